Context: an optimization exercise on an open-source flow, tuned for small area and a short achievable clock period. The choices shown serve that exercise and are no tape-out recipe. At most, simulation tests tie the RTL to the original design; equivalence was not proved. Order is by start time. A run may have started before the one above it ended, and the first run may already hold edits. The series may have gaps, and a smaller design here may also do less where the tests do not look. The RTL of runs 2 and 4 was laid out without a check of its function. Power and IR drop assume default switching activity.

**flow/config.mk**
```make
export PLATFORM = sky130hd
export DESIGN_NAME = Multiplier
export DESIGN_NICKNAME = Multiplier
export VERILOG_FILES = /design/flow/design.v
export SDC_FILE = /design/flow/constraint.sdc
export NUM_CORES = 4
export LEC_CHECK = 0
export CAP_MARGIN = 20
export CORE_MARGIN = 2
export CORE_UTILIZATION = 40
export SLEW_MARGIN = 20
```
**flow/constraint.sdc**
```tcl
create_clock -name core_clock -period 6.0 [get_ports {clk}]
set_input_delay 1.2000 -clock core_clock [delete_from_list [all_inputs] [get_ports {clk}]]
set_output_delay 1.2000 -clock core_clock [all_outputs]
set_load 0.01 [all_outputs]
```
**flow/design.v**
```verilog
`timescale 1ns / 1ps
module Multiplier #(parameter	Waiting=3'h0,
					Multiplying=3'h1,
					Accumulating=3'h2,
					Activating=3'h3,
					MultWithoutAcc=3'h4)
	(
	input clk,
	input resetn,
	input [2:0] step,
	input [7:0] shift,
	input signed [7:0] A,
	input signed [7:0] B0,
	input signed [7:0] B1,
	input signed [7:0] B2,
	input signed [7:0] B3,
	input signed [7:0] B4,
	input signed [7:0] B5,
	input signed [7:0] B6,
	input signed [7:0] B7,
	output [7:0] Y0,
	output [7:0] Y1,
	output [7:0] Y2,
	output [7:0] Y3,
	output [7:0] Y4,
	output [7:0] Y5,
	output [7:0] Y6,
	output [7:0] Y7,
	output reg overflow
	);
	reg [2:0] state;
	wire signed [17:0] extA;
	wire signed [17:0] extB[7:0];
	wire signed [35:0] AB[7:0];
	reg signed [27:0] AB_Dly[7:0];
	reg signed [27:0] AB_acc[7:0];
	reg signed [27:0] extY[7:0];
	assign extA={ A[7:0], 10'b0 };
	assign extB[0]={ B0, 10'b0 };
	assign extB[1]={ B1, 10'b0 };
	assign extB[2]={ B2, 10'b0 };
	assign extB[3]={ B3, 10'b0 };
	assign extB[4]={ B4, 10'b0 };
	assign extB[5]={ B5, 10'b0 };
	assign extB[6]={ B6, 10'b0 };
	assign extB[7]={ B7, 10'b0 };
	assign AB[0] = extA  * extB[0];
	assign AB[1] = extA  * extB[1];
	assign AB[2] = extA  * extB[2];
	assign AB[3] = extA  * extB[3];
	assign AB[4] = extA  * extB[4];
	assign AB[5] = extA  * extB[5];
	assign AB[6] = extA  * extB[6];
	assign AB[7] = extA  * extB[7];
	reg now_ov[7:0];
	always @(posedge clk) begin
		if(~resetn) begin	overflow <= 0; end
		else begin overflow <= overflow
			| (now_ov[0] | now_ov[1] | now_ov[2] | now_ov[3] | now_ov[4] | now_ov[5] | now_ov[6] | now_ov[7]); end
	end
	always @(posedge clk) begin
		state <= step;
	end
	integer i;
	always @(posedge clk) begin
	for(i=0; i<8; i=i+1) begin  
		if(~resetn) begin
			AB_Dly[i] <= 0;
			AB_acc[i] <= 0;
			extY[i] <= 0;
			now_ov[i] <= 0;
		end
		else begin
			if(state==Waiting) begin
				AB_Dly[i] <= AB_Dly[i];
				AB_acc[i] <= AB_acc[i];
			end
			else if(state==Multiplying) begin  
				AB_Dly[i] <= { {12{AB[i][35]}}, AB[i][35:20]};
			end
			else if(state==MultWithoutAcc) begin  
				AB_acc[i] <= 0;
				AB_Dly[i] <= { {12{AB[i][35]}}, AB[i][35:20]};
			end
			else if(state==Accumulating) begin  
				AB_acc[i] <= AB_acc[i] + AB_Dly[i];
				now_ov[i] <= (AB_acc[i][26] ^ AB_acc[i][27]);
			end
			else if(state==Activating) begin  
				extY[i] <= (AB_acc[i][27]) ? (0): ( AB_acc[i]>>shift );
			end
			else begin
				AB_Dly[i] <= 0;
				AB_acc[i] <= 0;
			end
		end
	end
	end
	assign Y0 = (extY[0] > 28'sd127)?(8'sd127):(extY[0][7:0]);  
	assign Y1 = (extY[1] > 28'sd127)?(8'sd127):(extY[1][7:0]);
	assign Y2 = (extY[2] > 28'sd127)?(8'sd127):(extY[2][7:0]);
	assign Y3 = (extY[3] > 28'sd127)?(8'sd127):(extY[3][7:0]);
	assign Y4 = (extY[4] > 28'sd127)?(8'sd127):(extY[4][7:0]);
	assign Y5 = (extY[5] > 28'sd127)?(8'sd127):(extY[5][7:0]);
	assign Y6 = (extY[6] > 28'sd127)?(8'sd127):(extY[6][7:0]);
	assign Y7 = (extY[7] > 28'sd127)?(8'sd127):(extY[7][7:0]);
endmodule
```
**flow/run.sh**
```bash
#!/bin/bash
# synth_recipe.tcl (not shown) runs the flow's synth.tcl, then flattens the netlist and writes it again
# the make line also repeats each setting of config.mk as NAME=value (left out here)
make -C /OpenROAD-flow-scripts/flow DESIGN_CONFIG=/design/flow/config.mk WORK_HOME=/design/flow/orfs CLKGATE_MAP_FILE= SYNTH_SCRIPT=/design/flow/synth_recipe.tcl finish
```
==> out/results.tsv, run 1 <==
metric	value	unit
dpl.cell_count	9578	
cts_resized	0	
fillers	15000	
avgSynthCellArea	7.78	um2
ant_nets	0	
final_nets	8617	
fp.dieArea	153000	um2
slew_headroom	16.2	%
drc_errors	0	
cp.arrival	5960	ps
die_x	391	um
cap_viol_max_count	0	
cts.htree.levels	3	
syn_area	60000	um2
p_per_area	290	nW/um2
clock_sinks	588	
port-buffer-count	149	
clk_latency	670	ps
post_cts_buffers	0	
io_pins	150	
period_share	90.8	%
tightest_slew	1260	ps
final_cell_mix	nand2_1, inv_1, nor2_1, dfxtp_1, a21oi_1	
fin_hold_ws	446	ps
clock.fmax	0.184	GHz
status	finished clean	
ys_async_sr_fraction	0	%
finalSetupViolations	0	
viasPerCell	5.47	
endpoint_kind	flop	
synth_edf_count	0	
final_common_cell	nand2_1	
p_leak	0.0291	uW
dr_total_vias	53100	
rows	142	
critPathRequiredTime	6510	ps
final_cells	9706	
ctsHoldBuffers	0	
drt_first_iter_violations	4787	
wl	182	mm
synth_seq_area_share	19.6	%
cts_max_path_buffers	3	
worstSetupStartpointType	primary input	
cts_tree	done	
grt-ovfl-total	0	
grtUsageTotal	23.5	%
grt_pass1_vias	50300	
core-area	149000	um2
dr.pass1.iters	6	
synthFlopType	dfxtp_1	
layout-drive-gt1-share	5.62	%
ys_ff_latch	588	
hpwlAfterDp	138	mm
crit_type	in2reg	
grt_max_degree	226	
vdd_ir_drop_max	0.000195	V
areaGrowthSynthToFinish	10.3	%
place.gp.congestion	0.939	
cts_root_buf	clkbuf_16	
slew_viol_final	0	
hold_viol	0	
antenna_found_initial	6	
ys_warn_count	5	
die_y	391	um
cts.clk_slew.worst_paths	60	ps
cp_max_fo	5	
grt_setup_unrepaired	false	
cts_made_buffers	72	
grt_pass1_wl	289	mm
initial_core_util	40.2	%
wl_per_cell	18.7	um
min_period	5450	ps
worst_clock_skew	36.9	ps
synth_cell_types	80	
netlist_instances	7708	
hold_class	reg2reg	
-- area by class of cell --
class / instances / area [um2] / share of cell area [%]
multi-input combinational: 5913 / 43700 / 66.1
sequential: 588 / 11800 / 17.8
timing repair buffer: 304 / 2910 / 4.40
inverter: 757 / 2860 / 4.32
tap: 2016 / 2520 / 3.81
clock buffer: 100 / 2090 / 3.16
clock inverter: 27 / 305 / 0.461
antenna: 1 / 2.50 / 0.00378
-- synthesized netlist by cell type, types with 25 or more instances --
library cell	count	area (um2)
or3_1	34	213
nor2_1	609	2290
nand3_1	161	806
nor2b_1	73	457
dfxtp_1	588	11800
o21a_1	38	285
a22oi_1	172	1290
o21bai_1	52	390
inv_1	755	2830
and2_1	360	2250
nand2b_1	110	688
a211oi_1	75	563
nor3_1	98	490
o21ai_0	458	2290
or2_2	25	156
mux2_2	80	901
xnor2_1	197	1730
mux2i_1	174	1740
a21o_1	127	953
a21oi_1	549	2750
o211ai_1	104	781
ha_1	448	5610
a221oi_1	26	228
buf_1	83	312
clkbuf_1	344	1290
and3_1	35	219
a31oi_1	57	357
nand2_1	939	3520
xor2_1	108	946
fa_1	448	8970
nor4_1	96	601
-- registers in the layout (all words and copies together), names as in the netlist --
register  count
state         3
now_ov        8
AB_acc      224
AB_Dly      128
extY        224
overflow      1
-- metrics by stage --
stage	setup slack, ps	TNS [ps]	utilization (%)	instance area [um2]	power, uW
after floorplan	465	0	-	60000	12000
after global placement	21.8	0	42.7	63800	14500
after detailed placement	-63.4	-103	42.7	63800	14700
after CTS	629	0	44.3	66200	19300
after global routing	229	0	44.3	66200	20800
final	553	0	44.3	66200	19200
-- cell families after synthesis --
logic type	Yosys count	synth area share (%)
adders and majority gates	896	24.3
DFF	588	19.6
muxes	254	4.40
AOI/OAI and AO/OA	1864	19.5
buffers and inverters	1207	7.60
xor gates and xnor gates	305	4.45
and+or+nand+nor	2594	20.2
-- final timing paths --
check / start / to / slack, ps / cells after the start
setup / recovery: B5[0] / AB_Dly[5][14] / 550 / 20
hold / removal: extY[6][0] / extY[6][0] / 450 / 2
hold reg to reg: extY[6][0] / extY[6][0] / 450 / 2
setup reg to reg: state[2] / extY[1][7] / 2420 / 7
-- worst max-delay path: stages --
cell             delay (ps)
clkdlybuf4s50_1         570
and2_1                  280
fa_1                    490
inv_1                    60
fa_1                    510
inv_1                    60
fa_1                    520
inv_1                    50
fa_1                    490
inv_1                    50
ha_1                    320
a21oi_1                 260
o21bai_1                100
a21oi_1                 230
o21bai_1                 90
a21oi_1                 220
o21bai_1                 80
a21oi_1                 170
xor2_1                  150
o21ai_0                  80
-- routing by layer --
| layer | GRT usage [%] | wire, um | vias to the layer above |
|---|---|---|---|
| met3 | 4.23 | 12900 | 168 |
| li1 | - | - | 26000 |
| met4 | 4.85 | 3020 | 10 |
| met1 | 35.8 | 92000 | 25300 |
| met2 | 34.0 | 74000 | 1617 |
| met5 | 0 | 57 | - |
-- power breakdown --
part	internal [uW]	switching, uW
clock	2650	1860
sequential	4210	491
combinational	4220	5760
total	11100	8120
==> run 2, diff against run 1 <==
==> flow/design.v (replaced) <==
module Multiplier (
	input clk,
	input resetn,
	input [2:0] step,
	input [7:0] shift,
	input signed [7:0] A,
	input signed [7:0] B0,
	input signed [7:0] B1,
	input signed [7:0] B2,
	input signed [7:0] B3,
	input signed [7:0] B4,
	input signed [7:0] B5,
	input signed [7:0] B6,
	input signed [7:0] B7,
	output [7:0] Y0,
	output [7:0] Y1,
	output [7:0] Y2,
	output [7:0] Y3,
	output [7:0] Y4,
	output [7:0] Y5,
	output [7:0] Y6,
	output [7:0] Y7,
	output reg overflow
	);
	reg s_mul;    
	reg s_zp;     
	reg s_acc;    
	reg s_act;    
	reg s_clr;    
	always @(posedge clk) begin
		s_mul <= (step == 3'd1) | (step == 3'd4);
		s_zp  <= step[2] & (step[1] | step[0]);
		s_acc <= (step == 3'd2);
		s_act <= (step == 3'd3);
		s_clr <= step[2];
	end
	wire rst = ~resetn;
	reg [7:0] a_r;
	wire [7:0] a_nx = (rst | s_zp) ? 8'd0 : s_mul ? A : a_r;
	always @(posedge clk) a_r <= a_nx;
	reg [3:0] d_one, d_two, d_neg;
	wire [8:0] ae = {a_nx, 1'b0};
	wire nx_acc = (step == 3'd2);
	integer j;
	always @(posedge clk) begin
		for (j = 0; j < 4; j = j + 1) begin
			d_one[j] <= nx_acc & (ae[2*j+1] ^ ae[2*j]);
			d_two[j] <= nx_acc & ((ae[2*j+2] & ~ae[2*j+1] & ~ae[2*j]) | (~ae[2*j+2] & ae[2*j+1] & ae[2*j]));
			d_neg[j] <= nx_acc & ae[2*j+2] & ~(ae[2*j+1] & ae[2*j]);
		end
	end
	wire [7:0] b_in [0:7];
	assign b_in[0] = B0; assign b_in[1] = B1; assign b_in[2] = B2; assign b_in[3] = B3;
	assign b_in[4] = B4; assign b_in[5] = B5; assign b_in[6] = B6; assign b_in[7] = B7;
	wire sh_big = |shift[7:5];
	wire [4:0] sh = shift[4:0];
	wire [26:7] m;
	genvar g, k;
	generate for (k = 7; k < 27; k = k + 1) begin : mk
		assign m[k] = ({1'b0, sh} <= k - 7);
	end endgenerate
	reg [6:0] y_r [0:7];
	reg f_r;
	wire [7:0] fl;
	generate for (g = 0; g < 8; g = g + 1) begin : lane
		reg [7:0] b_r;
		reg [27:0] acc;
		always @(posedge clk) if (s_mul) b_r <= b_in[g];
		wire [17:0] u;
		mac_lo mac (.acc(acc[15:0]), .b(b_r), .one(d_one), .two(d_two), .neg(d_neg), .u(u));
		wire [11:0] hi_p = acc[27:16] + 12'd1;
		wire [11:0] hi_m = acc[27:16] - 12'd1;
		wire [11:0] hi = u[17] ? hi_p : u[16] ? acc[27:16] : hi_m;
		always @(posedge clk) begin
			if (rst | s_clr) acc <= 28'd0;
			else acc <= {hi, u[15:0]};
		end
		wire [26:0] x0 = acc[26:0];
		wire [22:0] x1 = sh[4] ? {4'd0, x0[26:16]} : x0[22:0];
		wire [14:0] x2 = sh[3] ? x1[22:8] : x1[14:0];
		wire [10:0] x3 = sh[2] ? x2[14:4] : x2[10:0];
		wire [8:0] x4 = sh[1] ? x3[10:2] : x3[8:0];
		wire [6:0] x5 = sh[0] ? x4[7:1] : x4[6:0];
		wire sat = |(acc[26:7] & m);
		wire [6:0] ynew = (acc[27] | sh_big) ? 7'd0 : sat ? 7'h7f : x5;
		always @(posedge clk) begin
			if (rst) y_r[g] <= 7'd0;
			else if (s_act) y_r[g] <= ynew;
		end
		assign fl[g] = acc[26] ^ acc[27];
	end endgenerate
	always @(posedge clk) begin
		if (rst) begin
			f_r <= 1'b0;
			overflow <= 1'b0;
		end else begin
			if (s_acc) f_r <= |fl;
			overflow <= overflow | f_r;
		end
	end
	assign Y0 = {1'b0, y_r[0]};
	assign Y1 = {1'b0, y_r[1]};
	assign Y2 = {1'b0, y_r[2]};
	assign Y3 = {1'b0, y_r[3]};
	assign Y4 = {1'b0, y_r[4]};
	assign Y5 = {1'b0, y_r[5]};
	assign Y6 = {1'b0, y_r[6]};
	assign Y7 = {1'b0, y_r[7]};
endmodule
module mac_lo (
	input [15:0] acc,
	input [7:0] b,
	input [3:0] one,
	input [3:0] two,
	input [3:0] neg,
	output [17:0] u
);
	wire [8:0] bx = {b[7], b};
	wire [9:0] bs = {bx, 1'b0};
	wire [8:0] pp0 = (({9{one[0]}} & bx) | ({9{two[0]}} & bs[8:0])) ^ {9{neg[0]}};
	wire [8:0] pp1 = (({9{one[1]}} & bx) | ({9{two[1]}} & bs[8:0])) ^ {9{neg[1]}};
	wire [8:0] pp2 = (({9{one[2]}} & bx) | ({9{two[2]}} & bs[8:0])) ^ {9{neg[2]}};
	wire [8:0] pp3 = (({9{one[3]}} & bx) | ({9{two[3]}} & bs[8:0])) ^ {9{neg[3]}};
	wire t_1;
	wire t_2;
	wire t_3;
	wire t_4;
	wire t_5;
	wire t_6;
	wire t_7;
	wire t_8;
	wire t_9;
	wire t_10;
	wire t_11;
	wire t_12;
	wire t_13;
	wire t_14;
	wire t_15;
	wire t_16;
	wire t_17;
	wire t_18;
	wire t_19;
	wire t_20;
	wire t_21;
	wire t_22;
	wire t_23;
	wire t_24;
	wire t_25;
	wire t_26;
	wire t_27;
	wire t_28;
	wire t_29;
	wire t_30;
	wire t_31;
	wire t_32;
	wire t_33;
	wire t_34;
	wire t_35;
	wire t_36;
	wire t_37;
	wire t_38;
	wire t_39;
	wire t_40;
	wire t_41;
	wire t_42;
	wire t_43;
	wire t_44;
	wire t_45;
	wire t_46;
	wire t_47;
	wire t_48;
	wire t_49;
	wire t_50;
	wire t_51;
	wire t_52;
	wire t_53;
	wire t_54;
	wire t_55;
	wire t_56;
	wire t_57;
	wire t_58;
	wire t_59;
	wire t_60;
	wire t_61;
	wire t_62;
	wire t_63;
	wire t_64;
	wire t_65;
	wire t_66;
	wire t_67;
	wire t_68;
	wire t_69;
	wire t_70;
	wire t_71;
	wire t_72;
	wire t_73;
	wire t_74;
	wire t_75;
	wire t_76;
	wire t_77;
	wire t_78;
	wire t_79;
	wire t_80;
	assign t_1 = acc[4] ^ pp0[4];
	assign t_2 = acc[4] & pp0[4];
	assign t_3 = acc[5] ^ pp0[5];
	assign t_4 = acc[5] & pp0[5];
	assign t_5 = acc[6] ^ pp0[6] ^ pp1[4];
	assign t_6 = (acc[6] & pp0[6]) | (acc[6] & pp1[4]) | (pp0[6] & pp1[4]);
	assign t_7 = pp2[2] ^ pp3[0];
	assign t_8 = pp2[2] & pp3[0];
	assign t_9 = acc[7] ^ pp0[7] ^ pp1[5];
	assign t_10 = (acc[7] & pp0[7]) | (acc[7] & pp1[5]) | (pp0[7] & pp1[5]);
	assign t_11 = pp2[3] ^ pp3[1];
	assign t_12 = pp2[3] & pp3[1];
	assign t_13 = acc[8] ^ ~pp0[8] ^ pp1[6];
	assign t_14 = (acc[8] & ~pp0[8]) | (acc[8] & pp1[6]) | (~pp0[8] & pp1[6]);
	assign t_15 = ~(pp2[4] ^ pp3[2]);
	assign t_16 = pp2[4] | pp3[2];
	assign t_17 = acc[9] ^ pp1[7] ^ pp2[5];
	assign t_18 = (acc[9] & pp1[7]) | (acc[9] & pp2[5]) | (pp1[7] & pp2[5]);
	assign t_19 = ~pp3[3];
	assign t_20 = pp3[3];
	assign t_21 = acc[10] ^ ~pp1[8] ^ pp2[6];
	assign t_22 = (acc[10] & ~pp1[8]) | (acc[10] & pp2[6]) | (~pp1[8] & pp2[6]);
	assign t_23 = acc[11] ^ pp2[7];
	assign t_24 = acc[11] & pp2[7];
	assign t_25 = acc[2] ^ pp0[2];
	assign t_26 = acc[2] & pp0[2];
	assign t_27 = acc[3] ^ pp0[3];
	assign t_28 = acc[3] & pp0[3];
	assign t_29 = pp1[2] ^ pp2[0] ^ neg[2];
	assign t_30 = (pp1[2] & pp2[0]) | (pp1[2] & neg[2]) | (pp2[0] & neg[2]);
	assign t_31 = pp1[3] ^ pp2[1] ^ t_3;
	assign t_32 = (pp1[3] & pp2[1]) | (pp1[3] & t_3) | (pp2[1] & t_3);
	assign t_33 = neg[3] ^ t_5 ^ t_7;
	assign t_34 = (neg[3] & t_5) | (neg[3] & t_7) | (t_5 & t_7);
	assign t_35 = t_9 ^ t_11 ^ t_6;
	assign t_36 = (t_9 & t_11) | (t_9 & t_6) | (t_11 & t_6);
	assign t_37 = t_13 ^ t_15 ^ t_10;
	assign t_38 = (t_13 & t_15) | (t_13 & t_10) | (t_15 & t_10);
	assign t_39 = t_17 ^ t_19 ^ t_14;
	assign t_40 = (t_17 & t_19) | (t_17 & t_14) | (t_19 & t_14);
	assign t_41 = pp3[4] ^ t_21 ^ t_18;
	assign t_42 = (pp3[4] & t_21) | (pp3[4] & t_18) | (t_21 & t_18);
	assign t_43 = ~(pp3[5] ^ t_23);
	assign t_44 = pp3[5] | t_23;
	assign t_45 = acc[12] ^ ~pp2[8] ^ pp3[6];
	assign t_46 = (acc[12] & ~pp2[8]) | (acc[12] & pp3[6]) | (~pp2[8] & pp3[6]);
	assign t_47 = acc[13] ^ pp3[7];
	assign t_48 = acc[13] & pp3[7];
	assign t_49 = acc[0] ^ pp0[0];
	assign t_50 = acc[0] & pp0[0];
	assign t_51 = acc[1] ^ pp0[1];
	assign t_52 = acc[1] & pp0[1];
	assign t_53 = pp1[0] ^ neg[1] ^ t_25;
	assign t_54 = (pp1[0] & neg[1]) | (pp1[0] & t_25) | (neg[1] & t_25);
	assign t_55 = pp1[1] ^ t_27 ^ t_26;
	assign t_56 = (pp1[1] & t_27) | (pp1[1] & t_26) | (t_27 & t_26);
	assign t_57 = t_1 ^ t_29 ^ t_28;
	assign t_58 = (t_1 & t_29) | (t_1 & t_28) | (t_29 & t_28);
	assign t_59 = t_2 ^ t_31 ^ t_30;
	assign t_60 = (t_2 & t_31) | (t_2 & t_30) | (t_31 & t_30);
	assign t_61 = t_4 ^ t_33 ^ t_32;
	assign t_62 = (t_4 & t_33) | (t_4 & t_32) | (t_33 & t_32);
	assign t_63 = t_8 ^ t_35 ^ t_34;
	assign t_64 = (t_8 & t_35) | (t_8 & t_34) | (t_35 & t_34);
	assign t_65 = t_12 ^ t_37 ^ t_36;
	assign t_66 = (t_12 & t_37) | (t_12 & t_36) | (t_37 & t_36);
	assign t_67 = t_16 ^ t_39 ^ t_38;
	assign t_68 = (t_16 & t_39) | (t_16 & t_38) | (t_39 & t_38);
	assign t_69 = t_20 ^ t_41 ^ t_40;
	assign t_70 = (t_20 & t_41) | (t_20 & t_40) | (t_41 & t_40);
	assign t_71 = t_22 ^ t_43 ^ t_42;
	assign t_72 = (t_22 & t_43) | (t_22 & t_42) | (t_43 & t_42);
	assign t_73 = t_24 ^ t_45 ^ t_44;
	assign t_74 = (t_24 & t_45) | (t_24 & t_44) | (t_45 & t_44);
	assign t_75 = ~(t_47 ^ t_46);
	assign t_76 = t_47 | t_46;
	assign t_77 = acc[14] ^ ~pp3[8] ^ t_48;
	assign t_78 = (acc[14] & ~pp3[8]) | (acc[14] & t_48) | (~pp3[8] & t_48);
	assign t_79 = ~acc[15];
	assign t_80 = acc[15];
	wire [17:0] ra = {1'b0, t_80, t_79, t_77, t_75, t_73, t_71, t_69, t_67, t_65, t_63, t_61, t_59, t_57, t_55, t_53, t_51, neg[0]};
	wire [17:0] rb = {1'b0, 1'b0, t_78, t_76, t_74, t_72, t_70, t_68, t_66, t_64, t_62, t_60, t_58, t_56, t_54, t_52, t_50, t_49};
	assign u = ra + rb;
endmodule
==> out/results.tsv, run 2 <==
metric	value	unit	change
endpoint_kind	flop		
antenna_found_initial	6		unchanged
cap_viol_max_count	0		unchanged
port-buffer-count	141		-5.4%
synth_edf_count	64		+64
clock.fmax	0.170	GHz	-7.3%
hold_viol	0		unchanged
layout-drive-gt1-share	11.6	%	+5.9 points
clock_sinks	371		-37%
hpwlAfterDp	95.6	mm	-31%
worst_clock_skew	26.7	ps	-10.1 ps
cp_slowest_cell	or4_1		
slowest_delay	560	ps	about the same
min_delay_path_depth	1		-1
top_regs	lane.acc x224, lane.b_r x64, y_r x56		
ys_ff_latch	371		-37%
fp.dieArea	96800	um2	-37%
ys_async_sr_fraction	0	%	unchanged
viasPerCell	5.57		+1.9%
ant_nets	0		unchanged
p_leak	0.0189	uW	-35%
initial_core_util	40.4	%	+0.26 points
hold_class	reg2reg		
min_period	5880	ps	+429 ps
p_per_area	386	nW/um2	+33%
io_pins	150		unchanged
synth_cell_types	97		+21%
r2r_end	lane[5].acc[27]		
die_x	311	um	-21%
core-area	93300	um2	-38%
synth_top_area_share	16.3	%	-3.3 points
areaGrowthSynthToFinish	16.5	%	
yosys-top-cells-count	inv_1, ha_1, xnor2_1		
synth.most_common_cell	inv_1		
place.gp.congestion	0.988		+5.2%
rows	112		-21%
ctsHoldBuffers	0		unchanged
tightest_slew	1230	ps	-30.7 ps
drc_errors	0		unchanged
syn_area	37700	um2	-37%
cts_made_buffers	47		-35%
grt_max_degree	93		-59%
dr_total_vias	32500		-39%
fillers	9080		-40%
grt_pass1_vias	30700		-39%
fin_ws	124	ps	-429 ps
cts_root_buf	clkbuf_16		
grt-ovfl-total	0		unchanged
wl	122	mm	-33%
worstSetupStartpointType	flop		
avgSynthCellArea	8.61	um2	+11%
cts_max_path_buffers	3		unchanged
r2r_start	lane[5].b_r[3]		
status	finished clean		
holdPathEnd	y_r[7][5]		
synthFlopType	dfxtp_1		
path_delay_family	compound AO/OA/AOI/OAI gates		
ys_warn_count	2		-3
hp-start	y_r[7][5]		
grt_setup_unrepaired	true		
crit_buf_inv	3		-2
cts.htree.levels	2		-1
largest_reg_flops	224		
crit_top_cell	fa_1		
crit_chain	a22oi_1 > xor2_1 > fa_1 > fa_1 > fa_1 > inv_1 > ha_1 > or4_1 > o221ai_2 > a31oi_2 > a31o_2 > inv_2 > buf_4 > ha_1 > o21a_1 > a2111oi_4 > nor3_1 > o22a_1 > nor4b_1 > a31oi_1 > nand3_1		
ys_top_cells_by_area	dfxtp_1, ha_1, fa_1, xnor2_1, mux2i_1		
r2r_cells	21		+14
cts.clk_slew.worst_paths	60	ps	about the same
period_share	97.9	%	+7.1 points
final_common_cell	inv_1		
finalSetupViolations	0		unchanged
top_register	lane.acc		
netlist_instances	4382		-43%
drt_first_iter_violations	2858		-40%
grtUsageTotal	24.6	%	+1.1 points
place_ws	-36.4	ps	+27.0 ps
grt_pass1_wl	187	mm	-35%
setup_tns	0	ps	unchanged
final_cell_mix	inv_1, xnor2_1, nor2_1, ha_1, dfxtp_1		
wl_per_cell	21.0	um	+12%
critPathRequiredTime	6510	ps	about the same
dr.pass1.iters	6		unchanged
yosys.area.top_type	dfxtp_1		
cts_tree	done		
die_y	311	um	-21%
slew_viol_final	0		unchanged
clk_latency	630	ps	-40 ps
cp.arrival	6390	ps	+430 ps
synth_seq_area_share	21.4	%	+1.8 points
vdd_ir_drop_max	0.000275	V	+41%
final_nets	5144		-40%
crit_type	reg2reg		
r2r_setup_slack	120	ps	-2300 ps
cp_max_fo	4		-1
slew_headroom	17.7	%	+1.5 points
run 2: kinds of logic after synthesis:
| logic type | share of synthesized area, % |
|---|---|
| multiplexers | 6.73 |
| other | 0.00994 |
| XOR/XNOR | 10.8 |
| buffers and inverters | 7.36 |
| AND/OR/NAND/NOR | 10.5 |
| AO/OA/AOI/OAI | 21.9 |
| flip-flops | 21.4 |
| adder cells (fa/ha/maj) | 21.3 |
run 2: repair_timing:
| action | CTS | global route |
|---|---|---|
| setup buffers | 1 | 27 |
| pin swaps | 0 | 67 |
| hold endpoints to repair | 0 | 0 |
| gates resized for setup | 4 | 89 |
| endpoints found under the setup margin | 3 | 33 |
run 2: routing by layer:
layer  global-route usage [%]  up-vias  share of wire (%)
met5                        0        -                  0
met1                     37.5    15400                 49
met4                     5.63        0                2.3
met3                     4.99      169                8.5
li1                         -    15700                  -
met2                     35.0     1247                 40
run 2: report_power, final:
group,total [uW],switching (uW),internal (uW)
combinational,10200,5420,4750
sequential,3710,767,2940
clock,3090,1270,1810
run 2: worst max path at each step:
stage | slack (ps) | from | to | cells after the start
final | 120 | lane[5].b_r[3] | lane[5].acc[27] | 21
after floorplan | -220 | d_neg[1] | lane[1].acc[27] | 25
after global placement | -20 | d_two[1] | lane[0].acc[27] | 26
after detailed placement | -40 | d_two[1] | lane[1].acc[27] | 26
after CTS | -7 | d_one[0] | lane[1].acc[27] | 25
after global routing | -140 | lane[5].b_r[4] | lane[5].acc[27] | 21
run 2: final cells by class:
class / count / area (um2) / share of cell area (%)
Multi-Input combinational cell: 3326 / 27500 / 62.6
Clock inverter: 34 / 412 / 0.937
Antenna cell: 1 / 2.50 / 0.00569
Timing Repair Buffer: 391 / 3610 / 8.21
Inverter: 399 / 1500 / 3.41
Sequential cell: 371 / 8100 / 18.4
Tap cell: 1254 / 1570 / 3.57
Clock buffer: 54 / 1240 / 2.83
run 2: through the flow:
step	hold slack [ps]	cell area [um2]	utilization, %	cells	power (uW)
2_1_floorplan	441	38000	-	4389	11000
3_3_place_gp	435	41600	44.5	5713	13200
3_5_place_dp	443	41600	44.5	5713	13300
4_1_cts	456	43300	46.3	5802	16500
5_1_grt	473	43900	47.1	5829	18300
6_report	451	43900	47.1	5830	17000
==> run 3, diff against run 2 <==
--- a/flow/design.v
+++ b/flow/design.v
@@ -64,17 +64,35 @@
 	wire [7:0] fl;
 	generate for (g = 0; g < 8; g = g + 1) begin : lane
 		reg [7:0] b_r;
-		reg [27:0] acc;
+		reg [27:0] v;        
+		reg [1:0] q;         
 		always @(posedge clk) if (s_mul) b_r <= b_in[g];
-		wire [17:0] u;
-		mac_lo mac (.acc(acc[15:0]), .b(b_r), .one(d_one), .two(d_two), .neg(d_neg), .u(u));
-		wire [11:0] hi_p = acc[27:16] + 12'd1;
-		wire [11:0] hi_m = acc[27:16] - 12'd1;
-		wire [11:0] hi = u[17] ? hi_p : u[16] ? acc[27:16] : hi_m;
+		wire [15:0] vn;
+		wire [1:0] qn;
+		mac_lo mac (.v(v[15:0]), .b(b_r), .one(d_one), .two(d_two), .neg(d_neg),
+			.vn(vn), .qn(qn));
+		wire [11:0] ah = v[27:16];
+		wire [11:0] hi_p, hi_m;
+		for (k = 0; k < 12; k = k + 1) begin : incdec
+			if (k == 0) begin : b0
+				assign hi_p[k] = ~ah[k];
+				assign hi_m[k] = ~ah[k];
+			end else begin : bk
+				assign hi_p[k] = ah[k] ^ (&ah[k-1:0]);
+				assign hi_m[k] = ah[k] ^ ~(|ah[k-1:0]);
+			end
+		end
+		wire [11:0] hin = ({12{q[1]}} & hi_m) | ({12{~q[1] & q[0]}} & hi_p) | ({12{~q[0]}} & ah);
 		always @(posedge clk) begin
-			if (rst | s_clr) acc <= 28'd0;
-			else acc <= {hi, u[15:0]};
-		end
+			if (rst | s_clr) begin
+				v <= 28'd0;
+				q <= 2'd0;
+			end else begin
+				v <= {hin, vn};
+				q <= qn;
+			end
+		end
+		wire [27:0] acc = {hin, v[15:0]};
 		wire [26:0] x0 = acc[26:0];
 		wire [22:0] x1 = sh[4] ? {4'd0, x0[26:16]} : x0[22:0];
 		wire [14:0] x2 = sh[3] ? x1[22:8] : x1[14:0];
@@ -108,12 +126,13 @@
 	assign Y7 = {1'b0, y_r[7]};
 endmodule
 module mac_lo (
-	input [15:0] acc,
+	input [15:0] v,
 	input [7:0] b,
 	input [3:0] one,
 	input [3:0] two,
 	input [3:0] neg,
-	output [17:0] u
+	output [15:0] vn,
+	output [1:0] qn
 );
 	wire [8:0] bx = {b[7], b};
 	wire [9:0] bs = {bx, 1'b0};
@@ -201,34 +220,34 @@
 	wire t_78;
 	wire t_79;
 	wire t_80;
-	assign t_1 = acc[4] ^ pp0[4];
-	assign t_2 = acc[4] & pp0[4];
-	assign t_3 = acc[5] ^ pp0[5];
-	assign t_4 = acc[5] & pp0[5];
-	assign t_5 = acc[6] ^ pp0[6] ^ pp1[4];
-	assign t_6 = (acc[6] & pp0[6]) | (acc[6] & pp1[4]) | (pp0[6] & pp1[4]);
+	assign t_1 = v[4] ^ pp0[4];
+	assign t_2 = v[4] & pp0[4];
+	assign t_3 = v[5] ^ pp0[5];
+	assign t_4 = v[5] & pp0[5];
+	assign t_5 = v[6] ^ pp0[6] ^ pp1[4];
+	assign t_6 = (v[6] & pp0[6]) | (v[6] & pp1[4]) | (pp0[6] & pp1[4]);
 	assign t_7 = pp2[2] ^ pp3[0];
 	assign t_8 = pp2[2] & pp3[0];
-	assign t_9 = acc[7] ^ pp0[7] ^ pp1[5];
-	assign t_10 = (acc[7] & pp0[7]) | (acc[7] & pp1[5]) | (pp0[7] & pp1[5]);
+	assign t_9 = v[7] ^ pp0[7] ^ pp1[5];
+	assign t_10 = (v[7] & pp0[7]) | (v[7] & pp1[5]) | (pp0[7] & pp1[5]);
 	assign t_11 = pp2[3] ^ pp3[1];
 	assign t_12 = pp2[3] & pp3[1];
-	assign t_13 = acc[8] ^ ~pp0[8] ^ pp1[6];
-	assign t_14 = (acc[8] & ~pp0[8]) | (acc[8] & pp1[6]) | (~pp0[8] & pp1[6]);
+	assign t_13 = v[8] ^ ~pp0[8] ^ pp1[6];
+	assign t_14 = (v[8] & ~pp0[8]) | (v[8] & pp1[6]) | (~pp0[8] & pp1[6]);
 	assign t_15 = ~(pp2[4] ^ pp3[2]);
 	assign t_16 = pp2[4] | pp3[2];
-	assign t_17 = acc[9] ^ pp1[7] ^ pp2[5];
-	assign t_18 = (acc[9] & pp1[7]) | (acc[9] & pp2[5]) | (pp1[7] & pp2[5]);
+	assign t_17 = v[9] ^ pp1[7] ^ pp2[5];
+	assign t_18 = (v[9] & pp1[7]) | (v[9] & pp2[5]) | (pp1[7] & pp2[5]);
 	assign t_19 = ~pp3[3];
 	assign t_20 = pp3[3];
-	assign t_21 = acc[10] ^ ~pp1[8] ^ pp2[6];
-	assign t_22 = (acc[10] & ~pp1[8]) | (acc[10] & pp2[6]) | (~pp1[8] & pp2[6]);
-	assign t_23 = acc[11] ^ pp2[7];
-	assign t_24 = acc[11] & pp2[7];
-	assign t_25 = acc[2] ^ pp0[2];
-	assign t_26 = acc[2] & pp0[2];
-	assign t_27 = acc[3] ^ pp0[3];
-	assign t_28 = acc[3] & pp0[3];
+	assign t_21 = v[10] ^ ~pp1[8] ^ pp2[6];
+	assign t_22 = (v[10] & ~pp1[8]) | (v[10] & pp2[6]) | (~pp1[8] & pp2[6]);
+	assign t_23 = v[11] ^ pp2[7];
+	assign t_24 = v[11] & pp2[7];
+	assign t_25 = v[2] ^ pp0[2];
+	assign t_26 = v[2] & pp0[2];
+	assign t_27 = v[3] ^ pp0[3];
+	assign t_28 = v[3] & pp0[3];
 	assign t_29 = pp1[2] ^ pp2[0] ^ neg[2];
 	assign t_30 = (pp1[2] & pp2[0]) | (pp1[2] & neg[2]) | (pp2[0] & neg[2]);
 	assign t_31 = pp1[3] ^ pp2[1] ^ t_3;
@@ -245,14 +264,14 @@
 	assign t_42 = (pp3[4] & t_21) | (pp3[4] & t_18) | (t_21 & t_18);
 	assign t_43 = ~(pp3[5] ^ t_23);
 	assign t_44 = pp3[5] | t_23;
-	assign t_45 = acc[12] ^ ~pp2[8] ^ pp3[6];
-	assign t_46 = (acc[12] & ~pp2[8]) | (acc[12] & pp3[6]) | (~pp2[8] & pp3[6]);
-	assign t_47 = acc[13] ^ pp3[7];
-	assign t_48 = acc[13] & pp3[7];
-	assign t_49 = acc[0] ^ pp0[0];
-	assign t_50 = acc[0] & pp0[0];
-	assign t_51 = acc[1] ^ pp0[1];
-	assign t_52 = acc[1] & pp0[1];
+	assign t_45 = v[12] ^ ~pp2[8] ^ pp3[6];
+	assign t_46 = (v[12] & ~pp2[8]) | (v[12] & pp3[6]) | (~pp2[8] & pp3[6]);
+	assign t_47 = v[13] ^ pp3[7];
+	assign t_48 = v[13] & pp3[7];
+	assign t_49 = v[0] ^ pp0[0];
+	assign t_50 = v[0] & pp0[0];
+	assign t_51 = v[1] ^ pp0[1];
+	assign t_52 = v[1] & pp0[1];
 	assign t_53 = pp1[0] ^ neg[1] ^ t_25;
 	assign t_54 = (pp1[0] & neg[1]) | (pp1[0] & t_25) | (neg[1] & t_25);
 	assign t_55 = pp1[1] ^ t_27 ^ t_26;
@@ -277,11 +296,13 @@
 	assign t_74 = (t_24 & t_45) | (t_24 & t_44) | (t_45 & t_44);
 	assign t_75 = ~(t_47 ^ t_46);
 	assign t_76 = t_47 | t_46;
-	assign t_77 = acc[14] ^ ~pp3[8] ^ t_48;
-	assign t_78 = (acc[14] & ~pp3[8]) | (acc[14] & t_48) | (~pp3[8] & t_48);
-	assign t_79 = ~acc[15];
-	assign t_80 = acc[15];
-	wire [17:0] ra = {1'b0, t_80, t_79, t_77, t_75, t_73, t_71, t_69, t_67, t_65, t_63, t_61, t_59, t_57, t_55, t_53, t_51, neg[0]};
-	wire [17:0] rb = {1'b0, 1'b0, t_78, t_76, t_74, t_72, t_70, t_68, t_66, t_64, t_62, t_60, t_58, t_56, t_54, t_52, t_50, t_49};
-	assign u = ra + rb;
+	assign t_77 = v[14] ^ ~pp3[8] ^ t_48;
+	assign t_78 = (v[14] & ~pp3[8]) | (v[14] & t_48) | (~pp3[8] & t_48);
+	assign t_79 = ~v[15];
+	assign t_80 = v[15];
+	wire [17:0] ra = {1'b1, 1'b1, t_79, t_77, t_75, t_73, t_71, t_69, t_67, t_65, t_63, t_61, t_59, t_57, t_55, t_53, t_51, neg[0]};
+	wire [17:0] rb = {1'b0, t_80, t_78, t_76, t_74, t_72, t_70, t_68, t_66, t_64, t_62, t_60, t_58, t_56, t_54, t_52, t_50, t_49};
+	wire [17:0] u = ra + rb;
+	assign vn = u[15:0];
+	assign qn = u[17:16];
 endmodule
--- a/flow/config.mk
+++ b/flow/config.mk
@@ -5,6 +5,7 @@
 export SDC_FILE = /design/flow/constraint.sdc
 export NUM_CORES = 4
 export LEC_CHECK = 0
+export ABC_AREA = 1
 export CAP_MARGIN = 20
 export CORE_MARGIN = 2
 export CORE_UTILIZATION = 40
==> out/results.tsv, run 3 <==
metric	value	unit	change
placed_area	40400	um2	-2.9%
wl_per_cell	19.8	um	-5.6%
worst_clock_skew	33.6	ps	+6.88 ps
cp_max_fo	26		+22
tightest_slew	1080	ps	-144 ps
yosys-top-cells-count	nand2_1, inv_1, nor2_1		
synth_edf_count	64		unchanged
grtUsageTotal	26.9	%	+2.3 points
synth_top_area_share	17.2	%	+0.87 points
cts_made_buffers	52		+11%
drc_errors	0		unchanged
dr_total_vias	36600		+13%
hpwlAfterDp	102	mm	+7.0%
worstSetupStartpointType	flop		
period_share	79.5	%	-18 points
status	finished clean		
final_cell_mix	nand2_1, inv_1, nor2_1, a21oi_1, nand3_1		
areaGrowthSynthToFinish	12.2	%	
cts.clk_slew.worst_paths	60	ps	about the same
crit_type	reg2reg		
post_cts_buffers	0		-1
place.gp.congestion	0.969		-1.9%
hp-start	y_r[1][2]		
min_delay_path_depth	2		+1
cts_resized	0		-4
crit_chain	clkinv_1 > buf_4 > o22ai_1 > xor2_1 > ha_1 > inv_1 > fa_1 > fa_1 > inv_1 > ha_1 > inv_1 > nor3_1 > nand2_1 > nand2_1 > a31oi_1 > o21ai_0 > a31oi_1 > o21ai_0 > a21oi_1		
cp.arrival	5310	ps	-1080 ps
p_per_area	336	nW/um2	-13%
core-area	93300	um2	unchanged
p_leak	0.0199	uW	+5.4%
r2r_setup_slack	1230	ps	+1110 ps
yosys.area.top_type	dfxtp_1		
clock_sinks	387		+4.3%
grt_max_degree	105		+13%
rows	112		unchanged
slew_headroom	27.8	%	+10 points
cp_slowest_cell	o21ai_0		
r2r_end	lane[2].v[14]		
port-buffer-count	141		unchanged
die_x	311	um	about the same
cts.htree.levels	2		unchanged
vdd_ir_drop_max	0.000214	V	-22%
clk_latency	650	ps	+20 ps
ys_top_cells_by_area	dfxtp_1, nand2_1, ha_1, fa_1, inv_1		
synth_cell_types	59		-39%
min_period	4770	ps	-1110 ps
final_common_cell	nand2_1		
fin_util	45.3	%	-1.8 points
ys_warn_count	2		unchanged
syn_area	37700	um2	-0.13%
cts_tree	done		
grt_pass1_vias	33700		+9.8%
layout-drive-gt1-share	4.66	%	-6.9 points
netlist_instances	5372		+23%
endpoint_kind	flop		
finalSetupViolations	0		unchanged
avgSynthCellArea	7.01	um2	-19%
grt-ovfl-total	0		unchanged
largest_reg_flops	224		unchanged
synthFlopType	dfxtp_1		
io_pins	150		unchanged
cts_max_path_buffers	3		unchanged
ys_async_sr_fraction	0	%	unchanged
final_cell_area	42300	um2	-3.9%
hold_class	reg2reg		
antenna_found_initial	3		-3
cts_root_buf	clkbuf_16		
top_register	lane.v		
r2r_cells	19		-9.5%
slowest_delay	610	ps	+50 ps
hold_viol	0		unchanged
final_nets	6013		+17%
crit_buf_inv	5		+2
die_y	311	um	about the same
r2r_start	d_two[0]		
initial_core_util	40.4	%	-0.051 points
synth.most_common_cell	nand2_1		
ctsHoldBuffers	0		unchanged
holdPathEnd	y_r[1][2]		
grt_pass1_wl	204	mm	+8.7%
setup_tns	0	ps	unchanged
clock.fmax	0.210	GHz	+23%
fin_hold_ws	463	ps	+11.3 ps
synth_seq_area_share	22.3	%	+0.88 points
critPathRequiredTime	6540	ps	+30 ps
grt_setup_unrepaired	false		
ant_nets	0		unchanged
drt_first_iter_violations	3787		+33%
viasPerCell	5.44		-2.3%
fp.dieArea	96700	um2	-0.12%
crit_top_cell	inv_1		
path_delay_family	adder cells		
top_regs	lane.v x224, lane.b_r x64, y_r x56		
wl	133	mm	+8.9%
ys_ff_latch	387		+4.3%
slew_viol_final	0		unchanged
dr.pass1.iters	6		unchanged
cap_viol_max_count	0		unchanged
[run 3: cells by family (layout without fill, tap and decap cells)]
family	count (synthesis)	in the layout	share of synthesized area, %
adder cells (fa/ha/maj)	501	501	20.5
buffers and inverters	1042	1132	10.6
XOR/XNOR	296	296	6.88
flip-flops	387	387	22.3
AO/OA/AOI/OAI	1094	1094	16.7
AND/OR/NAND/NOR	2049	2049	23.0
other	1	9	0.00995
multiplexers	2	2	0.0531
[run 3: worst register-to-register path, stage by stage, from the launching register on]
cell and delay (ps):
dfxtp_1 330, clkinv_1 300, buf_4 350, o22ai_1 230, xor2_1 100, ha_1 300
inv_1 50, fa_1 490, fa_1 510, inv_1 40, ha_1 370, inv_1 60
nor3_1 180, nand2_1 70, nand2_1 100, a31oi_1 130, o21ai_0 610, a31oi_1 190
o21ai_0 190, a21oi_1 60
[run 3: where the power goes]
part	internal, uW	switching, uW
sequential	2970	506
combinational	2440	4820
clock	2100	1380
total	7510	6700
[run 3: cell type report]
cell class                      count  area [um2]
Antenna cell                        1        2.50
Clock buffer                       65        1400
Clock inverter                     31         467
Fill cell                        9759       51100
Inverter                          825        3100
Multi-Input combinational cell   3950       25300
Sequential cell                   387        8400
Tap cell                         1254        1570
Timing Repair Buffer              211        2000
[run 3: stage by stage]
| step | instances | power [uW] | setup slack (ps) |
|---|---|---|---|
| finish | 6724 | 14200 | 1230 |
| global route | 6723 | 15400 | 845 |
| CTS | 6723 | 14200 | 1290 |
| detailed placement | 6627 | 10600 | 1310 |
| global placement | 6627 | 10600 | 1360 |
| floorplan | 5379 | 8560 | 1340 |
[run 3: layer usage]
layer	routed length (um)	up-vias	global-route usage (%)	share of wire, %
li1	-	17800	-	-
met1	64100	17000	40.5	48
met2	53900	1547	39.0	40
met3	10800	230	4.29	8.1
met4	4440	4	8.37	3.3
met5	26	-	0	0.020
[run 3: worst max-delay path by stage]
stage	start	endpoint	cells past startpoint
final	d_two[0]	lane[2].v[14]	19
after global routing	d_two[0]	lane[2].v[14]	19
after CTS	d_two[0]	lane[2].v[14]	19
after detailed placement	d_two[0]	lane[2].v[14]	19
after global placement	d_two[0]	lane[2].v[14]	19
after floorplan	d_neg[0]	lane[1].v[14]	19
==> run 4, diff against run 3 <==
==> flow/design.v (replaced) <==
module Multiplier (
	input clk,
	input resetn,
	input [2:0] step,
	input [7:0] shift,
	input signed [7:0] A,
	input signed [7:0] B0,
	input signed [7:0] B1,
	input signed [7:0] B2,
	input signed [7:0] B3,
	input signed [7:0] B4,
	input signed [7:0] B5,
	input signed [7:0] B6,
	input signed [7:0] B7,
	output [7:0] Y0,
	output [7:0] Y1,
	output [7:0] Y2,
	output [7:0] Y3,
	output [7:0] Y4,
	output [7:0] Y5,
	output [7:0] Y6,
	output [7:0] Y7,
	output reg overflow
	);
	reg s_mul;    
	reg s_zp;     
	reg s_acc;    
	reg s_act;    
	reg s_clr;    
	always @(posedge clk) begin
		s_mul <= (step == 3'd1) | (step == 3'd4);
		s_zp  <= step[2] & (step[1] | step[0]);
		s_acc <= (step == 3'd2);
		s_act <= (step == 3'd3);
		s_clr <= step[2];
	end
	wire rst = ~resetn;
	wire clr = rst | s_clr;
	wire [8:0] ae = {A, 1'b0};
	wire [3:0] one, two, neg;
	genvar j;
	generate for (j = 0; j < 4; j = j + 1) begin : enc
		assign one[j] = ae[2*j+1] ^ ae[2*j];
		assign two[j] = (ae[2*j+2] & ~ae[2*j+1] & ~ae[2*j]) | (~ae[2*j+2] & ae[2*j+1] & ae[2*j]);
		assign neg[j] = ae[2*j+2] & ~(ae[2*j+1] & ae[2*j]);
	end endgenerate
	reg [3:0] p_neg;
	reg p_zero;
	always @(posedge clk) begin
		if (s_mul) p_neg <= neg;
		if (rst | s_zp) p_zero <= 1'b1;
		else if (s_mul) p_zero <= 1'b0;
	end
	wire add_en = s_acc & ~p_zero;
	wire [7:0] b_in [0:7];
	assign b_in[0] = B0; assign b_in[1] = B1; assign b_in[2] = B2; assign b_in[3] = B3;
	assign b_in[4] = B4; assign b_in[5] = B5; assign b_in[6] = B6; assign b_in[7] = B7;
	wire sh_big = |shift[7:5];
	wire [4:0] sh = shift[4:0];
	wire [26:7] m;
	genvar g, k;
	generate for (k = 7; k < 27; k = k + 1) begin : mk
		assign m[k] = ({1'b0, sh} <= k - 7);
	end endgenerate
	reg [6:0] y_r [0:7];
	reg f_r;
	wire [7:0] fl;
	generate for (g = 0; g < 8; g = g + 1) begin : lane
		wire [26:0] hn;
		reg [26:0] h;
		mul_rows mr (.b(b_in[g]), .one(one), .two(two), .neg(neg), .h(hn));
		always @(posedge clk) if (s_mul) h <= hn;
		reg [27:0] v;        
		reg [1:0] q;         
		wire [15:0] vn;
		wire [1:0] qn;
		acc_lo al (.v(v[15:0]), .h(h), .neg(p_neg), .vn(vn), .qn(qn));
		wire [11:0] ah = v[27:16];
		wire [11:0] hi_p, hi_m;
		for (k = 0; k < 12; k = k + 1) begin : incdec
			if (k == 0) begin : b0
				assign hi_p[k] = ~ah[k];
				assign hi_m[k] = ~ah[k];
			end else begin : bk
				assign hi_p[k] = ah[k] ^ (&ah[k-1:0]);
				assign hi_m[k] = ah[k] ^ ~(|ah[k-1:0]);
			end
		end
		wire [11:0] hin = ({12{q[1]}} & hi_m) | ({12{~q[1] & q[0]}} & hi_p) | ({12{~q[0]}} & ah);
		always @(posedge clk) begin
			if (clr) begin
				v <= 28'd0;
				q <= 2'd0;
			end else if (add_en) begin
				v <= {hin, vn};
				q <= qn;
			end
		end
		wire [27:0] acc = {hin, v[15:0]};
		wire [26:0] x0 = acc[26:0];
		wire [22:0] x1 = sh[4] ? {4'd0, x0[26:16]} : x0[22:0];
		wire [14:0] x2 = sh[3] ? x1[22:8] : x1[14:0];
		wire [10:0] x3 = sh[2] ? x2[14:4] : x2[10:0];
		wire [8:0] x4 = sh[1] ? x3[10:2] : x3[8:0];
		wire [6:0] x5 = sh[0] ? x4[7:1] : x4[6:0];
		wire sat = |(acc[26:7] & m);
		wire [6:0] ynew = (acc[27] | sh_big) ? 7'd0 : sat ? 7'h7f : x5;
		always @(posedge clk) begin
			if (rst) y_r[g] <= 7'd0;
			else if (s_act) y_r[g] <= ynew;
		end
		assign fl[g] = acc[26] ^ acc[27];
	end endgenerate
	always @(posedge clk) begin
		if (rst) begin
			f_r <= 1'b0;
			overflow <= 1'b0;
		end else begin
			if (s_acc) f_r <= |fl;
			overflow <= overflow | f_r;
		end
	end
	assign Y0 = {1'b0, y_r[0]};
	assign Y1 = {1'b0, y_r[1]};
	assign Y2 = {1'b0, y_r[2]};
	assign Y3 = {1'b0, y_r[3]};
	assign Y4 = {1'b0, y_r[4]};
	assign Y5 = {1'b0, y_r[5]};
	assign Y6 = {1'b0, y_r[6]};
	assign Y7 = {1'b0, y_r[7]};
endmodule
module mul_rows (
	input [7:0] b,
	input [3:0] one,
	input [3:0] two,
	input [3:0] neg,
	output [26:0] h
);
	wire [8:0] bx = {b[7], b};
	wire [8:0] bs = {b, 1'b0};
	wire [8:0] pp0 = (({9{one[0]}} & bx) | ({9{two[0]}} & bs)) ^ {9{neg[0]}};
	wire [8:0] pp1 = (({9{one[1]}} & bx) | ({9{two[1]}} & bs)) ^ {9{neg[1]}};
	wire [8:0] pp2 = (({9{one[2]}} & bx) | ({9{two[2]}} & bs)) ^ {9{neg[2]}};
	wire [8:0] pp3 = (({9{one[3]}} & bx) | ({9{two[3]}} & bs)) ^ {9{neg[3]}};
	wire m_1;
	wire m_2;
	wire m_3;
	wire m_4;
	wire m_5;
	wire m_6;
	wire m_7;
	wire m_8;
	wire m_9;
	wire m_10;
	wire m_11;
	wire m_12;
	wire m_13;
	wire m_14;
	wire m_15;
	wire m_16;
	wire m_17;
	wire m_18;
	wire m_19;
	wire m_20;
	wire m_21;
	wire m_22;
	wire m_23;
	wire m_24;
	wire m_25;
	wire m_26;
	wire m_27;
	wire m_28;
	assign m_1 = pp0[6] ^ pp1[4];
	assign m_2 = pp0[6] & pp1[4];
	assign m_3 = pp0[7] ^ pp1[5] ^ pp2[3];
	assign m_4 = (pp0[7] & pp1[5]) | (pp0[7] & pp2[3]) | (pp1[5] & pp2[3]);
	assign m_5 = ~pp0[8] ^ pp1[6] ^ pp2[4];
	assign m_6 = (~pp0[8] & pp1[6]) | (~pp0[8] & pp2[4]) | (pp1[6] & pp2[4]);
	assign m_7 = pp1[7] ^ pp2[5];
	assign m_8 = pp1[7] & pp2[5];
	assign m_9 = ~pp1[8] ^ pp2[6];
	assign m_10 = ~pp1[8] & pp2[6];
	assign m_11 = pp0[4] ^ pp1[2];
	assign m_12 = pp0[4] & pp1[2];
	assign m_13 = pp0[5] ^ pp1[3] ^ pp2[1];
	assign m_14 = (pp0[5] & pp1[3]) | (pp0[5] & pp2[1]) | (pp1[3] & pp2[1]);
	assign m_15 = pp2[2] ^ pp3[0] ^ m_1;
	assign m_16 = (pp2[2] & pp3[0]) | (pp2[2] & m_1) | (pp3[0] & m_1);
	assign m_17 = pp3[1] ^ m_3 ^ m_2;
	assign m_18 = (pp3[1] & m_3) | (pp3[1] & m_2) | (m_3 & m_2);
	assign m_19 = pp3[2] ^ m_5 ^ m_4;
	assign m_20 = (pp3[2] & m_5) | (pp3[2] & m_4) | (m_5 & m_4);
	assign m_21 = pp3[3] ^ m_7 ^ m_6;
	assign m_22 = (pp3[3] & m_7) | (pp3[3] & m_6) | (m_7 & m_6);
	assign m_23 = pp3[4] ^ m_9 ^ m_8;
	assign m_24 = (pp3[4] & m_9) | (pp3[4] & m_8) | (m_9 & m_8);
	assign m_25 = pp2[7] ^ pp3[5] ^ m_10;
	assign m_26 = (pp2[7] & pp3[5]) | (pp2[7] & m_10) | (pp3[5] & m_10);
	assign m_27 = ~pp2[8] ^ pp3[6];
	assign m_28 = ~pp2[8] & pp3[6];
	assign h[0] = pp0[0];    
	assign h[1] = pp0[1];    
	assign h[2] = pp0[2];    
	assign h[3] = pp1[0];    
	assign h[4] = pp0[3];    
	assign h[5] = pp1[1];    
	assign h[6] = pp2[0];    
	assign h[7] = m_11;    
	assign h[8] = m_13;    
	assign h[9] = m_12;    
	assign h[10] = m_15;    
	assign h[11] = m_14;    
	assign h[12] = m_17;    
	assign h[13] = m_16;    
	assign h[14] = m_19;    
	assign h[15] = m_18;    
	assign h[16] = m_21;    
	assign h[17] = m_20;    
	assign h[18] = m_23;    
	assign h[19] = m_22;    
	assign h[20] = m_25;    
	assign h[21] = m_24;    
	assign h[22] = m_27;    
	assign h[23] = m_26;    
	assign h[24] = pp3[7];    
	assign h[25] = m_28;    
	assign h[26] = ~pp3[8];    
endmodule
module acc_lo (
	input [15:0] v,
	input [26:0] h,
	input [3:0] neg,
	output [15:0] vn,
	output [1:0] qn
);
	wire t_1;
	wire t_2;
	wire t_3;
	wire t_4;
	wire t_5;
	wire t_6;
	wire t_7;
	wire t_8;
	wire t_9;
	wire t_10;
	wire t_11;
	wire t_12;
	wire t_13;
	wire t_14;
	wire t_15;
	wire t_16;
	wire t_17;
	wire t_18;
	wire t_19;
	wire t_20;
	wire t_21;
	wire t_22;
	wire t_23;
	wire t_24;
	wire t_25;
	wire t_26;
	wire t_27;
	wire t_28;
	wire t_29;
	wire t_30;
	wire t_31;
	wire t_32;
	wire t_33;
	wire t_34;
	wire t_35;
	wire t_36;
	wire t_37;
	wire t_38;
	wire t_39;
	wire t_40;
	wire t_41;
	wire t_42;
	wire t_43;
	wire t_44;
	wire t_45;
	wire t_46;
	wire t_47;
	wire t_48;
	wire t_49;
	wire t_50;
	wire t_51;
	wire t_52;
	wire t_53;
	wire t_54;
	wire t_55;
	wire t_56;
	assign t_1 = v[2] ^ h[2];
	assign t_2 = v[2] & h[2];
	assign t_3 = v[3] ^ h[4];
	assign t_4 = v[3] & h[4];
	assign t_5 = v[4] ^ h[6] ^ h[7];
	assign t_6 = (v[4] & h[6]) | (v[4] & h[7]) | (h[6] & h[7]);
	assign t_7 = v[5] ^ h[8];
	assign t_8 = v[5] & h[8];
	assign t_9 = v[6] ^ h[10] ^ h[11];
	assign t_10 = (v[6] & h[10]) | (v[6] & h[11]) | (h[10] & h[11]);
	assign t_11 = v[7] ^ h[12];
	assign t_12 = v[7] & h[12];
	assign t_13 = v[8] ^ h[14] ^ h[15];
	assign t_14 = (v[8] & h[14]) | (v[8] & h[15]) | (h[14] & h[15]);
	assign t_15 = v[9] ^ h[16] ^ h[17];
	assign t_16 = (v[9] & h[16]) | (v[9] & h[17]) | (h[16] & h[17]);
	assign t_17 = v[10] ^ h[18];
	assign t_18 = v[10] & h[18];
	assign t_19 = v[11] ^ h[20] ^ h[21];
	assign t_20 = (v[11] & h[20]) | (v[11] & h[21]) | (h[20] & h[21]);
	assign t_21 = v[12] ^ h[22];
	assign t_22 = v[12] & h[22];
	assign t_23 = v[13] ^ h[24] ^ h[25];
	assign t_24 = (v[13] & h[24]) | (v[13] & h[25]) | (h[24] & h[25]);
	assign t_25 = v[0] ^ h[0];
	assign t_26 = v[0] & h[0];
	assign t_27 = v[1] ^ h[1];
	assign t_28 = v[1] & h[1];
	assign t_29 = h[3] ^ neg[1] ^ t_1;
	assign t_30 = (h[3] & neg[1]) | (h[3] & t_1) | (neg[1] & t_1);
	assign t_31 = h[5] ^ t_3 ^ t_2;
	assign t_32 = (h[5] & t_3) | (h[5] & t_2) | (t_3 & t_2);
	assign t_33 = neg[2] ^ t_5 ^ t_4;
	assign t_34 = (neg[2] & t_5) | (neg[2] & t_4) | (t_5 & t_4);
	assign t_35 = h[9] ^ t_7 ^ t_6;
	assign t_36 = (h[9] & t_7) | (h[9] & t_6) | (t_7 & t_6);
	assign t_37 = neg[3] ^ t_9 ^ t_8;
	assign t_38 = (neg[3] & t_9) | (neg[3] & t_8) | (t_9 & t_8);
	assign t_39 = h[13] ^ t_11 ^ t_10;
	assign t_40 = (h[13] & t_11) | (h[13] & t_10) | (t_11 & t_10);
	assign t_41 = ~(t_13 ^ t_12);
	assign t_42 = t_13 | t_12;
	assign t_43 = ~(t_15 ^ t_14);
	assign t_44 = t_15 | t_14;
	assign t_45 = h[19] ^ t_17 ^ t_16;
	assign t_46 = (h[19] & t_17) | (h[19] & t_16) | (t_17 & t_16);
	assign t_47 = ~(t_19 ^ t_18);
	assign t_48 = t_19 | t_18;
	assign t_49 = h[23] ^ t_21 ^ t_20;
	assign t_50 = (h[23] & t_21) | (h[23] & t_20) | (t_21 & t_20);
	assign t_51 = ~(t_23 ^ t_22);
	assign t_52 = t_23 | t_22;
	assign t_53 = v[14] ^ h[26] ^ t_24;
	assign t_54 = (v[14] & h[26]) | (v[14] & t_24) | (h[26] & t_24);
	assign t_55 = ~v[15];
	assign t_56 = v[15];
	wire [17:0] ra = {1'b1, 1'b1, t_55, t_53, t_51, t_49, t_47, t_45, t_43, t_41, t_39, t_37, t_35, t_33, t_31, t_29, t_27, neg[0]};
	wire [17:0] rb = {1'b0, t_56, t_54, t_52, t_50, t_48, t_46, t_44, t_42, t_40, t_38, t_36, t_34, t_32, t_30, t_28, t_26, t_25};
	wire [17:0] u = ra + rb;
	assign vn = u[15:0];
	assign qn = u[17:16];
endmodule
--- a/flow/config.mk
+++ b/flow/config.mk
@@ -9,4 +9,5 @@
 export CAP_MARGIN = 20
 export CORE_MARGIN = 2
 export CORE_UTILIZATION = 40
+export SETUP_SLACK_MARGIN = 2.8
 export SLEW_MARGIN = 20
==> out/results.tsv, run 4 <==
metric	value	unit	change
final_common_cell	nand2_1		
antenna_found_initial	3		unchanged
syn_area	45600	um2	+21%
die_y	342	um	+9.9%
place.gp.congestion	0.983		+1.4%
wl_per_cell	20.3	um	+2.4%
p_leak	0.0250	uW	+26%
die_x	342	um	+9.9%
finalSetupViolations	0		unchanged
dr_total_vias	42600		+16%
final_cell_mix	nand2_1, inv_1, a21oi_1, nand3_1, nor2_1		
drt_first_iter_violations	4580		+21%
core-area	113000	um2	+21%
fin_hold_ws	433	ps	-29.9 ps
fp.dieArea	117000	um2	+21%
dr.pass1.iters	7		+1
final_nets	6953		+16%
synth_edf_count	220		+240%
areaGrowthSynthToFinish	15.6	%	
viasPerCell	5.40		-0.89%
largest_reg_flops	224		unchanged
period_share	52.0	%	-27 points
cts_max_path_buffers	3		unchanged
switching_share	39.0	%	-8.1 points
grtUsageTotal	26.5	%	-0.37 points
grt_pass1_wl	240	mm	+18%
hold_viol	0		unchanged
intPower	9380	uW	+25%
endpoint_kind	flop		
r2r_end	lane[2].q[0]		
clockPowerShare	29.5	%	+5.1 points
slew_headroom	31.7	%	+3.9 points
status	finished clean		
synth_seq_area_share	27.8	%	+5.6 points
port-buffer-count	141		unchanged
vdd_ir_drop_max	0.000197	V	-8.1%
slew_viol_final	0		unchanged
cts_made_buffers	69		+33%
tightest_slew	1020	ps	-58.1 ps
synth_cell_types	52		-12%
min_period	3120	ps	-1650 ps
cts_root_buf	clkbuf_16		
hpwlAfterDp	117	mm	+15%
ys_warn_count	3		+1
cp_max_fo	57		+120%
hold_class	reg2reg		
yosys.area.top_type	edfxtp_1		
setup_tns	0	ps	unchanged
clock_sinks	524		+35%
ys_top_cells_by_area	edfxtp_1, dfxtp_1, nand2_1, ha_1, inv_1		
initial_core_util	40.4	%	+0.075 points
synth.most_common_cell	nand2_1		
avgSynthCellArea	7.29	um2	+4.0%
io_pins	150		unchanged
cts.clk_slew.worst_paths	60	ps	about the same
p_per_area	292	nW/um2	-13%
fin_util	46.8	%	+1.5 points
cap_viol_max_count	0		unchanged
pwr-share-comb	42.1	%	-9.0 points
clk_latency	650	ps	about the same
grt-ovfl-total	0		unchanged
critPathRequiredTime	6380	ps	-160 ps
worstSetupStartpointType	primary input		
ant_nets	0		unchanged
seq_power_share	28.4	%	+3.9 points
wl	160	mm	+20%
top_regs	lane.v x224, lane.h x216, y_r x56		
layout-drive-gt1-share	8.00	%	+3.3 points
worst_clock_skew	24.8	ps	-8.81 ps
cts_tree	done		
top_register	lane.v		
r2r_start	p_neg[1]		
crit_type	in2reg		
rows	123		+9.8%
netlist_instances	6255		+16%
setup.worst_path.end	lane[7].h[12]		
r2r_setup_slack	2920	ps	+1690 ps
cts.htree.levels	3		+1
grt_max_degree	167		+59%
synthFlopType	dfxtp_1		
yosys-top-cells-count	nand2_1, inv_1, a21oi_1		
grt_pass1_vias	38500		+14%
r2r_cells	18		-1
cp.arrival	3490	ps	-1820 ps
synth_top_area_share	14.5	%	-2.7 points
grt_setup_unrepaired	true		
ys_ff_latch	524		+35%
clock.fmax	0.321	GHz	+53%
ys_async_sr_fraction	0	%	unchanged
switching_power	6010	uW	-10%
drc_errors	0		unchanged
cp-startpoint	A[4]		
-- run 4: cell types whose count changed after synthesis, sizes merged, moves of 55 or more --
cell / before / now
inv: 824 / 1129
edfxtp: 64 / 220
nand2: 1073 / 1224
o21ai: 249 / 394
a21oi: 407 / 476
xnor2: 5 / 60
-- run 4: logic make-up (layout without fill, tap and decap cells) --
| logic type | after synthesis | count (layout) | synth area share (%) |
|---|---|---|---|
| simple gates | 2117 | 2118 | 19.2 |
| mux | 5 | 5 | 0.110 |
| other cells | 1 | 9 | 0.00822 |
| compound gates | 1293 | 1294 | 15.9 |
| flops | 524 | 524 | 27.8 |
| fa+ha+maj | 539 | 539 | 18.1 |
| buf+inv | 1405 | 1525 | 11.8 |
| xor+xnor | 371 | 371 | 7.12 |
-- run 4: repair_timing --
action	in CTS	in global routing
gates resized for setup	127	170
endpoints found under the setup margin	247	215
setup buffers	29	33
pin swaps	21	49
cloned	3	4
hold buffers	0	0
endpoints found under the hold margin	0	0
-- run 4: area by class of cell --
class,count,area (um2)
Antenna cell,1,2.50
Clock buffer,87,1910
Clock inverter,39,528
Fill cell,11200,60100
Inverter,1136,4360
Multi-Input combinational cell,4335,28700
Sequential cell,524,12700
Tap cell,1500,1880
Timing Repair Buffer,263,2690
-- run 4: through the flow --
| stage | cell area, um2 | std cells | setup slack (ps) | total power [uW] |
|---|---|---|---|---|
| after floorplan | 46100 | 6262 | 2560 | 8530 |
| after global placement | 48600 | 7689 | 1400 | 9960 |
| after detailed placement | 48600 | 7689 | 1400 | 10000 |
| after CTS | 51700 | 7847 | 2810 | 14900 |
| after global routing | 52800 | 7884 | 2730 | 16400 |
| final | 52800 | 7885 | 2880 | 15400 |
-- run 4: how the worst min path moves through the flow --
stage / startpoint / end / slack, ps / cells after the start
after floorplan: s_zp / p_zero / 400 / 2
after global placement: s_zp / p_zero / 420 / 2
after detailed placement: s_zp / p_zero / 430 / 2
after CTS: s_zp / p_zero / 440 / 2
after global routing: s_zp / p_zero / 460 / 2
final: s_zp / p_zero / 430 / 2
-- run 4: power groups by stage --
stage | Combinational [uW] | Clock, uW | Sequential (uW)
after floorplan | 4210 | 0 | 4320
after global placement | 5520 | 0 | 4430
after detailed placement | 5610 | 0 | 4440
after CTS | 5870 | 4620 | 4360
after global routing | 7240 | 4750 | 4390
final | 6470 | 4550 | 4370
-- run 4: critical path: stages --
cell and delay (ps):
clkdlybuf4s15_2 340, ha_4 290, inv_12 260, o22ai_2 120, xor2_1 170, fa_1 560
inv_1 60, fa_1 440
-- run 4: layer usage --
| layer | global-route usage, % | wire, um |
|---|---|---|
| met5 | 0 | 12 |
| met4 | 7.22 | 4040 |
| met3 | 4.22 | 14500 |
| met2 | 36.9 | 63900 |
| met1 | 41.6 | 77500 |
==> run 5, diff against run 4 <==
==> flow/design.v: back to that of run 3 <==
--- a/flow/config.mk
+++ b/flow/config.mk
@@ -9,5 +9,5 @@
 export CAP_MARGIN = 20
 export CORE_MARGIN = 2
 export CORE_UTILIZATION = 40
-export SETUP_SLACK_MARGIN = 2.8
+export SETUP_SLACK_MARGIN = 1.8
 export SLEW_MARGIN = 20
==> out/results.tsv, run 5 <==
metric	value	unit	change
cts_made_buffers	50		-28%
largest_reg_flops	224		unchanged
final_common_cell	nand2_1		
dr_total_vias	37300		-12%
period_share	68.7	%	+17 points
grt_setup_unrepaired	true		
slowest_delay	520	ps	-40 ps
crit_chain	clkinvlp_4 > buf_12 > o22ai_2 > xor2_1 > fa_1 > inv_1 > fa_1 > inv_1 > fa_1 > inv_1 > ha_2 > nand2_1 > nor2_2 > nand3_1 > o2111ai_2 > nand3_2 > o21bai_4 > xor2_1 > nor2_1		
dr.pass1.iters	7		unchanged
antenna_found_initial	5		+2
min_delay_path_depth	2		unchanged
areaGrowthSynthToFinish	14.9	%	
netlist_instances	5372		-14%
switching_share	47.3	%	+8.3 points
cts.clk_slew.worst_paths	60	ps	about the same
status	finished clean		
min_period	4120	ps	+1000 ps
io_pins	150		unchanged
place.gp.congestion	0.988		+0.59%
seq_power_share	23.8	%	-4.6 points
worst_clock_skew	22.4	ps	-2.40 ps
die_y	311	um	-9.0%
grt_pass1_vias	34200		-11%
initial_core_util	40.4	%	-0.075 points
cp_max_fo	30		-47%
rows	112		-8.9%
synth.most_common_cell	nand2_1		
ys_warn_count	2		-1
ys_ff_latch	387		-26%
yosys-top-cells-count	nand2_1, inv_1, nor2_1		
avgSynthCellArea	7.01	um2	-3.8%
slew_viol_final	0		unchanged
viasPerCell	5.52		+2.3%
final_cell_area	43300	um2	-18%
grt-ovfl-total	0		unchanged
cts_tree	done		
cap_viol_max_count	0		unchanged
ys_top_cells_by_area	dfxtp_1, nand2_1, ha_1, fa_1, inv_1		
r2r_cells	19		+1
placed_area	40300	um2	-17%
vdd_ir_drop_max	0.000209	V	+6.4%
slew_headroom	19.1	%	-13 points
final_cell_mix	nand2_1, inv_1, nor2_1, a21oi_1, nand3_1		
endpoint_kind	flop		
switching_power	6900	uW	+15%
drc_errors	0		unchanged
dpl.cell_count	6618		-14%
setup_tns	0	ps	unchanged
final_nets	6044		-13%
pwr-share-comb	53.2	%	+11 points
grtUsageTotal	27.3	%	+0.82 points
worstSetupStartpointType	flop		
syn_area	37700	um2	-17%
critPathRequiredTime	6500	ps	+120 ps
layout-drive-gt1-share	7.05	%	-0.95 points
ant_nets	0		unchanged
synth_cell_types	59		+13%
synth_seq_area_share	22.3	%	-5.6 points
top_regs	lane.v x224, lane.b_r x64, y_r x56		
drt_first_iter_violations	4312		-5.9%
clk_latency	660	ps	about the same
wl	137	mm	-14%
p_leak	0.0202	uW	-19%
hold_viol	0		unchanged
top_register	lane.v		
port-buffer-count	141		unchanged
ys_async_sr_fraction	0	%	unchanged
final_cells	6754		-14%
clock.fmax	0.243	GHz	-24%
synthFlopType	dfxtp_1		
finalSetupViolations	0		unchanged
p_per_area	337	nW/um2	+15%
wl_per_cell	20.3	um	+0.19%
grt_max_degree	105		-37%
cts.htree.levels	2		-1
cts_root_buf	clkbuf_16		
yosys.area.top_type	dfxtp_1		
hpwlAfterDp	103	mm	-12%
clockPowerShare	22.9	%	-6.6 points
cp.arrival	4620	ps	+1130 ps
r2r_setup_slack	1880	ps	-1040 ps
crit_type	reg2reg		
synth_edf_count	64		-71%
hold_class	reg2reg		
core-area	93300	um2	-17%
grt_pass1_wl	207	mm	-14%
cp_slowest_cell	fa_1		
tightest_slew	1210	ps	+181 ps
clock_sinks	387		-26%
synth_top_area_share	17.2	%	+2.7 points
fp.dieArea	96700	um2	-17%
cts_max_path_buffers	3		unchanged
die_x	311	um	-9.0%
intPower	7680	uW	-18%
insertedDiodeCount	0		-1
==> run 5: cell count changes after synthesis, sizes merged, moves of 30 or more <==
cell / change
ha: -30
xnor2: -55
inv: -305
o211ai: -37
nand2: -151
nor2: +40
edfxtp: -156
a21oi: -69
o21ai: -145
o21a: +30
clkbuf: -50
==> run 5: final cells by class <==
cell class	instances	area, um2
Sequential cell	387	8420
Tap cell	1254	1570
Timing Repair inverter	2	13.8
Clock inverter	29	419
Clock buffer	65	1370
Timing Repair Buffer	242	2380
Multi-Input combinational cell	3950	25900
Inverter	825	3180
Fill cell	9654	50000
==> run 5: final timing paths <==
path | startpoint | endpoint
setup / recovery | d_one[1] | lane[2].v[15]
hold / removal | y_r[6][4] | y_r[6][4]
setup reg to reg | d_one[1] | lane[2].v[15]
hold reg to reg | y_r[6][4] | y_r[6][4]
==> run 5: kinds of logic (layout without fill, tap and decap cells) <==
logic type	count (synthesis)	in the layout	synth area share, %
simple gates	2049	2049	23.0
flops	387	387	22.3
buf+inv	1042	1163	10.6
mux	2	2	0.0531
other cells	1	8	0.00995
xor+xnor	296	296	6.88
compound gates	1094	1094	16.7
fa+ha+maj	501	501	20.5
==> run 5: metrics by stage <==
stage / utilization, % / total power, uW / setup WS (ps) / hold slack (ps)
2_1_floorplan: - / 8560 / 1790 / 422
3_3_place_gp: 43.2 / 10600 / 932 / 449
3_5_place_dp: 43.2 / 10600 / 932 / 452
4_1_cts: 45.3 / 14000 / 1730 / 465
5_1_grt: 46.4 / 15800 / 1670 / 485
6_report: 46.4 / 14600 / 1880 / 464
==> run 5: critical path: cells and delay by family, from the launching register on <==
| kind | cells | cell delay [ps] |
|---|---|---|
| buffers and inverters | 5 | 480 |
| AND/OR/NAND/NOR | 5 | 530 |
| adder cells (fa/ha/maj) | 4 | 1870 |
| AO/OA/AOI/OAI | 3 | 480 |
| flip-flops | 1 | 370 |
| XOR/XNOR | 2 | 250 |
==> run 5: what timing repair did <==
| item | in CTS | in global routing |
|---|---|---|
| pin swaps | 3 | 32 |
| gates cloned | 0 | 5 |
| buffers inserted | 9 | 28 |
| hold buffers | 0 | 0 |
| resized for setup | 47 | 149 |
| setup endpoints to repair | 116 | 95 |
==> run 5: layer usage <==
layer | part of all wire (%) | vias to the layer above | GRT usage [%]
met1 | 46 | 17300 | 41.2
met3 | 9.7 | 313 | 5.12
met5 | 0.020 | - | 0
li1 | - | 17900 | -
met4 | 3.9 | 4 | 9.32
met2 | 40 | 1840 | 38.6
==> run 5: power groups by stage <==
stage	Sequential (uW)	Clock [uW]	Combinational, uW
2_1_floorplan	3220	0	5340
3_3_place_gp	3510	0	7080
3_5_place_dp	3510	0	7100
4_1_cts	3450	3410	7190
5_1_grt	3510	3510	8750
6_report	3470	3340	7760
==> run 6, diff against run 5 <==
==> flow/design.v (replaced) <==
module Multiplier (
	input clk,
	input resetn,
	input [2:0] step,
	input [7:0] shift,
	input signed [7:0] A,
	input signed [7:0] B0,
	input signed [7:0] B1,
	input signed [7:0] B2,
	input signed [7:0] B3,
	input signed [7:0] B4,
	input signed [7:0] B5,
	input signed [7:0] B6,
	input signed [7:0] B7,
	output [7:0] Y0,
	output [7:0] Y1,
	output [7:0] Y2,
	output [7:0] Y3,
	output [7:0] Y4,
	output [7:0] Y5,
	output [7:0] Y6,
	output [7:0] Y7,
	output reg overflow
	);
	reg s_mul;    
	reg s_zp;     
	reg s_acc;    
	reg s_act;    
	reg s_clr;    
	always @(posedge clk) begin
		s_mul <= (step == 3'd1) | (step == 3'd4);
		s_zp  <= step[2] & (step[1] | step[0]);
		s_acc <= (step == 3'd2);
		s_act <= (step == 3'd3);
		s_clr <= step[2];
	end
	wire rst = ~resetn;
	wire clr = rst | s_clr;
	wire [8:0] ae = {A, 1'b0};
	wire [3:0] one, two, neg;
	genvar j;
	generate for (j = 0; j < 4; j = j + 1) begin : enc
		assign one[j] = ae[2*j+1] ^ ae[2*j];
		assign two[j] = (ae[2*j+2] & ~ae[2*j+1] & ~ae[2*j]) | (~ae[2*j+2] & ae[2*j+1] & ae[2*j]);
		assign neg[j] = ae[2*j+2] & ~(ae[2*j+1] & ae[2*j]);
	end endgenerate
	reg [3:0] p_neg;
	reg p_zero;
	always @(posedge clk) begin
		if (s_mul) p_neg <= neg;
		if (rst | s_zp) p_zero <= 1'b1;
		else if (s_mul) p_zero <= 1'b0;
	end
	wire add_en = s_acc & ~p_zero;
	wire [7:0] b_in [0:7];
	assign b_in[0] = B0; assign b_in[1] = B1; assign b_in[2] = B2; assign b_in[3] = B3;
	assign b_in[4] = B4; assign b_in[5] = B5; assign b_in[6] = B6; assign b_in[7] = B7;
	wire sh_big = |shift[7:5];
	wire [4:0] sh = shift[4:0];
	wire [26:7] m;
	genvar g, k;
	generate for (k = 7; k < 27; k = k + 1) begin : mk
		assign m[k] = ({1'b0, sh} <= k - 7);
	end endgenerate
	reg [6:0] y_r [0:7];
	reg f_r;
	wire [7:0] fl;
	generate for (g = 0; g < 8; g = g + 1) begin : lane
		wire [26:0] hn;
		reg [26:0] h;
		mul_rows mr (.b(b_in[g]), .one(one), .two(two), .neg(neg), .h(hn));
		always @(posedge clk) if (s_mul) h <= hn;
		reg [27:0] v;        
		reg [1:0] q;         
		wire [15:0] vn;
		wire [1:0] qn;
		acc_lo al (.v(v[15:0]), .h(h), .neg(p_neg), .vn(vn), .qn(qn));
		wire [11:0] ah = v[27:16];
		wire [11:0] hin;
		for (k = 0; k < 12; k = k + 1) begin : hadj
			if (k == 0) begin : b0
				assign hin[k] = ah[k] ^ q[0];
			end else begin : bk
				assign hin[k] = ah[k] ^ (q[0] & (q[1] ? ~(|ah[k-1:0]) : (&ah[k-1:0])));
			end
		end
		always @(posedge clk) begin
			if (clr) begin
				v <= 28'd0;
				q <= 2'd0;
			end else if (add_en) begin
				v <= {hin, vn};
				q <= qn;
			end
		end
		wire [27:0] acc = {hin, v[15:0]};
		wire [26:0] x0 = acc[26:0];
		wire [22:0] x1 = sh[4] ? {4'd0, x0[26:16]} : x0[22:0];
		wire [14:0] x2 = sh[3] ? x1[22:8] : x1[14:0];
		wire [10:0] x3 = sh[2] ? x2[14:4] : x2[10:0];
		wire [8:0] x4 = sh[1] ? x3[10:2] : x3[8:0];
		wire [6:0] x5 = sh[0] ? x4[7:1] : x4[6:0];
		wire sat = |(acc[26:7] & m);
		wire [6:0] ynew = (acc[27] | sh_big) ? 7'd0 : sat ? 7'h7f : x5;
		always @(posedge clk) begin
			if (rst) y_r[g] <= 7'd0;
			else if (s_act) y_r[g] <= ynew;
		end
		assign fl[g] = acc[26] ^ acc[27];
	end endgenerate
	always @(posedge clk) begin
		if (rst) begin
			f_r <= 1'b0;
			overflow <= 1'b0;
		end else begin
			if (s_acc) f_r <= |fl;
			overflow <= overflow | f_r;
		end
	end
	assign Y0 = {1'b0, y_r[0]};
	assign Y1 = {1'b0, y_r[1]};
	assign Y2 = {1'b0, y_r[2]};
	assign Y3 = {1'b0, y_r[3]};
	assign Y4 = {1'b0, y_r[4]};
	assign Y5 = {1'b0, y_r[5]};
	assign Y6 = {1'b0, y_r[6]};
	assign Y7 = {1'b0, y_r[7]};
endmodule
module mul_rows (
	input [7:0] b,
	input [3:0] one,
	input [3:0] two,
	input [3:0] neg,
	output [26:0] h
);
	wire [8:0] bx = {b[7], b};
	wire [8:0] bs = {b, 1'b0};
	wire [8:0] pp0 = (({9{one[0]}} & bx) | ({9{two[0]}} & bs)) ^ {9{neg[0]}};
	wire [8:0] pp1 = (({9{one[1]}} & bx) | ({9{two[1]}} & bs)) ^ {9{neg[1]}};
	wire [8:0] pp2 = (({9{one[2]}} & bx) | ({9{two[2]}} & bs)) ^ {9{neg[2]}};
	wire [8:0] pp3 = (({9{one[3]}} & bx) | ({9{two[3]}} & bs)) ^ {9{neg[3]}};
	wire m_1;
	wire m_2;
	wire m_3;
	wire m_4;
	wire m_5;
	wire m_6;
	wire m_7;
	wire m_8;
	wire m_9;
	wire m_10;
	wire m_11;
	wire m_12;
	wire m_13;
	wire m_14;
	wire m_15;
	wire m_16;
	wire m_17;
	wire m_18;
	wire m_19;
	wire m_20;
	wire m_21;
	wire m_22;
	wire m_23;
	wire m_24;
	wire m_25;
	wire m_26;
	wire m_27;
	wire m_28;
	assign m_1 = pp0[6] ^ pp1[4];
	assign m_2 = pp0[6] & pp1[4];
	assign m_3 = pp0[7] ^ pp1[5] ^ pp2[3];
	assign m_4 = (pp0[7] & pp1[5]) | (pp0[7] & pp2[3]) | (pp1[5] & pp2[3]);
	assign m_5 = ~pp0[8] ^ pp1[6] ^ pp2[4];
	assign m_6 = (~pp0[8] & pp1[6]) | (~pp0[8] & pp2[4]) | (pp1[6] & pp2[4]);
	assign m_7 = pp1[7] ^ pp2[5];
	assign m_8 = pp1[7] & pp2[5];
	assign m_9 = ~pp1[8] ^ pp2[6];
	assign m_10 = ~pp1[8] & pp2[6];
	assign m_11 = pp0[4] ^ pp1[2];
	assign m_12 = pp0[4] & pp1[2];
	assign m_13 = pp0[5] ^ pp1[3] ^ pp2[1];
	assign m_14 = (pp0[5] & pp1[3]) | (pp0[5] & pp2[1]) | (pp1[3] & pp2[1]);
	assign m_15 = pp2[2] ^ pp3[0] ^ m_1;
	assign m_16 = (pp2[2] & pp3[0]) | (pp2[2] & m_1) | (pp3[0] & m_1);
	assign m_17 = pp3[1] ^ m_3 ^ m_2;
	assign m_18 = (pp3[1] & m_3) | (pp3[1] & m_2) | (m_3 & m_2);
	assign m_19 = pp3[2] ^ m_5 ^ m_4;
	assign m_20 = (pp3[2] & m_5) | (pp3[2] & m_4) | (m_5 & m_4);
	assign m_21 = pp3[3] ^ m_7 ^ m_6;
	assign m_22 = (pp3[3] & m_7) | (pp3[3] & m_6) | (m_7 & m_6);
	assign m_23 = pp3[4] ^ m_9 ^ m_8;
	assign m_24 = (pp3[4] & m_9) | (pp3[4] & m_8) | (m_9 & m_8);
	assign m_25 = pp2[7] ^ pp3[5] ^ m_10;
	assign m_26 = (pp2[7] & pp3[5]) | (pp2[7] & m_10) | (pp3[5] & m_10);
	assign m_27 = ~pp2[8] ^ pp3[6];
	assign m_28 = ~pp2[8] & pp3[6];
	assign h[0] = pp0[0];    
	assign h[1] = pp0[1];    
	assign h[2] = pp0[2];    
	assign h[3] = pp1[0];    
	assign h[4] = pp0[3];    
	assign h[5] = pp1[1];    
	assign h[6] = pp2[0];    
	assign h[7] = m_11;    
	assign h[8] = m_13;    
	assign h[9] = m_12;    
	assign h[10] = m_15;    
	assign h[11] = m_14;    
	assign h[12] = m_17;    
	assign h[13] = m_16;    
	assign h[14] = m_19;    
	assign h[15] = m_18;    
	assign h[16] = m_21;    
	assign h[17] = m_20;    
	assign h[18] = m_23;    
	assign h[19] = m_22;    
	assign h[20] = m_25;    
	assign h[21] = m_24;    
	assign h[22] = m_27;    
	assign h[23] = m_26;    
	assign h[24] = pp3[7];    
	assign h[25] = m_28;    
	assign h[26] = ~pp3[8];    
endmodule
module acc_lo (
	input [15:0] v,
	input [26:0] h,
	input [3:0] neg,
	output [15:0] vn,
	output [1:0] qn
);
	wire t_1;
	wire t_2;
	wire t_3;
	wire t_4;
	wire t_5;
	wire t_6;
	wire t_7;
	wire t_8;
	wire t_9;
	wire t_10;
	wire t_11;
	wire t_12;
	wire t_13;
	wire t_14;
	wire t_15;
	wire t_16;
	wire t_17;
	wire t_18;
	wire t_19;
	wire t_20;
	wire t_21;
	wire t_22;
	wire t_23;
	wire t_24;
	wire t_25;
	wire t_26;
	wire t_27;
	wire t_28;
	wire t_29;
	wire t_30;
	wire t_31;
	wire t_32;
	wire t_33;
	wire t_34;
	wire t_35;
	wire t_36;
	wire t_37;
	wire t_38;
	wire t_39;
	wire t_40;
	wire t_41;
	wire t_42;
	wire t_43;
	wire t_44;
	wire t_45;
	wire t_46;
	wire t_47;
	wire t_48;
	wire t_49;
	wire t_50;
	wire t_51;
	wire t_52;
	wire t_53;
	wire t_54;
	wire t_55;
	wire t_56;
	assign t_1 = v[2] ^ h[2];
	assign t_2 = v[2] & h[2];
	assign t_3 = v[3] ^ h[4];
	assign t_4 = v[3] & h[4];
	assign t_5 = v[4] ^ h[6] ^ h[7];
	assign t_6 = (v[4] & h[6]) | (v[4] & h[7]) | (h[6] & h[7]);
	assign t_7 = v[5] ^ h[8];
	assign t_8 = v[5] & h[8];
	assign t_9 = v[6] ^ h[10] ^ h[11];
	assign t_10 = (v[6] & h[10]) | (v[6] & h[11]) | (h[10] & h[11]);
	assign t_11 = v[7] ^ h[12];
	assign t_12 = v[7] & h[12];
	assign t_13 = v[8] ^ h[14] ^ h[15];
	assign t_14 = (v[8] & h[14]) | (v[8] & h[15]) | (h[14] & h[15]);
	assign t_15 = v[9] ^ h[16] ^ h[17];
	assign t_16 = (v[9] & h[16]) | (v[9] & h[17]) | (h[16] & h[17]);
	assign t_17 = v[10] ^ h[18];
	assign t_18 = v[10] & h[18];
	assign t_19 = v[11] ^ h[20] ^ h[21];
	assign t_20 = (v[11] & h[20]) | (v[11] & h[21]) | (h[20] & h[21]);
	assign t_21 = v[12] ^ h[22];
	assign t_22 = v[12] & h[22];
	assign t_23 = v[13] ^ h[24] ^ h[25];
	assign t_24 = (v[13] & h[24]) | (v[13] & h[25]) | (h[24] & h[25]);
	assign t_25 = v[0] ^ h[0];
	assign t_26 = v[0] & h[0];
	assign t_27 = v[1] ^ h[1];
	assign t_28 = v[1] & h[1];
	assign t_29 = h[3] ^ neg[1] ^ t_1;
	assign t_30 = (h[3] & neg[1]) | (h[3] & t_1) | (neg[1] & t_1);
	assign t_31 = h[5] ^ t_3 ^ t_2;
	assign t_32 = (h[5] & t_3) | (h[5] & t_2) | (t_3 & t_2);
	assign t_33 = neg[2] ^ t_5 ^ t_4;
	assign t_34 = (neg[2] & t_5) | (neg[2] & t_4) | (t_5 & t_4);
	assign t_35 = h[9] ^ t_7 ^ t_6;
	assign t_36 = (h[9] & t_7) | (h[9] & t_6) | (t_7 & t_6);
	assign t_37 = neg[3] ^ t_9 ^ t_8;
	assign t_38 = (neg[3] & t_9) | (neg[3] & t_8) | (t_9 & t_8);
	assign t_39 = h[13] ^ t_11 ^ t_10;
	assign t_40 = (h[13] & t_11) | (h[13] & t_10) | (t_11 & t_10);
	assign t_41 = ~(t_13 ^ t_12);
	assign t_42 = t_13 | t_12;
	assign t_43 = ~(t_15 ^ t_14);
	assign t_44 = t_15 | t_14;
	assign t_45 = h[19] ^ t_17 ^ t_16;
	assign t_46 = (h[19] & t_17) | (h[19] & t_16) | (t_17 & t_16);
	assign t_47 = ~(t_19 ^ t_18);
	assign t_48 = t_19 | t_18;
	assign t_49 = h[23] ^ t_21 ^ t_20;
	assign t_50 = (h[23] & t_21) | (h[23] & t_20) | (t_21 & t_20);
	assign t_51 = ~(t_23 ^ t_22);
	assign t_52 = t_23 | t_22;
	assign t_53 = v[14] ^ h[26] ^ t_24;
	assign t_54 = (v[14] & h[26]) | (v[14] & t_24) | (h[26] & t_24);
	assign t_55 = ~v[15];
	assign t_56 = v[15];
	wire [17:0] ra = {1'b1, 1'b1, t_55, t_53, t_51, t_49, t_47, t_45, t_43, t_41, t_39, t_37, t_35, t_33, t_31, t_29, t_27, neg[0]};
	wire [17:0] rb = {1'b0, t_56, t_54, t_52, t_50, t_48, t_46, t_44, t_42, t_40, t_38, t_36, t_34, t_32, t_30, t_28, t_26, t_25};
	wire [17:0] u_p0 = ra ^ rb;
	wire [17:0] u_g0 = ra & rb;
	wire [17:0] u_pp0 = u_p0;
	wire [17:0] u_g1, u_pp1;
	assign u_g1[0] = u_g0[0];
	assign u_pp1[0] = u_pp0[0];
	assign u_g1[1] = u_g0[1] | (u_pp0[1] & u_g0[0]);
	assign u_pp1[1] = u_pp0[1] & u_pp0[0];
	assign u_g1[2] = u_g0[2];
	assign u_pp1[2] = u_pp0[2];
	assign u_g1[3] = u_g0[3] | (u_pp0[3] & u_g0[2]);
	assign u_pp1[3] = u_pp0[3] & u_pp0[2];
	assign u_g1[4] = u_g0[4];
	assign u_pp1[4] = u_pp0[4];
	assign u_g1[5] = u_g0[5] | (u_pp0[5] & u_g0[4]);
	assign u_pp1[5] = u_pp0[5] & u_pp0[4];
	assign u_g1[6] = u_g0[6];
	assign u_pp1[6] = u_pp0[6];
	assign u_g1[7] = u_g0[7] | (u_pp0[7] & u_g0[6]);
	assign u_pp1[7] = u_pp0[7] & u_pp0[6];
	assign u_g1[8] = u_g0[8];
	assign u_pp1[8] = u_pp0[8];
	assign u_g1[9] = u_g0[9] | (u_pp0[9] & u_g0[8]);
	assign u_pp1[9] = u_pp0[9] & u_pp0[8];
	assign u_g1[10] = u_g0[10];
	assign u_pp1[10] = u_pp0[10];
	assign u_g1[11] = u_g0[11] | (u_pp0[11] & u_g0[10]);
	assign u_pp1[11] = u_pp0[11] & u_pp0[10];
	assign u_g1[12] = u_g0[12];
	assign u_pp1[12] = u_pp0[12];
	assign u_g1[13] = u_g0[13] | (u_pp0[13] & u_g0[12]);
	assign u_pp1[13] = u_pp0[13] & u_pp0[12];
	assign u_g1[14] = u_g0[14];
	assign u_pp1[14] = u_pp0[14];
	assign u_g1[15] = u_g0[15] | (u_pp0[15] & u_g0[14]);
	assign u_pp1[15] = u_pp0[15] & u_pp0[14];
	assign u_g1[16] = u_g0[16];
	assign u_pp1[16] = u_pp0[16];
	assign u_g1[17] = u_g0[17] | (u_pp0[17] & u_g0[16]);
	assign u_pp1[17] = u_pp0[17] & u_pp0[16];
	wire [17:0] u_g2, u_pp2;
	assign u_g2[0] = u_g1[0];
	assign u_pp2[0] = u_pp1[0];
	assign u_g2[1] = u_g1[1];
	assign u_pp2[1] = u_pp1[1];
	assign u_g2[2] = u_g1[2] | (u_pp1[2] & u_g1[1]);
	assign u_pp2[2] = u_pp1[2] & u_pp1[1];
	assign u_g2[3] = u_g1[3] | (u_pp1[3] & u_g1[1]);
	assign u_pp2[3] = u_pp1[3] & u_pp1[1];
	assign u_g2[4] = u_g1[4];
	assign u_pp2[4] = u_pp1[4];
	assign u_g2[5] = u_g1[5];
	assign u_pp2[5] = u_pp1[5];
	assign u_g2[6] = u_g1[6] | (u_pp1[6] & u_g1[5]);
	assign u_pp2[6] = u_pp1[6] & u_pp1[5];
	assign u_g2[7] = u_g1[7] | (u_pp1[7] & u_g1[5]);
	assign u_pp2[7] = u_pp1[7] & u_pp1[5];
	assign u_g2[8] = u_g1[8];
	assign u_pp2[8] = u_pp1[8];
	assign u_g2[9] = u_g1[9];
	assign u_pp2[9] = u_pp1[9];
	assign u_g2[10] = u_g1[10] | (u_pp1[10] & u_g1[9]);
	assign u_pp2[10] = u_pp1[10] & u_pp1[9];
	assign u_g2[11] = u_g1[11] | (u_pp1[11] & u_g1[9]);
	assign u_pp2[11] = u_pp1[11] & u_pp1[9];
	assign u_g2[12] = u_g1[12];
	assign u_pp2[12] = u_pp1[12];
	assign u_g2[13] = u_g1[13];
	assign u_pp2[13] = u_pp1[13];
	assign u_g2[14] = u_g1[14] | (u_pp1[14] & u_g1[13]);
	assign u_pp2[14] = u_pp1[14] & u_pp1[13];
	assign u_g2[15] = u_g1[15] | (u_pp1[15] & u_g1[13]);
	assign u_pp2[15] = u_pp1[15] & u_pp1[13];
	assign u_g2[16] = u_g1[16];
	assign u_pp2[16] = u_pp1[16];
	assign u_g2[17] = u_g1[17];
	assign u_pp2[17] = u_pp1[17];
	wire [17:0] u_g3, u_pp3;
	assign u_g3[0] = u_g2[0];
	assign u_pp3[0] = u_pp2[0];
	assign u_g3[1] = u_g2[1];
	assign u_pp3[1] = u_pp2[1];
	assign u_g3[2] = u_g2[2];
	assign u_pp3[2] = u_pp2[2];
	assign u_g3[3] = u_g2[3];
	assign u_pp3[3] = u_pp2[3];
	assign u_g3[4] = u_g2[4] | (u_pp2[4] & u_g2[3]);
	assign u_pp3[4] = u_pp2[4] & u_pp2[3];
	assign u_g3[5] = u_g2[5] | (u_pp2[5] & u_g2[3]);
	assign u_pp3[5] = u_pp2[5] & u_pp2[3];
	assign u_g3[6] = u_g2[6] | (u_pp2[6] & u_g2[3]);
	assign u_pp3[6] = u_pp2[6] & u_pp2[3];
	assign u_g3[7] = u_g2[7] | (u_pp2[7] & u_g2[3]);
	assign u_pp3[7] = u_pp2[7] & u_pp2[3];
	assign u_g3[8] = u_g2[8];
	assign u_pp3[8] = u_pp2[8];
	assign u_g3[9] = u_g2[9];
	assign u_pp3[9] = u_pp2[9];
	assign u_g3[10] = u_g2[10];
	assign u_pp3[10] = u_pp2[10];
	assign u_g3[11] = u_g2[11];
	assign u_pp3[11] = u_pp2[11];
	assign u_g3[12] = u_g2[12] | (u_pp2[12] & u_g2[11]);
	assign u_pp3[12] = u_pp2[12] & u_pp2[11];
	assign u_g3[13] = u_g2[13] | (u_pp2[13] & u_g2[11]);
	assign u_pp3[13] = u_pp2[13] & u_pp2[11];
	assign u_g3[14] = u_g2[14] | (u_pp2[14] & u_g2[11]);
	assign u_pp3[14] = u_pp2[14] & u_pp2[11];
	assign u_g3[15] = u_g2[15] | (u_pp2[15] & u_g2[11]);
	assign u_pp3[15] = u_pp2[15] & u_pp2[11];
	assign u_g3[16] = u_g2[16];
	assign u_pp3[16] = u_pp2[16];
	assign u_g3[17] = u_g2[17];
	assign u_pp3[17] = u_pp2[17];
	wire [17:0] u_g4, u_pp4;
	assign u_g4[0] = u_g3[0];
	assign u_pp4[0] = u_pp3[0];
	assign u_g4[1] = u_g3[1];
	assign u_pp4[1] = u_pp3[1];
	assign u_g4[2] = u_g3[2];
	assign u_pp4[2] = u_pp3[2];
	assign u_g4[3] = u_g3[3];
	assign u_pp4[3] = u_pp3[3];
	assign u_g4[4] = u_g3[4];
	assign u_pp4[4] = u_pp3[4];
	assign u_g4[5] = u_g3[5];
	assign u_pp4[5] = u_pp3[5];
	assign u_g4[6] = u_g3[6];
	assign u_pp4[6] = u_pp3[6];
	assign u_g4[7] = u_g3[7];
	assign u_pp4[7] = u_pp3[7];
	assign u_g4[8] = u_g3[8] | (u_pp3[8] & u_g3[7]);
	assign u_pp4[8] = u_pp3[8] & u_pp3[7];
	assign u_g4[9] = u_g3[9] | (u_pp3[9] & u_g3[7]);
	assign u_pp4[9] = u_pp3[9] & u_pp3[7];
	assign u_g4[10] = u_g3[10] | (u_pp3[10] & u_g3[7]);
	assign u_pp4[10] = u_pp3[10] & u_pp3[7];
	assign u_g4[11] = u_g3[11] | (u_pp3[11] & u_g3[7]);
	assign u_pp4[11] = u_pp3[11] & u_pp3[7];
	assign u_g4[12] = u_g3[12] | (u_pp3[12] & u_g3[7]);
	assign u_pp4[12] = u_pp3[12] & u_pp3[7];
	assign u_g4[13] = u_g3[13] | (u_pp3[13] & u_g3[7]);
	assign u_pp4[13] = u_pp3[13] & u_pp3[7];
	assign u_g4[14] = u_g3[14] | (u_pp3[14] & u_g3[7]);
	assign u_pp4[14] = u_pp3[14] & u_pp3[7];
	assign u_g4[15] = u_g3[15] | (u_pp3[15] & u_g3[7]);
	assign u_pp4[15] = u_pp3[15] & u_pp3[7];
	assign u_g4[16] = u_g3[16];
	assign u_pp4[16] = u_pp3[16];
	assign u_g4[17] = u_g3[17];
	assign u_pp4[17] = u_pp3[17];
	wire [17:0] u_g5, u_pp5;
	assign u_g5[0] = u_g4[0];
	assign u_pp5[0] = u_pp4[0];
	assign u_g5[1] = u_g4[1];
	assign u_pp5[1] = u_pp4[1];
	assign u_g5[2] = u_g4[2];
	assign u_pp5[2] = u_pp4[2];
	assign u_g5[3] = u_g4[3];
	assign u_pp5[3] = u_pp4[3];
	assign u_g5[4] = u_g4[4];
	assign u_pp5[4] = u_pp4[4];
	assign u_g5[5] = u_g4[5];
	assign u_pp5[5] = u_pp4[5];
	assign u_g5[6] = u_g4[6];
	assign u_pp5[6] = u_pp4[6];
	assign u_g5[7] = u_g4[7];
	assign u_pp5[7] = u_pp4[7];
	assign u_g5[8] = u_g4[8];
	assign u_pp5[8] = u_pp4[8];
	assign u_g5[9] = u_g4[9];
	assign u_pp5[9] = u_pp4[9];
	assign u_g5[10] = u_g4[10];
	assign u_pp5[10] = u_pp4[10];
	assign u_g5[11] = u_g4[11];
	assign u_pp5[11] = u_pp4[11];
	assign u_g5[12] = u_g4[12];
	assign u_pp5[12] = u_pp4[12];
	assign u_g5[13] = u_g4[13];
	assign u_pp5[13] = u_pp4[13];
	assign u_g5[14] = u_g4[14];
	assign u_pp5[14] = u_pp4[14];
	assign u_g5[15] = u_g4[15];
	assign u_pp5[15] = u_pp4[15];
	assign u_g5[16] = u_g4[16] | (u_pp4[16] & u_g4[15]);
	assign u_pp5[16] = u_pp4[16] & u_pp4[15];
	assign u_g5[17] = u_g4[17] | (u_pp4[17] & u_g4[15]);
	assign u_pp5[17] = u_pp4[17] & u_pp4[15];
	wire [17:0] u = u_p0 ^ {u_g5[16:0], 1'b0};
	assign vn = u[15:0];
	assign qn = u[17:16];
endmodule
--- a/flow/config.mk
+++ b/flow/config.mk
@@ -9,5 +9,5 @@
 export CAP_MARGIN = 20
 export CORE_MARGIN = 2
 export CORE_UTILIZATION = 40
-export SETUP_SLACK_MARGIN = 1.8
+export SETUP_SLACK_MARGIN = 2.8
 export SLEW_MARGIN = 20
==> out/results.tsv, run 6 <==
metric	value	unit	change
status	finished clean		
hpwlAfterDp	109	mm	+5.3%
final_cell_mix	nand2_1, inv_1, nand3_1, xor2_1, o21ai_0		
placed_area	45800	um2	+14%
clock_sinks	524		+35%
cts_made_buffers	67		+34%
path_delay_family	adder cells		
avgSynthCellArea	7.59	um2	+8.3%
initial_core_util	40.2	%	-0.13 points
cts_max_path_buffers	3		unchanged
largest_reg_flops	224		unchanged
vdd_ir_drop_max	0.000219	V	+4.8%
grt-ovfl-total	0		unchanged
slew_headroom	34.5	%	+15 points
synth.most_common_cell	nand2_1		
final_nets	6377		+5.5%
die_x	332	um	+6.7%
ys_warn_count	3		+1
final_cell_area	50800	um2	+17%
cp_slowest_cell	fa_1		
final_common_cell	nand2_1		
core-area	107000	um2	+14%
rows	120		+7.1%
drt_first_iter_violations	4677		+8.5%
syn_area	43000	um2	+14%
top_register	lane.v		
endpoint_kind	flop		
min_delay_path_depth	2		unchanged
r2r_setup_slack	2540	ps	+660 ps
dr_total_vias	39500		+6.0%
worst_clock_skew	17.3	ps	-5.09 ps
worstSetupStartpointType	flop		
synth_cell_types	52		-12%
ys_ff_latch	524		+35%
min_period	3460	ps	-662 ps
yosys-top-cells-count	nand2_1, inv_1, nand3_1		
wl_per_cell	21.4	um	+5.1%
cts_root_buf	clkbuf_16		
r2r_cells	21		+2
viasPerCell	5.44		-1.4%
areaGrowthSynthToFinish	18.3	%	
cts.clk_slew.worst_paths	60	ps	about the same
grt_pass1_vias	36400		+6.4%
path_depth	21		+2
port-buffer-count	141		unchanged
register_area	12700	um2	+51%
period_share	57.7	%	-11 points
top_regs	lane.v x224, lane.h x216, y_r x56		
synthFlopType	dfxtp_1		
setup_tns	0	ps	unchanged
cap_viol_max_count	0		unchanged
ant_nets	0		unchanged
crit_type	reg2reg		
p_leak	0.0232	uW	+15%
io_pins	150		unchanged
drc_errors	0		unchanged
r2r_end	lane[1].v[15]		
cp_max_fo	4		-87%
fin_hold_ws	455	ps	-8.74 ps
r2r_start	lane[1].h[6]		
cp.arrival	3990	ps	-630 ps
ys_async_sr_fraction	0	%	unchanged
hold_viol	0		unchanged
layout-drive-gt1-share	11.3	%	+4.3 points
wl	155	mm	+13%
dr.pass1.iters	6		-1
synth_seq_area_share	29.5	%	+7.3 points
slowest_delay	550	ps	+30 ps
antenna_found_initial	2		-3
holdPathEnd	p_zero		
p_per_area	290	nW/um2	-14%
hp-start	s_zp		
tightest_slew	983	ps	-222 ps
fp.dieArea	110000	um2	+14%
clk_latency	640	ps	-20 ps
cts_tree	done		
multiInputGateArea	27000	um2	+4.3%
synth_top_area_share	15.4	%	-1.8 points
fillers	10400		+7.5%
cts.htree.levels	3		+1
die_y	332	um	+6.7%
critPathRequiredTime	6530	ps	+30 ps
insertedDiodeCount	0		unchanged
place.gp.congestion	1.02		+3.1%
grt_setup_unrepaired	true		
clock.fmax	0.289	GHz	+19%
cp-startpoint	lane[1].h[6]		
grt_pass1_wl	232	mm	+12%
synth_edf_count	220		+240%
crit_chain	fa_1 > fa_1 > ha_1 > nand2_1 > inv_1 > nand2_1 > nand2_2 > a21o_1 > a21oi_4 > nor2_4 > nor2_4 > nor3_2 > nor2_2 > inv_2 > buf_6 > buf_6 > buf_6 > nand2_2 > nand3_2 > nand2_1 > inv_1		
hold_class	reg2reg		
yosys.area.top_type	edfxtp_1		
crit_buf_inv	6		+1
grt_max_degree	174		+66%
grtUsageTotal	27.4	%	+0.070 points
slew_viol_final	0		unchanged
finalSetupViolations	0		unchanged
netlist_instances	5657		+5.3%
ys_top_cells_by_area	edfxtp_1, dfxtp_1, fa_1, nand2_1, ha_1		
## run 6: report_power, final
group	internal, uW	switching [uW]
clock	2550	1730
sequential	4140	187
combinational	2690	3470
total	9370	5380
## run 6: layout make-up
| type | instances | area share (%) |
|---|---|---|
| Clock buffer | 94 | 3.78 |
| Timing Repair inverter | 1 | 0.0148 |
| Sequential cell | 524 | 25.0 |
| Multi-Input combinational cell | 3970 | 53.2 |
| Tap cell | 1403 | 3.45 |
| Clock inverter | 26 | 0.692 |
| Inverter | 895 | 6.79 |
| Timing Repair Buffer | 342 | 7.02 |
## run 6: worst max-delay path by stage
| stage | slack, ps | to |
|---|---|---|
| final | 2540 | lane[1].v[15] |
| after CTS | 2450 | lane[1].v[15] |
| after floorplan | 2580 | lane[0].h[12] |
| after detailed placement | 1340 | lane[2].h[16] |
| after global placement | 1440 | lane[6].h[26] |
| after global routing | 2420 | lane[1].v[15] |
## run 6: cells by family after synthesis
group,synth area share (%)
AND/OR/NAND/NOR,20.1
AO/OA/AOI/OAI,13.9
XOR/XNOR,7.81
flip-flops,29.5
adder cells (fa/ha/maj),18.2
other,0.00873
buffers and inverters,10.5
## run 6: worst register-to-register path: cells and delay by family, from the launching register on
kind | cells | cell delay [ps]
compound gates | 2 | 370
fa+ha+maj | 3 | 1290
buf+inv | 6 | 450
flops | 1 | 410
simple gates | 10 | 830
## run 6: repair_timing
item / CTS / global route
hold buffers: 0 / 0
gates resized for setup: 185 / 191
gates cloned: 11 / 3
endpoints found under the setup margin: 283 / 174
pin swaps: 116 / 139
setup buffers: 93 / 42
## run 6: metal layers
layer	global-route usage [%]	wire, um	up-vias
li1	-	-	18800
met1	42.0	72800	18500
met3	4.62	14100	307
met2	39.0	62900	1906
met4	8.19	5010	2
met5	0	7	-
## run 6: through the flow
stage	setup slack [ps]	util [%]	std cells	total power, uW
floorplan	2580	-	5664	7860
global placement	1440	42.9	6986	9030
detailed placement	1340	42.9	6986	9160
CTS	2450	46.6	7210	14100
global route	2420	47.6	7255	15700
finish	2540	47.6	7255	14800
==> run 7, diff against run 6 <==
--- a/flow/design.v
+++ b/flow/design.v
@@ -352,36 +352,36 @@
 	assign u_pp1[0] = u_pp0[0];
 	assign u_g1[1] = u_g0[1] | (u_pp0[1] & u_g0[0]);
 	assign u_pp1[1] = u_pp0[1] & u_pp0[0];
-	assign u_g1[2] = u_g0[2];
-	assign u_pp1[2] = u_pp0[2];
+	assign u_g1[2] = u_g0[2] | (u_pp0[2] & u_g0[1]);
+	assign u_pp1[2] = u_pp0[2] & u_pp0[1];
 	assign u_g1[3] = u_g0[3] | (u_pp0[3] & u_g0[2]);
 	assign u_pp1[3] = u_pp0[3] & u_pp0[2];
-	assign u_g1[4] = u_g0[4];
-	assign u_pp1[4] = u_pp0[4];
+	assign u_g1[4] = u_g0[4] | (u_pp0[4] & u_g0[3]);
+	assign u_pp1[4] = u_pp0[4] & u_pp0[3];
 	assign u_g1[5] = u_g0[5] | (u_pp0[5] & u_g0[4]);
 	assign u_pp1[5] = u_pp0[5] & u_pp0[4];
-	assign u_g1[6] = u_g0[6];
-	assign u_pp1[6] = u_pp0[6];
+	assign u_g1[6] = u_g0[6] | (u_pp0[6] & u_g0[5]);
+	assign u_pp1[6] = u_pp0[6] & u_pp0[5];
 	assign u_g1[7] = u_g0[7] | (u_pp0[7] & u_g0[6]);
 	assign u_pp1[7] = u_pp0[7] & u_pp0[6];
-	assign u_g1[8] = u_g0[8];
-	assign u_pp1[8] = u_pp0[8];
+	assign u_g1[8] = u_g0[8] | (u_pp0[8] & u_g0[7]);
+	assign u_pp1[8] = u_pp0[8] & u_pp0[7];
 	assign u_g1[9] = u_g0[9] | (u_pp0[9] & u_g0[8]);
 	assign u_pp1[9] = u_pp0[9] & u_pp0[8];
-	assign u_g1[10] = u_g0[10];
-	assign u_pp1[10] = u_pp0[10];
+	assign u_g1[10] = u_g0[10] | (u_pp0[10] & u_g0[9]);
+	assign u_pp1[10] = u_pp0[10] & u_pp0[9];
 	assign u_g1[11] = u_g0[11] | (u_pp0[11] & u_g0[10]);
 	assign u_pp1[11] = u_pp0[11] & u_pp0[10];
-	assign u_g1[12] = u_g0[12];
-	assign u_pp1[12] = u_pp0[12];
+	assign u_g1[12] = u_g0[12] | (u_pp0[12] & u_g0[11]);
+	assign u_pp1[12] = u_pp0[12] & u_pp0[11];
 	assign u_g1[13] = u_g0[13] | (u_pp0[13] & u_g0[12]);
 	assign u_pp1[13] = u_pp0[13] & u_pp0[12];
-	assign u_g1[14] = u_g0[14];
-	assign u_pp1[14] = u_pp0[14];
+	assign u_g1[14] = u_g0[14] | (u_pp0[14] & u_g0[13]);
+	assign u_pp1[14] = u_pp0[14] & u_pp0[13];
 	assign u_g1[15] = u_g0[15] | (u_pp0[15] & u_g0[14]);
 	assign u_pp1[15] = u_pp0[15] & u_pp0[14];
-	assign u_g1[16] = u_g0[16];
-	assign u_pp1[16] = u_pp0[16];
+	assign u_g1[16] = u_g0[16] | (u_pp0[16] & u_g0[15]);
+	assign u_pp1[16] = u_pp0[16] & u_pp0[15];
 	assign u_g1[17] = u_g0[17] | (u_pp0[17] & u_g0[16]);
 	assign u_pp1[17] = u_pp0[17] & u_pp0[16];
 	wire [17:0] u_g2, u_pp2;
@@ -389,38 +389,38 @@
 	assign u_pp2[0] = u_pp1[0];
 	assign u_g2[1] = u_g1[1];
 	assign u_pp2[1] = u_pp1[1];
-	assign u_g2[2] = u_g1[2] | (u_pp1[2] & u_g1[1]);
-	assign u_pp2[2] = u_pp1[2] & u_pp1[1];
+	assign u_g2[2] = u_g1[2] | (u_pp1[2] & u_g1[0]);
+	assign u_pp2[2] = u_pp1[2] & u_pp1[0];
 	assign u_g2[3] = u_g1[3] | (u_pp1[3] & u_g1[1]);
 	assign u_pp2[3] = u_pp1[3] & u_pp1[1];
-	assign u_g2[4] = u_g1[4];
-	assign u_pp2[4] = u_pp1[4];
-	assign u_g2[5] = u_g1[5];
-	assign u_pp2[5] = u_pp1[5];
-	assign u_g2[6] = u_g1[6] | (u_pp1[6] & u_g1[5]);
-	assign u_pp2[6] = u_pp1[6] & u_pp1[5];
+	assign u_g2[4] = u_g1[4] | (u_pp1[4] & u_g1[2]);
+	assign u_pp2[4] = u_pp1[4] & u_pp1[2];
+	assign u_g2[5] = u_g1[5] | (u_pp1[5] & u_g1[3]);
+	assign u_pp2[5] = u_pp1[5] & u_pp1[3];
+	assign u_g2[6] = u_g1[6] | (u_pp1[6] & u_g1[4]);
+	assign u_pp2[6] = u_pp1[6] & u_pp1[4];
 	assign u_g2[7] = u_g1[7] | (u_pp1[7] & u_g1[5]);
 	assign u_pp2[7] = u_pp1[7] & u_pp1[5];
-	assign u_g2[8] = u_g1[8];
-	assign u_pp2[8] = u_pp1[8];
-	assign u_g2[9] = u_g1[9];
-	assign u_pp2[9] = u_pp1[9];
-	assign u_g2[10] = u_g1[10] | (u_pp1[10] & u_g1[9]);
-	assign u_pp2[10] = u_pp1[10] & u_pp1[9];
+	assign u_g2[8] = u_g1[8] | (u_pp1[8] & u_g1[6]);
+	assign u_pp2[8] = u_pp1[8] & u_pp1[6];
+	assign u_g2[9] = u_g1[9] | (u_pp1[9] & u_g1[7]);
+	assign u_pp2[9] = u_pp1[9] & u_pp1[7];
+	assign u_g2[10] = u_g1[10] | (u_pp1[10] & u_g1[8]);
+	assign u_pp2[10] = u_pp1[10] & u_pp1[8];
 	assign u_g2[11] = u_g1[11] | (u_pp1[11] & u_g1[9]);
 	assign u_pp2[11] = u_pp1[11] & u_pp1[9];
-	assign u_g2[12] = u_g1[12];
-	assign u_pp2[12] = u_pp1[12];
-	assign u_g2[13] = u_g1[13];
-	assign u_pp2[13] = u_pp1[13];
-	assign u_g2[14] = u_g1[14] | (u_pp1[14] & u_g1[13]);
-	assign u_pp2[14] = u_pp1[14] & u_pp1[13];
+	assign u_g2[12] = u_g1[12] | (u_pp1[12] & u_g1[10]);
+	assign u_pp2[12] = u_pp1[12] & u_pp1[10];
+	assign u_g2[13] = u_g1[13] | (u_pp1[13] & u_g1[11]);
+	assign u_pp2[13] = u_pp1[13] & u_pp1[11];
+	assign u_g2[14] = u_g1[14] | (u_pp1[14] & u_g1[12]);
+	assign u_pp2[14] = u_pp1[14] & u_pp1[12];
 	assign u_g2[15] = u_g1[15] | (u_pp1[15] & u_g1[13]);
 	assign u_pp2[15] = u_pp1[15] & u_pp1[13];
-	assign u_g2[16] = u_g1[16];
-	assign u_pp2[16] = u_pp1[16];
-	assign u_g2[17] = u_g1[17];
-	assign u_pp2[17] = u_pp1[17];
+	assign u_g2[16] = u_g1[16] | (u_pp1[16] & u_g1[14]);
+	assign u_pp2[16] = u_pp1[16] & u_pp1[14];
+	assign u_g2[17] = u_g1[17] | (u_pp1[17] & u_g1[15]);
+	assign u_pp2[17] = u_pp1[17] & u_pp1[15];
 	wire [17:0] u_g3, u_pp3;
 	assign u_g3[0] = u_g2[0];
 	assign u_pp3[0] = u_pp2[0];
@@ -430,34 +430,34 @@
 	assign u_pp3[2] = u_pp2[2];
 	assign u_g3[3] = u_g2[3];
 	assign u_pp3[3] = u_pp2[3];
-	assign u_g3[4] = u_g2[4] | (u_pp2[4] & u_g2[3]);
-	assign u_pp3[4] = u_pp2[4] & u_pp2[3];
-	assign u_g3[5] = u_g2[5] | (u_pp2[5] & u_g2[3]);
-	assign u_pp3[5] = u_pp2[5] & u_pp2[3];
-	assign u_g3[6] = u_g2[6] | (u_pp2[6] & u_g2[3]);
-	assign u_pp3[6] = u_pp2[6] & u_pp2[3];
+	assign u_g3[4] = u_g2[4] | (u_pp2[4] & u_g2[0]);
+	assign u_pp3[4] = u_pp2[4] & u_pp2[0];
+	assign u_g3[5] = u_g2[5] | (u_pp2[5] & u_g2[1]);
+	assign u_pp3[5] = u_pp2[5] & u_pp2[1];
+	assign u_g3[6] = u_g2[6] | (u_pp2[6] & u_g2[2]);
+	assign u_pp3[6] = u_pp2[6] & u_pp2[2];
 	assign u_g3[7] = u_g2[7] | (u_pp2[7] & u_g2[3]);
 	assign u_pp3[7] = u_pp2[7] & u_pp2[3];
-	assign u_g3[8] = u_g2[8];
-	assign u_pp3[8] = u_pp2[8];
-	assign u_g3[9] = u_g2[9];
-	assign u_pp3[9] = u_pp2[9];
-	assign u_g3[10] = u_g2[10];
-	assign u_pp3[10] = u_pp2[10];
-	assign u_g3[11] = u_g2[11];
-	assign u_pp3[11] = u_pp2[11];
-	assign u_g3[12] = u_g2[12] | (u_pp2[12] & u_g2[11]);
-	assign u_pp3[12] = u_pp2[12] & u_pp2[11];
-	assign u_g3[13] = u_g2[13] | (u_pp2[13] & u_g2[11]);
-	assign u_pp3[13] = u_pp2[13] & u_pp2[11];
-	assign u_g3[14] = u_g2[14] | (u_pp2[14] & u_g2[11]);
-	assign u_pp3[14] = u_pp2[14] & u_pp2[11];
+	assign u_g3[8] = u_g2[8] | (u_pp2[8] & u_g2[4]);
+	assign u_pp3[8] = u_pp2[8] & u_pp2[4];
+	assign u_g3[9] = u_g2[9] | (u_pp2[9] & u_g2[5]);
+	assign u_pp3[9] = u_pp2[9] & u_pp2[5];
+	assign u_g3[10] = u_g2[10] | (u_pp2[10] & u_g2[6]);
+	assign u_pp3[10] = u_pp2[10] & u_pp2[6];
+	assign u_g3[11] = u_g2[11] | (u_pp2[11] & u_g2[7]);
+	assign u_pp3[11] = u_pp2[11] & u_pp2[7];
+	assign u_g3[12] = u_g2[12] | (u_pp2[12] & u_g2[8]);
+	assign u_pp3[12] = u_pp2[12] & u_pp2[8];
+	assign u_g3[13] = u_g2[13] | (u_pp2[13] & u_g2[9]);
+	assign u_pp3[13] = u_pp2[13] & u_pp2[9];
+	assign u_g3[14] = u_g2[14] | (u_pp2[14] & u_g2[10]);
+	assign u_pp3[14] = u_pp2[14] & u_pp2[10];
 	assign u_g3[15] = u_g2[15] | (u_pp2[15] & u_g2[11]);
 	assign u_pp3[15] = u_pp2[15] & u_pp2[11];
-	assign u_g3[16] = u_g2[16];
-	assign u_pp3[16] = u_pp2[16];
-	assign u_g3[17] = u_g2[17];
-	assign u_pp3[17] = u_pp2[17];
+	assign u_g3[16] = u_g2[16] | (u_pp2[16] & u_g2[12]);
+	assign u_pp3[16] = u_pp2[16] & u_pp2[12];
+	assign u_g3[17] = u_g2[17] | (u_pp2[17] & u_g2[13]);
+	assign u_pp3[17] = u_pp2[17] & u_pp2[13];
 	wire [17:0] u_g4, u_pp4;
 	assign u_g4[0] = u_g3[0];
 	assign u_pp4[0] = u_pp3[0];
@@ -475,26 +475,26 @@
 	assign u_pp4[6] = u_pp3[6];
 	assign u_g4[7] = u_g3[7];
 	assign u_pp4[7] = u_pp3[7];
-	assign u_g4[8] = u_g3[8] | (u_pp3[8] & u_g3[7]);
-	assign u_pp4[8] = u_pp3[8] & u_pp3[7];
-	assign u_g4[9] = u_g3[9] | (u_pp3[9] & u_g3[7]);
-	assign u_pp4[9] = u_pp3[9] & u_pp3[7];
-	assign u_g4[10] = u_g3[10] | (u_pp3[10] & u_g3[7]);
-	assign u_pp4[10] = u_pp3[10] & u_pp3[7];
-	assign u_g4[11] = u_g3[11] | (u_pp3[11] & u_g3[7]);
-	assign u_pp4[11] = u_pp3[11] & u_pp3[7];
-	assign u_g4[12] = u_g3[12] | (u_pp3[12] & u_g3[7]);
-	assign u_pp4[12] = u_pp3[12] & u_pp3[7];
-	assign u_g4[13] = u_g3[13] | (u_pp3[13] & u_g3[7]);
-	assign u_pp4[13] = u_pp3[13] & u_pp3[7];
-	assign u_g4[14] = u_g3[14] | (u_pp3[14] & u_g3[7]);
-	assign u_pp4[14] = u_pp3[14] & u_pp3[7];
+	assign u_g4[8] = u_g3[8] | (u_pp3[8] & u_g3[0]);
+	assign u_pp4[8] = u_pp3[8] & u_pp3[0];
+	assign u_g4[9] = u_g3[9] | (u_pp3[9] & u_g3[1]);
+	assign u_pp4[9] = u_pp3[9] & u_pp3[1];
+	assign u_g4[10] = u_g3[10] | (u_pp3[10] & u_g3[2]);
+	assign u_pp4[10] = u_pp3[10] & u_pp3[2];
+	assign u_g4[11] = u_g3[11] | (u_pp3[11] & u_g3[3]);
+	assign u_pp4[11] = u_pp3[11] & u_pp3[3];
+	assign u_g4[12] = u_g3[12] | (u_pp3[12] & u_g3[4]);
+	assign u_pp4[12] = u_pp3[12] & u_pp3[4];
+	assign u_g4[13] = u_g3[13] | (u_pp3[13] & u_g3[5]);
+	assign u_pp4[13] = u_pp3[13] & u_pp3[5];
+	assign u_g4[14] = u_g3[14] | (u_pp3[14] & u_g3[6]);
+	assign u_pp4[14] = u_pp3[14] & u_pp3[6];
 	assign u_g4[15] = u_g3[15] | (u_pp3[15] & u_g3[7]);
 	assign u_pp4[15] = u_pp3[15] & u_pp3[7];
-	assign u_g4[16] = u_g3[16];
-	assign u_pp4[16] = u_pp3[16];
-	assign u_g4[17] = u_g3[17];
-	assign u_pp4[17] = u_pp3[17];
+	assign u_g4[16] = u_g3[16] | (u_pp3[16] & u_g3[8]);
+	assign u_pp4[16] = u_pp3[16] & u_pp3[8];
+	assign u_g4[17] = u_g3[17] | (u_pp3[17] & u_g3[9]);
+	assign u_pp4[17] = u_pp3[17] & u_pp3[9];
 	wire [17:0] u_g5, u_pp5;
 	assign u_g5[0] = u_g4[0];
 	assign u_pp5[0] = u_pp4[0];
@@ -528,10 +528,10 @@
 	assign u_pp5[14] = u_pp4[14];
 	assign u_g5[15] = u_g4[15];
 	assign u_pp5[15] = u_pp4[15];
-	assign u_g5[16] = u_g4[16] | (u_pp4[16] & u_g4[15]);
-	assign u_pp5[16] = u_pp4[16] & u_pp4[15];
-	assign u_g5[17] = u_g4[17] | (u_pp4[17] & u_g4[15]);
-	assign u_pp5[17] = u_pp4[17] & u_pp4[15];
+	assign u_g5[16] = u_g4[16] | (u_pp4[16] & u_g4[0]);
+	assign u_pp5[16] = u_pp4[16] & u_pp4[0];
+	assign u_g5[17] = u_g4[17] | (u_pp4[17] & u_g4[1]);
+	assign u_pp5[17] = u_pp4[17] & u_pp4[1];
 	wire [17:0] u = u_p0 ^ {u_g5[16:0], 1'b0};
 	assign vn = u[15:0];
 	assign qn = u[17:16];
==> out/results.tsv, run 7 <==
metric	value	unit	change
status	finished clean		
top_register	lane.v		
synth.most_common_cell	nand2_1		
drc_errors	0		unchanged
crit_buf_inv	1		-5
ys_top_cells_by_area	edfxtp_1, dfxtp_1, nand2_1, fa_1, ha_1		
top_regs	lane.v x224, lane.h x216, y_r x56		
avgSynthCellArea	7.46	um2	-1.8%
areaGrowthSynthToFinish	15.2	%	
tightest_slew	1030	ps	+47.0 ps
synthFlopType	dfxtp_1		
finalSetupViolations	0		unchanged
period_share	52.4	%	-5.3 points
fillers	10700		+3.2%
grt_pass1_vias	36300		-0.23%
dpl.cell_count	7167		+2.6%
die_y	334	um	+0.62%
ant_nets	0		unchanged
yosys.area.top_type	edfxtp_1		
syn_area	43500	um2	+1.2%
yosys-top-cells-count	nand2_1, inv_1, nand3_1		
r2r_cells	13		-38%
worstSetupStartpointType	flop		
cts.htree.levels	2		-1
slew_headroom	31.1	%	-3.4 points
hold_viol	0		unchanged
p_per_area	293	nW/um2	+0.94%
fp.dieArea	111000	um2	+1.2%
ys_ff_latch	524		unchanged
worst_clock_skew	21.5	ps	+4.20 ps
place.gp.congestion	1.01		-0.46%
dr_total_vias	40000		+1.3%
grtUsageTotal	27.0	%	-0.39 points
netlist_instances	5832		+3.1%
clock.fmax	0.318	GHz	+10%
insertedDiodeCount	0		unchanged
cts.clk_slew.worst_paths	60	ps	about the same
critPathRequiredTime	6550	ps	+20 ps
ys_async_sr_fraction	0	%	unchanged
io_pins	150		unchanged
min_period	3140	ps	-319 ps
clk_latency	670	ps	+30 ps
drt_first_iter_violations	4586		-1.9%
setup.worst_path.end	lane[4].v[14]		
synth_cell_types	51		-1.9%
grt_max_degree	147		-16%
cts_max_path_buffers	3		unchanged
cp_max_fo	4		unchanged
antenna_found_initial	0		-2
final_cell_mix	nand2_1, inv_1, nand3_1, a21oi_1, xor2_1		
wl	154	mm	-0.32%
viasPerCell	5.45		about the same
largest_reg_flops	224		unchanged
cts_root_buf	clkbuf_16		
slew_viol_final	0		unchanged
synth_top_area_share	15.2	%	-0.19 points
core-area	108000	um2	+0.70%
rows	120		unchanged
grt_setup_unrepaired	true		
r2r_setup_slack	2860	ps	+320 ps
ctsHoldBuffers	0		unchanged
fin_hold_ws	445	ps	-9.64 ps
setup_tns	0	ps	unchanged
final_cells	7345		+1.2%
clock_sinks	524		unchanged
grt_pass1_wl	232	mm	-0.22%
crit_chain	ha_1 > fa_1 > ha_1 > nand2_1 > nor2_2 > nor2_1 > o21ai_2 > a31oi_2 > o21ai_2 > a21oi_2 > xor2_1 > o21ai_0 > inv_1		
path_delay_family	adder cells		
slowest_delay	500	ps	-50 ps
cp_slowest_cell	dfxtp_1		
cp-startpoint	lane[4].v[3]		
ys_warn_count	3		unchanged
path_depth	13		-38%
hpwlAfterDp	113	mm	+4.2%
cts_made_buffers	61		-9.0%
vdd_ir_drop_max	0.000220	V	about the same
endpoint_kind	flop		
cap_viol_max_count	0		unchanged
die_x	334	um	+0.62%
dr.pass1.iters	6		unchanged
synth_edf_count	220		unchanged
layout-drive-gt1-share	7.74	%	-3.6 points
grt-ovfl-total	0		unchanged
crit_type	reg2reg		
synth_seq_area_share	29.2	%	-0.36 points
cp.arrival	3690	ps	-300 ps
initial_core_util	40.5	%	+0.22 points
hold_class	reg2reg		
r2r_start	lane[4].v[3]		
cts_tree	done		
wl_per_cell	21.0	um	-1.5%
final_nets	6457		+1.3%
p_leak	0.0233	uW	+0.27%
final_common_cell	nand2_1		
r2r_end	lane[4].v[14]		
port-buffer-count	141		unchanged
run 7: changes by cell type after synthesis, sizes merged, moves of 16 or more:
cell   change
fa        -24
a21oi     +67
inv       -32
ha        +16
xor2      +25
nand2     +61
nand4     +18
o21ai     +31
run 7: worst min-delay path by stage:
| stage | slack, ps | depth (start not counted) | startpoint | to |
|---|---|---|---|---|
| 2_1_floorplan | 400 | 2 | s_zp | p_zero |
| 3_3_place_gp | 420 | 2 | s_zp | p_zero |
| 3_5_place_dp | 410 | 2 | s_zp | p_zero |
| 4_1_cts | 450 | 2 | s_zp | p_zero |
| 5_1_grt | 480 | 2 | s_zp | p_zero |
| 6_report | 450 | 2 | s_zp | p_zero |
run 7: area by class of cell:
cell class / instances / area (um2) / area share (%)
tap: 1403 / 1760 / 3.50
clock inverter: 37 / 623 / 1.24
timing repair buffer: 261 / 2640 / 5.27
multi-input combinational: 4177 / 27400 / 54.6
inverter: 863 / 3340 / 6.66
sequential: 524 / 12700 / 25.4
timing repair inverter: 1 / 8.76 / 0.0175
clock buffer: 79 / 1670 / 3.32
run 7: where the power goes:
group / internal (uW) / switching (uW)
Combinational: 2380 / 3570
Clock: 2650 / 1680
Sequential: 4140 / 266
run 7: repair_timing:
item	in CTS	in global routing
pin swaps	17	42
gates cloned	6	0
buffers inserted	34	22
resized for setup	120	133
setup endpoints to repair	248	180
run 7: logic make-up (layout without fill, tap and decap cells):
logic type | after synthesis | in the layout | synth area share (%)
xor gates and xnor gates | 422 | 422 | 8.50
adders and majority gates | 483 | 483 | 17.3
DFF | 524 | 524 | 29.2
and+or+nand+nor | 2107 | 2107 | 20.3
buffers and inverters | 1139 | 1241 | 10.0
AOI/OAI and AO/OA | 1156 | 1157 | 14.7
other | 1 | 8 | 0.00862
run 7: worst register-to-register path: cells and delay by family (launching register included):
family	cells	cell delay, ps
AO/OA/AOI/OAI	5	890
XOR/XNOR	1	160
adder cells (fa/ha/maj)	3	1130
buffers and inverters	1	60
flip-flops	1	500
AND/OR/NAND/NOR	3	290
run 7: through the flow:
stage               setup WS (ps)  utilization, %  power, uW  area, um2
finish                       2860            46.6      14700      50100
CTS                          2800            46.0      14300      49500
global route                 2660            46.6      15600      50100
global placement             1560            43.2       9620      46400
detailed placement           1550            43.2       9710      46400
floorplan                    2560               -       8270      44000
run 7: metal layers:
| layer | vias to the layer above | global-route usage [%] | share of wire [%] |
|---|---|---|---|
| met5 | - | 0 | 0 |
| met4 | 0 | 7.77 | 3.2 |
| met3 | 249 | 4.48 | 8.4 |
| met2 | 1760 | 38.2 | 40 |
| met1 | 18700 | 41.7 | 48 |
| li1 | 19300 | - | - |
==> run 8, diff against run 7 <==
--- a/flow/config.mk
+++ b/flow/config.mk
@@ -9,5 +9,5 @@
 export CAP_MARGIN = 20
 export CORE_MARGIN = 2
 export CORE_UTILIZATION = 40
-export SETUP_SLACK_MARGIN = 2.8
+export SETUP_SLACK_MARGIN = 3.1
 export SLEW_MARGIN = 20
==> out/results.tsv, run 8 <==
metric	value	unit	change
die_x	334	um	unchanged
layout-drive-gt1-share	14.9	%	+7.1 points
p_per_area	303	nW/um2	+3.3%
final_common_cell	nand2_1		
final_cell_mix	nand2_1, inv_1, nand3_1, a21oi_1, xor2_1		
port-buffer-count	141		unchanged
final_nets	6617		+2.5%
hold_viol	0		unchanged
dr.pass1.iters	7		+1
grtUsageTotal	27.7	%	+0.72 points
antenna_found_initial	0		unchanged
cp_max_fo	8		+4
synth_edf_count	220		unchanged
cts_max_path_buffers	3		unchanged
p_leak	0.0245	uW	+4.9%
cts.clk_slew.worst_paths	60	ps	about the same
yosys-top-cells-count	nand2_1, inv_1, nand3_1		
final_cells	7501		+2.1%
cp-startpoint	p_neg[1]		
synthFlopType	dfxtp_1		
ys_async_sr_fraction	0	%	unchanged
syn_area	43500	um2	unchanged
ant_nets	0		unchanged
grt_setup_unrepaired	true		
endpoint_kind	flop		
hpwlAfterDp	112	mm	-0.86%
die_y	334	um	unchanged
cts_root_buf	clkbuf_16		
cp.arrival	3560	ps	-130 ps
ys_warn_count	3		unchanged
viasPerCell	5.51		+1.2%
r2r_start	p_neg[1]		
dr_total_vias	41400		+3.4%
wl	161	mm	+3.9%
clock_sinks	524		unchanged
ctsHoldBuffers	0		unchanged
grt_max_degree	150		+2.0%
ys_ff_latch	524		unchanged
synth_cell_types	51		unchanged
wl_per_cell	21.4	um	+1.8%
largest_reg_flops	224		unchanged
worstSetupStartpointType	flop		
synth.most_common_cell	nand2_1		
rows	120		unchanged
slew_headroom	36.2	%	+5.1 points
status	finished clean		
drc_errors	0		unchanged
synth_top_area_share	15.2	%	unchanged
fp.dieArea	111000	um2	unchanged
drt_first_iter_violations	5082		+11%
critPathRequiredTime	6510	ps	-40 ps
tightest_slew	957	ps	-72.8 ps
netlist_instances	5832		unchanged
yosys.area.top_type	edfxtp_1		
avgSynthCellArea	7.46	um2	unchanged
cts.htree.levels	3		+1
grt-ovfl-total	0		unchanged
io_pins	150		unchanged
core-area	108000	um2	unchanged
ys_top_cells_by_area	edfxtp_1, dfxtp_1, nand2_1, fa_1, ha_1		
areaGrowthSynthToFinish	23.4	%	
top_register	lane.v		
grt_pass1_vias	37700		+3.8%
crit_type	reg2reg		
vdd_ir_drop_max	0.000288	V	+31%
hp-start	s_zp		
setup_tns	0	ps	unchanged
worst_clock_skew	22.2	ps	+0.698 ps
hold_class	reg2reg		
cts_made_buffers	69		+13%
grt_pass1_wl	238	mm	+2.7%
fillers	10200		-4.6%
place.gp.congestion	0.989		-2.5%
cts_tree	done		
insertedDiodeCount	0		unchanged
synth_seq_area_share	29.2	%	unchanged
clock.fmax	0.328	GHz	+3.0%
min_period	3050	ps	-91.1 ps
cap_viol_max_count	0		unchanged
period_share	50.8	%	-1.5 points
initial_core_util	40.5	%	unchanged
clk_latency	630	ps	-40 ps
top_regs	lane.v x224, lane.h x216, y_r x56		
finalSetupViolations	0		unchanged
slew_viol_final	0		unchanged
dpl.cell_count	7166		-0.014%
==> run 8: cell counts after synthesis <==
Identical to the previous run, type by type.
==> run 8: where the power goes <==
part | internal [uW] | switching, uW | total, uW
combinational | 3310 | 4280 | 7590
sequential | 4140 | 272 | 4420
clock | 2540 | 1700 | 4250
total | 10000 | 6250 | 16300
==> run 8: cells by family (layout without fill, tap and decap cells) <==
family                     Yosys count  after routing  synth area share (%)
DFF                                524            524                  29.2
other                                1              8               0.00862
adders and majority gates          483            483                  17.3
buffers and inverters             1139           1396                  10.0
AOI/OAI and AO/OA                 1156           1157                  14.7
and+or+nand+nor                   2107           2108                  20.3
xor gates and xnor gates           422            422                  8.50
==> run 8: worst paths after layout <==
path         depth (start not counted)            to  slack [ps]
max                                 16  lane[7].q[0]        2950
min                                  2        p_zero         440
max reg2reg                         16  lane[7].q[0]        2950
min reg2reg                          2        p_zero         440
==> run 8: repair_timing <==
item | 4_1_cts | 5_1_grt
gates resized for setup | 323 | 461
cloned | 12 | 3
setup endpoints to repair | 316 | 237
setup buffers | 114 | 86
pin swaps | 104 | 171
==> run 8: metal layers <==
metal  track usage (%)  share of wire, %  up-vias
li1                  -                 -    19600
met1              41.4                45    19300
met2              40.3                41     2145
met3              4.44               9.8      376
met4              9.48               4.0        0
met5                 0                 0        -
==> run 8: layout make-up <==
type / instances / area, um2 / area share [%]
Clock inverter: 24 / 275 / 0.513
Tap cell: 1403 / 1760 / 3.27
Clock buffer: 96 / 1970 / 3.68
Inverter: 863 / 3390 / 6.31
Sequential cell: 524 / 12700 / 23.7
Multi-Input combinational cell: 4178 / 29100 / 54.2
Timing Repair Buffer: 410 / 4410 / 8.22
Timing Repair inverter: 3 / 36.3 / 0.0676
==> run 8: critical path: stages, from the launching register on <==
cell	delay, ps
edfxtp_1	370
clkinvlp_4	110
buf_12	160
buf_6	120
fa_1	540
inv_2	50
ha_4	280
nand3b_1	110
nand3_2	90
inv_1	70
o21ai_4	200
a31oi_4	130
o21ai_4	220
a21oi_2	110
xor2_2	180
o21ai_1	130
inv_1	50
==> run 8: metrics by stage <==
stage	power, uW	hold WS [ps]	area, um2	utilization [%]	worst slack [ps]
4_1_cts	15000	447	51200	47.6	2970
3_5_place_dp	9780	411	46500	43.2	1170
5_1_grt	17200	483	53700	49.9	2810
2_1_floorplan	8310	399	44100	-	2560
3_3_place_gp	9650	423	46500	43.2	1260
6_report	16300	441	53700	49.9	2950
==> run 9, diff against run 8 <==
--- a/flow/config.mk
+++ b/flow/config.mk
@@ -9,5 +9,5 @@
 export CAP_MARGIN = 20
 export CORE_MARGIN = 2
 export CORE_UTILIZATION = 40
-export SETUP_SLACK_MARGIN = 3.1
+export SETUP_SLACK_MARGIN = 3.0
 export SLEW_MARGIN = 20
==> out/results.tsv, run 9 <==
metric	value	unit	change
syn_area	43500	um2	unchanged
wirelength_met1	73.3	mm	+1.6%
initial_core_util	40.5	%	unchanged
top_regs	lane.v x224, lane.h x216, y_r x56		
worst_clock_skew	26.6	ps	+4.39 ps
hold_class	reg2reg		
layout-drive-gt1-share	12.2	%	-2.7 points
final_common_cell	nand2_1		
grt_pass1_wl	233	mm	-2.2%
antenna_found_initial	0		unchanged
drc_errors	0		unchanged
synth_seq_area_share	29.2	%	unchanged
insertedDiodeCount	0		unchanged
core-area	108000	um2	unchanged
dr.pass1.iters	9		+2
place_ws	841	ps	-334 ps
wl	160	mm	-0.59%
vdd_ir_drop_max	0.000218	V	-24%
path_delay_family	adder cells		
dr_total_vias	40900		-1.0%
cts.htree.levels	3		unchanged
crit_chain	ha_1 > inv_2 > fa_1 > inv_2 > ha_4 > a21oi_4 > nand2_2 > a21oi_2 > o21bai_2 > nand3_2 > nand2_2 > nand3_1 > nand4_1 > a21oi_2 > o21ai_0 > o211ai_1 > inv_1		
yosys-top-cells-count	nand2_1, inv_1, nand3_1		
cp_max_fo	4		-4
io_pins	150		unchanged
grt-ovfl-total	0		unchanged
synth.most_common_cell	nand2_1		
largest_reg_flops	224		unchanged
drt_first_iter_violations	4173		-18%
status	finished clean		
cp_slowest_cell	fa_1		
synth_cell_types	51		unchanged
top_register	lane.v		
avgSynthCellArea	7.46	um2	unchanged
critPathRequiredTime	6540	ps	+30 ps
ys_top_cells_by_area	edfxtp_1, dfxtp_1, nand2_1, fa_1, ha_1		
areaGrowthSynthToFinish	20.4	%	
cts_max_path_buffers	3		unchanged
yosys.area.top_type	edfxtp_1		
finalSetupViolations	0		unchanged
slew_headroom	31.2	%	-4.9 points
worstSetupStartpointType	flop		
grt_pass1_vias	36600		-3.0%
viasPerCell	5.50		-0.17%
hold_viol	0		unchanged
slowest_delay	500	ps	-40 ps
port-buffer-count	141		unchanged
grt_max_degree	164		+9.3%
grtUsageTotal	27.2	%	-0.59 points
ant_nets	0		unchanged
setup_tns	0	ps	unchanged
clock_sinks	524		unchanged
ys_warn_count	3		unchanged
period_share	51.3	%	+0.47 points
clock.fmax	0.325	GHz	-0.91%
final_cell_mix	nand2_1, inv_1, nand3_1, a21oi_1, xor2_1		
cts_root_buf	clkbuf_16		
final_cell_area	52400	um2	-2.4%
cp.arrival	3610	ps	+50 ps
highest_layer	met4		
slew_viol_final	0		unchanged
die_y	334	um	unchanged
cap_viol_max_count	0		unchanged
hpwlAfterDp	112	mm	-0.33%
netlist_instances	5832		unchanged
synth_edf_count	220		unchanged
rows	120		unchanged
crit_buf_inv	3		-3
final_nets	6545		-1.1%
p_per_area	304	nW/um2	+0.31%
wl_met3	14.9	mm	-5.7%
placed_area	46400	um2	about the same
ys_ff_latch	524		unchanged
fin_ws	2920	ps	-28.0 ps
min_period	3080	ps	+28.0 ps
ys_async_sr_fraction	0	%	unchanged
synthFlopType	dfxtp_1		
ctsHoldBuffers	0		unchanged
grt_setup_unrepaired	true		
fp.dieArea	111000	um2	unchanged
synth_top_area_share	15.2	%	unchanged
p_leak	0.0240	uW	-1.8%
place.gp.congestion	0.981		-0.77%
clk_latency	640	ps	about the same
die_x	334	um	unchanged
fin_util	48.7	%	-1.2 points
wl_per_cell	21.5	um	+0.28%
wl_met2	66.0	mm	about the same
cts_tree	done		
crit_type	reg2reg		
tightest_slew	1030	ps	+73.9 ps
cts.clk_slew.worst_paths	60	ps	about the same
cts_made_buffers	69		unchanged
endpoint_kind	flop		
[run 9: cell counts after synthesis]
No cell type changed its count.
[run 9: cell type report]
cell class	count	area, um2
Fill cell	10500	55100
Multi-Input combinational cell	4177	28500
Sequential cell	524	12700
Timing Repair Buffer	337	3590
Inverter	863	3370
Clock buffer	90	1970
Tap cell	1403	1760
Clock inverter	37	448
Timing Repair inverter	5	58.8
[run 9: worst min-delay path: stages (launching register included)]
cell     delay, ps
dfxtp_1        310
nor2_1          40
o21ai_0         60
[run 9: worst paths after layout]
path                            cells past startpoint  slack [ps]       endpoint          from
worst min-delay path                                2         440         p_zero          s_zp
worst max register to register                     17        2920  lane[4].v[15]  lane[4].h[2]
worst min register to register                      2         440         p_zero          s_zp
worst max-delay path                               17        2920  lane[4].v[15]  lane[4].h[2]
[run 9: stage by stage]
step	total power [uW]	instances	hold WS (ps)
4_1_cts	14800	7359	447
5_1_grt	16800	7436	463
3_3_place_gp	9630	7161	421
3_5_place_dp	9740	7161	425
6_report	15900	7436	436
2_1_floorplan	8300	5839	399
[run 9: per-layer routing]
metal  vias up  track usage [%]
li1      19500                -
met1     19200             41.5
met2      2007             38.8
met3       276             4.41
met4         0             8.18
met5         -                0
[run 9: cell families after synthesis]
family | share of synthesized area (%)
adder cells (fa/ha/maj) | 17.3
AO/OA/AOI/OAI | 14.7
buffers and inverters | 10.0
other | 0.00862
XOR/XNOR | 8.50
flip-flops | 29.2
AND/OR/NAND/NOR | 20.3
[run 9: what timing repair did]
| item | CTS | global route |
|---|---|---|
| gates resized for setup | 220 | 317 |
| cloned | 11 | 7 |
| pin swaps | 47 | 139 |
| endpoints found under the setup margin | 365 | 246 |
| setup buffers | 60 | 70 |
[run 9: power by group]
group | internal (uW) | switching [uW] | total (uW)
clock network | 2710 | 1770 | 4480
logic | 2970 | 4050 | 7010
registers | 4140 | 269 | 4410
==> run 10, diff against run 9 <==
--- a/flow/config.mk
+++ b/flow/config.mk
@@ -9,5 +9,5 @@
 export CAP_MARGIN = 20
 export CORE_MARGIN = 2
 export CORE_UTILIZATION = 40
-export SETUP_SLACK_MARGIN = 3.0
+export SETUP_SLACK_MARGIN = 2.9
 export SLEW_MARGIN = 20
==> out/results.tsv, run 10 <==
metric	value	unit	change
status	finished clean		
cts_max_path_buffers	3		unchanged
cap_viol_max_count	0		unchanged
cts_root_buf	clkbuf_16		
ys_warn_count	3		unchanged
crit_type	reg2reg		
wl	158	mm	-0.76%
final_cell_mix	nand2_1, inv_1, nand3_1, a21oi_1, xor2_1		
hp-start	s_zp		
core-area	108000	um2	unchanged
ys_ff_latch	524		unchanged
final_nets	6512		-0.50%
drc_errors	0		unchanged
final_common_cell	nand2_1		
hold_class	reg2reg		
netlist_instances	5832		unchanged
antenna_found_initial	1		+1
largest_reg_flops	224		unchanged
die_y	334	um	unchanged
cts.clk_slew.worst_paths	60	ps	about the same
top_regs	lane.v x224, lane.h x216, y_r x56		
hpwlAfterDp	113	mm	+0.80%
wl_per_cell	21.4	um	-0.26%
ctsHoldBuffers	0		unchanged
grt_pass1_vias	36600		-0.055%
synth_top_area_share	15.2	%	unchanged
endpoint_kind	flop		
clock_sinks	524		unchanged
critPathRequiredTime	6510	ps	-30 ps
viasPerCell	5.54		+0.58%
top_register	lane.v		
grt-ovfl-total	0		unchanged
p_leak	0.0237	uW	-1.5%
min_period	3050	ps	-27.3 ps
grt_pass1_wl	234	mm	+0.66%
initial_core_util	40.5	%	unchanged
r2r_setup_slack	2950	ps	+30 ps
drt_first_iter_violations	4707		+13%
hold_viol	0		unchanged
insertedDiodeCount	0		unchanged
fin_util	47.5	%	-1.2 points
synth_cell_types	51		unchanged
grt_setup_unrepaired	true		
layout-drive-gt1-share	9.79	%	-2.4 points
ys_top_cells_by_area	edfxtp_1, dfxtp_1, nand2_1, fa_1, ha_1		
synth_seq_area_share	29.2	%	unchanged
cts.htree.levels	3		unchanged
port-buffer-count	141		unchanged
period_share	50.9	%	-0.46 points
grtUsageTotal	27.4	%	+0.20 points
vdd_ir_drop_max	0.000190	V	-13%
cts_tree	done		
r2r_end	lane[7].q[0]		
rows	120		unchanged
ys_async_sr_fraction	0	%	unchanged
setup_tns	0	ps	unchanged
die_x	334	um	unchanged
avgSynthCellArea	7.46	um2	unchanged
slew_viol_final	0		unchanged
place.gp.congestion	0.999		+1.9%
fp.dieArea	111000	um2	unchanged
areaGrowthSynthToFinish	17.5	%	
syn_area	43500	um2	unchanged
clk_latency	650	ps	about the same
cp.arrival	3560	ps	-50 ps
dr.pass1.iters	8		-1
synthFlopType	dfxtp_1		
cts_made_buffers	66		-4.3%
ant_nets	0		unchanged
finalSetupViolations	0		unchanged
holdPathEnd	p_zero		
fillers	10600		+0.15%
r2r_start	lane[7].h[10]		
worstSetupStartpointType	flop		
r2r_cells	12		-5
slew_headroom	24.9	%	-6.4 points
clock.fmax	0.328	GHz	+0.89%
min_delay_path_depth	2		unchanged
synth.most_common_cell	nand2_1		
io_pins	150		unchanged
dr_total_vias	41000		+0.083%
worst_clock_skew	32.1	ps	+5.50 ps
synth_edf_count	220		unchanged
p_per_area	294	nW/um2	-3.3%
cp_max_fo	5		+1
tightest_slew	1120	ps	+91.2 ps
yosys-top-cells-count	nand2_1, inv_1, nand3_1		
grt_max_degree	146		-11%
yosys.area.top_type	edfxtp_1		
[run 10: cell counts after synthesis]
Identical to the previous run, type by type.
[run 10: area by class of cell]
class                      instances  area, um2  share of cell area (%)
multi-input combinational       4178      27800                    54.4
sequential                       524      12700                    24.9
inverter                         863       3350                    6.56
timing repair buffer             309       3280                    6.42
clock buffer                      87       1850                    3.62
tap                             1403       1760                    3.43
clock inverter                    33        340                   0.666
timing repair inverter             2       20.0                  0.0392
[run 10: worst max path at each step]
stage / start / endpoint / cells past startpoint
2_1_floorplan: A[1] / lane[0].h[12] / 10
3_3_place_gp: shift[3] / y_r[0][5] / 17
3_5_place_dp: shift[3] / y_r[4][4] / 17
4_1_cts: A[3] / lane[2].h[14] / 10
5_1_grt: lane[2].v[4] / lane[2].v[14] / 14
6_report: lane[7].h[10] / lane[7].q[0] / 12
[run 10: where the power goes]
part | internal (uW) | switching (uW) | total [uW] | leakage [uW]
Combinational | 2680 | 3780 | 6460 | 0.0180
Sequential | 4140 | 264 | 4410 | 0.00459
Clock | 2410 | 1740 | 4150 | 0.00108
[run 10: critical path: stages (launching register included)]
cell	delay, ps
edfxtp_1	400
fa_2	550
fa_1	450
ha_4	320
nand2_1	60
o21a_1	220
o21ai_4	90
a31oi_4	120
o21ai_2	200
a21oi_1	120
xor2_1	180
o21ai_0	160
inv_1	50
[run 10: per-layer routing]
metal  share of wire [%]  GRT usage [%]  vias up
li1                    -              -    19400
met1                  46           41.8    19300
met2                  41           38.6     2014
met3                 9.2           4.35      302
met4                 3.6           9.31        0
met5                   0              0        -
[run 10: logic make-up (layout without fill, tap and decap cells)]
| logic type | Yosys count | count (layout) | synth area share, % |
|---|---|---|---|
| AO/OA/AOI/OAI | 1156 | 1157 | 14.7 |
| XOR/XNOR | 422 | 422 | 8.50 |
| adder cells (fa/ha/maj) | 483 | 483 | 17.3 |
| buffers and inverters | 1139 | 1294 | 10.0 |
| flip-flops | 524 | 524 | 29.2 |
| other | 1 | 8 | 0.00862 |
| AND/OR/NAND/NOR | 2107 | 2108 | 20.3 |
[run 10: metrics by stage]
step	power, uW	area, um2	std cells	hold slack, ps	worst slack (ps)
global placement	9620	46400	7161	426	1280
floorplan	8280	44000	5839	399	2560
detailed placement	9740	46400	7161	416	1250
finish	15000	51100	7399	435	2950
global route	15900	51100	7399	444	2760
CTS	14300	49700	7336	438	2890
[run 10: what timing repair did]
item	in CTS	in global routing
pin swaps	23	94
resized for setup	170	196
setup endpoints to repair	328	227
gates cloned	12	4
setup buffers	43	59

separate check: timing with driven ports:
The results above use ideal ports. As a check the final layouts listed here were re-extracted and re-timed, cells and wires unchanged. Step 1 sets driving cells, clkbuf_16 on the clock port and buf_2 on the other inputs (assumed; they add their load-dependent delay and slew). Step 2 also shifts input and output timing later by t, the mid clock arrival at the registers, as if the neighbouring blocks saw the same clock. Slacks: no drivers / after step 1 / after step 2; pairs: no drivers / after step 1.
run | t, ns | setup slack, ns | worst hold slack (ns)
run 1 | 0.733 | 0.553 / 0.610 / -0.123 | 0.446 / 0.446 / 0.446
run 2 | 0.692 | 0.124 / 0.124 / 0.124 | 0.451 / 0.451 / 0.451
run 3 | 0.703 | 1.232 / 1.232 / 1.232 | 0.463 / 0.463 / 0.463
run 4 | 0.707 | 2.881 / 2.872 / 2.165 | 0.433 / 0.433 / 0.433
run 5 | 0.708 | 1.878 / 1.878 / 1.397 | 0.464 / 0.464 / 0.464
run 6 | 0.710 | 2.539 / 2.539 / 2.171 | 0.455 / 0.455 / 0.455
run 7 | 0.726 | 2.858 / 2.858 / 2.160 | 0.445 / 0.445 / 0.445
run 8 | 0.695 | 2.949 / 2.949 / 2.391 | 0.441 / 0.441 / 0.441
run 9 | 0.701 | 2.921 / 2.921 / 2.334 | 0.436 / 0.436 / 0.436
run 10 | 0.707 | 2.949 / 2.949 / 2.298 | 0.435 / 0.435 / 0.435
With both steps, setup timing fails in run 1, where it was met with ideal ports. For run 4, which loses most, drivers alone change the setup slack by -0.009 ns; drivers and shift together by -0.716 ns.
